This design comes from an exercise in tuning for small area on the open sky130 flow, not from production work.
RTL that was checked went through simulation tests only; none was proved equivalent to the original.
The runs stand in the order in which they began. Some may have run side by side, so a run need not build on the results above it, and the first need not be the original design.
Not every run is shown, and edits may drop behaviour that the tests do not exercise.
Function not checked in run 2: the RTL went through the layout flow alone.
The clock cells of runs 25 to 28 come from the design's own scripts or RTL, not from TritonCTS.
No driver is modelled on the clock port, so clock power and skew are understated where the tree is cut down; a real chip needs a root buffer or a tree.

### flow/config.mk
export PLATFORM = sky130hd
export DESIGN_NAME = DUT
export DESIGN_NICKNAME = DUT
export VERILOG_FILES = /design/flow/design.v
export SDC_FILE = /design/flow/constraint.sdc
export NUM_CORES = 4
export LEC_CHECK = 0
export CAP_MARGIN = 20
export CORE_MARGIN = 2
export CORE_UTILIZATION = 40
export SLEW_MARGIN = 20
### flow/constraint.sdc
create_clock -name core_clock -period 5.0 [get_ports {CLK}]
set_input_delay 1.0000 -clock core_clock [delete_from_list [all_inputs] [get_ports {CLK}]]
set_output_delay 1.0000 -clock core_clock [all_outputs]
set_load 0.01 [all_outputs]
### flow/design.v
`timescale 1ns / 1ps
module ControlUnit(CLK, RST, START,
	IN_PRICE_CH, IN_MONEY, IN_PRICE_ADMIN, IN_PRICE_ADMIN_END, IN_MONEY_ENTER,
	KIND, NUM_ZERO, GE_PRICE, GE1000, GE500, GE100, GE50,
	OUT);
input CLK, RST, START;
input IN_PRICE_CH;
input [0:1] IN_MONEY;
input IN_PRICE_ADMIN, IN_PRICE_ADMIN_END, IN_MONEY_ENTER;
input KIND, NUM_ZERO, GE_PRICE, GE1000, GE500, GE100, GE50;
output [0:22] OUT;
localparam [4:0]
	IDLE              = 5'b00000,
	START_STATE       = 5'b00001,
	PRICE_ADMIN       = 5'b00010,
	MONEY_INPUT       = 5'b00011,
	PRICE_DOWN_JUICE0 = 5'b00100,
	PRICE_UP_JUICE0   = 5'b00101,
	PRICE_DOWN_JUICE1 = 5'b00110,
	PRICE_UP_JUICE1   = 5'b00111,
	MONEY_50UP        = 5'b01000,
	MONEY_100UP       = 5'b01001,
	MONEY_500UP       = 5'b01010,
	MONEY_1000UP      = 5'b01011,
	MONEY_RETURN_1000 = 5'b01100,
	MONEY_RETURN_500  = 5'b01101,
	MONEY_RETURN_100  = 5'b01110,
	MONEY_RETURN_50   = 5'b01111,
	MONEY_JUDGE       = 5'b10000,
	JUICE0_OUT_READY  = 5'b10001,
	JUICE0_OUT_SUC    = 5'b10010,
	JUICE1_OUT_READY  = 5'b10101,
	JUICE1_OUT_SUC    = 5'b10110,
	MONEY_RETURN      = 5'b11000,
	END_STATE         = 5'b11001;
reg [4:0] state, next_state;
always @* begin
	case(state)
		IDLE:					next_state = START ? START_STATE : IDLE;
		START_STATE:		next_state = IN_PRICE_ADMIN ? PRICE_ADMIN : MONEY_INPUT;
		PRICE_ADMIN:		next_state = {3'b001, KIND, IN_PRICE_CH};
		PRICE_DOWN_JUICE0,
		PRICE_UP_JUICE0,
		PRICE_DOWN_JUICE1,
		PRICE_UP_JUICE1:	next_state = IN_PRICE_ADMIN_END ? START_STATE : PRICE_ADMIN;
		MONEY_INPUT:		next_state = IN_MONEY_ENTER ? MONEY_JUDGE : {3'b010, IN_MONEY};
		MONEY_50UP,
		MONEY_100UP,
		MONEY_500UP,
		MONEY_1000UP:		next_state = MONEY_INPUT;
		MONEY_JUDGE:		next_state = (NUM_ZERO | ~GE_PRICE) ? MONEY_RETURN :
									(KIND ? JUICE1_OUT_READY : JUICE0_OUT_READY);
		JUICE0_OUT_READY:	next_state = JUICE0_OUT_SUC;
		JUICE1_OUT_READY:	next_state = JUICE1_OUT_SUC;
		JUICE0_OUT_SUC,
		JUICE1_OUT_SUC:	next_state = MONEY_JUDGE;
		MONEY_RETURN:		next_state = GE1000 ? MONEY_RETURN_1000 :
									GE500 ? MONEY_RETURN_500 :
									GE100 ? MONEY_RETURN_100 :
									GE50 ? MONEY_RETURN_50 : END_STATE;
		MONEY_RETURN_1000,
		MONEY_RETURN_500,
		MONEY_RETURN_100,
		MONEY_RETURN_50:	next_state = MONEY_RETURN;
		default:				next_state = IDLE;
	endcase
end
always @(posedge CLK) begin
	if(RST)	state <= IDLE;
	else		state <= next_state;
end
assign OUT[0]  = state == IDLE;
assign OUT[1]  = state == START_STATE;
assign OUT[2]  = state == PRICE_ADMIN;
assign OUT[3]  = state == PRICE_DOWN_JUICE0;
assign OUT[4]  = state == PRICE_UP_JUICE0;
assign OUT[5]  = state == PRICE_DOWN_JUICE1;
assign OUT[6]  = state == PRICE_UP_JUICE1;
assign OUT[7]  = state == MONEY_INPUT;
assign OUT[8]  = state == MONEY_50UP;
assign OUT[9]  = state == MONEY_100UP;
assign OUT[10] = state == MONEY_500UP;
assign OUT[11] = state == MONEY_1000UP;
assign OUT[12] = state == MONEY_JUDGE;
assign OUT[13] = state == JUICE0_OUT_READY;
assign OUT[14] = state == JUICE0_OUT_SUC;
assign OUT[15] = state == JUICE1_OUT_READY;
assign OUT[16] = state == JUICE1_OUT_SUC;
assign OUT[17] = state == MONEY_RETURN;
assign OUT[18] = state == MONEY_RETURN_1000;
assign OUT[19] = state == MONEY_RETURN_500;
assign OUT[20] = state == MONEY_RETURN_100;
assign OUT[21] = state == MONEY_RETURN_50;
assign OUT[22] = state == END_STATE;
endmodule
`timescale 1ns / 1ps
module MONEY_REG(CLK, RST, S, Q0, Q1, KIND, M, SUM, GE_PRICE, GE1000, GE500, GE100, GE50);
input CLK, RST;
input [0:22] S;
input [13:0] Q0, Q1;
input KIND;
output reg [14:0] M;
output [14:0] SUM;
output GE_PRICE, GE1000, GE500, GE100, GE50;
wire price_op = S[3] | S[4] | S[5] | S[6];
wire sel1 = S[5] | S[6] | (KIND & ~(S[3] | S[4]));
wire [13:0] qs = sel1 ? Q1 : Q0;
wire [14:0] a = price_op ? {qs, 1'b0} : M;
reg [14:0] b;
reg cin;
always @* begin
	b = 15'd0;
	cin = 1'b0;
	if(S[11])					b = 15'd500;
	else if(S[10])				b = 15'd250;
	else if(S[9] | S[4] | S[6])	b = 15'd50;
	else if(S[8])				b = 15'd25;
	else if(S[18])				b = 15'h7e0c;	 
	else if(S[19])				b = 15'h7f06;	 
	else if(S[20] | S[3] | S[5])	b = 15'h7fce;	 
	else if(S[21])				b = 15'h7fe7;	 
	else begin
		b = ~{qs, 1'b0};			 
		cin = 1'b1;
	end
end
wire [15:0] c;
assign c[0] = cin;
genvar i;
generate for(i = 0; i < 15; i = i + 1) begin : rca
	assign SUM[i] = a[i] ^ b[i] ^ c[i];
	assign c[i+1] = (a[i] & b[i]) | (c[i] & (a[i] ^ b[i]));
end endgenerate
assign GE_PRICE = c[15];	 
wire upd = S[8] | S[9] | S[10] | S[11] | S[18] | S[19] | S[20] | S[21] | S[14] | S[16];
always @(posedge CLK) begin
	if(RST | S[1])	M <= 15'd0;
	else if(upd)	M <= SUM;
end
assign GE1000 = (|M[14:9]) | (M[8] & M[7] & M[6] & M[5] & M[4] & (M[3] | M[2]));
assign GE500  = (|M[14:8]) | (M[7] & M[6] & M[5] & M[4] & M[3] & (M[2] | M[1]));
assign GE100  = (|M[14:6]) | (M[5] & M[4] & (M[3] | M[2] | M[1]));
assign GE50   = (|M[14:5]) | (M[4] & M[3] & (M[2] | M[1] | M[0]));
endmodule
`timescale 1ns / 1ps
module PRICE_REG(CLK, LOAD, SAVE, IN, Q);
input CLK;
input LOAD, SAVE;
input [13:0] IN;
output reg [13:0] Q;
always @(posedge CLK) begin
	if(LOAD)			Q <= 14'd50;
	else if(SAVE)	Q <= IN;
end
endmodule
`timescale 1ns / 1ps
module JUICE_NUM_REG(CLK, IN, SAVE, DEC, RST, OUT
    );
input CLK;
input [0:2] IN;
input SAVE, DEC, RST;
output reg [0:2] OUT;
always @(posedge CLK) begin
	if(RST) 			OUT <= 0;
	else if(SAVE)	OUT <= IN;
	else if(DEC)	OUT <= OUT - 1;
end
endmodule
`timescale 1ns / 1ps
module JUICE_KIND_REG(CLK, IN, SAVE, RST, OUT
    );
input CLK, IN, SAVE, RST;
output reg OUT;
always @(posedge CLK) begin
	if(RST) OUT <= 0;
	else if(SAVE) OUT <= IN;
end
endmodule
`timescale 1ns / 1ps
module DUT( RST,
				START,
				CLK,
				IN_MONEY,
				IN_PRICE_CH,
				IN_KIND,
				IN_NUM,
				IN_PRICE_ADMIN,
				IN_PRICE_ADMIN_END,
				IN_MONEY_ENTER,
				OUT_MONEY,
				OUT_JUICE0_MADE,
				OUT_JUICE1_MADE,
				END,
				OUT_1000WON,
				OUT_500WON,
				OUT_100WON,
				OUT_50WON,
				OUT_JUICE0_PRICE,
				OUT_JUICE1_PRICE,
				OUT_CU_SIGNAL
    );
input RST, START, CLK;
input [0:1] IN_MONEY;
input IN_PRICE_CH, IN_KIND;
input [0:2] IN_NUM;
input IN_PRICE_ADMIN, IN_PRICE_ADMIN_END, IN_MONEY_ENTER;
output [0:15] OUT_MONEY;
output OUT_JUICE0_MADE, OUT_JUICE1_MADE, END;
output OUT_1000WON, OUT_500WON, OUT_100WON, OUT_50WON;
output [0:15] OUT_JUICE0_PRICE;
output [0:15] OUT_JUICE1_PRICE;
output [0:22] OUT_CU_SIGNAL;
wire [14:0] m, sum;
wire [13:0] q0, q1;
wire [2:0] num;
wire kind;
wire [0:22] s;
wire ge_price, ge1000, ge500, ge100, ge50;
ControlUnit CU(.CLK(CLK), .RST(RST), .START(START),
	.IN_PRICE_CH(IN_PRICE_CH), .IN_MONEY(IN_MONEY), .IN_PRICE_ADMIN(IN_PRICE_ADMIN),
	.IN_PRICE_ADMIN_END(IN_PRICE_ADMIN_END), .IN_MONEY_ENTER(IN_MONEY_ENTER),
	.KIND(kind), .NUM_ZERO(num == 3'd0), .GE_PRICE(ge_price),
	.GE1000(ge1000), .GE500(ge500), .GE100(ge100), .GE50(ge50),
	.OUT(s));
MONEY_REG money(.CLK(CLK), .RST(RST), .S(s), .Q0(q0), .Q1(q1), .KIND(kind),
	.M(m), .SUM(sum), .GE_PRICE(ge_price), .GE1000(ge1000), .GE500(ge500), .GE100(ge100), .GE50(ge50));
PRICE_REG price0(.CLK(CLK), .LOAD(RST | s[0]), .SAVE(s[3] | s[4]), .IN(sum[14:1]), .Q(q0));
PRICE_REG price1(.CLK(CLK), .LOAD(RST | s[0]), .SAVE(s[5] | s[6]), .IN(sum[14:1]), .Q(q1));
JUICE_NUM_REG juice_num(.CLK(CLK), .IN(IN_NUM), .SAVE(s[7]), .DEC(s[14] | s[16]),
	.RST(RST | s[1]), .OUT(num));
JUICE_KIND_REG juice_kind(.CLK(CLK), .IN(IN_KIND), .SAVE(s[7] | s[2]), .RST(RST | s[1]),
	.OUT(kind));
assign OUT_CU_SIGNAL = s;
assign OUT_MONEY = {m, 1'b0};
assign OUT_JUICE0_PRICE = {q0, 2'b00};
assign OUT_JUICE1_PRICE = {q1, 2'b00};
assign OUT_JUICE0_MADE = s[14];
assign OUT_JUICE1_MADE = s[16];
assign END = s[0];
assign OUT_1000WON = s[18];
assign OUT_500WON = s[19];
assign OUT_100WON = s[20];
assign OUT_50WON = s[21];
endmodule
### flow/run.sh
#!/bin/bash
# synth_recipe.tcl (not shown) runs the flow's synth.tcl, then flattens the netlist and writes it again
# the make line also repeats each setting of config.mk as NAME=value (left out here)
make -C /OpenROAD-flow-scripts/flow DESIGN_CONFIG=/design/flow/config.mk WORK_HOME=/design/flow/orfs CLKGATE_MAP_FILE= SYNTH_SCRIPT=/design/flow/synth_recipe.tcl finish
==> impl_metrics.csv, run 1 <==
group,metric,value,unit
worst_setup_path,reg2reg_depth,27,
synthesis,synthArstFlopShare,0,%
global_routing,grt-ovfl-total,0,
timing,fin_crit,6.56,ns
floorplan,initial_core_util,40.8,%
synthesis,synthAdderAreaFrac,9.29,%
final_layout,multi_input_area,2300,um2
global_routing,grt_pass1_wl,19600,um
timing,hold_viol,0,
cts,cts_made_buffers,5,
timing,period_share,131,%
floorplan,die_h,97.6,um
worst_setup_path,path_max_fanout,4,
detailed_routing,drc,0,
synthesis,yosys_most_used_dff,"dfxtp_1",
synthesis,synth_seq_cells,52,
final_layout,layout_commonest_cell,"clkdlybuf4s50_1",
timing,worst_slew_pin_slew,0.969,ns
outcome,status,"finished with violations",
timing,finalSetupTns,-14.81,ns
worst_setup_path,critPathLaunch,"CU.state[3]",
synthesis,netlist_area,3500,um2
synthesis,ys_seq_area_share,29.7,%
detailed_routing,num_vias,3685,
worst_setup_path,cp-end-kind,"flip-flop",
final_layout,antenna_cells,0,
floorplan,die_area,9520,um2
hold_path,hold_end,"price1.Q[8]",
detailed_routing,viasPerCell,5.49,
timing,setup_ws,-1.56,ns
cts,cts_max_level,2,
outcome,so_faults,"negative setup slack",
synthesis,syn_avg_cell_area,7.73,um2
placement,io_buffers,85,
placement,place_ws,-1.58,ns
hold_path,whs_path_depth,2,
synthesis,synth_compound_area_share,19.5,%
worst_setup_path,reg2reg_from,"CU.state[3]",
final_layout,syn_to_final_growth,40.2,%
hold_path,min_from,"price1.Q[8]",
synthesis,yosysWarningCount,5,
timing,rsz0062_at_grt,"true",
job,maxCapViolations,0,
placement,dp_hpwl,9100,um
cts,cts.path.max_buffers,2,
timing,finalSetupViolations,15,
synthesis,synth_edf_count,0,
placement,place_area,4720,um2
floorplan,io_pins,91,
floorplan,die_w,97.6,um
placement,dp_cells,661,
global_routing,grt_use_total,25.6,%
cts,cts_tree,"done",
timing,max_freq,152,MHz
detailed_routing,drtPass1Iterations,5,
final_layout,fillCellCount,814,
final_layout,drive_above_1_share,22.2,%
synthesis,synth_xor_area_share,0,%
timing,worst_clock_skew,0.0156,ns
detailed_routing,ant_nets,0,
worst_setup_path,r2r-end,"CU.state[3]",
worst_setup_path,worstPathRequired,5.25,ns
synthesis,synth-simple-area-share,23.5,%
floorplan,rows,34,
global_routing,grt_pass1_vias,3669,
final_layout,final_cells,671,
placement,place_congestion,0.954,
final_layout,final_cell_mix,"85 x clkdlybuf4s50_1, 84 x nand2_1, 55 x buf_4",
synthesis,synth_cell_types,58,
hold_path,hp-class,"reg -> reg",
cts,cts_sinks,52,
synthesis,synth_top_family_by_area,"simple AND/OR/NAND/NOR gates",
timing,slew_violations,0,
timing,slew_headroom,35.2,%
detailed_routing,routedWlPerCell,18.1,um
synthesis,muxShareOfSynthArea,9.29,%
cts,clk_latency,0.32,ns
detailed_routing,drt-total-wl,12100,um
final_layout,fin_area,4910,um2
worst_setup_path,startpoint_type,"flip-flop",
cts,ctsRootBufferMaster,"clkbuf_8",
floorplan,core,8590,um2
final_layout,nets,592,
worst_setup_path,critPathArrivalTime,6.81,ns
global_routing,grt_antenna_before_repair,0,
worst_setup_path,path_class,"reg -> reg",
final_layout,seq_area,1040,um2
cts,cts_hold_buf,0,
worst_setup_path,ff2ff_setup_slack,-1.56,ns
detailed_routing,drtIter0Drc,166,
synthesis,synth_cells,453,
cts,clkTransAtPathRegs,0.10,ns
global_routing,grt_max_degree,23,
synth_stat cells, drive strengths merged, types with 4 or more instances:
cell type	count	area share (%)
mux2	12	3.9
a221oi	4	1.0
nand2b	6	1.1
mux2i	19	5.4
fa	15	8.6
nand2	87	9.3
a211oi	10	2.1
a21oi	50	7.5
dfxtp	52	30
o21ai	20	3.0
nor2	50	5.4
inv	14	1.5
or2	4	0.71
nand3	9	1.3
nor2b	5	0.89
buf	29	5.3
clkbuf	16	1.7
through the flow:
step           util, %  hold slack (ns)
3_5_place_dp      54.9            0.480
5_1_grt           57.1            0.525
2_1_floorplan        -            0.471
4_1_cts           56.2            0.496
3_3_place_gp      54.9            0.477
6_report          57.1            0.496
what timing repair did:
item                                    CTS  global route
pin swaps                                 0             6
endpoints found under the setup margin   18            20
buffers inserted                          1             2
resized for setup                         4            23
how the worst max path moves through the flow:
stage | to | slack [ns] | depth (start not counted)
2_1_floorplan | CU.state[0] | -1.52 | 27
3_3_place_gp | CU.state[0] | -1.49 | 25
3_5_place_dp | CU.state[0] | -1.58 | 25
4_1_cts | CU.state[0] | -1.53 | 28
5_1_grt | CU.state[3] | -1.74 | 28
6_report | CU.state[3] | -1.56 | 27
critical path, stage by stage (launching register included):
cell and delay (ns):
dfxtp_1 0.32, or3b_4 0.43, and2_4 0.18, fa_2 0.38, fa_2 0.35, fa_2 0.35
fa_2 0.34, inv_2 0.07, fa_2 0.18, inv_2 0.04, fa_2 0.33, fa_2 0.34
inv_2 0.06, fa_2 0.19, fa_2 0.19, inv_2 0.04, fa_2 0.34, fa_2 0.36
fa_2 0.35, fa_2 0.36, fa_2 0.35, fa_2 0.37, nand2b_4 0.09, buf_4 0.11
buf_6 0.08, buf_6 0.08, a21oi_2 0.04, a31oi_1 0.18
registers in the layout, indices dropped and copies added, names as in the netlist:
register,flops
CU.state,5
juice_kind.OUT,1
juice_num.OUT,3
money.M,15
price0.Q,14
price1.Q,14
cell type report:
cell class              instances  share of cell area, %
flip-flops and latches         52                   21.2
clock buffers                   6                   1.48
well taps                     108                   2.75
inverters                      14                   1.07
clock inverters                 2                  0.280
multi-input cells             346                   46.8
repair buffers                143                   26.4
per-layer routing:
layer / wire, um / part of all wire (%) / vias up / GRT usage (%)
li1: - / - / 1755 / -
met1: 5640 / 46 / 1771 / 36.6
met2: 5640 / 46 / 143 / 41.5
met3: 637 / 5.3 / 16 / 2.95
met4: 219 / 1.8 / 0 / 6.20
met5: 0 / 0 / - / 0
kinds of logic (layout without fill, tap and decap cells):
kind of cell / after synthesis / in the layout
buf+inv: 59 / 165
simple gates: 184 / 184
mux: 31 / 31
other cells: 1 / 5
fa+ha+maj: 17 / 17
flops: 52 / 52
compound gates: 109 / 109
Power of run 1 is not shown: the default activity estimate is doubtful for this run.
==> run 2: changes to the inputs <==
--- a/flow/design.v
+++ b/flow/design.v
@@ -105,7 +105,7 @@
 wire price_op = S[3] | S[4] | S[5] | S[6];
 wire sel1 = S[5] | S[6] | (KIND & ~(S[3] | S[4]));
 wire [13:0] qs = sel1 ? Q1 : Q0;
-wire [14:0] a = price_op ? {qs, 1'b0} : M;
+wire [14:0] a = M | ({15{price_op}} & {qs, 1'b0});
 reg [14:0] b;
 reg cin;
 always @* begin
==> flow/flow/run.sh (new file) <==
#!/bin/bash
# Layout flow: the standard layout (standard.sh), with
#  - full/half adders left to abc as plain gates (no fa/ha cells), so the
#    carry chain meets the clock period;
#  - the input and output ports buffered with the platform's smallest buffer.
# Each tool's full output goes to ORFS's own per-step logs under orfs/logs;
# make's output goes to make.log here.
set -euo pipefail
export BUFFER_PORTS_ARGS="-buffer_cell sky130_fd_sc_hd__buf_1"
bash standard.sh ADDER_MAP_FILE= finish > make.log 2>&1
==> flow/standard.sh (new file) <==
#!/bin/bash
# synth_recipe.tcl (not shown) runs the flow's synth.tcl, then flattens the netlist and writes it again
# the make line also repeats each setting of config.mk as NAME=value (left out here)
make -C /OpenROAD-flow-scripts/flow DESIGN_CONFIG=/design/flow/config.mk WORK_HOME=/design/flow/orfs CLKGATE_MAP_FILE= SYNTH_SCRIPT=/design/flow/synth_recipe.tcl "${@:-finish}"
--- a/flow/config.mk
+++ b/flow/config.mk
@@ -5,6 +5,7 @@
 export SDC_FILE = /design/flow/constraint.sdc
 export NUM_CORES = 4
 export LEC_CHECK = 0
+export ABC_AREA = 1
 export CAP_MARGIN = 20
 export CORE_MARGIN = 2
 export CORE_UTILIZATION = 40
removed: flow/run.sh
==> run 2 against run 1 <==
  * Now clean on timing, DRC and antenna
  * Routed wire length is 14% lower
  * Global-route usage is 4.4 points lower
  * Non-clock buffer count is 57 lower
  * Area after synthesis is 3.7% higher
  * Largest cell class unchanged
  * Fmax is 61% higher
  * Synthesized cell count is 29% higher
  * Core utilization is 11 points lower
  * Setup slack better by 2.5 ns
  * Clock skew is 0.010 ns lower
  * Register-to-register slack better by 2.5 ns
==> impl_metrics.csv, run 2 <==
group,metric,value,unit
synthesis,yosysWarningCount,5,
worst_setup_path,slowest_stage,"dfxtp_1",
final_layout,syn_to_final_growth,11.5,%
job,maxCapViolations,0,
cts,cts_hold_buf,0,
final_layout,regMostFlops,"money.M",
final_layout,multi_input_area,2000,um2
synthesis,synth_cells,585,
worst_setup_path,cp_common_cell,"nand2_2",
floorplan,die_w,99.3,um
detailed_routing,drtPass1Iterations,5,
detailed_routing,routedWlPerCell,13.7,um
cts,cts_made_buffers,5,
global_routing,grt_pass1_vias,3499,
global_routing,use_met2,36.9,%
timing,slew_headroom,34.9,%
timing,finalSetupTns,0,ns
detailed_routing,drt-total-wl,10500,um
global_routing,grt_use_total,21.3,%
worst_setup_path,slowest_delay,0.45,ns
detailed_routing,drc,0,
synthesis,yosysMostFrequentCell,"inv_1",
final_layout,fillCellCount,947,
floorplan,rows,34,
floorplan,die_area,9860,um2
cts,cts.path.max_buffers,2,
synthesis,synth_edf_count,0,
hold_path,hp-class,"reg -> reg",
timing,hold_viol,0,
global_routing,grt_antenna_before_repair,0,
synthesis,synth_area_leader_cell,"dfxtp_1",
synthesis,synthArstFlopShare,0,%
worst_setup_path,cp_top_family,"simple AND/OR/NAND/NOR gates",
cts,ctsRootBufferMaster,"clkbuf_8",
worst_setup_path,path_class,"reg -> reg",
global_routing,grt.busiest_layer,"met2",
synthesis,synth.area.top_cells,"dfxtp_1 29%, inv_1 12%, nand2_1 11%, nor2_1 6.3%, o21ai_0 5.4%",
global_routing,grt_max_degree,28,
synthesis,ys_seq_area_share,28.7,%
cts,cts_sinks,52,
synthesis,yosys_most_used_dff,"dfxtp_1",
synthesis,netlist_area,3630,um2
detailed_routing,drtIter0Drc,236,
final_layout,drive_above_1_share,9.30,%
timing,worst_clock_skew,0.00543,ns
floorplan,io_pins,91,
detailed_routing,ant_nets,0,
floorplan,core,8760,um2
timing,worst_slew_pin_slew,0.973,ns
global_routing,met3_usage,3.65,%
worst_setup_path,worst-path-buf-inv,3,
global_routing,grt-ovfl-total,0,
cts,post_cts_resized,0,
final_layout,nets,668,
timing,rsz0062_at_grt,"false",
synthesis,ys_top_cells_by_count,"112 x inv_1, 110 x nand2_1, 61 x nor2_1",
final_layout,layout_commonest_cell,"inv_1",
placement,io_buffers,85,
timing,period_share,81.5,%
synthesis,synth_cell_types,36,
cts,cts_max_level,2,
placement,place_ws,0.924,ns
timing,max_freq,246,MHz
synthesis,synth_seq_cells,52,
timing,slew_violations,0,
cts,cts_tree,"done",
global_routing,grt_pass1_wl,16800,um
worst_setup_path,path_max_fanout,27,
synthesis,netlist.area_leader.share,28.7,%
worst_setup_path,cp-end-kind,"flip-flop",
cts,clkTransAtPathRegs,0.10,ns
cts,clk_latency,0.30,ns
global_routing,use_met1,27.7,%
worst_setup_path,startpoint_type,"flip-flop",
floorplan,initial_core_util,41.4,%
final_layout,antenna_cells,0,
outcome,status,"complete, no violations",
final_layout,seq_area,1040,um2
worst_setup_path,worstPathRequired,5.25,ns
synthesis,syn_avg_cell_area,6.21,um2
detailed_routing,viasPerCell,4.97,
timing,finalSetupViolations,0,
placement,dp_hpwl,8270,um
final_layout,reg_top3,"money.M: 15 flops, price0.Q: 14 flops, price1.Q: 14 flops",
floorplan,die_h,99.3,um
timing,setup_ws,0.927,ns
final_layout,largest_reg_flops,15,
placement,place_congestion,0.942,
worst_setup_path,critPathArrivalTime,4.33,ns
final_layout,final_util,46.2,%
timing,fin_crit,4.07,ns
detailed_routing,num_vias,3794,
final_layout,final_cell_mix,"112 x inv_1, 110 x nand2_1, 85 x buf_1",
cts,post_cts_buffers,0,
run 2: changes by cell type in the layout (fill, tap and decap cells not counted), moves of 16 or more:
| cell | before | now |
|---|---|---|
| buf_4 | 55 | 1 |
| inv_1 | 10 | 112 |
| mux2i_1 | 19 | 0 |
| o211ai_1 | 0 | 18 |
| buf_1 | 0 | 85 |
| clkdlybuf4s50_1 | 85 | 0 |
| nand2_1 | 84 | 110 |
| nand2_2 | 3 | 29 |
| nand3_1 | 9 | 25 |
| o21ai_0 | 16 | 39 |
run 2: final cells by class:
type                       count  area share (%)
multi-input combinational    390            49.4
timing repair buffer          86            8.07
tap                          108            3.34
inverter                     120            11.1
sequential                    52            25.7
clock inverter                 1           0.185
clock buffer                   7            2.13
run 2: through the flow:
step / hold WS [ns] / cells / area, um2
global placement: 0.484 / 756 / 3960
global route: 0.539 / 764 / 4050
finish: 0.498 / 764 / 4050
CTS: 0.501 / 764 / 4050
detailed placement: 0.485 / 756 / 3960
floorplan: 0.464 / 589 / 3650
run 2: path summary, 6_finish.rpt:
kind | from | endpoint | slack, ns | cells after the start
setup / recovery | CU.state[2] | price1.Q[13] | 0.93 | 37
hold / removal | juice_num.OUT[0] | juice_num.OUT[0] | 0.50 | 2
setup reg to reg | CU.state[2] | price1.Q[13] | 0.93 | 37
hold reg to reg | juice_num.OUT[0] | juice_num.OUT[0] | 0.50 | 2
run 2: cell families (layout without fill, tap and decap cells):
group,Yosys count,count (layout),synth area share [%]
other,1,5,0.103
and+or+nand+nor,252,252,31.1
DFF,52,52,28.7
AOI/OAI and AO/OA,107,107,17.2
xor gates and xnor gates,26,26,6.27
buffers and inverters,147,214,16.6
run 2: routing by layer:
layer	vias up	wire length [um]
met3	10	598
met5	-	0
li1	1944	-
met4	0	112
met1	1730	4710
met2	110	5030
run 2: tightest hold or removal path: cells and delay by family, from the launching register on:
kind / cells / cell delay, ns
compound gates: 1 / 0.06
flops: 1 / 0.32
simple gates: 1 / 0.07
Power of run 2 is not shown: the default activity estimate is doubtful for this run.
==> run 3: changes to the inputs <==
==> flow/design.v (replaced) <==
`timescale 1ns / 1ps
module ControlUnit(CLK, RST, START,
	IN_PRICE_CH, IN_MONEY, IN_PRICE_ADMIN, IN_PRICE_ADMIN_END, IN_MONEY_ENTER,
	KIND, NUM_ZERO, GE_PRICE, GE1000, GE500, GE100, GE50,
	OUT, COIN, SUB, IDX, PRICE, PSEL, UP, SUC);
input CLK, RST, START;
input IN_PRICE_CH;
input [0:1] IN_MONEY;
input IN_PRICE_ADMIN, IN_PRICE_ADMIN_END, IN_MONEY_ENTER;
input KIND, NUM_ZERO, GE_PRICE, GE1000, GE500, GE100, GE50;
output [0:22] OUT;
output COIN, SUB, PRICE, PSEL, UP, SUC;
output [1:0] IDX;
reg [4:0] st;
wire [1:0] ix = st[1:0];
wire g0 = ~st[4] & ~st[3] & ~st[2];
wire gx = ~st[4] & ~st[3] & st[2];
wire gc = ~st[4] & st[3] & ~st[2];
wire gr = ~st[4] & st[3] & st[2];
wire gj = st[4] & ~st[3];
wire gp = st[4] & st[3];
wire s_idle   = g0 & (ix == 2'd0);
wire s_start  = g0 & (ix == 2'd1);
wire s_admin  = g0 & (ix == 2'd2);
wire s_input  = g0 & (ix == 2'd3);
wire s_judge  = gx & ~ix[1] & ~ix[0];
wire s_return = gx & ix[0];
wire s_end    = gx & ix[1];
wire ok = ~NUM_ZERO & GE_PRICE;
reg [4:0] nx;
always @* begin
	nx[4] = s_admin | (s_judge & ok) | (gj & ~ix[0]);
	nx[3] = s_admin | (s_input & ~IN_MONEY_ENTER) | (s_return & GE50);
	nx[2] = (s_input & IN_MONEY_ENTER) | (s_judge & ~ok) | (gj & ix[0]) | s_return | gr;
	nx[1] = s_start | (s_admin & KIND) | (gp & ~IN_PRICE_ADMIN_END) |
		(s_input & ~IN_MONEY_ENTER & IN_MONEY[0]) | gc | (s_judge & ok & KIND) |
		(gj & ~ix[0] & ix[1]) | (s_return & (GE500 | ~GE50));
	nx[0] = (s_idle & START) | (s_start & ~IN_PRICE_ADMIN) | (s_admin & IN_PRICE_CH) |
		(gp & IN_PRICE_ADMIN_END) | (s_input & ~IN_MONEY_ENTER & IN_MONEY[1]) | gc |
		(s_judge & ~ok) | (gj & ~ix[0]) | (s_return & (GE1000 | (GE100 & ~GE500))) | gr;
end
always @(posedge CLK) begin
	if(RST)	st <= 5'd0;
	else		st <= nx;
end
assign OUT[0]  = s_idle;
assign OUT[1]  = s_start;
assign OUT[2]  = s_admin;
assign OUT[3]  = gp & (ix == 2'd0);
assign OUT[4]  = gp & (ix == 2'd1);
assign OUT[5]  = gp & (ix == 2'd2);
assign OUT[6]  = gp & (ix == 2'd3);
assign OUT[7]  = s_input;
assign OUT[8]  = gc & (ix == 2'd0);
assign OUT[9]  = gc & (ix == 2'd1);
assign OUT[10] = gc & (ix == 2'd2);
assign OUT[11] = gc & (ix == 2'd3);
assign OUT[12] = s_judge;
assign OUT[13] = gj & (ix == 2'd0);
assign OUT[14] = gj & (ix == 2'd1);
assign OUT[15] = gj & (ix == 2'd2);
assign OUT[16] = gj & (ix == 2'd3);
assign OUT[17] = s_return;
assign OUT[18] = gr & (ix == 2'd3);
assign OUT[19] = gr & (ix == 2'd2);
assign OUT[20] = gr & (ix == 2'd1);
assign OUT[21] = gr & (ix == 2'd0);
assign OUT[22] = s_end;
assign COIN  = ~st[4] & st[3];
assign SUB   = st[2];
assign IDX   = ix;
assign PRICE = gp;
assign PSEL  = ix[1];
assign UP    = ix[0];
assign SUC   = gj & ix[0];
endmodule
`timescale 1ns / 1ps
module MONEY_REG(CLK, RST, CLR, COIN, SUB, IDX, PRICE, PSEL, UP, SUC,
	Q0, Q1, KIND, M, SUM, GE_PRICE, GE1000, GE500, GE100, GE50);
input CLK, RST, CLR;
input COIN, SUB, PRICE, PSEL, UP, SUC;
input [1:0] IDX;
input [13:0] Q0, Q1;
input KIND;
output reg [14:0] M;
output [14:0] SUM;
output GE_PRICE, GE1000, GE500, GE100, GE50;
wire sel1 = PRICE ? PSEL : KIND;
wire [13:0] qs = sel1 ? Q1 : Q0;
wire [1:0] ci = PRICE ? 2'd1 : IDX;
reg [14:0] csize;
always @* begin
	case(ci)
		2'd0:		csize = 15'd25;
		2'd1:		csize = 15'd50;
		2'd2:		csize = 15'd250;
		default:	csize = 15'd500;
	endcase
end
wire [14:0] a = M | ({15{PRICE}} & {qs, 1'b0});
wire use_c = COIN | PRICE;
wire neg = COIN ? SUB : (PRICE ? ~UP : 1'b1);
wire [14:0] b = (use_c ? csize : {qs, 1'b0}) ^ {15{neg}};
wire [15:0] c;
assign c[0] = neg;
genvar i;
generate for(i = 0; i < 15; i = i + 1) begin : rca
	assign SUM[i] = a[i] ^ b[i] ^ c[i];
	assign c[i+1] = (a[i] & b[i]) | (c[i] & (a[i] ^ b[i]));
end endgenerate
assign GE_PRICE = c[15];	 
always @(posedge CLK) begin
	if(RST | CLR)			M <= 15'd0;
	else if(COIN | SUC)	M <= SUM;
end
assign GE1000 = (|M[14:9]) | (M[8] & M[7] & M[6] & M[5] & M[4] & (M[3] | M[2]));
assign GE500  = (|M[14:8]) | (M[7] & M[6] & M[5] & M[4] & M[3] & (M[2] | M[1]));
assign GE100  = (|M[14:6]) | (M[5] & M[4] & (M[3] | M[2] | M[1]));
assign GE50   = (|M[14:5]) | (M[4] & M[3] & (M[2] | M[1] | M[0]));
endmodule
`timescale 1ns / 1ps
module PRICE_REG(CLK, LOAD, SAVE, IN, Q);
input CLK;
input LOAD, SAVE;
input [13:0] IN;
output reg [13:0] Q;
always @(posedge CLK) begin
	if(LOAD)			Q <= 14'd50;
	else if(SAVE)	Q <= IN;
end
endmodule
`timescale 1ns / 1ps
module JUICE_NUM_REG(CLK, IN, SAVE, DEC, RST, OUT
    );
input CLK;
input [0:2] IN;
input SAVE, DEC, RST;
output reg [0:2] OUT;
always @(posedge CLK) begin
	if(RST) 			OUT <= 0;
	else if(SAVE)	OUT <= IN;
	else if(DEC)	OUT <= OUT - 1;
end
endmodule
`timescale 1ns / 1ps
module JUICE_KIND_REG(CLK, IN, SAVE, RST, OUT
    );
input CLK, IN, SAVE, RST;
output reg OUT;
always @(posedge CLK) begin
	if(RST) OUT <= 0;
	else if(SAVE) OUT <= IN;
end
endmodule
`timescale 1ns / 1ps
module DUT( RST,
				START,
				CLK,
				IN_MONEY,
				IN_PRICE_CH,
				IN_KIND,
				IN_NUM,
				IN_PRICE_ADMIN,
				IN_PRICE_ADMIN_END,
				IN_MONEY_ENTER,
				OUT_MONEY,
				OUT_JUICE0_MADE,
				OUT_JUICE1_MADE,
				END,
				OUT_1000WON,
				OUT_500WON,
				OUT_100WON,
				OUT_50WON,
				OUT_JUICE0_PRICE,
				OUT_JUICE1_PRICE,
				OUT_CU_SIGNAL
    );
input RST, START, CLK;
input [0:1] IN_MONEY;
input IN_PRICE_CH, IN_KIND;
input [0:2] IN_NUM;
input IN_PRICE_ADMIN, IN_PRICE_ADMIN_END, IN_MONEY_ENTER;
output [0:15] OUT_MONEY;
output OUT_JUICE0_MADE, OUT_JUICE1_MADE, END;
output OUT_1000WON, OUT_500WON, OUT_100WON, OUT_50WON;
output [0:15] OUT_JUICE0_PRICE;
output [0:15] OUT_JUICE1_PRICE;
output [0:22] OUT_CU_SIGNAL;
wire [14:0] m, sum;
wire [13:0] q0, q1;
wire [2:0] num;
wire kind;
wire [0:22] s;
wire coin, sub, price, psel, up, suc;
wire [1:0] idx;
wire ge_price, ge1000, ge500, ge100, ge50;
ControlUnit CU(.CLK(CLK), .RST(RST), .START(START),
	.IN_PRICE_CH(IN_PRICE_CH), .IN_MONEY(IN_MONEY), .IN_PRICE_ADMIN(IN_PRICE_ADMIN),
	.IN_PRICE_ADMIN_END(IN_PRICE_ADMIN_END), .IN_MONEY_ENTER(IN_MONEY_ENTER),
	.KIND(kind), .NUM_ZERO(num == 3'd0), .GE_PRICE(ge_price),
	.GE1000(ge1000), .GE500(ge500), .GE100(ge100), .GE50(ge50),
	.OUT(s), .COIN(coin), .SUB(sub), .IDX(idx), .PRICE(price), .PSEL(psel), .UP(up),
	.SUC(suc));
MONEY_REG money(.CLK(CLK), .RST(RST), .CLR(s[1]), .COIN(coin), .SUB(sub), .IDX(idx),
	.PRICE(price), .PSEL(psel), .UP(up), .SUC(suc), .Q0(q0), .Q1(q1), .KIND(kind),
	.M(m), .SUM(sum), .GE_PRICE(ge_price),
	.GE1000(ge1000), .GE500(ge500), .GE100(ge100), .GE50(ge50));
PRICE_REG price0(.CLK(CLK), .LOAD(RST | s[0]), .SAVE(price & ~psel), .IN(sum[14:1]), .Q(q0));
PRICE_REG price1(.CLK(CLK), .LOAD(RST | s[0]), .SAVE(price & psel), .IN(sum[14:1]), .Q(q1));
JUICE_NUM_REG juice_num(.CLK(CLK), .IN(IN_NUM), .SAVE(s[7]), .DEC(suc),
	.RST(RST | s[1]), .OUT(num));
JUICE_KIND_REG juice_kind(.CLK(CLK), .IN(IN_KIND), .SAVE(s[2] | s[7]), .RST(RST | s[1]),
	.OUT(kind));
assign OUT_CU_SIGNAL = s;
assign OUT_MONEY = {m, 1'b0};
assign OUT_JUICE0_PRICE = {q0, 2'b00};
assign OUT_JUICE1_PRICE = {q1, 2'b00};
assign OUT_JUICE0_MADE = s[14];
assign OUT_JUICE1_MADE = s[16];
assign END = s[0];
assign OUT_1000WON = s[18];
assign OUT_500WON = s[19];
assign OUT_100WON = s[20];
assign OUT_50WON = s[21];
endmodule
==> run 3 against run 2 <==
  * Non-clock buffer count is 2 higher
  * Via count is 3.8% lower
  * Still clean
  * Cell count is 4.1% lower
  * Fmax is 6.5% lower
  * Critical path depth is 2 lower
==> impl_metrics.csv, run 3 <==
group,metric,value,unit
synthesis,ys_seq_area_share,29.2,%
hold_path,hp-class,"reg -> reg",
final_layout,largest_reg_flops,15,
timing,finalSetupViolations,0,
synthesis,yosys_most_used_dff,"dfxtp_1",
synthesis,synth_top_family_by_area,"simple AND/OR/NAND/NOR gates",
global_routing,grt_antenna_before_repair,0,
synthesis,synthAdderAreaFrac,0,%
final_layout,multi_input_area,1930,um2
timing,slew_violations,0,
final_layout,fillCellCount,962,
cts,ctsRootBufferMaster,"clkbuf_8",
timing,worst_clock_skew,0.00895,ns
worst_setup_path,worstPathRequired,5.27,ns
final_layout,seq_area,1040,um2
detailed_routing,routedWlPerCell,13.4,um
detailed_routing,num_vias,3649,
worst_setup_path,slowest_delay,0.82,ns
timing,slew_headroom,49.4,%
cts,cts_max_level,2,
worst_setup_path,cp-end-kind,"flip-flop",
global_routing,grt_use_total,20.4,%
worst_setup_path,cp_common_cell,"nand2_2",
cts,cts.path.max_buffers,2,
floorplan,die_h,98.3,um
synthesis,synth.area.top_cells,"dfxtp_1 29%, inv_1 10%, nand2_1 9.7%, o21ai_0 8.9%, nor2_1 6.5%",
final_layout,syn_to_final_growth,10.1,%
floorplan,io_pins,91,
synthesis,synthArstFlopShare,0,%
synthesis,syn_avg_cell_area,6.35,um2
cts,clkTransAtPathRegs,0.10,ns
final_layout,antenna_cells,0,
synthesis,ys_top_cells_by_count,"95 x inv_1, 92 x nand2_1, 63 x o21ai_0",
detailed_routing,drtIter0Drc,155,
cts,post_cts_buffers,0,
synthesis,synth_area_leader_cell,"dfxtp_1",
floorplan,die_area,9670,um2
worst_setup_path,slowest_stage,"dfxtp_1",
cts,cts_sinks,52,
job,maxCapViolations,0,
detailed_routing,ant_nets,0,
placement,place_congestion,0.907,
outcome,status,"complete, no violations",
synthesis,synth_seq_cells,52,
floorplan,die_w,98.3,um
synthesis,synth_cells,561,
global_routing,grt_pass1_wl,16200,um
detailed_routing,viasPerCell,4.98,
synthesis,synth-simple-area-share,26.0,%
global_routing,grt-ovfl-total,0,
final_layout,nets,637,
detailed_routing,drc,0,
detailed_routing,drt-total-wl,9790,um
synthesis,muxShareOfSynthArea,0.281,%
synthesis,synth_xor_area_share,6.61,%
synthesis,synth_edf_count,0,
final_layout,drive_above_1_share,8.48,%
worst_setup_path,startpoint_type,"flip-flop",
timing,rsz0062_at_grt,"false",
floorplan,initial_core_util,41.0,%
synthesis,synth_cell_types,40,
placement,io_buffers,85,
cts,clk_latency,0.32,ns
detailed_routing,drtPass1Iterations,6,
cts,cts_hold_buf,0,
timing,fin_hold_ws,0.516,ns
synthesis,yosysMostFrequentCell,"inv_1",
timing,period_share,87.1,%
worst_setup_path,critPathArrivalTime,4.63,ns
synthesis,netlist_area,3560,um2
synthesis,synth_compound_area_share,20.7,%
global_routing,grt_pass1_vias,3396,
final_layout,layout_commonest_cell,"inv_1",
synthesis,netlist.area_leader.share,29.2,%
floorplan,core,8680,um2
timing,finalSetupTns,0,ns
worst_setup_path,path_class,"reg -> reg",
synthesis,yosysWarningCount,5,
worst_setup_path,path_max_fanout,26,
final_layout,regMostFlops,"money.M",
floorplan,rows,34,
cts,cts_tree,"done",
final_layout,reg_top3,"money.M: 15 flops, price0.Q: 14 flops, price1.Q: 14 flops",
timing,worst_slew_pin_slew,0.757,ns
global_routing,grt_max_degree,30,
final_layout,final_cell_mix,"95 x inv_1, 92 x nand2_1, 85 x buf_1",
placement,dp_hpwl,7730,um
timing,max_freq,230,MHz
timing,fin_crit,4.36,ns
cts,cts_made_buffers,5,
cts,post_cts_resized,0,
timing,hold_viol,0,
==> run 3: changes by cell type after synthesis, sizes merged, moves of 3 or more <==
cell / change
nor3: -6
o21ai: +24
nand2: -22
nand3: -8
buf: +7
a21oi: +16
a2111oi: +3
o211ai: -14
nor2: -5
inv: -18
==> run 3: worst max-delay path: cells and delay by family (launching register included) <==
family	cells	cell delay (ns)
simple gates	29	2.60
flops	1	0.82
compound gates	3	0.40
xor+xnor	1	0.33
buf+inv	2	0.13
==> run 3: cell type report <==
class	count	area share, %
Clock inverter	3	0.575
Inverter	102	9.77
Multi-Input combinational cell	375	49.2
Sequential cell	52	26.6
Clock buffer	5	1.76
Timing Repair Buffer	88	8.72
Tap cell	108	3.45
==> run 3: cell families after synthesis <==
kind of cell | count (synthesis)
other | 1
buffers and inverters | 138
and+or+nand+nor | 208
xor gates and xnor gates | 26
muxes | 1
AOI/OAI and AO/OA | 135
DFF | 52
==> run 3: path summary, 6_finish.rpt <==
| kind | slack [ns] | cells after the start | to | start |
|---|---|---|---|---|
| setup / recovery | 0.64 | 35 | price1.Q[13] | CU.st[3] |
| hold / removal | 0.52 | 2 | juice_num.OUT[1] | juice_num.OUT[1] |
| setup reg to reg | 0.64 | 35 | price1.Q[13] | CU.st[3] |
| hold reg to reg | 0.52 | 2 | juice_num.OUT[1] | juice_num.OUT[1] |
==> run 3: through the flow <==
stage          instances  instance area (um2)  setup slack [ns]  utilization (%)
2_1_floorplan        565                 3570              1.95                -
3_3_place_gp         725                 3830             0.857             44.1
3_5_place_dp         725                 3830             0.689             44.1
4_1_cts              733                 3920             0.654             45.2
5_1_grt              733                 3920             0.137             45.2
6_report             733                 3920             0.643             45.2
==> run 3: layer usage <==
metal / track usage (%) / wire length [um] / part of all wire [%] / up-vias
li1: - / - / - / 1864
met1: 25.1 / 4130 / 42 / 1649
met2: 36.1 / 4900 / 50 / 122
met3: 4.29 / 599 / 6.1 / 14
met4: 5.58 / 170 / 1.7 / 0
met5: 0 / 0 / 0 / -
Power of run 3 is not shown: the default activity estimate is doubtful for this run.
==> run 4: changes to the inputs <==
==> flow/flow/run.sh (replaced) <==
#!/bin/bash
# Layout flow: the standard layout (standard.sh), with
#  - synthesis mapped by abc with an area-oriented script (flow/abc.script);
#    registers are made exactly as in the standard synthesis;
#  - full/half adders left to abc as plain gates (no fa/ha cells);
#  - the input and output ports buffered with the platform's smallest buffer.
# Each tool's full output goes to ORFS's own per-step logs under orfs/logs;
# make's output goes to make.log here.
set -euo pipefail
here=$(pwd)
export FLOW_ABC_SCRIPT="$here/flow/abc.script"
export BUFFER_PORTS_ARGS="-buffer_cell sky130_fd_sc_hd__buf_1"
bash standard.sh ADDER_MAP_FILE= SYNTH_SCRIPT="$here/flow/synth.tcl" finish > make.log 2>&1
==> flow/flow/abc.script (new file) <==
strash
dch
amap
topo
stime -c
buffer -c
upsize -c
dnsize -c
==> flow/flow/synth.tcl (new file) <==
# The standard flow's synthesis script (synth_recipe.tcl), with abc run on abc.script
# (area-oriented standard-cell mapping) in place of ORFS's own abc script.
proc synth {args} { yosys synth -nofsm -noshare {*}$args }
if {[llength [info commands abc]]} { rename abc __yosys_abc }
proc abc {args} {
  set i [lsearch -exact $args -script]
  if {$i >= 0} { lset args [expr {$i + 1}] $::env(FLOW_ABC_SCRIPT) }
  yosys abc {*}$args
}
source $::env(SCRIPTS_DIR)/synth.tcl
# left out here: clear keep_hierarchy, flatten, clean up, hide names made inside functions, write 1_2_yosys.v
==> run 4 against run 3 <==
  * Synthesized cell count shrank 28%
  * Clock-buffer cell count unchanged
  * Register-to-register slack worse by 0.21 ns
  * Cell count fell by 21%
  * Routed wire length shrank 0.76%
  * Area after synthesis is 12% lower
  * Clock skew down 0.0012 ns
  * Fmax fell by 4.6%
  * Setup slack got worse by 0.21 ns
  * Largest cell class unchanged
==> impl_metrics.csv, run 4 <==
group,metric,value,unit
final_layout,final_cell_mix,"85 x buf_1, 57 x nor2_1, 50 x dfxtp_1",
final_layout,final_cells,580,
outcome,status,"complete, no violations",
cts,cts_hold_buf,0,
detailed_routing,viasPerCell,5.67,
cts,ctsRootBufferMaster,"clkbuf_8",
detailed_routing,drt-total-wl,9720,um
global_routing,grt_pass1_vias,2904,
final_layout,antenna_cells,0,
job,maxCapViolations,0,
detailed_routing,drtPass1Iterations,5,
synthesis,syn_avg_cell_area,7.79,um2
detailed_routing,routedWlPerCell,16.8,um
detailed_routing,num_vias,3291,
final_layout,syn_to_final_growth,16.0,%
synthesis,yosysWarningCount,5,
final_layout,regMostFlops,"money.M",
worst_setup_path,cp_common_cell,"nand2_2",
synthesis,synth_area_leader_cell,"dfxtp_1",
timing,slew_headroom,36.9,%
synthesis,synth_cells,403,
final_layout,reg_top3,"money.M: 15 flops, price0.Q: 14 flops, price1.Q: 14 flops",
cts,cts_tree,"done",
timing,slew_violations,0,
timing,finalSetupViolations,0,
final_layout,layout_commonest_cell,"buf_1",
floorplan,initial_core_util,41.1,%
floorplan,die_h,92.6,um
worst_setup_path,path_max_fanout,20,
floorplan,rows,32,
placement,place_area,3460,um2
global_routing,grt_pass1_wl,15100,um
cts,cts.path.max_buffers,2,
timing,hold_viol,0,
worst_setup_path,reg2reg_from,"CU.st[3]",
final_layout,drive_above_1_share,20.7,%
worst_setup_path,worstPathRequired,5.20,ns
placement,io_buffers,85,
worst_setup_path,cp-end-kind,"flip-flop",
timing,worst_slew_pin_slew,0.943,ns
synthesis,yosys_most_used_dff,"dfxtp_1",
worst_setup_path,critPathLaunch,"CU.st[3]",
placement,place_congestion,0.926,
synthesis,ys_seq_area_share,33.2,%
hold_path,hp-class,"reg -> reg",
synthesis,synth.area.top_cells,"dfxtp_1 33%, o221a_2 12%, nor2_1 6.8%, o21a_1 5.0%, buf_4 4.5%",
cts,clkTransAtPathRegs,0.10,ns
final_layout,largest_reg_flops,15,
floorplan,io_pins,91,
placement,dp_hpwl,7270,um
worst_setup_path,critPathArrivalTime,4.77,ns
synthesis,synth_edf_count,0,
synthesis,netlist_area,3140,um2
cts,clk_latency,0.32,ns
timing,worst_clock_skew,0.00774,ns
worst_setup_path,slowest_delay,0.37,ns
synthesis,synth_cell_types,40,
detailed_routing,drc,0,
synthesis,synth_seq_cells,52,
global_routing,grt_max_degree,29,
timing,max_freq,219,MHz
cts,cts_sinks,52,
floorplan,die_area,8570,um2
global_routing,grt-ovfl-total,0,
synthesis,netlist.area_leader.share,33.2,%
placement,dp_cells,567,
global_routing,grt_use_total,22.2,%
detailed_routing,ant_nets,0,
cts,cts_max_level,2,
floorplan,core,7650,um2
detailed_routing,drtIter0Drc,247,
synthesis,synthArstFlopShare,0,%
synthesis,ys_top_cells_by_count,"57 x nor2_1, 52 x dfxtp_1, 34 x inv_1",
synthesis,yosysMostFrequentCell,"nor2_1",
final_layout,fin_area,3640,um2
timing,fin_crit,4.57,ns
cts,cts_made_buffers,5,
floorplan,die_w,92.6,um
worst_setup_path,slowest_stage,"dfxtp_2",
timing,period_share,91.4,%
worst_setup_path,path_class,"reg -> reg",
hold_path,min_from,"juice_num.OUT[1]",
worst_setup_path,startpoint_type,"flip-flop",
final_layout,nets,490,
global_routing,grt_antenna_before_repair,0,
## run 4: final timing paths
check	to	slack [ns]	cells past startpoint
worst max-delay path	CU.st[2]	0.43	44
worst min-delay path	juice_num.OUT[1]	0.51	2
worst max register to register	CU.st[2]	0.43	44
worst min register to register	juice_num.OUT[1]	0.51	2
## run 4: what timing repair did
item / 4_1_cts / 5_1_grt
buffers inserted: 0 / 5
resized for setup: 0 / 16
setup endpoints to repair: 0 / 7
## run 4: critical path, delay by kind of cell (launching register included)
kind,cells,cell delay (ns)
compound gates,11,1.33
buf+inv,4,0.37
flops,1,0.37
simple gates,29,2.41
## run 4: metal layers
| layer | global-route usage, % | routed length (um) | up-vias |
|---|---|---|---|
| li1 | - | - | 1592 |
| met1 | 34.4 | 4660 | 1543 |
| met2 | 31.4 | 4150 | 140 |
| met3 | 3.74 | 755 | 16 |
| met4 | 5.85 | 161 | 0 |
| met5 | 0 | 0 | - |
## run 4: layout make-up
| class | count | area (um2) |
|---|---|---|
| Fill cell | 781 | 4010 |
| Multi-Input combinational cell | 279 | 1770 |
| Sequential cell | 52 | 1040 |
| Timing Repair Buffer | 99 | 432 |
| Inverter | 40 | 170 |
| Tap cell | 102 | 128 |
| Clock buffer | 5 | 68.8 |
| Clock inverter | 3 | 27.5 |
## run 4: metrics by stage
stage	hold slack, ns	setup WS, ns	utilization (%)	TNS [ns]
finish	0.505	0.431	47.6	0
floorplan	0.455	0.922	-	0
detailed placement	0.492	0.280	45.2	0
CTS	0.510	0.258	46.5	0
global route	0.526	-0.0390	47.6	-0.0697
global placement	0.479	0.396	45.2	0
## run 4: cell families after synthesis
kind of cell	Yosys count	share of synthesized area, %
DFF	52	33.2
AOI/OAI and AO/OA	144	35.6
other	1	0.119
and+or+nand+nor	130	19.4
buffers and inverters	76	11.8
Power of run 4 is not shown: the default activity estimate is doubtful for this run.
==> run 5: changes to the inputs <==
==> flow/flow/abc.script (replaced) <==
strash
dch
amap
==> run 5 against run 4 <==
  * Still clean on timing, DRC and antenna
  * Setup slack better by 0.053 ns
  * Area after synthesis decreased by 6.7%
  * Clock-buffer cell count grew 2
  * Die area is 6.4% lower
  * Highest routed layer unchanged
==> impl_metrics.csv, run 5 <==
group,metric,value,unit
outcome,status,"complete, no violations",
final_layout,reg_top3,"money.M: 15 flops, price0.Q: 14 flops, price1.Q: 14 flops",
timing,slew_headroom,41.9,%
final_layout,drive_above_1_share,13.4,%
worst_setup_path,ff2ff_setup_slack,0.48,ns
detailed_routing,drtIter0Drc,258,
hold_path,hp-class,"reg -> reg",
synthesis,netlist.area_leader.share,35.5,%
timing,max_freq,221,MHz
global_routing,grt.busiest_layer,"met2",
global_routing,grt_max_degree,29,
synthesis,synth_seq_cells,52,
worst_setup_path,path_max_fanout,13,
global_routing,use_met1,32.2,%
final_layout,layout_commonest_cell,"buf_1",
worst_setup_path,startpoint_type,"flip-flop",
floorplan,core,7180,um2
global_routing,grt_pass1_vias,2965,
placement,io_buffers,85,
synthesis,yosysMostFrequentCell,"nor2_1",
global_routing,met3_usage,4.39,%
synthesis,ys_seq_area_share,35.5,%
final_layout,antenna_cells,0,
placement,dp_hpwl,7040,um
detailed_routing,drc,0,
synthesis,synth_edf_count,0,
timing,slew_violations,0,
floorplan,die_w,89.6,um
floorplan,io_pins,91,
worst_setup_path,cp-end-kind,"flip-flop",
detailed_routing,ant_nets,0,
timing,hold_viol,0,
worst_setup_path,worstPathRequired,5.23,ns
floorplan,rows,31,
synthesis,synth_cells,385,
timing,worst_clock_skew,0.0156,ns
synthesis,ys_top_cells_by_count,"59 x nor2_1, 53 x nand2_1, 52 x dfxtp_1",
timing,period_share,90.3,%
placement,place_congestion,0.947,
synthesis,syn_avg_cell_area,7.61,um2
global_routing,grt_use_total,24.3,%
cts,ctsRootBufferMaster,"clkbuf_8",
floorplan,die_h,89.6,um
timing,worst_slew_pin_slew,0.865,ns
final_layout,nets,505,
global_routing,use_met2,39.2,%
synthesis,synth.area.top_cells,"dfxtp_1 36%, o221a_1 13%, nor2_1 7.6%, nand2_1 6.8%, o21ai_0 5.8%",
detailed_routing,drt-total-wl,9920,um
worst_setup_path,path_class,"reg -> reg",
detailed_routing,drtPass1Iterations,6,
cts,cts.path.max_buffers,2,
worst_setup_path,cp_common_cell,"nand2_1",
cts,cts_tree,"done",
cts,cts_hold_buf,0,
detailed_routing,num_vias,3362,
cts,clkTransAtPathRegs,0.09,ns
cts,cts_sinks,52,
cts,cts_max_level,2,
synthesis,netlist_area,2930,um2
global_routing,grt-ovfl-total,0,
synthesis,synthArstFlopShare,0,%
worst_setup_path,slowest_stage,"dfxtp_4",
worst_setup_path,slowest_delay,0.39,ns
synthesis,yosysWarningCount,5,
synthesis,yosys_most_used_dff,"dfxtp_1",
final_layout,largest_reg_flops,15,
placement,dp_cells,571,
final_layout,final_cells,592,
final_layout,syn_to_final_growth,26.7,%
floorplan,die_area,8030,um2
timing,fin_crit,4.52,ns
job,maxCapViolations,0,
detailed_routing,routedWlPerCell,16.7,um
worst_setup_path,critPathArrivalTime,4.75,ns
synthesis,synth_area_leader_cell,"dfxtp_1",
cts,cts_made_buffers,5,
floorplan,initial_core_util,40.8,%
global_routing,grt_antenna_before_repair,0,
final_layout,final_cell_mix,"85 x buf_1, 57 x nor2_1, 50 x dfxtp_1",
cts,clk_latency,0.31,ns
detailed_routing,viasPerCell,5.68,
final_layout,regMostFlops,"money.M",
timing,finalSetupViolations,0,
synthesis,synth_cell_types,27,
global_routing,grt_pass1_wl,14800,um
[run 5: timing repair]
item / 4_1_cts / 5_1_grt
resized for setup: 1 / 30
endpoints found under the setup margin: 2 / 10
buffers inserted: 1 / 12
pin swaps: 1 / 16
[run 5: cell families (layout without fill, tap and decap cells)]
logic type / after synthesis / in the layout / share of synthesized area, %
other: 1 / 5 / 0.128
flip-flops: 52 / 52 / 35.5
buffers and inverters: 58 / 162 / 9.74
AO/OA/AOI/OAI: 144 / 144 / 36.8
AND/OR/NAND/NOR: 130 / 130 / 17.8
[run 5: final timing paths]
check,from,end,depth (start not counted)
worst max-delay path,CU.st[3],CU.st[1],45
worst max register to register,CU.st[3],CU.st[1],45
worst min-delay path,juice_kind.OUT,juice_kind.OUT,2
worst min register to register,juice_kind.OUT,juice_kind.OUT,2
[run 5: layout make-up]
type	instances	area, um2
Fill cell	729	3460
Multi-Input combinational cell	279	1710
Timing Repair Buffer	114	537
Clock inverter	1	8.76
Tap cell	99	124
Clock buffer	7	108
Inverter	40	175
Sequential cell	52	1050
[run 5: through the flow]
stage	cell area (um2)	hold slack [ns]	setup WS (ns)	util (%)	setup TNS, ns
after floorplan	3000	0.453	0.00795	-	0
after global placement	3420	0.482	0.161	47.7	0
after detailed placement	3420	0.495	0.0261	47.7	0
after CTS	3550	0.509	0.0203	49.5	0
after global routing	3710	0.533	-0.0589	51.7	-0.0589
final	3710	0.514	0.484	51.7	0
[run 5: critical path, delay by kind of cell, from the launching register on]
kind | cells | cell delay [ns]
compound gates | 10 | 0.99
simple gates | 31 | 2.74
buf+inv | 4 | 0.31
flops | 1 | 0.39
[run 5: routing by layer]
| metal | wire [um] | up-vias |
|---|---|---|
| met5 | 0 | - |
| met4 | 231 | 0 |
| met3 | 637 | 23 |
| met2 | 4620 | 139 |
| met1 | 4420 | 1576 |
| li1 | - | 1624 |
Power of run 5 is not shown: the default activity estimate is doubtful for this run.
==> run 6: changes to the inputs <==
==> flow/flow/abc.script (replaced) <==
strash
dch
amap
topo
stime -c
buffer -c
upsize -c
dnsize -c
--- a/flow/config.mk
+++ b/flow/config.mk
@@ -6,7 +6,7 @@
 export NUM_CORES = 4
 export LEC_CHECK = 0
 export ABC_AREA = 1
-export CAP_MARGIN = 20
+export CAP_MARGIN = 0
 export CORE_MARGIN = 2
-export CORE_UTILIZATION = 40
-export SLEW_MARGIN = 20
+export CORE_UTILIZATION = 60
+export SLEW_MARGIN = 0
==> run 6 against run 5 <==
  * Routed wire length decreased by 8.9%
  * Setup slack got worse by 0.12 ns
  * Register-to-register slack got worse by 0.12 ns
  * Global-route usage increased by 6.3 points
  * Core utilization increased by 19 points
  * Area after synthesis increased by 7.1%
  * Fmax decreased by 2.5%
  * Clock skew decreased by 0.0065 ns
  * Via count decreased by 1.7%
  * Flip-flop and latch count unchanged
==> impl_metrics.csv, run 6 <==
group,metric,value,unit
outcome,status,"complete, no violations",
global_routing,grt-ovfl-total,0,
final_layout,reg_top3,"money.M: 15 flops, price0.Q: 14 flops, price1.Q: 14 flops",
timing,period_share,92.6,%
placement,place_area,3420,um2
detailed_routing,num_vias,3305,
placement,dp_hpwl,6910,um
synthesis,netlist_area,3140,um2
placement,place_congestion,0.893,
cts,cts.path.max_buffers,2,
worst_setup_path,cp_common_cell,"nand2_2",
synthesis,synth_area_leader_cell,"dfxtp_1",
final_layout,nets,488,
worst_setup_path,path_class,"reg -> reg",
synthesis,synth_seq_cells,52,
synthesis,synth.area.top_cells,"dfxtp_1 33%, o221a_2 12%, nor2_1 6.8%, o21a_1 5.0%, buf_4 4.5%",
global_routing,grt_antenna_before_repair,0,
timing,worst_slew_pin_slew,0.784,ns
synthesis,netlist.area_leader.share,33.2,%
global_routing,grt_max_degree,29,
cts,cts_sinks,52,
hold_path,hold_end,"juice_num.OUT[1]",
worst_setup_path,worst-path-buf-inv,5,
detailed_routing,routedWlPerCell,16.5,um
timing,hold_viol,0,
worst_setup_path,worstPathRequired,5.20,ns
final_layout,layout_commonest_cell,"buf_1",
timing,slew_violations,0,
worst_setup_path,slowest_stage,"dfxtp_2",
synthesis,synth_cell_types,40,
worst_setup_path,path_max_fanout,20,
global_routing,grt_pass1_vias,2936,
hold_path,min_from,"juice_num.OUT[1]",
synthesis,yosysMostFrequentCell,"nor2_1",
final_layout,final_cell_mix,"85 x buf_1, 57 x nor2_1, 50 x dfxtp_1",
synthesis,synthArstFlopShare,0,%
floorplan,io_pins,91,
worst_setup_path,reg2reg_from,"CU.st[3]",
cts,clkTransAtPathRegs,0.10,ns
timing,setup_ws,0.369,ns
worst_setup_path,slowest_delay,0.35,ns
floorplan,rows,26,
cts,clk_latency,0.32,ns
synthesis,ys_top_cells_by_count,"57 x nor2_1, 52 x dfxtp_1, 34 x inv_1",
final_layout,fin_area,3570,um2
final_layout,regMostFlops,"money.M",
timing,slew_headroom,47.5,%
floorplan,die_h,76.3,um
worst_setup_path,startpoint_type,"flip-flop",
final_layout,largest_reg_flops,15,
cts,cts_hold_buf,0,
timing,finalSetupTns,0,ns
worst_setup_path,reg2reg_depth,41,
floorplan,die_w,76.3,um
worst_setup_path,cp_top_family,"simple AND/OR/NAND/NOR gates",
detailed_routing,drc,0,
worst_setup_path,cp-end-kind,"flip-flop",
hold_path,hp-class,"reg -> reg",
cts,cts_made_buffers,5,
worst_setup_path,ff2ff_setup_slack,0.37,ns
worst_setup_path,critPathArrivalTime,4.83,ns
detailed_routing,ant_nets,0,
synthesis,synth_edf_count,0,
floorplan,core,5070,um2
synthesis,ys_seq_area_share,33.2,%
final_layout,syn_to_final_growth,13.8,%
placement,io_buffers,85,
timing,fin_crit,4.63,ns
timing,worst_clock_skew,0.00906,ns
final_layout,drive_above_1_share,19.5,%
synthesis,synth_cells,403,
synthesis,yosysWarningCount,5,
final_layout,antenna_cells,0,
timing,max_freq,216,MHz
cts,cts_max_level,2,
timing,finalSetupViolations,0,
timing,rsz0062_at_grt,"false",
detailed_routing,viasPerCell,6.05,
job,maxCapViolations,0,
detailed_routing,drtPass1Iterations,7,
detailed_routing,drt-total-wl,9030,um
synthesis,syn_avg_cell_area,7.79,um2
worst_setup_path,r2r-end,"CU.st[2]",
synthesis,yosys_most_used_dff,"dfxtp_1",
floorplan,die_area,5830,um2
global_routing,grt_use_total,30.6,%
placement,place_ws,0.243,ns
cts,ctsRootBufferMaster,"clkbuf_8",
global_routing,grt_pass1_wl,14500,um
floorplan,initial_core_util,61.9,%
cts,cts_tree,"done",
hold_path,whs_path_depth,2,
detailed_routing,drtIter0Drc,269,
[run 6: cell count changes after synthesis, sizes merged]
cell and delta:
buf +2, clkinv -40, clkbuf +16, inv +40
[run 6: how the worst max path moves through the flow]
stage                     startpoint       end  slack (ns)  depth (start not counted)
final                       CU.st[3]  CU.st[2]        0.37                         41
after global routing        CU.st[3]  CU.st[2]       0.006                         44
after CTS                   CU.st[4]  CU.st[2]        0.22                         42
after detailed placement    CU.st[4]  CU.st[2]        0.24                         42
after global placement      CU.st[4]  CU.st[2]        0.40                         42
after floorplan             CU.st[3]  CU.st[2]        0.92                         45
[run 6: what timing repair did]
action	in CTS	in global routing
setup endpoints to repair	0	4
setup buffers	0	3
gates resized for setup	0	6
[run 6: logic make-up after synthesis]
group	count (synthesis)	synth area share, %
AOI/OAI and AO/OA	144	35.6
and+or+nand+nor	130	19.4
buffers and inverters	76	11.8
DFF	52	33.2
other	1	0.119
[run 6: final cells by class]
type / count / area (um2)
multi-input cells: 279 / 1750
repair buffers: 97 / 409
fillers: 454 / 1500
clock inverters: 3 / 46.3
clock buffers: 5 / 68.8
well taps: 70 / 87.6
inverters: 40 / 168
flip-flops and latches: 52 / 1040
[run 6: worst reg2reg max path: cells and delay by family, from the launching register on]
kind | cells | cell delay (ns)
DFF | 1 | 0.35
buffers and inverters | 5 | 0.69
and+or+nand+nor | 25 | 2.03
AOI/OAI and AO/OA | 11 | 1.44
[run 6: routing by layer]
| layer | vias up | wire [um] | track usage (%) |
|---|---|---|---|
| li1 | 1579 | - | - |
| met1 | 1547 | 4120 | 46.2 |
| met2 | 168 | 3900 | 45.5 |
| met3 | 11 | 923 | 5.33 |
| met4 | 0 | 85 | 6.36 |
| met5 | - | 0 | 0 |
[run 6: stage by stage]
step,hold slack [ns],cells,util [%]
after floorplan,0.455,407,-
after global placement,0.476,535,67.4
after detailed placement,0.482,535,67.4
after CTS,0.499,543,69.6
after global routing,0.547,546,70.4
final,0.497,546,70.4
Power of run 6 is not shown: the default activity estimate is doubtful for this run.
==> run 7: changes to the inputs <==
==> flow/flow/abc.script (replaced) <==
strash
dc2
dch
amap
topo
stime -c
buffer -c
upsize -c
dnsize -c
==> run 7 against run 6 <==
  * Cell count increased by 9.3%
  * Via count rose by 6.0%
  * Flip-flop and latch count did not move
  * Non-clock buffer count down 3
  * Critical path depth grew 2
  * Final area decreased by 1.2%
  * Global-route usage increased by 1.7 points
  * Register-to-register slack better by 0.02 ns
  * Setup slack better by 0.019 ns
  * Clock-buffer cell count increased by 1
==> impl_metrics.csv, run 7 <==
group,metric,value,unit
cts,clkTransAtPathRegs,0.10,ns
timing,slew_violations,0,
worst_setup_path,path_class,"reg -> reg",
placement,place_congestion,1.04,
synthesis,yosysWarningCount,5,
job,maxCapViolations,0,
final_layout,antenna_cells,0,
final_layout,layout_commonest_cell,"nor2_1",
worst_setup_path,critPathArrivalTime,4.85,ns
global_routing,grt_antenna_before_repair,0,
synthesis,synth_top_family_by_area,"simple AND/OR/NAND/NOR gates",
final_layout,largest_reg_flops,15,
final_layout,final_util,69.6,%
floorplan,die_w,76.1,um
floorplan,die_area,5790,um2
final_layout,drive_above_1_share,10.6,%
cts,clk_latency,0.31,ns
detailed_routing,drt-total-wl,9530,um
synthesis,syn_avg_cell_area,6.84,um2
timing,max_freq,217,MHz
timing,slew_headroom,42.7,%
global_routing,grt_pass1_vias,3032,
floorplan,rows,26,
timing,rsz0062_at_grt,"false",
worst_setup_path,ff2ff_setup_slack,0.39,ns
cts,cts_sinks,52,
synthesis,synth_cells,456,
worst_setup_path,slowest_stage,"dfxtp_2",
detailed_routing,ant_nets,0,
global_routing,grt_max_degree,29,
final_layout,final_cell_mix,"99 x nor2_1, 85 x buf_1, 50 x dfxtp_1",
final_layout,reg_top3,"money.M: 15 flops, price0.Q: 14 flops, price1.Q: 14 flops",
outcome,status,"complete, no violations",
cts,cts_made_buffers,5,
synthesis,netlist.area_leader.share,33.4,%
timing,fin_crit,4.61,ns
global_routing,grt-ovfl-total,0,
synthesis,synth_area_leader_cell,"dfxtp_1",
synthesis,synth-simple-area-share,28.0,%
timing,worst_slew_pin_slew,0.857,ns
cts,ctsRootBufferMaster,"clkbuf_8",
synthesis,netlist_area,3120,um2
placement,dp_cells,587,
synthesis,muxShareOfSynthArea,0,%
worst_setup_path,slowest_delay,0.37,ns
worst_setup_path,cp-end-kind,"flip-flop",
timing,period_share,92.2,%
floorplan,core,5070,um2
detailed_routing,num_vias,3502,
worst_setup_path,startpoint_type,"flip-flop",
final_layout,nets,539,
synthesis,yosysMostFrequentCell,"nor2_1",
final_layout,syn_to_final_growth,13.2,%
synthesis,synthAdderAreaFrac,0,%
worst_setup_path,reg2reg_depth,43,
synthesis,ys_top_cells_by_count,"99 x nor2_1, 52 x dfxtp_1, 48 x nand2_1",
worst_setup_path,cp_common_cell,"nand2_2",
placement,dp_hpwl,7250,um
floorplan,die_h,76.1,um
detailed_routing,routedWlPerCell,16.0,um
hold_path,hp-class,"reg -> reg",
detailed_routing,viasPerCell,5.87,
floorplan,io_pins,91,
global_routing,grt_use_total,32.2,%
synthesis,synthArstFlopShare,0,%
synthesis,synth_xor_area_share,0,%
worst_setup_path,critPathLaunch,"CU.st[4]",
synthesis,synth_cell_types,41,
worst_setup_path,path_max_fanout,20,
cts,cts_hold_buf,0,
timing,finalSetupViolations,0,
synthesis,yosys_most_used_dff,"dfxtp_1",
timing,finalSetupTns,0,ns
timing,hold_viol,0,
worst_setup_path,r2r-end,"CU.st[0]",
synthesis,synth_seq_cells,52,
worst_setup_path,reg2reg_from,"CU.st[4]",
global_routing,grt_pass1_wl,15200,um
worst_setup_path,worstPathRequired,5.24,ns
detailed_routing,drtPass1Iterations,6,
synthesis,ys_seq_area_share,33.4,%
cts,cts_max_level,2,
worst_setup_path,setup.worst_path.end,"CU.st[0]",
placement,io_buffers,85,
synthesis,synth_edf_count,0,
synthesis,synth.area.top_cells,"dfxtp_1 33%, nor2_1 12%, nand2_1 5.8%, o21a_1 5.5%, o21ai_0 5.5%",
final_layout,regMostFlops,"money.M",
floorplan,initial_core_util,61.5,%
synthesis,synth_compound_area_share,28.0,%
cts,cts_tree,"done",
detailed_routing,drtIter0Drc,281,
cts,cts.path.max_buffers,2,
final_layout,final_cells,597,
timing,worst_clock_skew,0.00498,ns
detailed_routing,drc,0,
-- run 7: cell types whose count changed after synthesis, sizes merged, moves of 9 or more --
| cell | previous run | this run |
|---|---|---|
| nor3 | 5 | 29 |
| inv | 40 | 30 |
| a21oi | 15 | 24 |
| o21ai | 34 | 44 |
| nand2 | 53 | 62 |
| nor2 | 59 | 101 |
| o221a | 33 | 5 |
-- run 7: worst max-delay path, delay by kind of cell, from the launching register on --
family / cells / cell delay, ns
AO/OA/AOI/OAI: 11 / 1.13
AND/OR/NAND/NOR: 28 / 2.51
buffers and inverters: 4 / 0.50
flip-flops: 1 / 0.37
-- run 7: timing repair --
item                                    4_1_cts  5_1_grt
buffers inserted                              0        2
endpoints found under the setup margin        0       13
gates resized for setup                       0        7
-- run 7: worst min path at each step --
stage / start / endpoint / slack [ns] / cells after the start
after floorplan: juice_num.OUT[0] / juice_num.OUT[0] / 0.46 / 2
after global placement: juice_num.OUT[0] / juice_num.OUT[0] / 0.48 / 2
after detailed placement: price0.Q[8] / price0.Q[8] / 0.50 / 2
after CTS: money.M[12] / money.M[12] / 0.52 / 2
after global routing: price0.Q[11] / price0.Q[11] / 0.54 / 2
final: money.M[12] / money.M[12] / 0.52 / 2
-- run 7: area by class of cell --
type	instances	area [um2]
Fill cell	467	1540
Sequential cell	52	1040
Timing Repair Buffer	94	390
Multi-Input combinational cell	341	1770
Clock buffer	6	72.6
Inverter	32	130
Tap cell	70	87.6
Clock inverter	2	35.0
-- run 7: cells by family after synthesis --
group           count (synthesis)
compound gates                134
buf+inv                        67
flops                          52
other cells                     1
simple gates                  202
-- run 7: per-stage QoR --
step	hold slack (ns)	setup WS (ns)	area, um2
detailed placement	0.504	0.0799	3390
finish	0.519	0.388	3530
global route	0.535	0.000228	3530
global placement	0.483	0.263	3390
floorplan	0.465	1.08	3140
CTS	0.519	0.0211	3500
-- run 7: layer usage --
metal / track usage [%] / routed length (um) / vias up
met4: 11.8 / 291 / 0
met1: 42.3 / 4010 / 1578
met3: 4.74 / 889 / 28
met5: 0 / 0 / -
li1: - / - / 1682
met2: 54.1 / 4340 / 214
Power of run 7 is not shown: the default activity estimate is doubtful for this run.
==> run 8: changes to the inputs <==
==> flow/flow/abc.script (replaced) <==
strash
dch
amap
topo
stime -c
upsize -c
dnsize -c
==> run 8 against run 7 <==
  * Final area rose by 2.8%
  * Flip-flop and latch count did not move
  * Setup slack got worse by 0.0088 ns
  * Clock-buffer cell count did not move
  * Via count fell by 1.8%
  * Area after synthesis fell by 1.2%
  * First-iteration DRC count fell by 24%
==> impl_metrics.csv, run 8 <==
group,metric,value,unit
worst_setup_path,cp_common_cell,"nand2_2",
synthesis,yosysWarningCount,5,
worst_setup_path,ff2ff_setup_slack,0.38,ns
cts,ctsRootBufferMaster,"clkbuf_8",
worst_setup_path,slowest_delay,0.36,ns
final_layout,antenna_cells,0,
synthesis,ys_seq_area_share,33.8,%
final_layout,layout_commonest_cell,"buf_1",
job,maxCapViolations,0,
final_layout,syn_to_final_growth,17.7,%
timing,max_freq,216,MHz
worst_setup_path,path_max_fanout,17,
timing,worst_clock_skew,0.00843,ns
synthesis,syn_avg_cell_area,8.01,um2
detailed_routing,ant_nets,0,
worst_setup_path,setup.worst_path.end,"CU.st[1]",
synthesis,synthAdderAreaFrac,0,%
worst_setup_path,path_depth,45,
detailed_routing,drtIter0Drc,214,
final_layout,final_cells,551,
synthesis,synth_edf_count,0,
floorplan,die_w,75.7,um
timing,slew_headroom,35.5,%
cts,cts.path.max_buffers,2,
synthesis,muxShareOfSynthArea,0,%
worst_setup_path,startpoint_type,"flip-flop",
detailed_routing,routedWlPerCell,17.3,um
detailed_routing,viasPerCell,6.24,
timing,period_share,92.4,%
final_layout,reg_top3,"money.M: 15 flops, price0.Q: 14 flops, price1.Q: 14 flops",
global_routing,grt_pass1_wl,14200,um
global_routing,grt_pass1_vias,2905,
detailed_routing,drc,0,
final_layout,regMostFlops,"money.M",
worst_setup_path,path_class,"reg -> reg",
final_layout,drive_above_1_share,14.1,%
placement,place_congestion,0.972,
placement,io_buffers,85,
global_routing,grt_max_degree,29,
placement,dp_cells,533,
timing,finalSetupViolations,0,
timing,slew_violations,0,
floorplan,die_area,5730,um2
synthesis,synth_cell_types,41,
synthesis,netlist.area_leader.share,33.8,%
timing,worst_slew_pin_slew,0.960,ns
timing,fin_hold_ws,0.496,ns
worst_setup_path,r2r-end,"CU.st[1]",
global_routing,grt-ovfl-total,0,
cts,clkTransAtPathRegs,0.10,ns
synthesis,synth_cells,385,
placement,dp_hpwl,6540,um
floorplan,rows,26,
worst_setup_path,critPathArrivalTime,4.85,ns
cts,cts_tree,"done",
final_layout,largest_reg_flops,15,
floorplan,core,5040,um2
cts,cts_sinks,52,
outcome,status,"complete, no violations",
cts,cts_hold_buf,0,
detailed_routing,num_vias,3440,
synthesis,synth.area.top_cells,"dfxtp_1 34%, o221a_1 12%, nor2_1 6.9%, o21a_1 5.1%, nand2_2 4.5%",
final_layout,final_cell_mix,"85 x buf_1, 57 x nor2_1, 49 x dfxtp_1",
hold_path,hp-class,"reg -> reg",
cts,cts_made_buffers,5,
floorplan,die_h,75.7,um
worst_setup_path,reg2reg_depth,45,
synthesis,synth-simple-area-share,19.6,%
worst_setup_path,cp_top_family,"simple AND/OR/NAND/NOR gates",
global_routing,grt_antenna_before_repair,0,
cts,cts_max_level,2,
synthesis,synth_xor_area_share,0,%
final_layout,final_util,72.0,%
synthesis,synth_seq_cells,52,
detailed_routing,drtPass1Iterations,5,
cts,clk_latency,0.31,ns
synthesis,yosys_most_used_dff,"dfxtp_1",
timing,fin_crit,4.62,ns
timing,setup_ws,0.379,ns
synthesis,synth_compound_area_share,36.8,%
global_routing,grt_use_total,32.9,%
worst_setup_path,critPathLaunch,"CU.st[3]",
worst_setup_path,worst-path-buf-inv,4,
worst_setup_path,reg2reg_from,"CU.st[3]",
synthesis,netlist_area,3080,um2
timing,hold_viol,0,
floorplan,io_pins,91,
synthesis,synthArstFlopShare,0,%
final_layout,nets,493,
placement,place_ws,0.116,ns
floorplan,initial_core_util,61.2,%
detailed_routing,drt-total-wl,9560,um
synthesis,yosysMostFrequentCell,"nor2_1",
worst_setup_path,worstPathRequired,5.23,ns
worst_setup_path,slowest_stage,"dfxtp_2",
synthesis,synth_top_family_by_area,"compound AO/OA/AOI/OAI gates",
synthesis,synth_area_leader_cell,"dfxtp_1",
synthesis,ys_top_cells_by_count,"57 x nor2_1, 52 x dfxtp_1, 35 x clkinv_1",
worst_setup_path,cp-end-kind,"flip-flop",
[run 8: cell types whose count changed after synthesis, moves of 17 or more]
cell	before	now
nor2_1	99	57
inv_1	24	0
nand2_1	48	31
nor3_1	29	5
clkinv_1	2	35
o221a_1	0	33
[run 8: cell type report]
| cell class | count | area (um2) |
|---|---|---|
| clock buffer | 6 | 72.6 |
| clock inverter | 2 | 35.0 |
| fill | 419 | 1410 |
| inverter | 40 | 171 |
| multi-input combinational | 279 | 1770 |
| sequential | 52 | 1050 |
| tap | 70 | 87.6 |
| timing repair buffer | 102 | 450 |
[run 8: per-stage QoR]
step           area (um2)   TNS, ns
2_1_floorplan        3100         0
6_report             3630         0
5_1_grt              3630  -0.00561
3_3_place_gp         3420         0
3_5_place_dp         3420         0
4_1_cts              3530         0
[run 8: worst min-delay path by stage]
stage | from | endpoint | slack (ns) | cells after the start
floorplan | juice_num.OUT[1] | juice_num.OUT[1] | 0.45 | 2
finish | juice_num.OUT[1] | juice_num.OUT[1] | 0.50 | 2
global route | juice_num.OUT[1] | juice_num.OUT[1] | 0.54 | 2
global placement | juice_num.OUT[1] | juice_num.OUT[1] | 0.47 | 2
detailed placement | juice_num.OUT[1] | juice_num.OUT[1] | 0.48 | 2
CTS | juice_num.OUT[1] | juice_num.OUT[1] | 0.50 | 2
[run 8: worst reg2reg max path, delay by kind of cell, from the launching register on]
kind	cells	cell delay [ns]
buf+inv	4	0.38
compound gates	10	1.06
flops	1	0.36
simple gates	31	2.76
[run 8: per-layer routing]
layer	wire [um]	GRT usage [%]	vias to the layer above
li1	-	-	1598
met1	4120	44.0	1616
met2	4360	50.3	188
met3	747	7.28	38
met4	332	15.6	0
met5	0	0	-
[run 8: logic make-up after synthesis]
logic type / after synthesis
AOI/OAI and AO/OA: 144
other: 1
buffers and inverters: 58
and+or+nand+nor: 130
DFF: 52
[run 8: what timing repair did]
action	in CTS	in global routing
setup buffers	0	10
endpoints found under the setup margin	0	7
gates resized for setup	0	9
Power of run 8 is not shown: the default activity estimate is doubtful for this run.
==> run 9: changes to the inputs <==
==> flow/flow/run.sh (replaced) <==
#!/bin/bash
# Layout flow: the standard layout (standard.sh), with
#  - synthesis mapped by abc with an area-oriented script (flow/abc.script);
#    registers are made exactly as in the standard synthesis;
#  - full/half adders left to abc as plain gates (no fa/ha cells);
#  - the input and output ports buffered with the platform's smallest buffer;
#  - clock tree synthesis without dummy loads.
# Each tool's full output goes to ORFS's own per-step logs under orfs/logs;
# make's output goes to make.log here.
set -euo pipefail
here=$(pwd)
export FLOW_ABC_SCRIPT="$here/flow/abc.script"
export BUFFER_PORTS_ARGS="-buffer_cell sky130_fd_sc_hd__buf_1"
export CTS_ARGS="-sink_clustering_enable -repair_clock_nets -dont_use_dummy_load -buf_list {sky130_fd_sc_hd__clkbuf_4 sky130_fd_sc_hd__clkbuf_8}"
bash standard.sh ADDER_MAP_FILE= SYNTH_SCRIPT="$here/flow/synth.tcl" finish > make.log 2>&1
==> flow/flow/abc.script (replaced) <==
strash
dc2
dch
amap
topo
stime -c
buffer -c
upsize -c
dnsize -c
==> run 9 against run 8 <==
  * Cell count increased by 8.0%
  * Critical path depth fell by 2
  * Fmax rose by 0.86%
  * Clock-buffer cell count decreased by 1
  * Non-clock buffer count decreased by 7
  * Sequential share of layout area increased by 0.95 points
  * Global-route usage decreased by 0.67 points
  * Synthesized cell count rose by 18%
==> impl_metrics.csv, run 9 <==
group,metric,value,unit
floorplan,die_area,5790,um2
final_layout,reg_top3,"money.M: 15 flops, price0.Q: 14 flops, price1.Q: 14 flops",
detailed_routing,viasPerCell,5.84,
worst_setup_path,startpoint_type,"flip-flop",
cts,clk_latency,0.30,ns
cts,cts_sinks,52,
final_layout,syn_to_final_growth,12.2,%
detailed_routing,drc,0,
worst_setup_path,path_class,"reg -> reg",
global_routing,grt_antenna_before_repair,0,
final_layout,multi_input_area,1770,um2
worst_setup_path,path_max_fanout,20,
cts,cts_max_level,2,
cts,clkTransAtPathRegs,0.09,ns
detailed_routing,num_vias,3473,
outcome,status,"complete, no violations",
synthesis,synth_cells,456,
worst_setup_path,slowest_stage,"dfxtp_2",
synthesis,yosysWarningCount,5,
detailed_routing,routedWlPerCell,16.0,um
detailed_routing,drtPass1Iterations,5,
timing,worst_slew_pin_slew,0.863,ns
final_layout,drive_above_1_share,10.5,%
timing,period_share,91.6,%
synthesis,synth_seq_cells,52,
job,maxCapViolations,0,
synthesis,synthAdderAreaFrac,0,%
cts,cts.path.max_buffers,2,
cts,ctsRootBufferMaster,"clkbuf_8",
placement,place_congestion,1.04,
floorplan,initial_core_util,61.5,%
worst_setup_path,worstPathRequired,5.23,ns
synthesis,netlist.area_leader.share,33.4,%
synthesis,ys_seq_area_share,33.4,%
global_routing,grt_pass1_vias,3028,
synthesis,synth_xor_area_share,0,%
worst_setup_path,critPathArrivalTime,4.81,ns
detailed_routing,drtIter0Drc,311,
detailed_routing,drt-total-wl,9520,um
timing,max_freq,218,MHz
synthesis,synth_cell_types,41,
synthesis,synthArstFlopShare,0,%
hold_path,hp-class,"reg -> reg",
synthesis,synth_top_family_by_area,"simple AND/OR/NAND/NOR gates",
final_layout,fillCellCount,474,
synthesis,synth_edf_count,0,
synthesis,yosysMostFrequentCell,"nor2_1",
worst_setup_path,cp_top_family,"simple AND/OR/NAND/NOR gates",
global_routing,grt_max_degree,29,
timing,rsz0062_at_grt,"false",
final_layout,final_cell_mix,"99 x nor2_1, 85 x buf_1, 50 x dfxtp_1",
floorplan,core,5070,um2
timing,slew_violations,0,
timing,finalSetupTns,0,ns
placement,dp_hpwl,7250,um
placement,io_buffers,85,
synthesis,synth-simple-area-share,28.0,%
synthesis,synth_compound_area_share,28.0,%
floorplan,die_w,76.1,um
worst_setup_path,slowest_delay,0.36,ns
final_layout,regMostFlops,"money.M",
detailed_routing,ant_nets,0,
synthesis,synth.area.top_cells,"dfxtp_1 33%, nor2_1 12%, nand2_1 5.8%, o21a_1 5.5%, o21ai_0 5.5%",
timing,fin_hold_ws,0.515,ns
timing,slew_headroom,42.2,%
final_layout,antenna_cells,0,
final_layout,seq_area,1040,um2
synthesis,ys_top_cells_by_count,"99 x nor2_1, 52 x dfxtp_1, 48 x nand2_1",
worst_setup_path,worst-path-buf-inv,4,
cts,cts_hold_buf,0,
synthesis,yosys_most_used_dff,"dfxtp_1",
worst_setup_path,cp_common_cell,"nand2_2",
timing,hold_viol,0,
timing,worst_clock_skew,0.0121,ns
synthesis,netlist_area,3120,um2
global_routing,grt-ovfl-total,0,
floorplan,rows,26,
synthesis,muxShareOfSynthArea,0,%
cts,cts_tree,"done",
timing,finalSetupViolations,0,
floorplan,io_pins,91,
worst_setup_path,cp-end-kind,"flip-flop",
global_routing,grt_pass1_wl,15100,um
synthesis,synth_area_leader_cell,"dfxtp_1",
floorplan,die_h,76.1,um
final_layout,largest_reg_flops,15,
timing,fin_crit,4.58,ns
final_layout,layout_commonest_cell,"nor2_1",
synthesis,syn_avg_cell_area,6.84,um2
cts,cts_made_buffers,5,
global_routing,grt_use_total,32.2,%
final_layout,nets,540,
## run 9: changes by cell type in the layout (fill, tap and decap cells not counted), moves of 17 or more
cell | previous run | this run
nor2_1 | 57 | 99
nor3_1 | 5 | 29
clkinv_1 | 34 | 2
inv_1 | 0 | 24
o221a_1 | 33 | 0
nand2_1 | 31 | 48
## run 9: final timing paths
check                   start           to  slack, ns  depth (start not counted)
hold / removal    money.M[12]  money.M[12]       0.51                          2
hold reg to reg   money.M[12]  money.M[12]       0.51                          2
setup reg to reg     CU.st[4]     CU.st[0]       0.42                         43
setup / recovery     CU.st[4]     CU.st[0]       0.42                         43
## run 9: cells by family (layout without fill, tap and decap cells)
logic type / Yosys count / count (layout)
flip-flops: 52 / 52
AND/OR/NAND/NOR: 202 / 202
AO/OA/AOI/OAI: 134 / 134
other: 1 / 5
buffers and inverters: 67 / 132
## run 9: stage by stage
step | setup slack (ns) | utilization (%) | instance area [um2] | instances
floorplan | 1.08 | - | 3140 | 460
global placement | 0.263 | 66.8 | 3390 | 587
detailed placement | 0.0799 | 66.8 | 3390 | 587
CTS | 0.0234 | 68.2 | 3460 | 592
global route | 0.0291 | 69.0 | 3500 | 595
finish | 0.419 | 69.0 | 3500 | 595
## run 9: what timing repair did
| item | CTS | global route |
|---|---|---|
| endpoints found under the setup margin | 0 | 13 |
| gates resized for setup | 0 | 7 |
| setup buffers | 0 | 3 |
## run 9: layout make-up
class | instances | area share, %
clock buffer | 5 | 1.97
multi-input combinational | 341 | 50.6
inverter | 32 | 3.72
timing repair buffer | 95 | 11.4
sequential | 52 | 29.8
tap | 70 | 2.50
## run 9: tightest hold or removal path: stages, from the launching register on
cell and delay, ns:
dfxtp_1 0.32, inv_1 0.08, a21oi_1 0.07
## run 9: routing by layer
metal / wire length [um] / GRT usage (%) / vias to the layer above
met1: 4050 / 42.6 / 1570
met4: 280 / 11.5 / 0
met3: 876 / 4.38 / 25
met5: 0 / 0 / -
met2: 4310 / 54.1 / 197
li1: - / - / 1681
Power of run 9 is not shown: the default activity estimate is doubtful for this run.
==> run 10: changes to the inputs <==
--- a/flow/flow/run.sh
+++ b/flow/flow/run.sh
@@ -11,5 +11,5 @@
 here=$(pwd)
 export FLOW_ABC_SCRIPT="$here/flow/abc.script"
 export BUFFER_PORTS_ARGS="-buffer_cell sky130_fd_sc_hd__buf_1"
-export CTS_ARGS="-sink_clustering_enable -repair_clock_nets -dont_use_dummy_load -buf_list {sky130_fd_sc_hd__clkbuf_4 sky130_fd_sc_hd__clkbuf_8}"
+export CTS_ARGS="-sink_clustering_enable -repair_clock_nets -dont_use_dummy_load"
 bash standard.sh ADDER_MAP_FILE= SYNTH_SCRIPT="$here/flow/synth.tcl" finish > make.log 2>&1
==> run 10 against run 9 <==
  * Cell count is the same
  * Critical path type unchanged
  * Critical endpoint unchanged
  * Die area unchanged
  * Non-clock buffer count unchanged
  * First-iteration DRC count unchanged
  * Sequential share of layout area stayed put
  * Synthesized cell count is the same
  * Clock-buffer cell count stayed put
==> impl_metrics.csv, run 10 <==
group,metric,value,unit
detailed_routing,routedWlPerCell,16.0,um
worst_setup_path,slowest_delay,0.36,ns
final_layout,largest_reg_flops,15,
global_routing,grt_pass1_vias,3028,
worst_setup_path,critPathLaunch,"CU.st[4]",
global_routing,grt_antenna_before_repair,0,
cts,ctsRootBufferMaster,"clkbuf_8",
synthesis,synth_edf_count,0,
synthesis,yosys_most_used_dff,"dfxtp_1",
final_layout,multi_input_area,1770,um2
synthesis,netlist.area_leader.share,33.4,%
placement,dp_hpwl,7250,um
final_layout,reg_top3,"money.M: 15 flops, price0.Q: 14 flops, price1.Q: 14 flops",
synthesis,yosysWarningCount,5,
timing,period_share,91.6,%
worst_setup_path,path_max_fanout,20,
cts,cts_tree,"done",
final_layout,regMostFlops,"money.M",
cts,clk_latency,0.30,ns
placement,io_buffers,85,
detailed_routing,ant_nets,0,
synthesis,synth_seq_cells,52,
timing,worst_slew_pin_slew,0.863,ns
floorplan,io_pins,91,
worst_setup_path,reg2reg_depth,43,
timing,rsz0062_at_grt,"false",
job,maxCapViolations,0,
timing,hold_viol,0,
worst_setup_path,reg2reg_from,"CU.st[4]",
synthesis,ys_seq_area_share,33.4,%
synthesis,synth.area.top_cells,"dfxtp_1 33%, nor2_1 12%, nand2_1 5.8%, o21a_1 5.5%, o21ai_0 5.5%",
worst_setup_path,ff2ff_setup_slack,0.42,ns
detailed_routing,viasPerCell,5.84,
worst_setup_path,setup.worst_path.end,"CU.st[0]",
global_routing,grt_max_degree,29,
final_layout,final_cell_mix,"99 x nor2_1, 85 x buf_1, 50 x dfxtp_1",
floorplan,core,5070,um2
worst_setup_path,critPathArrivalTime,4.81,ns
final_layout,drive_above_1_share,10.5,%
detailed_routing,num_vias,3473,
timing,slew_headroom,42.2,%
floorplan,die_h,76.1,um
final_layout,nets,540,
worst_setup_path,startpoint_type,"flip-flop",
synthesis,netlist_area,3120,um2
global_routing,grt-ovfl-total,0,
cts,cts.path.max_buffers,2,
detailed_routing,drtPass1Iterations,5,
timing,finalSetupTns,0,ns
synthesis,synth_area_leader_cell,"dfxtp_1",
global_routing,grt_pass1_wl,15100,um
final_layout,syn_to_final_growth,12.2,%
worst_setup_path,cp_common_cell,"nand2_2",
synthesis,syn_avg_cell_area,6.84,um2
synthesis,ys_top_cells_by_count,"99 x nor2_1, 52 x dfxtp_1, 48 x nand2_1",
worst_setup_path,worstPathRequired,5.23,ns
synthesis,synth_cells,456,
cts,clkTransAtPathRegs,0.09,ns
floorplan,die_w,76.1,um
hold_path,hp-class,"reg -> reg",
global_routing,grt_use_total,32.2,%
cts,cts_max_level,2,
worst_setup_path,r2r-end,"CU.st[0]",
synthesis,synthArstFlopShare,0,%
timing,finalSetupViolations,0,
final_layout,layout_commonest_cell,"nor2_1",
final_layout,fillCellCount,474,
timing,worst_clock_skew,0.0121,ns
placement,place_congestion,1.04,
detailed_routing,drc,0,
timing,fin_crit,4.58,ns
floorplan,die_area,5790,um2
synthesis,synth_cell_types,41,
worst_setup_path,slowest_stage,"dfxtp_2",
worst_setup_path,cp-end-kind,"flip-flop",
timing,max_freq,218,MHz
final_layout,seq_area,1040,um2
timing,slew_violations,0,
cts,cts_sinks,52,
synthesis,yosysMostFrequentCell,"nor2_1",
final_layout,antenna_cells,0,
detailed_routing,drt-total-wl,9520,um
cts,cts_made_buffers,5,
detailed_routing,drtIter0Drc,311,
floorplan,initial_core_util,61.5,%
floorplan,rows,26,
worst_setup_path,path_class,"reg -> reg",
outcome,status,"complete, no violations",
==> run 10: cell counts in the layout (fill, tap and decap cells not counted) <==
Identical to the previous run, type by type.
==> run 10: cell type report <==
cell class              instances  share of cell area (%)
repair buffers                 95                    11.4
well taps                      70                    2.50
flip-flops and latches         52                    29.8
clock buffers                   5                    1.97
inverters                      32                    3.72
multi-input cells             341                    50.6
==> run 10: cells by family after synthesis <==
logic type | after synthesis | synth area share, %
AND/OR/NAND/NOR | 202 | 28.0
AO/OA/AOI/OAI | 134 | 28.0
buffers and inverters | 67 | 10.5
flip-flops | 52 | 33.4
other | 1 | 0.120
==> run 10: worst min-delay path by stage <==
stage	from	endpoint	slack, ns	depth (start not counted)
final	money.M[12]	money.M[12]	0.51	2
after floorplan	juice_num.OUT[0]	juice_num.OUT[0]	0.46	2
after global routing	price0.Q[11]	price0.Q[11]	0.54	2
after detailed placement	price0.Q[8]	price0.Q[8]	0.50	2
after global placement	juice_num.OUT[0]	juice_num.OUT[0]	0.48	2
after CTS	money.M[12]	money.M[12]	0.52	2
==> run 10: what timing repair did <==
action	4_1_cts	5_1_grt
buffers inserted	0	3
resized for setup	0	7
setup endpoints to repair	0	13
hold buffers	0	0
==> run 10: metrics by stage <==
step / utilization (%) / setup WS [ns] / hold WS (ns) / area [um2] / std cells
after global placement: 66.8 / 0.263 / 0.483 / 3390 / 587
after detailed placement: 66.8 / 0.0799 / 0.504 / 3390 / 587
after floorplan: - / 1.08 / 0.465 / 3140 / 460
final: 69.0 / 0.419 / 0.515 / 3500 / 595
after global routing: 69.0 / 0.0291 / 0.535 / 3500 / 595
after CTS: 68.2 / 0.0234 / 0.517 / 3460 / 592
==> run 10: critical path: cells and delay by family, from the launching register on <==
kind / cells / cell delay, ns
buffers and inverters: 4 / 0.49
AND/OR/NAND/NOR: 28 / 2.49
flip-flops: 1 / 0.36
AO/OA/AOI/OAI: 11 / 1.13
==> run 10: metal layers <==
layer | global-route usage [%] | vias up | share of wire (%)
met4 | 11.5 | 0 | 2.9
met3 | 4.38 | 25 | 9.2
met1 | 42.6 | 1570 | 43
met2 | 54.1 | 197 | 45
li1 | - | 1681 | -
met5 | 0 | - | 0
Power of run 10 is not shown: the default activity estimate is doubtful for this run.
==> run 11: changes to the inputs <==
--- a/flow/design.v
+++ b/flow/design.v
@@ -1,15 +1,16 @@
 `timescale 1ns / 1ps
 module ControlUnit(CLK, RST, START,
-	IN_PRICE_CH, IN_MONEY, IN_PRICE_ADMIN, IN_PRICE_ADMIN_END, IN_MONEY_ENTER,
+	IN_KIND, IN_PRICE_CH, IN_MONEY, IN_PRICE_ADMIN, IN_PRICE_ADMIN_END, IN_MONEY_ENTER,
 	KIND, NUM_ZERO, GE_PRICE, GE1000, GE500, GE100, GE50,
-	OUT, COIN, SUB, IDX, PRICE, PSEL, UP, SUC);
+	OUT, COIN, SUB, IDX, PRICE, UP, SUC, KSAVE, KIN);
 input CLK, RST, START;
 input IN_PRICE_CH;
 input [0:1] IN_MONEY;
 input IN_PRICE_ADMIN, IN_PRICE_ADMIN_END, IN_MONEY_ENTER;
+input IN_KIND;
 input KIND, NUM_ZERO, GE_PRICE, GE1000, GE500, GE100, GE50;
 output [0:22] OUT;
-output COIN, SUB, PRICE, PSEL, UP, SUC;
+output COIN, SUB, PRICE, UP, SUC, KSAVE, KIN;
 output [1:0] IDX;
 reg [4:0] st;
 wire [1:0] ix = st[1:0];
@@ -32,7 +33,7 @@
 	nx[4] = s_admin | (s_judge & ok) | (gj & ~ix[0]);
 	nx[3] = s_admin | (s_input & ~IN_MONEY_ENTER) | (s_return & GE50);
 	nx[2] = (s_input & IN_MONEY_ENTER) | (s_judge & ~ok) | (gj & ix[0]) | s_return | gr;
-	nx[1] = s_start | (s_admin & KIND) | (gp & ~IN_PRICE_ADMIN_END) |
+	nx[1] = s_start | (s_admin & IN_KIND) | (gp & ~IN_PRICE_ADMIN_END) |
 		(s_input & ~IN_MONEY_ENTER & IN_MONEY[0]) | gc | (s_judge & ok & KIND) |
 		(gj & ~ix[0] & ix[1]) | (s_return & (GE500 | ~GE50));
 	nx[0] = (s_idle & START) | (s_start & ~IN_PRICE_ADMIN) | (s_admin & IN_PRICE_CH) |
@@ -46,10 +47,10 @@
 assign OUT[0]  = s_idle;
 assign OUT[1]  = s_start;
 assign OUT[2]  = s_admin;
-assign OUT[3]  = gp & (ix == 2'd0);
-assign OUT[4]  = gp & (ix == 2'd1);
-assign OUT[5]  = gp & (ix == 2'd2);
-assign OUT[6]  = gp & (ix == 2'd3);
+assign OUT[3]  = gp & ~KIND & ~ix[0];
+assign OUT[4]  = gp & ~KIND & ix[0];
+assign OUT[5]  = gp & KIND & ~ix[0];
+assign OUT[6]  = gp & KIND & ix[0];
 assign OUT[7]  = s_input;
 assign OUT[8]  = gc & (ix == 2'd0);
 assign OUT[9]  = gc & (ix == 2'd1);
@@ -70,23 +71,23 @@
 assign SUB   = st[2];
 assign IDX   = ix;
 assign PRICE = gp;
-assign PSEL  = ix[1];
 assign UP    = ix[0];
 assign SUC   = gj & ix[0];
-endmodule
-`timescale 1ns / 1ps
-module MONEY_REG(CLK, RST, CLR, COIN, SUB, IDX, PRICE, PSEL, UP, SUC,
+assign KSAVE = gp;
+assign KIN   = ix[1];
+endmodule
+`timescale 1ns / 1ps
+module MONEY_REG(CLK, RST, CLR, COIN, SUB, IDX, PRICE, UP, SUC,
 	Q0, Q1, KIND, M, SUM, GE_PRICE, GE1000, GE500, GE100, GE50);
 input CLK, RST, CLR;
-input COIN, SUB, PRICE, PSEL, UP, SUC;
+input COIN, SUB, PRICE, UP, SUC;
 input [1:0] IDX;
 input [13:0] Q0, Q1;
 input KIND;
 output reg [14:0] M;
 output [14:0] SUM;
 output GE_PRICE, GE1000, GE500, GE100, GE50;
-wire sel1 = PRICE ? PSEL : KIND;
-wire [13:0] qs = sel1 ? Q1 : Q0;
+wire [13:0] qs = KIND ? Q1 : Q0;
 wire [1:0] ci = PRICE ? 2'd1 : IDX;
 reg [14:0] csize;
 always @* begin
@@ -191,26 +192,26 @@
 wire [2:0] num;
 wire kind;
 wire [0:22] s;
-wire coin, sub, price, psel, up, suc;
+wire coin, sub, price, up, suc, ksave, kin;
 wire [1:0] idx;
 wire ge_price, ge1000, ge500, ge100, ge50;
 ControlUnit CU(.CLK(CLK), .RST(RST), .START(START),
-	.IN_PRICE_CH(IN_PRICE_CH), .IN_MONEY(IN_MONEY), .IN_PRICE_ADMIN(IN_PRICE_ADMIN),
+	.IN_KIND(IN_KIND), .IN_PRICE_CH(IN_PRICE_CH), .IN_MONEY(IN_MONEY), .IN_PRICE_ADMIN(IN_PRICE_ADMIN),
 	.IN_PRICE_ADMIN_END(IN_PRICE_ADMIN_END), .IN_MONEY_ENTER(IN_MONEY_ENTER),
 	.KIND(kind), .NUM_ZERO(num == 3'd0), .GE_PRICE(ge_price),
 	.GE1000(ge1000), .GE500(ge500), .GE100(ge100), .GE50(ge50),
-	.OUT(s), .COIN(coin), .SUB(sub), .IDX(idx), .PRICE(price), .PSEL(psel), .UP(up),
-	.SUC(suc));
+	.OUT(s), .COIN(coin), .SUB(sub), .IDX(idx), .PRICE(price), .UP(up),
+	.SUC(suc), .KSAVE(ksave), .KIN(kin));
 MONEY_REG money(.CLK(CLK), .RST(RST), .CLR(s[1]), .COIN(coin), .SUB(sub), .IDX(idx),
-	.PRICE(price), .PSEL(psel), .UP(up), .SUC(suc), .Q0(q0), .Q1(q1), .KIND(kind),
+	.PRICE(price), .UP(up), .SUC(suc), .Q0(q0), .Q1(q1), .KIND(kind),
 	.M(m), .SUM(sum), .GE_PRICE(ge_price),
 	.GE1000(ge1000), .GE500(ge500), .GE100(ge100), .GE50(ge50));
-PRICE_REG price0(.CLK(CLK), .LOAD(RST | s[0]), .SAVE(price & ~psel), .IN(sum[14:1]), .Q(q0));
-PRICE_REG price1(.CLK(CLK), .LOAD(RST | s[0]), .SAVE(price & psel), .IN(sum[14:1]), .Q(q1));
+PRICE_REG price0(.CLK(CLK), .LOAD(RST | s[0]), .SAVE(price & ~kind), .IN(sum[14:1]), .Q(q0));
+PRICE_REG price1(.CLK(CLK), .LOAD(RST | s[0]), .SAVE(price & kind), .IN(sum[14:1]), .Q(q1));
 JUICE_NUM_REG juice_num(.CLK(CLK), .IN(IN_NUM), .SAVE(s[7]), .DEC(suc),
 	.RST(RST | s[1]), .OUT(num));
-JUICE_KIND_REG juice_kind(.CLK(CLK), .IN(IN_KIND), .SAVE(s[2] | s[7]), .RST(RST | s[1]),
-	.OUT(kind));
+JUICE_KIND_REG juice_kind(.CLK(CLK), .IN(ksave ? kin : IN_KIND), .SAVE(s[7] | ksave),
+	.RST(RST | s[1]), .OUT(kind));
 assign OUT_CU_SIGNAL = s;
 assign OUT_MONEY = {m, 1'b0};
 assign OUT_JUICE0_PRICE = {q0, 2'b00};
==> run 11 against run 10 <==
  * Setup slack improved by 0.015 ns
  * Flip-flop and latch count did not move
  * Register-to-register slack barely moved
  * Clock skew rose by 0.012 ns
  * Routed wire length fell by 6.4%
==> impl_metrics.csv, run 11 <==
group,metric,value,unit
cts,cts_made_buffers,5,
cts,cts.path.max_buffers,2,
synthesis,synth_edf_count,0,
hold_path,whs_path_depth,2,
synthesis,synth.area.top_cells,"dfxtp_1 33%, nor2_1 12%, o21ai_0 6.1%, o21a_1 5.1%, nand2_2 4.8%",
timing,worst_clock_skew,0.0242,ns
synthesis,ys_seq_area_share,33.5,%
timing,hold_viol,0,
final_layout,antenna_cells,0,
detailed_routing,drtPass1Iterations,5,
cts,cts_max_level,2,
floorplan,die_h,76.0,um
final_layout,nets,527,
global_routing,grt_pass1_vias,3031,
job,maxCapViolations,0,
synthesis,synth_cell_types,43,
placement,io_buffers,85,
final_layout,fillCellCount,476,
synthesis,synth_seq_cells,52,
floorplan,die_area,5770,um2
timing,slew_headroom,64.0,%
floorplan,core,5040,um2
timing,rsz0062_at_grt,"false",
cts,cts_tree,"done",
worst_setup_path,cp-end-kind,"flip-flop",
synthesis,synthArstFlopShare,0,%
timing,finalSetupTns,0,ns
hold_path,hp-class,"reg -> reg",
global_routing,grt.busiest_layer,"met2",
detailed_routing,routedWlPerCell,15.3,um
worst_setup_path,reg2reg_depth,38,
global_routing,grt_antenna_before_repair,0,
timing,worst_slew_pin_slew,0.541,ns
floorplan,rows,26,
final_layout,multi_input_area,1760,um2
placement,place_congestion,1.03,
synthesis,yosysWarningCount,5,
worst_setup_path,startpoint_type,"flip-flop",
synthesis,netlist.area_leader.share,33.5,%
detailed_routing,drtIter0Drc,283,
worst_setup_path,path_max_fanout,16,
synthesis,synth_cells,446,
timing,max_freq,219,MHz
worst_setup_path,worstPathRequired,5.21,ns
timing,finalSetupViolations,0,
global_routing,use_met1,41.5,%
detailed_routing,drc,0,
synthesis,synth_area_leader_cell,"dfxtp_1",
final_layout,reg_top3,"money.M: 15 flops, price0.Q: 14 flops, price1.Q: 14 flops",
global_routing,grt-ovfl-total,0,
final_layout,syn_to_final_growth,11.1,%
worst_setup_path,slowest_stage,"dfxtp_1",
timing,slew_violations,0,
cts,clkTransAtPathRegs,0.10,ns
global_routing,met3_usage,5.81,%
worst_setup_path,cp_common_cell,"nand2_2",
timing,fin_crit,4.57,ns
floorplan,initial_core_util,61.7,%
synthesis,yosys_most_used_dff,"dfxtp_1",
final_layout,drive_above_1_share,12.7,%
cts,cts_sinks,52,
timing,period_share,91.3,%
placement,dp_hpwl,6820,um
synthesis,syn_avg_cell_area,6.97,um2
worst_setup_path,slowest_delay,0.60,ns
detailed_routing,viasPerCell,5.81,
final_layout,largest_reg_flops,15,
final_layout,layout_commonest_cell,"nor2_1",
floorplan,io_pins,91,
floorplan,die_w,76.0,um
worst_setup_path,path_class,"reg -> reg",
cts,cts_hold_buf,0,
synthesis,netlist_area,3110,um2
cts,clk_latency,0.31,ns
outcome,status,"complete, no violations",
detailed_routing,drt-total-wl,8910,um
cts,post_cts_buffers,0,
worst_setup_path,critPathArrivalTime,4.78,ns
global_routing,grt_use_total,30.9,%
final_layout,final_cell_mix,"97 x nor2_1, 85 x buf_1, 51 x dfxtp_1",
cts,ctsRootBufferMaster,"clkbuf_8",
global_routing,grt_max_degree,29,
final_layout,seq_area,1040,um2
global_routing,grt_pass1_wl,14500,um
global_routing,use_met2,49.6,%
detailed_routing,num_vias,3384,
synthesis,ys_top_cells_by_count,"97 x nor2_1, 52 x dfxtp_1, 38 x o21ai_0",
timing,fin_hold_ws,0.500,ns
final_layout,regMostFlops,"money.M",
detailed_routing,ant_nets,0,
synthesis,yosysMostFrequentCell,"nor2_1",
## run 11: timing repair
action / in CTS / in global routing
endpoints found under the setup margin: 0 / 4
hold endpoints to repair: 0 / 0
gates resized for setup: 0 / 2
## run 11: cells by family (layout without fill, tap and decap cells)
logic type / after synthesis / count (layout) / share of synthesized area, %
DFF: 52 / 52 / 33.5
AOI/OAI and AO/OA: 134 / 134 / 28.0
and+or+nand+nor: 192 / 192 / 27.6
other: 1 / 5 / 0.121
buffers and inverters: 67 / 129 / 10.8
## run 11: worst max-delay path: cells and delay by family, from the launching register on
kind / cells / cell delay [ns]
compound gates: 8 / 1.14
buf+inv: 1 / 0.26
flops: 1 / 0.60
simple gates: 29 / 2.47
## run 11: final cells by class
cell class                 instances  share of cell area, %
clock buffer                       5                   1.99
inverter                          32                   3.70
multi-input combinational        331                   50.8
sequential                        52                   30.2
tap                               70                   2.54
timing repair buffer              92                   10.8
## run 11: final timing paths
check                           slack (ns)      startpoint     endpoint
worst max-delay path                  0.43  juice_kind.OUT     CU.st[1]
worst max register to register        0.43  juice_kind.OUT     CU.st[1]
worst min-delay path                  0.50     price0.Q[5]  price0.Q[5]
worst min register to register        0.50     price0.Q[5]  price0.Q[5]
## run 11: metal layers
layer | vias to the layer above | wire length, um
li1 | 1646 | -
met1 | 1551 | 3910
met2 | 165 | 3970
met3 | 22 | 805
met4 | 0 | 227
met5 | - | 0
## run 11: per-stage QoR
stage | setup slack (ns) | instances | instance area (um2) | util (%)
final | 0.433 | 582 | 3450 | 68.5
after global routing | 0.0134 | 582 | 3450 | 68.5
after CTS | 0.234 | 582 | 3440 | 68.3
after detailed placement | 0.288 | 577 | 3380 | 66.9
after global placement | 0.452 | 577 | 3380 | 66.9
after floorplan | 1.06 | 450 | 3120 | -
Power of run 11 is not shown: the default activity estimate is doubtful for this run.
==> run 12: changes to the inputs <==
==> flow/flow/abc.script (replaced) <==
strash
dc2
dch
amap
topo
stime -c
upsize -c
dnsize -c
==> run 12 against run 11 <==
  * Synthesized cell count fell by 3.8%
  * Setup slack improved by 0.031 ns
  * Clock-buffer cell count unchanged
  * Routed wire length grew 3.5%
  * Via count up 1.9%
  * Die area down 1.6%
  * Core utilization grew 3.5 points
  * Final area is 0.47% higher
  * Area after synthesis fell by 1.7%
  * Flip-flop and latch count unchanged
  * Non-clock buffer count grew 1
  * Cell count shrank 0.34%
  * Critical endpoint unchanged
==> impl_metrics.csv, run 12 <==
group,metric,value,unit
hold_path,whs_path_depth,2,
outcome,status,"complete, no violations",
timing,slew_violations,0,
final_layout,multi_input_area,1770,um2
worst_setup_path,path_max_fanout,19,
hold_path,hp-class,"reg -> reg",
synthesis,netlist_area,3060,um2
synthesis,ys_seq_area_share,34.1,%
worst_setup_path,reg2reg_depth,42,
worst_setup_path,cp_top_family,"simple AND/OR/NAND/NOR gates",
detailed_routing,ant_nets,0,
cts,cts_sinks,52,
worst_setup_path,path_class,"reg -> reg",
final_layout,drive_above_1_share,10.9,%
floorplan,die_w,75.4,um
cts,clkTransAtPathRegs,0.09,ns
synthesis,synth_cell_types,43,
synthesis,ys_top_cells_by_count,"95 x nor2_1, 52 x dfxtp_1, 37 x o21ai_0",
placement,dp_hpwl,6950,um
floorplan,die_h,75.4,um
timing,fin_hold_ws,0.489,ns
worst_setup_path,cp-end-kind,"flip-flop",
detailed_routing,viasPerCell,5.95,
timing,period_share,90.7,%
global_routing,grt-ovfl-total,0,
final_layout,syn_to_final_growth,13.5,%
floorplan,die_area,5680,um2
timing,worst_clock_skew,0.0327,ns
timing,finalSetupViolations,0,
worst_setup_path,critPathArrivalTime,4.75,ns
timing,max_freq,220,MHz
worst_setup_path,ff2ff_setup_slack,0.46,ns
cts,cts_made_buffers,5,
final_layout,final_cells,580,
timing,slew_headroom,65.0,%
floorplan,initial_core_util,63.5,%
synthesis,yosys_most_used_dff,"dfxtp_1",
cts,cts_max_level,2,
placement,place_congestion,1.01,
timing,worst_slew_pin_slew,0.525,ns
worst_setup_path,slowest_stage,"dfxtp_2",
worst_setup_path,critPathLaunch,"CU.st[3]",
global_routing,grt_pass1_wl,14300,um
worst_setup_path,worst-path-buf-inv,2,
worst_setup_path,r2r-end,"CU.st[1]",
detailed_routing,drt-total-wl,9220,um
synthesis,synth_area_leader_cell,"dfxtp_1",
synthesis,yosysWarningCount,5,
final_layout,fin_area,3470,um2
synthesis,netlist.area_leader.share,34.1,%
worst_setup_path,setup.worst_path.end,"CU.st[1]",
timing,finalSetupTns,0,ns
synthesis,syn_avg_cell_area,7.13,um2
worst_setup_path,startpoint_type,"flip-flop",
placement,dp_cells,575,
final_layout,layout_commonest_cell,"nor2_1",
detailed_routing,drtIter0Drc,260,
detailed_routing,drtPass1Iterations,6,
placement,io_buffers,85,
worst_setup_path,path_depth,42,
job,maxCapViolations,0,
detailed_routing,num_vias,3449,
cts,cts_tree,"done",
detailed_routing,routedWlPerCell,15.9,um
synthesis,yosysMostFrequentCell,"nor2_1",
final_layout,seq_area,1040,um2
timing,hold_viol,0,
placement,place_area,3400,um2
worst_setup_path,cp_common_cell,"nand2_2",
synthesis,synth_cells,429,
detailed_routing,drc,0,
cts,ctsRootBufferMaster,"clkbuf_8",
final_layout,reg_top3,"money.M: 15 flops, price0.Q: 14 flops, price1.Q: 14 flops",
global_routing,grt_use_total,33.1,%
final_layout,antenna_cells,0,
final_layout,fillCellCount,435,
final_layout,final_cell_mix,"95 x nor2_1, 85 x buf_1, 51 x dfxtp_1",
final_layout,nets,528,
timing,rsz0062_at_grt,"false",
final_layout,largest_reg_flops,15,
floorplan,io_pins,91,
synthesis,synthArstFlopShare,0,%
synthesis,synth_seq_cells,52,
worst_setup_path,reg2reg_from,"CU.st[3]",
floorplan,rows,25,
floorplan,core,4820,um2
cts,clk_latency,0.31,ns
synthesis,synth_edf_count,0,
global_routing,grt_antenna_before_repair,0,
synthesis,synth.area.top_cells,"dfxtp_1 34%, nor2_1 12%, o21ai_0 6.1%, o21a_1 5.2%, nand2_2 4.7%",
cts,cts.path.max_buffers,2,
worst_setup_path,worstPathRequired,5.21,ns
worst_setup_path,slowest_delay,0.39,ns
global_routing,grt_pass1_vias,3012,
global_routing,grt_max_degree,23,
timing,fin_crit,4.54,ns
final_layout,regMostFlops,"money.M",
## run 12: changes by cell type in the layout (fill, tap and decap cells not counted), sizes merged
| cell | delta |
|---|---|
| clkinv | +22 |
| buf | +1 |
| inv | -22 |
## run 12: worst min-delay path by stage
stage | slack, ns | to | from
2_1_floorplan | 0.46 | juice_num.OUT[2] | juice_num.OUT[2]
3_3_place_gp | 0.47 | money.M[12] | money.M[12]
3_5_place_dp | 0.47 | money.M[10] | money.M[10]
4_1_cts | 0.49 | money.M[10] | money.M[10]
5_1_grt | 0.52 | money.M[12] | money.M[12]
6_report | 0.49 | money.M[10] | money.M[10]
## run 12: cells by family (layout without fill, tap and decap cells)
family,count (synthesis),in the layout,share of synthesized area [%]
other,1,5,0.123
DFF,52,52,34.1
buffers and inverters,50,130,8.64
AOI/OAI and AO/OA,134,134,28.4
and+or+nand+nor,192,192,28.7
## run 12: stage by stage
stage / utilization [%] / setup slack (ns)
2_1_floorplan: - / 0.933
3_3_place_gp: 70.6 / 0.665
3_5_place_dp: 70.6 / 0.485
4_1_cts: 72.0 / 0.434
5_1_grt: 72.0 / 0.0323
6_report: 72.0 / 0.464
## run 12: per-layer routing
| layer | GRT usage (%) | up-vias | wire [um] |
|---|---|---|---|
| met3 | 6.08 | 33 | 832 |
| met2 | 55.4 | 184 | 4280 |
| met4 | 10.9 | 0 | 251 |
| met5 | 0 | - | 0 |
| li1 | - | 1655 | - |
| met1 | 43.3 | 1577 | 3860 |
## run 12: cell type report
type | count | share of cell area (%)
Timing Repair Buffer | 93 | 10.9
Sequential cell | 52 | 30.0
Multi-Input combinational cell | 331 | 50.9
Tap cell | 67 | 2.42
Clock buffer | 5 | 1.98
Inverter | 32 | 3.71
## run 12: tightest hold or removal path, delay by kind of cell, from the launching register on
family / cells / cell delay, ns
AO/OA/AOI/OAI: 1 / 0.06
flip-flops: 1 / 0.32
buffers and inverters: 1 / 0.07
## run 12: repair_timing
action / 4_1_cts / 5_1_grt
buffers inserted: 0 / 0
gates resized for setup: 0 / 1
hold buffers: 0 / 0
endpoints found under the hold margin: 0 / 0
endpoints found under the setup margin: 0 / 3
Power of run 12 is not shown: the default activity estimate is doubtful for this run.
==> run 13: changes to the inputs <==
==> flow/flow/abc.script (replaced) <==
strash
dc2
dch
amap -A 8 -F 2
topo
stime -c
buffer -c
upsize -c
dnsize -c
==> run 13 against run 12 <==
  * Setup slack worse by 0.33 ns
  * Clock-buffer cell count unchanged
  * Synthesized cell count down 5.4%
  * Largest cell class unchanged
  * Flip-flop and latch count unchanged
  * Critical path type unchanged
==> impl_metrics.csv, run 13 <==
group,metric,value,unit
synthesis,syn_avg_cell_area,7.41,um2
worst_setup_path,path_class,"reg -> reg",
global_routing,grt-ovfl-total,0,
placement,place_congestion,1.04,
outcome,status,"complete, no violations",
detailed_routing,drt-total-wl,9370,um
cts,cts.path.max_buffers,2,
detailed_routing,drtPass1Iterations,5,
global_routing,grt_pass1_wl,13800,um
cts,cts_made_buffers,5,
detailed_routing,num_vias,3435,
global_routing,grt_use_total,32.4,%
detailed_routing,drc,0,
synthesis,yosysMostFrequentCell,"nor2_1",
final_layout,largest_reg_flops,15,
synthesis,synth_xor_area_share,0.291,%
worst_setup_path,startpoint_type,"flip-flop",
synthesis,synth_cell_types,41,
worst_setup_path,critPathArrivalTime,5.11,ns
timing,finalSetupViolations,0,
final_layout,drive_above_1_share,21.1,%
synthesis,synth-simple-area-share,18.2,%
synthesis,netlist_area,3010,um2
cts,cts_sinks,52,
final_layout,reg_top3,"money.M: 15 flops, price0.Q: 14 flops, price1.Q: 14 flops",
global_routing,grt_pass1_vias,2744,
timing,slew_headroom,20.3,%
synthesis,yosys_most_used_dff,"dfxtp_1",
worst_setup_path,cp_common_cell,"nor2_2",
detailed_routing,drtIter0Drc,289,
synthesis,netlist.area_leader.share,34.6,%
cts,ctsRootBufferMaster,"clkbuf_8",
timing,setup_ws,0.130,ns
final_layout,fillCellCount,401,
final_layout,antenna_cells,0,
cts,cts_max_level,2,
final_layout,final_cell_mix,"85 x buf_1, 74 x nor2_1, 50 x dfxtp_1",
job,maxCapViolations,0,
hold_path,hp-class,"reg -> reg",
global_routing,grt_antenna_before_repair,0,
placement,dp_hpwl,6770,um
worst_setup_path,cp-end-kind,"flip-flop",
synthesis,synth.area.top_cells,"dfxtp_1 35%, nor2_1 10%, o221a_2 10%, o21ai_0 6.0%, a21oi_1 5.8%",
cts,cts_tree,"done",
synthesis,yosysWarningCount,5,
synthesis,ys_top_cells_by_count,"84 x nor2_1, 52 x dfxtp_1, 36 x o21ai_0",
floorplan,core,4790,um2
timing,period_share,97.4,%
floorplan,die_h,74.8,um
worst_setup_path,worstPathRequired,5.24,ns
final_layout,syn_to_final_growth,20.8,%
cts,clkTransAtPathRegs,0.09,ns
final_layout,nets,512,
floorplan,die_area,5600,um2
detailed_routing,routedWlPerCell,16.6,um
placement,place_ws,-0.113,ns
floorplan,io_pins,91,
detailed_routing,ant_nets,0,
worst_setup_path,worst-path-buf-inv,2,
timing,rsz0062_at_grt,"true",
worst_setup_path,slowest_stage,"dfxtp_2",
worst_setup_path,path_max_fanout,6,
synthesis,synthAdderAreaFrac,0,%
final_layout,fin_area,3640,um2
final_layout,regMostFlops,"money.M",
floorplan,die_w,74.8,um
synthesis,muxShareOfSynthArea,0,%
floorplan,initial_core_util,62.9,%
detailed_routing,viasPerCell,6.09,
synthesis,synth_edf_count,0,
timing,fin_hold_ws,0.519,ns
synthesis,synthArstFlopShare,0,%
global_routing,grt_max_degree,29,
timing,max_freq,205,MHz
timing,worst_slew_pin_slew,1.19,ns
cts,clk_latency,0.31,ns
placement,io_buffers,85,
synthesis,ys_seq_area_share,34.6,%
timing,hold_viol,0,
worst_setup_path,cp_top_family,"simple AND/OR/NAND/NOR gates",
timing,worst_clock_skew,0.00916,ns
timing,fin_crit,4.87,ns
synthesis,synth_cells,406,
synthesis,synth_seq_cells,52,
synthesis,synth_compound_area_share,35.8,%
synthesis,synth_area_leader_cell,"dfxtp_1",
floorplan,rows,25,
timing,slew_violations,0,
cts,cts_hold_buf,0,
placement,place_area,3400,um2
final_layout,final_util,76.0,%
synthesis,synth_top_family_by_area,"compound AO/OA/AOI/OAI gates",
worst_setup_path,slowest_delay,0.36,ns
final_layout,layout_commonest_cell,"buf_1",
[run 13: cell types whose count changed after synthesis, sizes merged, moves of 12 or more]
cell / delta
o21a: -21
o221a: +23
inv: +28
clkbuf: +14
nor3: -23
a21oi: +12
nand2: -30
clkinv: -24
[run 13: kinds of logic (layout without fill, tap and decap cells)]
| group | after synthesis | after routing |
|---|---|---|
| AO/OA/AOI/OAI | 153 | 153 |
| XOR/XNOR | 1 | 1 |
| buffers and inverters | 69 | 156 |
| flip-flops | 52 | 52 |
| other | 1 | 5 |
| AND/OR/NAND/NOR | 130 | 130 |
[run 13: timing repair]
action / CTS / global route
resized for setup: 5 / 22
endpoints found under the setup margin: 2 / 10
buffers inserted: 1 / 9
pin swaps: 6 / 25
[run 13: path summary, 6_finish.rpt]
check	start	endpoint	slack, ns	cells after the start
worst max-delay path	CU.st[3]	CU.st[1]	0.13	39
worst min register to register	money.M[14]	money.M[14]	0.52	2
worst min-delay path	money.M[14]	money.M[14]	0.52	2
worst max register to register	CU.st[3]	CU.st[1]	0.13	39
[run 13: per-stage QoR]
stage | TNS [ns] | instances
2_1_floorplan | 0 | 410
3_3_place_gp | 0 | 549
3_5_place_dp | -0.151 | 549
4_1_cts | 0 | 555
5_1_grt | -0.788 | 564
6_report | 0 | 564
[run 13: metal layers]
| layer | routed length, um | part of all wire [%] | GRT usage, % | vias up |
|---|---|---|---|---|
| met2 | 4290 | 46 | 48.3 | 243 |
| met4 | 172 | 1.8 | 11.3 | 0 |
| li1 | - | - | - | 1619 |
| met1 | 4010 | 43 | 48.2 | 1550 |
| met5 | 0 | 0 | 0 | - |
| met3 | 894 | 9.5 | 4.02 | 23 |
[run 13: final cells by class]
| type | instances | area [um2] | area share (%) |
|---|---|---|---|
| repair buffers | 115 | 561 | 15.4 |
| clock buffers | 5 | 68.8 | 1.89 |
| well taps | 67 | 83.8 | 2.30 |
| multi-input cells | 289 | 1740 | 47.7 |
| flip-flops and latches | 52 | 1050 | 28.8 |
| inverters | 36 | 143 | 3.92 |
[run 13: worst reg2reg max path, delay by kind of cell (launching register included)]
family                 cells  cell delay (ns)
AOI/OAI and AO/OA         14             1.64
buffers and inverters      2             0.19
DFF                        1             0.36
and+or+nand+nor           23             2.64
Power of run 13 is not shown: the default activity estimate is doubtful for this run.
==> run 14: changes to the inputs <==
==> flow/flow/abc.script (replaced) <==
strash
dc2
dch
amap
topo
stime -c
buffer -c
upsize -c -D 3500
dnsize -c -D 3500
==> run 14 against run 13 <==
  * Cell count increased by 3.2%
  * Area after synthesis up 3.3%
  * Final area is 5.1% lower
  * Largest cell class unchanged
  * Non-clock buffer count down 23
  * Synthesized cell count rose by 9.9%
  * Worst hold slack worse by 0.019 ns
  * Clock-buffer cell count did not move
  * Sequential share of layout area grew 1.4 points
  * Highest routed layer unchanged
==> impl_metrics.csv, run 14 <==
group,metric,value,unit
timing,worst_slew_pin_slew,0.541,ns
final_layout,antenna_cells,0,
synthesis,synth_cells,446,
synthesis,yosysWarningCount,5,
synthesis,ys_top_cells_by_count,"97 x nor2_1, 52 x dfxtp_1, 38 x o21ai_0",
floorplan,die_h,76.0,um
timing,period_share,91.3,%
cts,cts_sinks,52,
worst_setup_path,reg2reg_from,"juice_kind.OUT",
cts,clkTransAtPathRegs,0.10,ns
synthesis,yosysMostFrequentCell,"nor2_1",
worst_setup_path,r2r-end,"CU.st[1]",
timing,fin_hold_ws,0.500,ns
timing,finalSetupViolations,0,
detailed_routing,drtPass1Iterations,5,
final_layout,nets,527,
detailed_routing,viasPerCell,5.81,
floorplan,core,5040,um2
cts,post_cts_resized,0,
floorplan,io_pins,91,
hold_path,hold_end,"price0.Q[5]",
global_routing,grt_pass1_wl,14500,um
global_routing,grt_max_degree,29,
floorplan,die_area,5770,um2
synthesis,synthArstFlopShare,0,%
timing,finalSetupTns,0,ns
detailed_routing,routedWlPerCell,15.3,um
hold_path,hp-class,"reg -> reg",
floorplan,initial_core_util,61.7,%
detailed_routing,drt-total-wl,8910,um
cts,clk_latency,0.31,ns
worst_setup_path,slowest_delay,0.60,ns
placement,place_area,3380,um2
cts,cts_made_buffers,5,
detailed_routing,num_vias,3384,
detailed_routing,drtIter0Drc,283,
global_routing,grt-ovfl-total,0,
synthesis,netlist_area,3110,um2
final_layout,regMostFlops,"money.M",
cts,cts.path.max_buffers,2,
timing,fin_crit,4.57,ns
synthesis,netlist.area_leader.share,33.5,%
final_layout,layout_commonest_cell,"nor2_1",
cts,cts_max_level,2,
global_routing,grt_use_total,30.9,%
placement,place_congestion,1.03,
worst_setup_path,ff2ff_setup_slack,0.43,ns
synthesis,ys_seq_area_share,33.5,%
synthesis,synth_edf_count,0,
synthesis,synth_seq_cells,52,
outcome,status,"complete, no violations",
worst_setup_path,cp-end-kind,"flip-flop",
cts,post_cts_buffers,0,
cts,ctsRootBufferMaster,"clkbuf_8",
job,maxCapViolations,0,
worst_setup_path,startpoint_type,"flip-flop",
final_layout,drive_above_1_share,12.7,%
worst_setup_path,path_class,"reg -> reg",
worst_setup_path,worstPathRequired,5.21,ns
final_layout,syn_to_final_growth,11.1,%
placement,dp_hpwl,6820,um
synthesis,synth_cell_types,43,
worst_setup_path,reg2reg_depth,38,
timing,worst_clock_skew,0.0242,ns
worst_setup_path,path_max_fanout,16,
hold_path,whs_path_depth,2,
timing,rsz0062_at_grt,"false",
floorplan,rows,26,
worst_setup_path,critPathArrivalTime,4.78,ns
final_layout,final_cell_mix,"97 x nor2_1, 85 x buf_1, 51 x dfxtp_1",
cts,cts_tree,"done",
floorplan,die_w,76.0,um
synthesis,synth_area_leader_cell,"dfxtp_1",
worst_setup_path,slowest_stage,"dfxtp_1",
final_layout,fin_area,3450,um2
timing,slew_headroom,64.0,%
global_routing,grt_antenna_before_repair,0,
detailed_routing,ant_nets,0,
detailed_routing,drc,0,
synthesis,yosys_most_used_dff,"dfxtp_1",
synthesis,synth.area.top_cells,"dfxtp_1 33%, nor2_1 12%, o21ai_0 6.1%, o21a_1 5.1%, nand2_2 4.8%",
final_layout,reg_top3,"money.M: 15 flops, price0.Q: 14 flops, price1.Q: 14 flops",
hold_path,min_from,"price0.Q[5]",
timing,max_freq,219,MHz
timing,slew_violations,0,
global_routing,grt_pass1_vias,3031,
cts,cts_hold_buf,0,
timing,hold_viol,0,
final_layout,largest_reg_flops,15,
synthesis,syn_avg_cell_area,6.97,um2
placement,io_buffers,85,
worst_setup_path,cp_common_cell,"nand2_2",
==> run 14: layout make-up <==
class / count / area [um2]
clock buffer: 5 / 68.8
fill: 476 / 1590
inverter: 32 / 128
multi-input combinational: 331 / 1760
sequential: 52 / 1040
tap: 70 / 87.6
timing repair buffer: 92 / 372
==> run 14: worst max-delay path by stage <==
stage               endpoint  cells after the start            from  slack [ns]
global placement    CU.st[1]                     38        CU.st[3]        0.45
floorplan           CU.st[1]                     43        CU.st[3]        1.06
CTS                 CU.st[1]                     38        CU.st[3]        0.23
finish              CU.st[1]                     38  juice_kind.OUT        0.43
detailed placement  CU.st[1]                     38        CU.st[3]        0.29
global route        CU.st[1]                     38  juice_kind.OUT        0.01
==> run 14: worst max-delay path: cells and delay by family (launching register included) <==
family | cells | cell delay (ns)
buffers and inverters | 1 | 0.26
flip-flops | 1 | 0.60
AND/OR/NAND/NOR | 29 | 2.47
AO/OA/AOI/OAI | 8 | 1.14
==> run 14: kinds of logic (layout without fill, tap and decap cells) <==
group                  after synthesis  count (layout)  share of synthesized area, %
and+or+nand+nor                    192             192                          27.6
buffers and inverters               67             129                          10.8
AOI/OAI and AO/OA                  134             134                          28.0
DFF                                 52              52                          33.5
other                                1               5                         0.121
==> run 14: per-layer routing <==
layer	vias up	part of all wire, %	track usage [%]
met5	-	0	0
met4	0	2.5	12.2
met3	22	9.0	5.81
met2	165	45	49.6
met1	1551	44	41.5
li1	1646	-	-
==> run 14: stage by stage <==
step | instances | util [%] | worst slack (ns)
after floorplan | 450 | - | 1.06
after global placement | 577 | 66.9 | 0.452
after detailed placement | 577 | 66.9 | 0.288
after CTS | 582 | 68.3 | 0.234
after global routing | 582 | 68.5 | 0.0134
final | 582 | 68.5 | 0.433
Power of run 14 is not shown: the default activity estimate is doubtful for this run.
==> run 15: changes to the inputs <==
==> flow/flow/abc.script (replaced) <==
strash
dc2
dch
amap
topo
stime -c
buffer -c
upsize -c -D 4500
dnsize -c -D 4500
==> run 15 against run 14 <==
  * Fmax up 1.6%
  * Global-route usage increased by 1.7 points
  * Register-to-register slack gained 0.07 ns
  * Final area stayed put
==> impl_metrics.csv, run 15 <==
group,metric,value,unit
global_routing,grt_max_degree,29,
final_layout,layout_commonest_cell,"nor2_1",
floorplan,core,4750,um2
detailed_routing,routedWlPerCell,15.7,um
synthesis,netlist.area_leader.share,34.8,%
cts,cts_made_buffers,5,
worst_setup_path,cp-end-kind,"flip-flop",
worst_setup_path,critPathArrivalTime,4.71,ns
timing,max_freq,222,MHz
timing,fin_crit,4.50,ns
final_layout,antenna_cells,0,
detailed_routing,drc,0,
detailed_routing,ant_nets,0,
final_layout,reg_top3,"money.M: 15 flops, price0.Q: 14 flops, price1.Q: 14 flops",
cts,clk_latency,0.31,ns
detailed_routing,num_vias,3475,
detailed_routing,drtPass1Iterations,6,
synthesis,synth.area.top_cells,"dfxtp_1 35%, nor2_1 12%, o21ai_0 7.2%, nand2_1 6.4%, o21a_1 5.5%",
timing,finalSetupViolations,0,
timing,worst_clock_skew,0.0208,ns
synthesis,synth_cells,446,
synthesis,yosys_most_used_dff,"dfxtp_1",
cts,cts_tree,"done",
synthesis,synth_seq_cells,52,
timing,slew_violations,0,
placement,io_buffers,85,
synthesis,ys_seq_area_share,34.8,%
detailed_routing,drt-total-wl,9210,um
worst_setup_path,cp_common_cell,"nand2_1",
floorplan,rows,25,
timing,hold_viol,0,
final_layout,fin_area,3450,um2
final_layout,drive_above_1_share,9.60,%
cts,ctsRootBufferMaster,"clkbuf_8",
synthesis,synth_area_leader_cell,"dfxtp_1",
global_routing,grt_pass1_wl,13800,um
cts,clkTransAtPathRegs,0.08,ns
floorplan,die_area,5560,um2
synthesis,synth_edf_count,0,
worst_setup_path,slowest_stage,"dfxtp_1",
floorplan,die_w,74.6,um
worst_setup_path,slowest_delay,0.32,ns
synthesis,synthArstFlopShare,0,%
job,maxCapViolations,0,
worst_setup_path,worstPathRequired,5.22,ns
worst_setup_path,startpoint_type,"flip-flop",
detailed_routing,viasPerCell,5.91,
placement,dp_hpwl,6860,um
cts,cts.path.max_buffers,2,
cts,cts_max_level,2,
placement,place_area,3280,um2
floorplan,io_pins,91,
cts,cts_sinks,52,
timing,slew_headroom,45.2,%
synthesis,syn_avg_cell_area,6.70,um2
worst_setup_path,path_max_fanout,6,
timing,period_share,89.9,%
final_layout,largest_reg_flops,15,
floorplan,die_h,74.6,um
synthesis,ys_top_cells_by_count,"99 x nor2_1, 52 x dfxtp_1, 51 x nand2_1",
synthesis,synth_cell_types,33,
synthesis,netlist_area,2990,um2
global_routing,grt_antenna_before_repair,0,
final_layout,fillCellCount,418,
final_layout,syn_to_final_growth,15.5,%
final_layout,regMostFlops,"money.M",
floorplan,initial_core_util,62.9,%
timing,worst_slew_pin_slew,0.818,ns
final_layout,final_cell_mix,"96 x nor2_1, 85 x buf_1, 50 x dfxtp_1",
worst_setup_path,path_class,"reg -> reg",
final_layout,nets,536,
global_routing,grt-ovfl-total,0,
hold_path,hp-class,"reg -> reg",
placement,place_congestion,1.04,
global_routing,grt_pass1_vias,2742,
detailed_routing,drtIter0Drc,347,
global_routing,grt_use_total,32.6,%
outcome,status,"complete, no violations",
synthesis,yosysMostFrequentCell,"nor2_1",
synthesis,yosysWarningCount,5,
run 15: worst paths after layout:
path                                  start  cells past startpoint          end  slack, ns
worst max register to register     CU.st[3]                     41     CU.st[1]       0.50
worst min-delay path            price0.Q[1]                      2  price0.Q[1]       0.51
worst min register to register  price0.Q[1]                      2  price0.Q[1]       0.51
worst max-delay path               CU.st[3]                     41     CU.st[1]       0.50
run 15: layer usage:
| layer | share of wire (%) | vias to the layer above | wire [um] | global-route usage [%] |
|---|---|---|---|---|
| met5 | 0 | - | 0 | 0 |
| met4 | 2.4 | 0 | 218 | 10.7 |
| met3 | 9.5 | 30 | 872 | 5.01 |
| met2 | 45 | 220 | 4150 | 50.4 |
| met1 | 43 | 1567 | 3970 | 46.5 |
| li1 | - | 1658 | - | - |
run 15: layout make-up:
cell class                      instances  area, um2  area share, %
Timing Repair Buffer                  101        447           12.9
Multi-Input combinational cell        331       1690           48.9
Clock buffer                            5       68.8           1.99
Tap cell                               67       83.8           2.43
Sequential cell                        52       1040           30.2
Inverter                               32        120           3.48
run 15: cell families (layout without fill, tap and decap cells):
logic type / after synthesis / count (layout) / share of synthesized area, %
AOI/OAI and AO/OA: 134 / 134 / 28.0
buffers and inverters: 67 / 138 / 10.7
DFF: 52 / 52 / 34.8
other: 1 / 5 / 0.125
and+or+nand+nor: 192 / 192 / 26.3
run 15: through the flow:
| stage | utilization, % | instances | setup TNS [ns] | hold WS (ns) | worst slack, ns |
|---|---|---|---|---|---|
| 2_1_floorplan | - | 450 | 0 | 0.455 | 0.573 |
| 3_3_place_gp | 68.9 | 576 | 0 | 0.477 | 0.427 |
| 3_5_place_dp | 68.9 | 576 | 0 | 0.488 | 0.185 |
| 4_1_cts | 70.3 | 581 | 0 | 0.508 | 0.145 |
| 5_1_grt | 72.6 | 588 | -0.0140 | 0.531 | -0.0140 |
| 6_report | 72.6 | 588 | 0 | 0.507 | 0.505 |
run 15: repair_timing:
action | CTS | global route
endpoints found under the setup margin | 0 | 7
gates resized for setup | 0 | 26
setup buffers | 0 | 7
hold buffers | 0 | 0
run 15: worst max-delay path, delay by kind of cell (launching register included):
| family | cells | cell delay (ns) |
|---|---|---|
| AO/OA/AOI/OAI | 9 | 0.91 |
| buffers and inverters | 2 | 0.29 |
| flip-flops | 1 | 0.32 |
| AND/OR/NAND/NOR | 30 | 2.93 |
Power of run 15 is not shown: the default activity estimate is doubtful for this run.
==> run 16: changes to the inputs <==
==> flow/flow/abc.script (replaced) <==
strash
dc2
dch
amap
topo
stime -c
upsize -c -D 4500
dnsize -c -D 4500
--- a/flow/config.mk
+++ b/flow/config.mk
@@ -9,4 +9,5 @@
 export CAP_MARGIN = 0
 export CORE_MARGIN = 2
 export CORE_UTILIZATION = 60
+export GPL_TIMING_DRIVEN = 0
 export SLEW_MARGIN = 0
==> run 16 against run 15 <==
  * Largest cell class unchanged
  * Worst hold slack got worse by 0.021 ns
  * Core utilization up 5.6 points
  * Final area is 7.0% higher
  * Global-route usage rose by 2.1 points
  * Critical path type unchanged
  * Sequential share of layout area fell by 1.7 points
  * Critical path depth did not move
  * Flip-flop and latch count unchanged
  * Cell count increased by 3.9%
==> impl_metrics.csv, run 16 <==
group,metric,value,unit
outcome,status,"complete, no violations",
final_layout,antenna_cells,0,
detailed_routing,routedWlPerCell,15.7,um
detailed_routing,ant_nets,0,
synthesis,synth_seq_cells,52,
global_routing,grt_max_degree,20,
global_routing,grt-ovfl-total,0,
worst_setup_path,critPathArrivalTime,4.92,ns
detailed_routing,drt-total-wl,9590,um
cts,clkTransAtPathRegs,0.10,ns
worst_setup_path,cp-end-kind,"flip-flop",
cts,clk_latency,0.31,ns
synthesis,yosysWarningCount,5,
detailed_routing,drc,0,
final_layout,largest_reg_flops,15,
timing,period_share,93.7,%
synthesis,netlist.area_leader.share,35.5,%
final_layout,multi_input_area,1720,um2
final_layout,final_cell_mix,"96 x nor2_1, 85 x buf_1, 47 x dfxtp_1",
detailed_routing,num_vias,3602,
worst_setup_path,r2r-end,"CU.st[1]",
detailed_routing,drtIter0Drc,336,
timing,worst_slew_pin_slew,1.16,ns
final_layout,regMostFlops,"money.M",
final_layout,nets,559,
synthesis,synth_cell_types,32,
timing,max_freq,213,MHz
worst_setup_path,path_class,"reg -> reg",
worst_setup_path,slowest_stage,"dfxtp_4",
cts,ctsRootBufferMaster,"clkbuf_8",
synthesis,yosysMostFrequentCell,"nor2_1",
synthesis,synth.area.top_cells,"dfxtp_1 36%, nor2_1 13%, o21ai_0 7.2%, nand2_1 6.5%, o21a_1 5.6%",
final_layout,seq_area,1050,um2
timing,setup_ws,0.314,ns
synthesis,synth_cells,429,
synthesis,synthArstFlopShare,0,%
global_routing,grt_antenna_before_repair,0,
timing,slew_headroom,22.3,%
synthesis,syn_avg_cell_area,6.83,um2
global_routing,grt_use_total,34.7,%
placement,io_buffers,85,
worst_setup_path,reg2reg_depth,41,
floorplan,initial_core_util,62.0,%
cts,cts_tree,"done",
detailed_routing,viasPerCell,5.90,
final_layout,syn_to_final_growth,26.1,%
timing,finalSetupViolations,0,
placement,place_ws,-0.643,ns
cts,cts.path.max_buffers,2,
placement,dp_hpwl,6390,um
final_layout,drive_above_1_share,14.2,%
synthesis,synth_area_leader_cell,"dfxtp_1",
hold_path,min_from,"money.M[10]",
timing,slew_violations,0,
hold_path,hp-class,"reg -> reg",
job,maxCapViolations,0,
floorplan,core,4720,um2
final_layout,layout_commonest_cell,"nor2_1",
detailed_routing,drtPass1Iterations,5,
global_routing,grt_pass1_wl,14600,um
worst_setup_path,cp_common_cell,"nand2_1",
cts,cts_made_buffers,5,
synthesis,netlist_area,2930,um2
final_layout,reg_top3,"money.M: 15 flops, price0.Q: 14 flops, price1.Q: 14 flops",
synthesis,synth_edf_count,0,
synthesis,yosys_most_used_dff,"dfxtp_1",
floorplan,rows,25,
placement,place_congestion,0.913,
floorplan,die_area,5460,um2
cts,cts_sinks,52,
worst_setup_path,slowest_delay,0.41,ns
synthesis,ys_top_cells_by_count,"99 x nor2_1, 52 x dfxtp_1, 51 x nand2_1",
floorplan,io_pins,91,
hold_path,hold_end,"money.M[10]",
floorplan,die_h,73.9,um
worst_setup_path,cp_top_family,"simple AND/OR/NAND/NOR gates",
worst_setup_path,worstPathRequired,5.23,ns
worst_setup_path,startpoint_type,"flip-flop",
hold_path,whs_path_depth,2,
worst_setup_path,path_max_fanout,7,
timing,hold_viol,0,
cts,cts_max_level,2,
synthesis,ys_seq_area_share,35.5,%
worst_setup_path,ff2ff_setup_slack,0.31,ns
timing,fin_crit,4.69,ns
floorplan,die_w,73.9,um
final_layout,fillCellCount,370,
worst_setup_path,worst-path-buf-inv,2,
worst_setup_path,reg2reg_from,"CU.st[3]",
global_routing,grt_pass1_vias,3110,
cts,cts_hold_buf,0,
timing,worst_clock_skew,0.0120,ns
## run 16: how the worst max path moves through the flow
stage	from	to	cells past startpoint
5_1_grt	CU.st[3]	CU.st[1]	41
2_1_floorplan	CU.st[3]	CU.st[1]	42
4_1_cts	CU.st[4]	CU.st[1]	41
3_5_place_dp	juice_kind.OUT	CU.st[1]	38
3_3_place_gp	juice_kind.OUT	CU.st[1]	38
6_report	CU.st[3]	CU.st[1]	41
## run 16: repair_timing
item | 4_1_cts | 5_1_grt
setup endpoints to repair | 8 | 7
setup buffers | 5 | 14
resized for setup | 10 | 35
pin swaps | 0 | 10
## run 16: layer usage
layer | track usage (%) | wire length, um | vias up
li1 | - | - | 1720
met1 | 43.4 | 3680 | 1631
met2 | 58.9 | 4690 | 227
met3 | 5.35 | 1020 | 24
met4 | 14.7 | 192 | 0
met5 | 0 | 0 | -
## run 16: logic make-up after synthesis
logic type,Yosys count,share of synthesized area (%)
buffers and inverters,50,8.71
AO/OA/AOI/OAI,134,28.7
other,1,0.128
flip-flops,52,35.5
AND/OR/NAND/NOR,192,26.9
## run 16: per-stage QoR
step | util [%] | hold slack (ns) | area [um2] | TNS (ns) | instances
after floorplan | - | 0.457 | 2940 | 0 | 433
after global placement | 70.9 | 0.462 | 3350 | -1.71 | 585
after detailed placement | 71.5 | 0.472 | 3380 | -2.56 | 587
after CTS | 74.3 | 0.487 | 3510 | 0 | 597
after global routing | 78.2 | 0.519 | 3690 | -0.0719 | 611
final | 78.2 | 0.486 | 3690 | 0 | 611
## run 16: area by class of cell
type	count	share of cell area [%]
clock buffer	5	1.86
timing repair buffer	106	13.3
inverter	32	3.83
multi-input combinational	331	46.6
sequential	52	28.5
buffer	18	3.66
tap	67	2.27
## run 16: worst reg2reg max path: cells and delay by family (launching register included)
family          cells  cell delay [ns]
simple gates       30             3.15
compound gates      9             0.89
flops               1             0.41
buf+inv             2             0.15
Power of run 16 is not shown: the default activity estimate is doubtful for this run.
==> run 17: changes to the inputs <==
==> flow/flow/abc.script (replaced) <==
strash
dc2
dch
amap
topo
stime -c
buffer -c
upsize -c
dnsize -c
--- a/flow/config.mk
+++ b/flow/config.mk
@@ -8,6 +8,5 @@
 export ABC_AREA = 1
 export CAP_MARGIN = 0
 export CORE_MARGIN = 2
-export CORE_UTILIZATION = 60
-export GPL_TIMING_DRIVEN = 0
+export CORE_UTILIZATION = 75
 export SLEW_MARGIN = 0
==> run 17 against run 16 <==
  * Fmax increased by 1.5%
  * Final area decreased by 7.4%
  * Global-route usage increased by 6.6 points
  * Clock skew increased by 0.0093 ns
  * Clock-buffer cell count unchanged
  * Register-to-register slack improved by 0.07 ns
  * Sequential share of layout area increased by 2.0 points
  * Non-clock buffer count decreased by 32
  * Flip-flop and latch count unchanged
  * Critical path depth unchanged
  * Die area decreased by 14%
  * Core utilization increased by 7.3 points
  * Critical path type unchanged
  * Largest cell class unchanged
==> impl_metrics.csv, run 17 <==
group,metric,value,unit
synthesis,synth_area_leader_cell,"dfxtp_1",
cts,ctsRootBufferMaster,"clkbuf_8",
hold_path,hp-class,"reg -> reg",
cts,post_cts_resized,0,
worst_setup_path,cp_top_family,"simple AND/OR/NAND/NOR gates",
synthesis,ys_seq_area_share,33.5,%
cts,cts_made_buffers,5,
synthesis,netlist_area,3110,um2
synthesis,synth_seq_cells,52,
global_routing,grt_pass1_wl,14200,um
cts,cts_sinks,52,
detailed_routing,drt-total-wl,9580,um
cts,clkTransAtPathRegs,0.09,ns
placement,dp_cells,557,
cts,cts_max_level,2,
timing,rsz0062_at_grt,"false",
timing,slew_violations,0,
global_routing,grt_antenna_before_repair,0,
floorplan,die_w,68.4,um
job,maxCapViolations,0,
cts,post_cts_buffers,0,
timing,finalSetupViolations,0,
final_layout,antenna_cells,0,
placement,io_buffers,85,
final_layout,regMostFlops,"money.M",
timing,period_share,92.3,%
worst_setup_path,cp_common_cell,"nand2_2",
cts,cts.path.max_buffers,2,
timing,slew_headroom,30.1,%
timing,hold_viol,0,
synthesis,muxShareOfSynthArea,0,%
global_routing,grt.busiest_layer,"met2",
synthesis,synth_cell_types,43,
floorplan,io_pins,91,
floorplan,initial_core_util,77.7,%
final_layout,fillCellCount,270,
worst_setup_path,critPathArrivalTime,4.86,ns
worst_setup_path,startpoint_type,"flip-flop",
floorplan,core,4000,um2
worst_setup_path,slowest_delay,0.46,ns
worst_setup_path,path_depth,41,
synthesis,netlist.area_leader.share,33.5,%
timing,max_freq,217,MHz
detailed_routing,drtPass1Iterations,8,
synthesis,yosysMostFrequentCell,"nor2_1",
worst_setup_path,reg2reg_depth,41,
cts,clk_latency,0.32,ns
final_layout,seq_area,1040,um2
final_layout,syn_to_final_growth,10.0,%
synthesis,synth_cells,446,
synthesis,synth_xor_area_share,0,%
floorplan,die_h,68.4,um
synthesis,synth_top_family_by_area,"compound AO/OA/AOI/OAI gates",
worst_setup_path,cp-end-kind,"flip-flop",
global_routing,grt_pass1_vias,3046,
detailed_routing,viasPerCell,6.53,
timing,fin_crit,4.61,ns
placement,place_congestion,1.01,
final_layout,layout_commonest_cell,"nor2_1",
final_layout,final_cell_mix,"97 x nor2_1, 85 x buf_1, 51 x dfxtp_1",
synthesis,synth.area.top_cells,"dfxtp_1 33%, nor2_1 12%, o21ai_0 6.1%, o21a_1 5.1%, nand2_2 4.8%",
worst_setup_path,path_class,"reg -> reg",
final_layout,nets,527,
synthesis,yosysWarningCount,5,
synthesis,ys_top_cells_by_count,"97 x nor2_1, 52 x dfxtp_1, 38 x o21ai_0",
synthesis,syn_avg_cell_area,6.97,um2
timing,worst_clock_skew,0.0213,ns
global_routing,use_met2,69.4,%
outcome,status,"complete, no violations",
cts,cts_hold_buf,0,
final_layout,multi_input_area,1750,um2
synthesis,yosys_most_used_dff,"dfxtp_1",
synthesis,synth-simple-area-share,27.6,%
global_routing,use_met1,49.9,%
synthesis,synth_edf_count,0,
detailed_routing,drtIter0Drc,336,
worst_setup_path,worstPathRequired,5.24,ns
global_routing,grt_max_degree,29,
timing,worst_slew_pin_slew,1.05,ns
hold_path,whs_path_depth,2,
final_layout,reg_top3,"money.M: 15 flops, price0.Q: 14 flops, price1.Q: 14 flops",
global_routing,grt-ovfl-total,0,
synthesis,synth_compound_area_share,28.0,%
worst_setup_path,path_max_fanout,19,
detailed_routing,num_vias,3672,
detailed_routing,drc,0,
final_layout,final_cells,562,
global_routing,grt_use_total,41.3,%
worst_setup_path,worst-path-buf-inv,2,
synthesis,synthArstFlopShare,0,%
worst_setup_path,slowest_stage,"dfxtp_2",
final_layout,largest_reg_flops,15,
cts,cts_tree,"done",
floorplan,die_area,4680,um2
timing,finalSetupTns,0,ns
synthesis,synthAdderAreaFrac,0,%
detailed_routing,ant_nets,0,
global_routing,met3_usage,8.72,%
floorplan,rows,23,
final_layout,drive_above_1_share,12.7,%
detailed_routing,routedWlPerCell,17.1,um
placement,dp_hpwl,7120,um
[run 17: path summary, 6_finish.rpt]
check	startpoint	to	slack [ns]
worst min register to register	price1.Q[1]	price1.Q[1]	0.51
worst max-delay path	CU.st[3]	CU.st[1]	0.39
worst min-delay path	price1.Q[1]	price1.Q[1]	0.51
worst max register to register	CU.st[3]	CU.st[1]	0.39
[run 17: cells by family (layout without fill, tap and decap cells)]
group | count (synthesis) | after routing
AOI/OAI and AO/OA | 134 | 134
buffers and inverters | 67 | 129
other | 1 | 5
and+or+nand+nor | 192 | 192
DFF | 52 | 52
[run 17: layout make-up]
class                   count  share of cell area (%)
flip-flops and latches     52                    30.5
well taps                  50                    1.83
multi-input cells         331                    51.1
clock buffers               5                    2.01
repair buffers             92                    10.9
inverters                  32                    3.73
[run 17: routing by layer]
metal	wire (um)	vias up
met3	1240	54
met2	4350	347
met5	0	-
met4	434	0
met1	3560	1623
li1	-	1648
[run 17: worst register-to-register path, delay by kind of cell (launching register included)]
| kind | cells | cell delay, ns |
|---|---|---|
| flip-flops | 1 | 0.46 |
| AO/OA/AOI/OAI | 9 | 0.96 |
| buffers and inverters | 2 | 0.29 |
| AND/OR/NAND/NOR | 30 | 2.84 |
[run 17: per-stage QoR]
| stage | util [%] | setup WS, ns | instance area [um2] | hold slack [ns] |
|---|---|---|---|---|
| floorplan | - | 1.06 | 3120 | 0.455 |
| global placement | 83.8 | 0.624 | 3350 | 0.472 |
| detailed placement | 83.8 | 0.379 | 3350 | 0.486 |
| CTS | 85.5 | 0.320 | 3420 | 0.506 |
| global route | 85.5 | 0.0103 | 3420 | 0.534 |
| finish | 85.5 | 0.385 | 3420 | 0.505 |
Power of run 17 is not shown: the default activity estimate is doubtful for this run.
==> run 18: changes to the inputs <==
--- a/flow/config.mk
+++ b/flow/config.mk
@@ -8,5 +8,5 @@
 export ABC_AREA = 1
 export CAP_MARGIN = 0
 export CORE_MARGIN = 2
-export CORE_UTILIZATION = 75
+export CORE_UTILIZATION = 45
 export SLEW_MARGIN = 0
==> run 18 against run 17 <==
  * Still clean
  * Via count fell by 8.9%
  * Sequential share of layout area fell by 0.29 points
  * Setup slack improved by 0.15 ns
  * Register-to-register slack improved by 0.15 ns
  * Flip-flop and latch count did not move
  * Synthesized cell count did not move
  * First-iteration DRC count fell by 57%
  * Clock skew fell by 0.0058 ns
==> impl_metrics.csv, run 18 <==
group,metric,value,unit
worst_setup_path,slowest_stage,"dfxtp_4",
global_routing,grt_use_total,25.8,%
cts,cts_max_level,2,
outcome,status,"complete, no violations",
placement,io_buffers,85,
final_layout,largest_reg_flops,15,
synthesis,yosysMostFrequentCell,"nor2_1",
placement,place_congestion,0.934,
global_routing,grt_antenna_before_repair,0,
synthesis,synth.area.top_cells,"dfxtp_1 33%, nor2_1 12%, o21ai_0 6.1%, o21a_1 5.1%, nand2_2 4.8%",
synthesis,netlist.area_leader.share,33.5,%
worst_setup_path,r2r-end,"CU.st[1]",
final_layout,antenna_cells,0,
timing,finalSetupTns,0,ns
hold_path,hp-class,"reg -> reg",
timing,max_freq,224,MHz
worst_setup_path,path_class,"reg -> reg",
synthesis,syn_avg_cell_area,6.97,um2
job,maxCapViolations,0,
cts,cts_made_buffers,5,
synthesis,synth_seq_cells,52,
floorplan,core,6760,um2
final_layout,final_util,51.2,%
timing,period_share,89.3,%
timing,hold_viol,0,
worst_setup_path,cp_common_cell,"nand2_2",
synthesis,netlist_area,3110,um2
synthesis,synth_area_leader_cell,"dfxtp_1",
worst_setup_path,path_max_fanout,19,
cts,cts.path.max_buffers,2,
detailed_routing,drt-total-wl,9470,um
detailed_routing,num_vias,3345,
cts,post_cts_buffers,0,
synthesis,ys_seq_area_share,33.5,%
cts,cts_hold_buf,0,
worst_setup_path,ff2ff_setup_slack,0.53,ns
final_layout,layout_commonest_cell,"nor2_1",
timing,rsz0062_at_grt,"false",
global_routing,grt_pass1_wl,15300,um
floorplan,rows,30,
final_layout,drive_above_1_share,12.7,%
synthesis,ys_top_cells_by_count,"97 x nor2_1, 52 x dfxtp_1, 38 x o21ai_0",
worst_setup_path,cp-end-kind,"flip-flop",
global_routing,grt-ovfl-total,0,
worst_setup_path,startpoint_type,"flip-flop",
synthesis,yosys_most_used_dff,"dfxtp_1",
synthesis,synth_cells,446,
cts,cts_tree,"done",
worst_setup_path,worstPathRequired,5.23,ns
worst_setup_path,critPathArrivalTime,4.70,ns
worst_setup_path,reg2reg_depth,42,
floorplan,initial_core_util,46.0,%
final_layout,regMostFlops,"money.M",
placement,dp_hpwl,7070,um
timing,slew_headroom,24.2,%
synthesis,synth_edf_count,0,
final_layout,reg_top3,"money.M: 15 flops, price0.Q: 14 flops, price1.Q: 14 flops",
synthesis,yosysWarningCount,5,
detailed_routing,routedWlPerCell,16.0,um
global_routing,grt_pass1_vias,3091,
hold_path,whs_path_depth,2,
floorplan,die_area,7590,um2
detailed_routing,drtPass1Iterations,5,
final_layout,final_cell_mix,"97 x nor2_1, 85 x buf_1, 51 x dfxtp_1",
cts,clkTransAtPathRegs,0.08,ns
floorplan,die_w,87.1,um
cts,cts_sinks,52,
detailed_routing,viasPerCell,5.65,
floorplan,io_pins,91,
final_layout,nets,527,
timing,worst_slew_pin_slew,1.13,ns
global_routing,grt_max_degree,29,
worst_setup_path,slowest_delay,0.39,ns
timing,worst_clock_skew,0.0156,ns
detailed_routing,drtIter0Drc,146,
floorplan,die_h,87.1,um
hold_path,hold_end,"juice_num.OUT[2]",
timing,finalSetupViolations,0,
timing,fin_crit,4.47,ns
final_layout,syn_to_final_growth,11.3,%
timing,slew_violations,0,
synthesis,synthArstFlopShare,0,%
synthesis,synth_cell_types,43,
cts,clk_latency,0.31,ns
hold_path,min_from,"juice_num.OUT[2]",
detailed_routing,ant_nets,0,
cts,ctsRootBufferMaster,"clkbuf_8",
worst_setup_path,reg2reg_from,"CU.st[3]",
timing,fin_hold_ws,0.490,ns
detailed_routing,drc,0,
[run 18: cell counts after synthesis]
No cell type changed its count.
[run 18: logic make-up after synthesis]
family | share of synthesized area [%]
other | 0.121
AND/OR/NAND/NOR | 27.6
flip-flops | 33.5
buffers and inverters | 10.8
AO/OA/AOI/OAI | 28.0
[run 18: per-stage QoR]
step	worst slack, ns	instances	cell area, um2
global placement	0.556	587	3390
finish	0.534	592	3460
floorplan	1.06	450	3120
detailed placement	0.382	587	3390
global route	0.0331	592	3460
CTS	0.338	592	3460
[run 18: metal layers]
layer | wire length [um] | GRT usage, % | share of wire (%) | vias up
met5 | 0 | 0 | 0 | -
met4 | 287 | 9.79 | 3.0 | 0
met3 | 683 | 4.08 | 7.2 | 23
met2 | 4050 | 40.0 | 43 | 156
met1 | 4450 | 36.2 | 47 | 1520
li1 | - | - | - | 1646
[run 18: repair_timing]
action                     CTS  global route
resized for setup            0             3
setup endpoints to repair    0             3
hold endpoints to repair     0             0
[run 18: final cells by class]
class,count,area (um2)
timing repair buffer,92,372
sequential,52,1040
tap,80,100
fill,706,3290
inverter,32,128
clock buffer,5,68.8
multi-input combinational,331,1750
[run 18: worst max-delay path by stage]
| stage | start | end | cells after the start |
|---|---|---|---|
| 2_1_floorplan | CU.st[3] | CU.st[1] | 43 |
| 3_3_place_gp | CU.st[3] | CU.st[1] | 38 |
| 3_5_place_dp | CU.st[3] | CU.st[1] | 38 |
| 4_1_cts | CU.st[3] | CU.st[1] | 38 |
| 5_1_grt | CU.st[3] | CU.st[1] | 42 |
| 6_report | CU.st[3] | CU.st[1] | 42 |
[run 18: critical path, delay by kind of cell, from the launching register on]
family,cells,cell delay (ns)
flops,1,0.39
simple gates,31,2.83
compound gates,9,0.91
buf+inv,2,0.28
Power of run 18 is not shown: the default activity estimate is doubtful for this run.
==> run 19: changes to the inputs <==
--- a/flow/design.v
+++ b/flow/design.v
@@ -32,7 +32,7 @@
 always @* begin
 	nx[4] = s_admin | (s_judge & ok) | (gj & ~ix[0]);
 	nx[3] = s_admin | (s_input & ~IN_MONEY_ENTER) | (s_return & GE50);
-	nx[2] = (s_input & IN_MONEY_ENTER) | (s_judge & ~ok) | (gj & ix[0]) | s_return | gr;
+	nx[2] = (s_input & IN_MONEY_ENTER) | s_judge | gj | s_return | gr;
 	nx[1] = s_start | (s_admin & IN_KIND) | (gp & ~IN_PRICE_ADMIN_END) |
 		(s_input & ~IN_MONEY_ENTER & IN_MONEY[0]) | gc | (s_judge & ok & KIND) |
 		(gj & ~ix[0] & ix[1]) | (s_return & (GE500 | ~GE50));
--- a/flow/config.mk
+++ b/flow/config.mk
@@ -8,5 +8,5 @@
 export ABC_AREA = 1
 export CAP_MARGIN = 0
 export CORE_MARGIN = 2
-export CORE_UTILIZATION = 45
+export CORE_UTILIZATION = 60
 export SLEW_MARGIN = 0
==> run 19 against run 18 <==
  * Area after synthesis decreased by 0.72%
  * Register-to-register slack improved by 0.17 ns
  * Clock skew decreased by 0.0035 ns
  * Die area shrank 24%
  * Global-route usage rose by 5.6 points
  * Non-clock buffer count decreased by 1
  * Critical endpoint is now money.M[14]
  * Largest cell class unchanged
  * Highest routed layer unchanged
==> impl_metrics.csv, run 19 <==
group,metric,value,unit
timing,rsz0062_at_grt,"false",
timing,period_share,85.8,%
hold_path,hold_end,"money.M[13]",
detailed_routing,routedWlPerCell,16.4,um
final_layout,final_cell_mix,"85 x buf_1, 53 x nor2_1, 52 x dfxtp_1",
worst_setup_path,path_max_fanout,20,
synthesis,synthArstFlopShare,0,%
floorplan,core,5040,um2
timing,worst_slew_pin_slew,1.08,ns
worst_setup_path,critPathArrivalTime,4.53,ns
final_layout,syn_to_final_growth,10.8,%
global_routing,grt_max_degree,29,
cts,post_cts_resized,0,
floorplan,rows,26,
floorplan,initial_core_util,61.2,%
global_routing,grt-ovfl-total,0,
timing,max_freq,233,MHz
floorplan,die_w,75.7,um
cts,cts_made_buffers,5,
global_routing,grt_antenna_before_repair,0,
timing,worst_clock_skew,0.0120,ns
detailed_routing,drtPass1Iterations,5,
outcome,status,"complete, no violations",
worst_setup_path,path_class,"reg -> reg",
detailed_routing,drtIter0Drc,269,
floorplan,die_h,75.7,um
cts,post_cts_buffers,0,
timing,finalSetupTns,0,ns
worst_setup_path,r2r-end,"money.M[14]",
worst_setup_path,ff2ff_setup_slack,0.71,ns
synthesis,synth_area_leader_cell,"dfxtp_1",
cts,clk_latency,0.30,ns
synthesis,yosysWarningCount,5,
final_layout,layout_commonest_cell,"buf_1",
cts,ctsRootBufferMaster,"clkbuf_8",
final_layout,largest_reg_flops,15,
global_routing,grt_pass1_vias,2637,
timing,finalSetupViolations,0,
worst_setup_path,worstPathRequired,5.24,ns
worst_setup_path,startpoint_type,"flip-flop",
cts,cts_hold_buf,0,
final_layout,final_util,67.8,%
worst_setup_path,reg2reg_depth,37,
synthesis,synth_edf_count,0,
final_layout,reg_top3,"money.M: 15 flops, price0.Q: 14 flops, price1.Q: 14 flops",
cts,cts.path.max_buffers,2,
synthesis,synth.area.top_cells,"dfxtp_1 34%, nor2_1 6.4%, o221a_2 6.2%, o21a_1 5.4%, o21ai_0 5.0%",
synthesis,synth_seq_cells,52,
timing,hold_viol,0,
final_layout,drive_above_1_share,15.5,%
synthesis,syn_avg_cell_area,7.58,um2
synthesis,synth_cell_types,37,
floorplan,io_pins,91,
hold_path,whs_path_depth,2,
cts,clkTransAtPathRegs,0.08,ns
worst_setup_path,reg2reg_from,"CU.st[3]",
floorplan,die_area,5730,um2
synthesis,yosysMostFrequentCell,"nor2_1",
job,maxCapViolations,0,
final_layout,antenna_cells,0,
synthesis,yosys_most_used_dff,"dfxtp_1",
synthesis,ys_seq_area_share,33.7,%
global_routing,grt_pass1_wl,13600,um
timing,slew_violations,0,
placement,dp_hpwl,6680,um
synthesis,ys_top_cells_by_count,"53 x nor2_1, 52 x dfxtp_1, 34 x nand2_1",
worst_setup_path,cp-end-kind,"flip-flop",
timing,fin_crit,4.29,ns
worst_setup_path,slowest_delay,0.47,ns
cts,cts_tree,"done",
worst_setup_path,cp_common_cell,"nand2_2",
cts,cts_sinks,52,
synthesis,netlist.area_leader.share,33.7,%
final_layout,nets,487,
synthesis,netlist_area,3090,um2
worst_setup_path,slowest_stage,"dfxtp_1",
detailed_routing,drt-total-wl,8880,um
synthesis,synth_cells,407,
final_layout,regMostFlops,"money.M",
detailed_routing,num_vias,3232,
detailed_routing,ant_nets,0,
placement,place_congestion,0.944,
hold_path,hp-class,"reg -> reg",
detailed_routing,viasPerCell,5.96,
cts,cts_max_level,2,
hold_path,min_from,"money.M[13]",
global_routing,grt_use_total,31.4,%
detailed_routing,drc,0,
placement,io_buffers,85,
timing,slew_headroom,28.0,%
## run 19: metrics by stage
stage	setup WS (ns)	hold WS, ns	area, um2	cells
2_1_floorplan	1.54	0.467	3100	411
3_3_place_gp	0.942	0.498	3350	537
3_5_place_dp	0.786	0.496	3350	537
4_1_cts	0.759	0.511	3420	542
5_1_grt	0.257	0.549	3420	542
6_report	0.708	0.513	3420	542
## run 19: critical path, delay by kind of cell (launching register included)
kind	cells	cell delay (ns)
buffers and inverters	2	0.44
and+or+nand+nor	28	2.41
DFF	1	0.47
AOI/OAI and AO/OA	7	0.93
## run 19: how the worst max path moves through the flow
stage,cells after the start,startpoint,endpoint,slack (ns)
floorplan,41,CU.st[3],CU.st[1],1.54
global placement,39,CU.st[3],CU.st[1],0.94
detailed placement,41,CU.st[3],CU.st[1],0.79
CTS,39,CU.st[3],CU.st[1],0.76
global route,42,CU.st[3],CU.st[1],0.26
finish,37,CU.st[3],money.M[14],0.71
## run 19: area by class of cell
cell class	count	area, um2
multi-input combinational	284	1710
fill	466	1620
sequential	52	1040
timing repair buffer	91	364
inverter	40	153
tap	70	87.6
clock buffer	5	68.8
## run 19: logic make-up after synthesis
kind of cell | count (synthesis) | share of synthesized area, %
flops | 52 | 33.7
other cells | 1 | 0.121
simple gates | 129 | 19.0
compound gates | 150 | 35.6
buf+inv | 75 | 11.5
## run 19: layer usage
metal | GRT usage [%] | share of wire [%] | up-vias
met5 | 0 | 0 | -
li1 | - | - | 1563
met1 | 45.9 | 45 | 1481
met3 | 4.50 | 8.0 | 15
met4 | 10.1 | 2.3 | 0
met2 | 47.7 | 44 | 173
Power of run 19 is not shown: the default activity estimate is doubtful for this run.
==> run 20: changes to the inputs <==
==> flow/flow/abc.script (replaced) <==
strash
dc2
dch
amap
topo
stime -c
buffer -c
upsize -c -D 4000
dnsize -c -D 4000
==> run 20 against run 19 <==
  * Core utilization rose by 3.0 points
  * Register-to-register slack lost 0.04 ns
  * Still clean
  * Synthesized cell count unchanged
  * Global-route usage increased by 0.37 points
  * Largest cell class unchanged
  * Critical endpoint is now CU.st[4]
  * Setup slack got worse by 0.042 ns
  * Clock-buffer cell count unchanged
  * Critical path depth is 5 higher
==> impl_metrics.csv, run 20 <==
group,metric,value,unit
outcome,status,"complete, no violations",
global_routing,grt_max_degree,29,
cts,ctsRootBufferMaster,"clkbuf_8",
hold_path,whs_path_depth,2,
worst_setup_path,worstPathRequired,5.22,ns
final_layout,final_cells,544,
detailed_routing,drtPass1Iterations,5,
synthesis,netlist.area_leader.share,34.9,%
synthesis,ys_top_cells_by_count,"58 x nand2_1, 54 x nor2_1, 52 x dfxtp_1",
floorplan,io_pins,91,
final_layout,antenna_cells,0,
timing,worst_slew_pin_slew,0.623,ns
detailed_routing,drtIter0Drc,212,
synthesis,synth.area.top_cells,"dfxtp_1 35%, o221a_2 10%, nand2_1 7.3%, o21ai_0 6.9%, nor2_1 6.8%",
detailed_routing,drc,0,
timing,slew_headroom,58.3,%
worst_setup_path,startpoint_type,"flip-flop",
timing,slew_violations,0,
detailed_routing,num_vias,3247,
synthesis,synth_seq_cells,52,
detailed_routing,ant_nets,0,
worst_setup_path,cp-end-kind,"flip-flop",
final_layout,largest_reg_flops,15,
detailed_routing,routedWlPerCell,16.0,um
cts,cts_tree,"done",
cts,cts.path.max_buffers,2,
timing,finalSetupViolations,0,
synthesis,yosysMostFrequentCell,"nand2_1",
synthesis,yosys_most_used_dff,"dfxtp_1",
floorplan,initial_core_util,62.7,%
floorplan,die_h,74.5,um
worst_setup_path,r2r-end,"CU.st[4]",
timing,hold_viol,0,
final_layout,regMostFlops,"money.M",
placement,place_congestion,1.03,
worst_setup_path,reg2reg_from,"CU.st[4]",
floorplan,die_w,74.5,um
cts,cts_max_level,2,
floorplan,die_area,5550,um2
synthesis,ys_seq_area_share,34.9,%
worst_setup_path,path_class,"reg -> reg",
global_routing,grt_pass1_vias,2724,
synthesis,synth_cells,407,
timing,fin_crit,4.33,ns
timing,max_freq,231,MHz
cts,post_cts_buffers,0,
floorplan,core,4750,um2
hold_path,hp-class,"reg -> reg",
global_routing,grt_antenna_before_repair,0,
synthesis,synth_edf_count,0,
synthesis,yosysWarningCount,5,
cts,cts_sinks,52,
global_routing,grt-ovfl-total,0,
final_layout,final_cell_mix,"85 x buf_1, 57 x nand2_1, 53 x nor2_1",
worst_setup_path,cp_common_cell,"nand2_1",
final_layout,reg_top3,"money.M: 15 flops, price0.Q: 14 flops, price1.Q: 14 flops",
worst_setup_path,ff2ff_setup_slack,0.67,ns
hold_path,min_from,"juice_num.OUT[2]",
placement,dp_hpwl,6580,um
timing,worst_clock_skew,0.0258,ns
worst_setup_path,path_max_fanout,5,
synthesis,syn_avg_cell_area,7.33,um2
final_layout,layout_commonest_cell,"buf_1",
cts,clk_latency,0.31,ns
final_layout,drive_above_1_share,11.1,%
placement,io_buffers,85,
synthesis,netlist_area,2980,um2
detailed_routing,viasPerCell,5.97,
worst_setup_path,reg2reg_depth,42,
timing,period_share,86.7,%
worst_setup_path,slowest_delay,0.32,ns
job,maxCapViolations,0,
cts,clkTransAtPathRegs,0.08,ns
placement,dp_cells,539,
detailed_routing,drt-total-wl,8690,um
cts,cts_hold_buf,0,
cts,cts_made_buffers,5,
worst_setup_path,critPathArrivalTime,4.55,ns
synthesis,synth_area_leader_cell,"dfxtp_1",
synthesis,synth_cell_types,31,
hold_path,hold_end,"juice_num.OUT[2]",
final_layout,syn_to_final_growth,13.0,%
floorplan,rows,25,
global_routing,grt_pass1_wl,13400,um
global_routing,grt_use_total,31.8,%
worst_setup_path,slowest_stage,"or2_2",
final_layout,nets,492,
synthesis,synthArstFlopShare,0,%
run 20: changes by cell type after synthesis, sizes merged:
cell / change
buf: -1
clkbuf: +1
clkinv: +1
inv: -1
run 20: what timing repair did:
action | in CTS | in global routing
gates resized for setup | 0 | 11
endpoints found under the setup margin | 0 | 9
hold endpoints to repair | 0 | 0
run 20: stage by stage:
stage	area [um2]	setup TNS [ns]	worst slack (ns)	hold slack (ns)	util [%]
after floorplan	3000	0	1.03	0.456	-
after global placement	3280	0	0.654	0.486	69.0
after detailed placement	3280	0	0.397	0.491	69.0
after CTS	3350	0	0.347	0.502	70.5
after global routing	3370	-0.0413	-0.0237	0.542	70.8
final	3370	0	0.667	0.498	70.8
run 20: cells by family (layout without fill, tap and decap cells):
| logic type | Yosys count | count (layout) | synth area share (%) |
|---|---|---|---|
| compound gates | 150 | 150 | 35.9 |
| simple gates | 129 | 129 | 17.3 |
| flops | 52 | 52 | 34.9 |
| buf+inv | 75 | 141 | 11.7 |
| other cells | 1 | 5 | 0.126 |
run 20: critical path: cells and delay by family, from the launching register on:
kind                   cells  cell delay, ns
AO/OA/AOI/OAI              9            1.02
buffers and inverters      3            0.27
flip-flops                 1            0.31
AND/OR/NAND/NOR           30            2.65
run 20: metal layers:
layer	wire [um]	global-route usage [%]	part of all wire, %	vias up
met5	0	0	0	-
met4	99	8.93	1.1	0
met3	743	4.07	8.5	11
met2	3860	50.0	44	192
met1	3990	45.9	46	1466
li1	-	-	-	1578
run 20: how the worst max path moves through the flow:
stage,startpoint,end,depth (start not counted)
final,CU.st[4],CU.st[4],42
after global routing,CU.st[3],CU.st[1],41
after CTS,CU.st[4],CU.st[4],39
after detailed placement,CU.st[3],CU.st[4],39
after global placement,CU.st[3],CU.st[4],38
after floorplan,CU.st[3],CU.st[1],39
run 20: final cells by class:
cell class / count / area, um2
Multi-Input combinational cell: 284 / 1620
Clock buffer: 5 / 68.8
Tap cell: 67 / 83.8
Sequential cell: 52 / 1040
Inverter: 40 / 150
Fill cell: 446 / 1390
Timing Repair Buffer: 96 / 402
Power of run 20 is not shown: the default activity estimate is doubtful for this run.
==> run 21: changes to the inputs <==
==> flow/flow/run.sh (replaced) <==
#!/bin/bash
# Layout flow: the standard layout (standard.sh), with
#  - synthesis mapped by abc with an area-oriented script (flow/abc.script);
#    registers are made exactly as in the standard synthesis;
#  - full/half adders left to abc as plain gates (no fa/ha cells);
#  - the input and output ports buffered with the platform's smallest buffer;
#  - clock tree synthesis without dummy loads;
#  - one tie cell for the constant outputs (no repair_tie_fanout).
# Each tool's full output goes to ORFS's own per-step logs under orfs/logs;
# make's output goes to make.log here.
set -euo pipefail
here=$(pwd)
export FLOW_ABC_SCRIPT="$here/flow/abc.script"
export BUFFER_PORTS_ARGS="-buffer_cell sky130_fd_sc_hd__buf_1"
export CTS_ARGS="-sink_clustering_enable -repair_clock_nets -dont_use_dummy_load"
bash standard.sh ADDER_MAP_FILE= SKIP_REPAIR_TIE_FANOUT=1 SYNTH_SCRIPT="$here/flow/synth.tcl" finish > make.log 2>&1
==> flow/flow/abc.script (replaced) <==
strash
dc2
dch
amap
topo
stime -c
buffer -c
upsize -c -D 4500
dnsize -c -D 4500
==> run 21 against run 20 <==
  * Via count grew 0.28%
  * Core utilization shrank 0.45 points
  * Sequential share of layout area grew 0.20 points
  * Critical endpoint is now CU.st[1]
  * Clock skew grew 0.0029 ns
  * Critical path depth grew 1
  * Largest cell class unchanged
  * Final area shrank 0.63%
  * Setup slack lost 0.12 ns
  * Worst hold slack gained 0.0079 ns
  * Synthesized cell count is the same
  * First-iteration DRC count grew 16%
==> impl_metrics.csv, run 21 <==
group,metric,value,unit
outcome,status,"complete, no violations",
global_routing,grt_pass1_wl,13700,um
floorplan,die_area,5550,um2
synthesis,synth_area_leader_cell,"dfxtp_1",
global_routing,grt_max_degree,29,
worst_setup_path,slowest_stage,"dfxtp_1",
timing,period_share,89.1,%
synthesis,yosysMostFrequentCell,"nand2_1",
detailed_routing,viasPerCell,6.04,
synthesis,synth_cells,407,
synthesis,netlist_area,2980,um2
cts,cts.path.max_buffers,2,
detailed_routing,drtPass1Iterations,5,
final_layout,syn_to_final_growth,12.3,%
synthesis,ys_seq_area_share,34.9,%
synthesis,synth.area.top_cells,"dfxtp_1 35%, o221a_2 10%, nand2_1 7.3%, o21ai_0 6.9%, nor2_1 6.8%",
cts,clk_latency,0.31,ns
floorplan,core,4750,um2
worst_setup_path,cp-end-kind,"flip-flop",
job,maxCapViolations,0,
global_routing,grt_use_total,32.1,%
timing,finalSetupTns,0,ns
floorplan,initial_core_util,62.7,%
global_routing,grt_pass1_vias,2775,
synthesis,netlist.area_leader.share,34.9,%
worst_setup_path,worstPathRequired,5.22,ns
final_layout,fillCellCount,458,
cts,cts_made_buffers,5,
final_layout,regMostFlops,"money.M",
worst_setup_path,path_max_fanout,19,
timing,worst_clock_skew,0.0287,ns
final_layout,antenna_cells,0,
synthesis,syn_avg_cell_area,7.32,um2
synthesis,yosysWarningCount,5,
cts,cts_max_level,2,
placement,dp_hpwl,6480,um
floorplan,rows,25,
final_layout,layout_commonest_cell,"buf_1",
cts,ctsRootBufferMaster,"clkbuf_8",
worst_setup_path,critPathArrivalTime,4.67,ns
worst_setup_path,startpoint_type,"flip-flop",
synthesis,ys_top_cells_by_count,"58 x nand2_1, 54 x nor2_1, 52 x dfxtp_1",
global_routing,grt-ovfl-total,0,
hold_path,hp-class,"reg -> reg",
timing,max_freq,225,MHz
timing,slew_violations,0,
synthesis,synthArstFlopShare,0,%
timing,worst_slew_pin_slew,1.05,ns
detailed_routing,ant_nets,0,
placement,io_buffers,85,
cts,clkTransAtPathRegs,0.08,ns
floorplan,die_h,74.5,um
timing,hold_viol,0,
detailed_routing,routedWlPerCell,16.3,um
floorplan,io_pins,91,
final_layout,final_cell_mix,"85 x buf_1, 58 x nand2_1, 53 x nor2_1",
worst_setup_path,path_class,"reg -> reg",
synthesis,synth_edf_count,0,
floorplan,die_w,74.5,um
worst_setup_path,slowest_delay,0.32,ns
detailed_routing,drt-total-wl,8770,um
detailed_routing,drtIter0Drc,246,
final_layout,reg_top3,"money.M: 15 flops, price0.Q: 14 flops, price1.Q: 14 flops",
timing,slew_headroom,29.7,%
cts,cts_sinks,52,
final_layout,drive_above_1_share,10.8,%
timing,fin_crit,4.45,ns
detailed_routing,drc,0,
timing,rsz0062_at_grt,"false",
cts,cts_tree,"done",
placement,place_congestion,0.991,
synthesis,synth_cell_types,30,
synthesis,synth_seq_cells,52,
global_routing,grt_antenna_before_repair,0,
final_layout,largest_reg_flops,15,
synthesis,yosys_most_used_dff,"dfxtp_1",
timing,finalSetupViolations,0,
cts,cts_hold_buf,0,
worst_setup_path,cp_common_cell,"nand2_1",
final_layout,nets,487,
detailed_routing,num_vias,3256,
run 21: final timing paths:
check               from     endpoint  slack (ns)  cells past startpoint
max             CU.st[4]     CU.st[1]        0.55                     43
min          money.M[13]  money.M[13]        0.51                      2
max reg2reg     CU.st[4]     CU.st[1]        0.55                     43
min reg2reg  money.M[13]  money.M[13]        0.51                      2
run 21: cell families (layout without fill, tap and decap cells):
logic type | Yosys count | after routing | synth area share, %
AOI/OAI and AO/OA | 150 | 150 | 35.9
buffers and inverters | 75 | 140 | 11.7
DFF | 52 | 52 | 34.9
other | 1 | 1 | 0.126
and+or+nand+nor | 129 | 129 | 17.3
run 21: final cells by class:
| type | instances | area (um2) | area share [%] |
|---|---|---|---|
| Clock buffer | 5 | 68.8 | 2.06 |
| Timing Repair Buffer | 95 | 407 | 12.1 |
| Tap cell | 67 | 83.8 | 2.50 |
| Sequential cell | 52 | 1040 | 31.1 |
| Inverter | 40 | 150 | 4.49 |
| Multi-Input combinational cell | 280 | 1600 | 47.7 |
run 21: repair_timing:
item / 4_1_cts / 5_1_grt
endpoints found under the hold margin: 0 / 0
endpoints found under the setup margin: 0 / 12
buffers inserted: 0 / 1
gates resized for setup: 0 / 11
run 21: per-layer routing:
| layer | GRT usage, % | wire length (um) | up-vias | part of all wire [%] |
|---|---|---|---|---|
| met2 | 49.6 | 3990 | 156 | 46 |
| met4 | 9.72 | 148 | 0 | 1.7 |
| met1 | 46.1 | 3840 | 1509 | 44 |
| li1 | - | - | 1573 | - |
| met3 | 5.56 | 781 | 18 | 8.9 |
| met5 | 0 | 0 | - | 0 |
run 21: stage by stage:
| step | hold WS (ns) | utilization (%) | setup WS, ns | std cells | cell area [um2] |
|---|---|---|---|---|---|
| 4_1_cts | 0.507 | 69.8 | 0.229 | 538 | 3320 |
| 2_1_floorplan | 0.456 | - | 0.963 | 407 | 2980 |
| 5_1_grt | 0.542 | 70.4 | 0.0193 | 539 | 3350 |
| 6_report | 0.506 | 70.4 | 0.546 | 539 | 3350 |
| 3_3_place_gp | 0.492 | 68.4 | 0.494 | 533 | 3250 |
| 3_5_place_dp | 0.493 | 68.4 | 0.280 | 533 | 3250 |
run 21: worst max-delay path, delay by kind of cell, from the launching register on:
| family | cells | cell delay, ns |
|---|---|---|
| AND/OR/NAND/NOR | 30 | 2.68 |
| buffers and inverters | 4 | 0.40 |
| flip-flops | 1 | 0.32 |
| AO/OA/AOI/OAI | 9 | 0.99 |
Power of run 21 is not shown: the default activity estimate is doubtful for this run.
==> run 22: changes to the inputs <==
==> flow/flow/abc.script (replaced) <==
strash
dc2
dch
amap
topo
stime -c
buffer -c
upsize -c -D 4000
dnsize -c -D 4000
==> run 22 against run 21 <==
  * Register-to-register slack improved by 0.09 ns
  * Sequential share of layout area fell by 0.12 points
  * Critical endpoint is now money.M[14]
  * Core utilization rose by 0.26 points
  * Worst hold slack improved by 0.012 ns
==> impl_metrics.csv, run 22 <==
group,metric,value,unit
worst_setup_path,reg2reg_from,"CU.st[3]",
worst_setup_path,cp-end-kind,"flip-flop",
synthesis,synth_area_leader_cell,"dfxtp_1",
cts,clk_latency,0.31,ns
cts,clkTransAtPathRegs,0.08,ns
timing,worst_clock_skew,0.0147,ns
worst_setup_path,slowest_stage,"dfxtp_1",
synthesis,synthArstFlopShare,0,%
worst_setup_path,critPathArrivalTime,4.61,ns
hold_path,min_from,"money.M[13]",
timing,max_freq,229,MHz
floorplan,die_h,74.5,um
detailed_routing,drc,0,
synthesis,netlist.area_leader.share,34.9,%
worst_setup_path,slowest_delay,0.39,ns
floorplan,rows,25,
worst_setup_path,reg2reg_depth,37,
global_routing,grt_pass1_wl,13600,um
final_layout,final_cells,541,
final_layout,regMostFlops,"money.M",
timing,hold_viol,0,
final_layout,largest_reg_flops,15,
timing,period_share,87.2,%
global_routing,grt-ovfl-total,0,
synthesis,synth_cells,407,
hold_path,whs_path_depth,2,
worst_setup_path,cp_top_family,"simple AND/OR/NAND/NOR gates",
cts,cts_tree,"done",
worst_setup_path,ff2ff_setup_slack,0.64,ns
worst_setup_path,r2r-end,"money.M[14]",
synthesis,synth_cell_types,31,
timing,fin_crit,4.36,ns
detailed_routing,viasPerCell,6.13,
cts,cts_max_level,2,
placement,dp_hpwl,6510,um
final_layout,fin_area,3360,um2
final_layout,nets,489,
cts,cts.path.max_buffers,2,
worst_setup_path,critPathLaunch,"CU.st[3]",
synthesis,syn_avg_cell_area,7.33,um2
global_routing,grt_use_total,31.9,%
floorplan,core,4750,um2
timing,finalSetupViolations,0,
placement,place_area,3240,um2
synthesis,netlist_area,2980,um2
detailed_routing,drt-total-wl,8740,um
worst_setup_path,worstPathRequired,5.25,ns
floorplan,die_area,5550,um2
final_layout,antenna_cells,0,
timing,fin_hold_ws,0.517,ns
cts,ctsRootBufferMaster,"clkbuf_8",
final_layout,fillCellCount,443,
detailed_routing,drtPass1Iterations,5,
timing,slew_violations,0,
timing,slew_headroom,30.8,%
synthesis,yosysMostFrequentCell,"nand2_1",
synthesis,synth_seq_cells,52,
global_routing,grt_pass1_vias,2876,
cts,cts_hold_buf,0,
placement,io_buffers,85,
final_layout,drive_above_1_share,11.2,%
placement,dp_cells,531,
worst_setup_path,worst-path-buf-inv,4,
job,maxCapViolations,0,
final_layout,final_cell_mix,"85 x buf_1, 57 x nand2_1, 53 x nor2_1",
worst_setup_path,startpoint_type,"flip-flop",
floorplan,io_pins,91,
timing,finalSetupTns,0,ns
detailed_routing,drtIter0Drc,276,
synthesis,ys_seq_area_share,34.9,%
global_routing,grt_antenna_before_repair,0,
worst_setup_path,path_max_fanout,19,
detailed_routing,ant_nets,0,
synthesis,yosys_most_used_dff,"dfxtp_1",
detailed_routing,num_vias,3319,
worst_setup_path,cp_common_cell,"nand2_1",
floorplan,die_w,74.5,um
synthesis,ys_top_cells_by_count,"58 x nand2_1, 54 x nor2_1, 52 x dfxtp_1",
synthesis,synth.area.top_cells,"dfxtp_1 35%, o221a_2 10%, nand2_1 7.3%, o21ai_0 6.9%, nor2_1 6.8%",
outcome,status,"complete, no violations",
detailed_routing,routedWlPerCell,16.2,um
placement,place_congestion,0.949,
final_layout,syn_to_final_growth,12.7,%
hold_path,hp-class,"reg -> reg",
timing,worst_slew_pin_slew,1.03,ns
synthesis,synth_edf_count,0,
final_layout,reg_top3,"money.M: 15 flops, price0.Q: 14 flops, price1.Q: 14 flops",
cts,cts_sinks,52,
hold_path,hold_end,"money.M[13]",
worst_setup_path,path_class,"reg -> reg",
cts,cts_made_buffers,5,
floorplan,initial_core_util,62.7,%
global_routing,grt_max_degree,29,
synthesis,yosysWarningCount,5,
final_layout,layout_commonest_cell,"buf_1",
-- run 22: cell count changes in the layout (fill, tap and decap cells not counted), sizes merged --
cell	before	now
buf	95	97
clkinv	1	0
clkinvlp	0	1
-- run 22: worst register-to-register path: cells and delay by family (launching register included) --
family	cells	cell delay, ns
flip-flops	1	0.39
buffers and inverters	4	0.61
AND/OR/NAND/NOR	27	2.39
AO/OA/AOI/OAI	6	0.92
-- run 22: final cells by class --
class / count / area (um2) / area share (%)
well taps: 67 / 83.8 / 2.50
multi-input cells: 280 / 1600 / 47.7
inverters: 40 / 154 / 4.58
clock buffers: 5 / 68.8 / 2.05
repair buffers: 97 / 409 / 12.2
flip-flops and latches: 52 / 1040 / 31.0
-- run 22: kinds of logic (layout without fill, tap and decap cells) --
logic type / after synthesis / count (layout) / synth area share (%)
AO/OA/AOI/OAI: 150 / 150 / 35.9
buffers and inverters: 75 / 142 / 11.7
flip-flops: 52 / 52 / 34.9
other: 1 / 1 / 0.126
AND/OR/NAND/NOR: 129 / 129 / 17.3
-- run 22: layer usage --
| metal | share of wire (%) | vias up | track usage, % |
|---|---|---|---|
| met3 | 9.3 | 27 | 5.96 |
| met4 | 2.3 | 0 | 11.7 |
| li1 | - | 1577 | - |
| met2 | 45 | 187 | 50.9 |
| met5 | 0 | - | 0 |
| met1 | 44 | 1528 | 43.1 |
-- run 22: what timing repair did --
item                                    4_1_cts  5_1_grt
setup buffers                                 0        5
resized for setup                             0        6
endpoints found under the setup margin        0        6
-- run 22: worst max-delay path by stage --
stage	to	cells after the start
floorplan	CU.st[1]	39
global placement	CU.st[4]	40
detailed placement	CU.st[4]	40
CTS	CU.st[4]	40
global route	CU.st[1]	41
finish	money.M[14]	37
-- run 22: metrics by stage --
step           utilization [%]  setup WS [ns]
2_1_floorplan                -           1.03
3_3_place_gp              68.1          0.778
3_5_place_dp              68.1          0.570
4_1_cts                   69.5          0.539
5_1_grt                   70.7        -0.0578
6_report                  70.7          0.638
Power of run 22 is not shown: the default activity estimate is doubtful for this run.
==> run 23: changes to the inputs <==
--- a/flow/design.v
+++ b/flow/design.v
@@ -22,8 +22,8 @@
 wire gp = st[4] & st[3];
 wire s_idle   = g0 & (ix == 2'd0);
 wire s_start  = g0 & (ix == 2'd1);
-wire s_admin  = g0 & (ix == 2'd2);
-wire s_input  = g0 & (ix == 2'd3);
+wire s_input  = g0 & (ix == 2'd2);
+wire s_admin  = g0 & (ix == 2'd3);
 wire s_judge  = gx & ~ix[1] & ~ix[0];
 wire s_return = gx & ix[0];
 wire s_end    = gx & ix[1];
@@ -36,8 +36,8 @@
 	nx[1] = s_start | (s_admin & IN_KIND) | (gp & ~IN_PRICE_ADMIN_END) |
 		(s_input & ~IN_MONEY_ENTER & IN_MONEY[0]) | gc | (s_judge & ok & KIND) |
 		(gj & ~ix[0] & ix[1]) | (s_return & (GE500 | ~GE50));
-	nx[0] = (s_idle & START) | (s_start & ~IN_PRICE_ADMIN) | (s_admin & IN_PRICE_CH) |
-		(gp & IN_PRICE_ADMIN_END) | (s_input & ~IN_MONEY_ENTER & IN_MONEY[1]) | gc |
+	nx[0] = (s_idle & START) | (s_start & IN_PRICE_ADMIN) | (s_admin & IN_PRICE_CH) |
+		gp | (s_input & ~IN_MONEY_ENTER & IN_MONEY[1]) |
 		(s_judge & ~ok) | (gj & ~ix[0]) | (s_return & (GE1000 | (GE100 & ~GE500))) | gr;
 end
 always @(posedge CLK) begin
==> run 23 against run 22 <==
  * Still clean
  * First-iteration DRC count rose by 19%
  * Synthesized cell count rose by 1.2%
  * Cell count did not move
  * Sequential share of layout area rose by 0.20 points
  * Highest routed layer unchanged
==> impl_metrics.csv, run 23 <==
group,metric,value,unit
worst_setup_path,critPathArrivalTime,4.61,ns
placement,io_buffers,85,
floorplan,die_h,74.8,um
global_routing,grt_antenna_before_repair,0,
cts,cts_sinks,52,
placement,place_congestion,0.952,
synthesis,synth_cell_types,32,
final_layout,multi_input_area,1630,um2
cts,cts_tree,"done",
cts,cts_hold_buf,0,
timing,hold_viol,0,
final_layout,seq_area,1040,um2
worst_setup_path,cp_common_cell,"nand2_1",
floorplan,io_pins,91,
placement,dp_hpwl,6650,um
timing,rsz0062_at_grt,"false",
synthesis,yosysMostFrequentCell,"nand2_1",
floorplan,initial_core_util,62.8,%
timing,fin_hold_ws,0.513,ns
detailed_routing,drc,0,
cts,cts_made_buffers,5,
detailed_routing,num_vias,3283,
cts,clkTransAtPathRegs,0.08,ns
global_routing,grt_max_degree,29,
synthesis,ys_top_cells_by_count,"65 x nand2_1, 62 x nor2_1, 52 x dfxtp_1",
cts,post_cts_buffers,0,
timing,fin_crit,4.46,ns
worst_setup_path,path_max_fanout,13,
floorplan,rows,25,
final_layout,regMostFlops,"money.M",
placement,place_area,3270,um2
global_routing,grt_pass1_wl,13600,um
worst_setup_path,slowest_stage,"dfxtp_1",
final_layout,antenna_cells,0,
timing,finalSetupTns,0,ns
global_routing,grt-ovfl-total,0,
worst_setup_path,worstPathRequired,5.15,ns
synthesis,synth_cells,412,
synthesis,synth.area.top_cells,"dfxtp_1 35%, o221a_2 10%, nand2_1 8.1%, nor2_1 7.7%, o21a_1 5.5%",
worst_setup_path,startpoint_type,"flip-flop",
timing,period_share,89.1,%
detailed_routing,routedWlPerCell,16.5,um
timing,worst_clock_skew,0.0202,ns
cts,cts.path.max_buffers,2,
synthesis,yosys_most_used_dff,"dfxtp_1",
final_layout,reg_top3,"money.M: 15 flops, price0.Q: 14 flops, price1.Q: 14 flops",
final_layout,syn_to_final_growth,11.0,%
cts,ctsRootBufferMaster,"clkbuf_8",
worst_setup_path,path_class,"reg -> reg",
synthesis,synthArstFlopShare,0,%
hold_path,hp-class,"reg -> reg",
timing,max_freq,224,MHz
final_layout,fillCellCount,429,
timing,slew_violations,0,
synthesis,synth_area_leader_cell,"dfxtp_1",
detailed_routing,viasPerCell,6.07,
final_layout,layout_commonest_cell,"buf_1",
final_layout,fin_area,3340,um2
cts,cts_max_level,2,
global_routing,grt_use_total,31.9,%
synthesis,synth_edf_count,0,
detailed_routing,drtIter0Drc,328,
worst_setup_path,cp-end-kind,"flip-flop",
timing,worst_slew_pin_slew,0.986,ns
synthesis,synth_seq_cells,52,
final_layout,nets,489,
synthesis,netlist_area,3010,um2
final_layout,largest_reg_flops,15,
detailed_routing,drtPass1Iterations,5,
final_layout,drive_above_1_share,9.49,%
cts,post_cts_resized,0,
timing,finalSetupViolations,0,
floorplan,core,4790,um2
timing,slew_headroom,34.1,%
floorplan,die_w,74.8,um
worst_setup_path,slowest_delay,0.40,ns
job,maxCapViolations,0,
synthesis,syn_avg_cell_area,7.30,um2
cts,clk_latency,0.31,ns
final_layout,final_cell_mix,"85 x buf_1, 65 x nand2_1, 61 x nor2_1",
global_routing,grt_pass1_vias,2737,
outcome,status,"complete, no violations",
detailed_routing,drt-total-wl,8930,um
floorplan,die_area,5600,um2
synthesis,ys_seq_area_share,34.6,%
detailed_routing,ant_nets,0,
synthesis,yosysWarningCount,5,
synthesis,netlist.area_leader.share,34.6,%
## run 23: per-layer routing
layer  GRT usage, %  wire [um]  share of wire (%)
met3           3.35        780                8.7
met5              0          0                  0
met4           6.94         82               0.92
met2           50.4       4060                 45
met1           47.2       4000                 45
## run 23: path summary, 6_finish.rpt
kind	startpoint	to	slack (ns)	cells past startpoint
worst max-delay path	CU.st[4]	CU.st[1]	0.54	40
worst min-delay path	juice_num.OUT[0]	juice_num.OUT[0]	0.51	2
worst max register to register	CU.st[4]	CU.st[1]	0.54	40
worst min register to register	juice_num.OUT[0]	juice_num.OUT[0]	0.51	2
## run 23: final cells by class
class                      instances  share of cell area, %
inverter                          37                   4.16
clock buffer                       5                   2.06
sequential                        52                   31.2
tap                               67                   2.51
timing repair buffer              93                   11.4
multi-input combinational        287                   48.7
## run 23: cell families (layout without fill, tap and decap cells)
logic type	after synthesis	after routing	share of synthesized area (%)
AOI/OAI and AO/OA	140	140	34.5
buffers and inverters	73	135	11.4
DFF	52	52	34.6
other	1	1	0.125
and+or+nand+nor	146	146	19.4
## run 23: worst max-delay path: cells and delay by family, from the launching register on
kind / cells / cell delay (ns)
simple gates: 29 / 2.56
compound gates: 7 / 0.88
flops: 1 / 0.40
buf+inv: 4 / 0.48
## run 23: metrics by stage
stage / worst slack (ns) / std cells / util [%]
after floorplan: 1.09 / 412 / -
after global placement: 0.771 / 536 / 68.3
after detailed placement: 0.593 / 536 / 68.3
after global routing: 0.0603 / 541 / 69.8
final: 0.544 / 541 / 69.8
after CTS: 0.545 / 541 / 69.7
Power of run 23 is not shown: the default activity estimate is doubtful for this run.
==> run 24: changes to the inputs <==
==> flow/flow/abc.script (replaced) <==
strash
dc2
dch
amap
topo
stime -c
buffer -c
upsize -c -D 4500
dnsize -c -D 4500
==> run 24 against run 23 <==
  * Final area grew 1.2%
  * Clock skew shrank 0.0014 ns
  * Critical endpoint unchanged
  * Critical path depth grew 1
  * Cell count grew 0.74%
  * First-iteration DRC count shrank 10%
  * Routed wire length grew 1.8%
  * Non-clock buffer count grew 4
  * Die area is essentially flat
  * Register-to-register slack gained 0.02 ns
==> impl_metrics.csv, run 24 <==
group,metric,value,unit
outcome,status,"complete, no violations",
timing,worst_clock_skew,0.0189,ns
detailed_routing,drt-total-wl,9080,um
floorplan,die_area,5590,um2
worst_setup_path,cp-end-kind,"flip-flop",
detailed_routing,routedWlPerCell,16.7,um
final_layout,seq_area,1040,um2
synthesis,synth_cells,412,
final_layout,reg_top3,"money.M: 15 flops, price0.Q: 14 flops, price1.Q: 14 flops",
detailed_routing,viasPerCell,6.17,
synthesis,synthArstFlopShare,0,%
worst_setup_path,path_class,"reg -> reg",
synthesis,yosys_most_used_dff,"dfxtp_1",
final_layout,antenna_cells,0,
placement,dp_cells,536,
timing,max_freq,226,MHz
floorplan,initial_core_util,62.8,%
synthesis,synth_area_leader_cell,"dfxtp_1",
global_routing,grt_antenna_before_repair,0,
hold_path,min_from,"juice_num.OUT[0]",
cts,cts.path.max_buffers,2,
detailed_routing,drtIter0Drc,294,
cts,cts_hold_buf,0,
final_layout,fillCellCount,442,
final_layout,final_cell_mix,"85 x buf_1, 65 x nand2_1, 60 x nor2_1",
timing,hold_viol,0,
timing,worst_slew_pin_slew,0.981,ns
final_layout,nets,493,
global_routing,grt_max_degree,29,
timing,finalSetupViolations,0,
final_layout,drive_above_1_share,10.7,%
worst_setup_path,cp_common_cell,"nand2_1",
final_layout,layout_commonest_cell,"buf_1",
synthesis,yosysMostFrequentCell,"nand2_1",
global_routing,grt_pass1_vias,2855,
worst_setup_path,worstPathRequired,5.15,ns
timing,slew_headroom,34.4,%
detailed_routing,ant_nets,0,
floorplan,die_w,74.8,um
final_layout,largest_reg_flops,15,
floorplan,io_pins,91,
cts,cts_tree,"done",
worst_setup_path,slowest_stage,"dfxtp_1",
final_layout,fin_area,3380,um2
synthesis,netlist.area_leader.share,34.6,%
global_routing,grt_use_total,32.5,%
synthesis,synth_seq_cells,52,
synthesis,yosysWarningCount,5,
placement,dp_hpwl,6780,um
final_layout,regMostFlops,"money.M",
placement,place_area,3270,um2
placement,io_buffers,85,
final_layout,multi_input_area,1630,um2
synthesis,synth_cell_types,31,
detailed_routing,num_vias,3365,
synthesis,ys_top_cells_by_count,"65 x nand2_1, 62 x nor2_1, 52 x dfxtp_1",
hold_path,hold_end,"juice_num.OUT[0]",
detailed_routing,drc,0,
synthesis,synth.area.top_cells,"dfxtp_1 35%, o221a_2 10%, nand2_1 8.1%, nor2_1 7.7%, o21a_1 5.5%",
cts,clk_latency,0.30,ns
worst_setup_path,reg2reg_from,"CU.st[3]",
final_layout,final_cells,545,
hold_path,hp-class,"reg -> reg",
cts,ctsRootBufferMaster,"clkbuf_8",
synthesis,synth_edf_count,0,
cts,clkTransAtPathRegs,0.07,ns
timing,fin_crit,4.43,ns
global_routing,grt_pass1_wl,13900,um
worst_setup_path,critPathArrivalTime,4.59,ns
timing,period_share,88.7,%
placement,place_congestion,0.922,
job,maxCapViolations,0,
floorplan,die_h,74.8,um
final_layout,syn_to_final_growth,12.4,%
global_routing,grt-ovfl-total,0,
cts,cts_max_level,2,
worst_setup_path,slowest_delay,0.38,ns
synthesis,syn_avg_cell_area,7.30,um2
cts,cts_sinks,52,
timing,slew_violations,0,
worst_setup_path,reg2reg_depth,41,
floorplan,core,4790,um2
floorplan,rows,25,
worst_setup_path,path_max_fanout,9,
hold_path,whs_path_depth,2,
synthesis,netlist_area,3010,um2
worst_setup_path,r2r-end,"CU.st[1]",
synthesis,ys_seq_area_share,34.6,%
worst_setup_path,startpoint_type,"flip-flop",
cts,cts_made_buffers,5,
detailed_routing,drtPass1Iterations,5,
worst_setup_path,ff2ff_setup_slack,0.57,ns
[run 24: cell types whose count changed after synthesis]
cell	previous run	this run
buf_2	1	0
clkbuf_1	17	18
[run 24: worst max-delay path by stage]
stage | slack (ns) | depth (start not counted) | startpoint | endpoint
detailed placement | 0.53 | 42 | CU.st[3] | CU.st[1]
finish | 0.57 | 41 | CU.st[3] | CU.st[1]
global route | -0.002 | 41 | CU.st[3] | CU.st[4]
CTS | 0.51 | 42 | CU.st[3] | CU.st[1]
floorplan | 0.99 | 36 | CU.st[4] | CU.st[1]
global placement | 0.75 | 42 | CU.st[3] | CU.st[1]
[run 24: routing by layer]
layer  up-vias  global-route usage (%)  share of wire [%]
met5         -                       0                  0
met1      1571                    45.5                 43
met3        18                    6.02                9.1
li1       1593                       -                  -
met4         0                    9.72                1.8
met2       183                    51.2                 46
[run 24: kinds of logic (layout without fill, tap and decap cells)]
group | after synthesis | count (layout) | share of synthesized area, %
AND/OR/NAND/NOR | 146 | 146 | 19.4
AO/OA/AOI/OAI | 140 | 140 | 34.5
buffers and inverters | 73 | 139 | 11.4
flip-flops | 52 | 52 | 34.6
other | 1 | 1 | 0.125
[run 24: what timing repair did]
action / in CTS / in global routing
setup endpoints to repair: 0 / 3
gates resized for setup: 0 / 5
setup buffers: 0 / 4
[run 24: final cells by class]
type	count	share of cell area [%]
clock buffer	5	2.04
inverter	37	4.33
multi-input combinational	287	48.2
sequential	52	30.8
tap	67	2.48
timing repair buffer	97	12.1
[run 24: stage by stage]
stage	TNS [ns]	util [%]	setup WS, ns	hold slack, ns
2_1_floorplan	0	-	0.990	0.459
3_3_place_gp	0	68.3	0.749	0.476
3_5_place_dp	0	68.3	0.535	0.494
4_1_cts	0	69.7	0.513	0.508
5_1_grt	-0.00161	70.6	-0.00161	0.547
6_report	0	70.6	0.566	0.503
[run 24: critical path: cells and delay by family, from the launching register on]
| kind | cells | cell delay [ns] |
|---|---|---|
| buffers and inverters | 6 | 0.74 |
| AO/OA/AOI/OAI | 7 | 0.80 |
| AND/OR/NAND/NOR | 28 | 2.41 |
| flip-flops | 1 | 0.38 |
Power of run 24 is not shown: the default activity estimate is doubtful for this run.
==> run 25: changes to the inputs <==
--- a/flow/flow/run.sh
+++ b/flow/flow/run.sh
@@ -4,7 +4,8 @@
 #    registers are made exactly as in the standard synthesis;
 #  - full/half adders left to abc as plain gates (no fa/ha cells);
 #  - the input and output ports buffered with the platform's smallest buffer;
-#  - clock tree synthesis without dummy loads;
+#  - a one-level clock tree: four clkbuf_8 driven by the clock port, each
+#    driving a cluster of registers (flow/clock_tree.tcl, after CTS);
 #  - one tie cell for the constant outputs (no repair_tie_fanout).
 # Each tool's full output goes to ORFS's own per-step logs under orfs/logs;
 # make's output goes to make.log here.
@@ -13,4 +14,7 @@
 export FLOW_ABC_SCRIPT="$here/flow/abc.script"
 export BUFFER_PORTS_ARGS="-buffer_cell sky130_fd_sc_hd__buf_1"
 export CTS_ARGS="-sink_clustering_enable -repair_clock_nets -dont_use_dummy_load"
+export POST_CTS_TCL="$here/flow/clock_tree.tcl"
+export ONEBUF_CELL=sky130_fd_sc_hd__clkbuf_8
+export ONEBUF_N=4
 bash standard.sh ADDER_MAP_FILE= SKIP_REPAIR_TIE_FANOUT=1 SYNTH_SCRIPT="$here/flow/synth.tcl" finish > make.log 2>&1
==> flow/flow/abc.script (replaced) <==
strash
dc2
dch
amap
topo
stime -c
buffer -c
upsize -c -D 4000
dnsize -c -D 4000
==> flow/flow/clock_tree.tcl (new file) <==
# POST_CTS hook: replace the clock tree that clock_tree_synthesis built with
# a flatter one: ONEBUF_N clock buffers (ONEBUF_CELL) driven by the clock
# port, each driving the register clock pins of one cluster of registers
# (k-means on their locations). Every register's clock goes through exactly
# one buffer.
set block [ord::get_db_block]
set db [ord::get_db]
set clk_bterm [$block findBTerm CLK]
set port_net [$clk_bterm getNet]
set sinks {}
set old_insts {}
set old_nets {}
set todo [list $port_net]
while {[llength $todo]} {
  set net [lindex $todo 0]
  set todo [lrange $todo 1 end]
  foreach it [$net getITerms] {
    set inst [$it getInst]
    set m [$inst getMaster]
    if {[$it isInputSignal] || [$it getSigType] == "CLOCK" || [[$it getMTerm] getName] == "CLK" || [[$it getMTerm] getName] == "A"} {
      if {[string match "sky130_fd_sc_hd__clkbuf_*" [$m getName]] || [string match "sky130_fd_sc_hd__clkinv*" [$m getName]]} {
        if {[[$it getMTerm] getName] == "A"} {
          lappend old_insts $inst
          set outnet [[$inst findITerm X] getNet]
          if {$outnet != "NULL"} { lappend old_nets $outnet; lappend todo $outnet }
        }
      } elseif {[[$it getMTerm] getName] == "CLK"} {
        lappend sinks $it
      }
    }
  }
}
puts "onebuf: [llength $sinks] sinks, removing [llength $old_insts] clock buffers"
set pts {}
foreach it $sinks {
  set b [[$it getInst] getBBox]
  lappend pts [list [expr {([$b xMin] + [$b xMax]) / 2}] [expr {([$b yMin] + [$b yMax]) / 2}]]
  $it disconnect
}
foreach inst $old_insts { odb::dbInst_destroy $inst }
foreach net $old_nets { odb::dbNet_destroy $net }
# k-means of the sink locations, one buffer per cluster
set k $::env(ONEBUF_N)
set n [llength $sinks]
set cents {}
set sorted [lsort -integer -index 0 $pts]
for {set c 0} {$c < $k} {incr c} { lappend cents [lindex $sorted [expr {int(($c + 0.5) * $n / $k)}]] }
for {set iter 0} {$iter < 20} {incr iter} {
  set asg {}
  foreach p $pts {
    set best 0; set bd 1e18
    for {set c 0} {$c < $k} {incr c} {
      set d [expr {pow([lindex $p 0] - [lindex $cents $c 0], 2) + pow([lindex $p 1] - [lindex $cents $c 1], 2)}]
      if {$d < $bd} { set bd $d; set best $c }
    }
    lappend asg $best
  }
  set new {}
  for {set c 0} {$c < $k} {incr c} {
    set sx 0; set sy 0; set cnt 0
    foreach p $pts a $asg { if {$a == $c} { set sx [expr {$sx + [lindex $p 0]}]; set sy [expr {$sy + [lindex $p 1]}]; incr cnt } }
    if {$cnt} { lappend new [list [expr {$sx / $cnt}] [expr {$sy / $cnt}]] } else { lappend new [lindex $cents $c] }
  }
  set cents $new
}
set master [$db findMaster $::env(ONEBUF_CELL)]
for {set c 0} {$c < $k} {incr c} {
  set buf [odb::dbInst_create $block $master clkbuf_${c}_CLK]
  $buf setLocation [expr {int([lindex $cents $c 0])}] [expr {int([lindex $cents $c 1])}]
  $buf setPlacementStatus PLACED
  [$buf findITerm A] connect $port_net
  set net [odb::dbNet_create $block clknet_${c}_CLK]
  $net setSigType CLOCK
  [$buf findITerm X] connect $net
  foreach it $sinks a $asg { if {$a == $c} { $it connect $net } }
}
detailed_placement
estimate_parasitics -placement
report_clock_skew
==> run 25 against run 24 <==
  * Worst hold slack improved by 0.0071 ns
  * Still clean
  * Highest routed layer unchanged
  * Register-to-register slack got worse by 0.05 ns
  * Flip-flop and latch count unchanged
  * Via count about the same
  * First-iteration DRC count increased by 8.5%
  * Critical endpoint unchanged
  * Critical path depth decreased by 1
  * Routed wire length decreased by 0.76%
  * Final area decreased by 1.6%
  * Die area about the same
==> impl_metrics.csv, run 25 <==
group,metric,value,unit
final_layout,reg_top3,"money.M: 15 flops, price0.Q: 14 flops, price1.Q: 14 flops",
worst_setup_path,startpoint_type,"flip-flop",
worst_setup_path,critPathArrivalTime,4.48,ns
worst_setup_path,ff2ff_setup_slack,0.52,ns
worst_setup_path,r2r-end,"CU.st[1]",
floorplan,die_w,74.8,um
final_layout,seq_area,1040,um2
global_routing,grt_pass1_vias,2715,
detailed_routing,drtPass1Iterations,5,
synthesis,yosysWarningCount,5,
worst_setup_path,worstPathRequired,5.00,ns
timing,fin_hold_ws,0.510,ns
detailed_routing,num_vias,3367,
timing,setup_ws,0.520,ns
timing,fin_crit,4.48,ns
worst_setup_path,path_class,"reg -> reg",
worst_setup_path,reg2reg_from,"CU.st[4]",
synthesis,synth_cell_types,32,
synthesis,synth_seq_cells,52,
floorplan,initial_core_util,62.8,%
timing,worst_slew_pin_slew,1.01,ns
global_routing,grt-ovfl-total,0,
detailed_routing,drc,0,
placement,io_buffers,85,
timing,finalSetupViolations,0,
placement,place_congestion,0.952,
synthesis,synth_cells,412,
hold_path,hp-class,"reg -> reg",
floorplan,rows,25,
placement,place_ws,0.593,ns
synthesis,synth_edf_count,0,
timing,slew_violations,0,
final_layout,nets,488,
hold_path,min_from,"juice_num.OUT[0]",
final_layout,fillCellCount,423,
synthesis,synth_area_leader_cell,"dfxtp_1",
synthesis,netlist_area,3010,um2
final_layout,layout_commonest_cell,"buf_1",
detailed_routing,routedWlPerCell,16.7,um
global_routing,grt_max_degree,29,
synthesis,netlist.area_leader.share,34.6,%
worst_setup_path,cp_top_family,"simple AND/OR/NAND/NOR gates",
outcome,status,"complete, no violations",
timing,worst_clock_skew,0.0335,ns
hold_path,whs_path_depth,2,
global_routing,grt_use_total,32.2,%
worst_setup_path,worst-path-buf-inv,4,
final_layout,fin_area,3320,um2
cts,clk_latency,0.16,ns
detailed_routing,drtIter0Drc,319,
floorplan,die_h,74.8,um
worst_setup_path,cp-end-kind,"flip-flop",
timing,period_share,89.6,%
cts,clkTransAtPathRegs,0.08,ns
detailed_routing,ant_nets,0,
final_layout,drive_above_1_share,9.30,%
floorplan,io_pins,91,
worst_setup_path,cp_common_cell,"nand2_1",
placement,dp_hpwl,6650,um
synthesis,yosys_most_used_dff,"dfxtp_1",
worst_setup_path,slowest_delay,0.40,ns
final_layout,syn_to_final_growth,10.5,%
job,maxCapViolations,0,
synthesis,syn_avg_cell_area,7.30,um2
placement,place_area,3270,um2
detailed_routing,drt-total-wl,9010,um
hold_path,hold_end,"juice_num.OUT[0]",
worst_setup_path,path_max_fanout,13,
detailed_routing,viasPerCell,6.24,
timing,finalSetupTns,0,ns
floorplan,core,4790,um2
global_routing,grt_pass1_wl,13600,um
worst_setup_path,slowest_stage,"dfxtp_1",
synthesis,ys_seq_area_share,34.6,%
final_layout,final_cell_mix,"85 x buf_1, 65 x nand2_1, 61 x nor2_1",
timing,max_freq,223,MHz
synthesis,ys_top_cells_by_count,"65 x nand2_1, 62 x nor2_1, 52 x dfxtp_1",
cts,cts_sinks,52,
floorplan,die_area,5600,um2
timing,hold_viol,0,
worst_setup_path,reg2reg_depth,40,
synthesis,yosysMostFrequentCell,"nand2_1",
timing,rsz0062_at_grt,"false",
final_layout,antenna_cells,0,
final_layout,multi_input_area,1630,um2
synthesis,synth.area.top_cells,"dfxtp_1 35%, o221a_2 10%, nand2_1 8.1%, nor2_1 7.7%, o21a_1 5.5%",
final_layout,largest_reg_flops,15,
synthesis,synthArstFlopShare,0,%
global_routing,grt_antenna_before_repair,0,
final_layout,regMostFlops,"money.M",
timing,slew_headroom,32.6,%
run 25: cell count changes after synthesis:
cell and change:
clkbuf_1 -1, buf_2 +1
run 25: cell families (layout without fill, tap and decap cells):
group / after synthesis / after routing / share of synthesized area, %
AND/OR/NAND/NOR: 146 / 146 / 19.4
buffers and inverters: 73 / 134 / 11.4
flip-flops: 52 / 52 / 34.6
other: 1 / 1 / 0.125
AO/OA/AOI/OAI: 140 / 140 / 34.5
run 25: per-layer routing:
layer / wire, um / part of all wire [%] / global-route usage (%) / vias to the layer above
met5: 0 / 0 / 0 / -
met4: 157 / 1.7 / 8.73 / 0
met3: 796 / 8.8 / 3.21 / 18
li1: - / - / - / 1577
met2: 4090 / 45 / 51.8 / 196
met1: 3970 / 44 / 46.4 / 1576
run 25: per-stage QoR:
step,std cells,util [%]
detailed placement,536,68.3
finish,540,69.5
floorplan,412,-
global route,540,69.5
global placement,536,68.3
run 25: worst max path at each step:
| stage | from | endpoint | depth (start not counted) |
|---|---|---|---|
| 2_1_floorplan | CU.st[4] | CU.st[1] | 36 |
| 3_3_place_gp | CU.st[3] | CU.st[1] | 42 |
| 3_5_place_dp | CU.st[3] | CU.st[1] | 42 |
| 5_1_grt | CU.st[4] | CU.st[1] | 40 |
| 6_report | CU.st[4] | CU.st[1] | 40 |
run 25: cell type report:
class | count | share of cell area (%)
inverter | 37 | 4.18
buffer | 4 | 1.66
multi-input combinational | 287 | 48.9
tap | 67 | 2.52
sequential | 52 | 31.3
timing repair buffer | 93 | 11.4
run 25: worst reg2reg max path: cells and delay by family (launching register included):
kind	cells	cell delay [ns]
buf+inv	4	0.48
simple gates	29	2.60
compound gates	7	0.87
flops	1	0.40
Power of run 25 is not shown: the default activity estimate is doubtful for this run.
==> run 26: changes to the inputs <==
--- a/flow/config.mk
+++ b/flow/config.mk
@@ -9,4 +9,5 @@
 export CAP_MARGIN = 0
 export CORE_MARGIN = 2
 export CORE_UTILIZATION = 60
+export SETUP_SLACK_MARGIN = -0.3
 export SLEW_MARGIN = 0
==> run 26 against run 25 <==
  * Sequential share of layout area barely moved
  * Fmax is 2.3% lower
  * Die area unchanged
==> impl_metrics.csv, run 26 <==
group,metric,value,unit
outcome,status,"complete, no violations",
detailed_routing,drtPass1Iterations,5,
final_layout,layout_commonest_cell,"buf_1",
synthesis,synth.area.top_cells,"dfxtp_1 35%, o221a_2 10%, nand2_1 8.1%, nor2_1 7.7%, o21a_1 5.5%",
global_routing,grt_pass1_vias,2715,
worst_setup_path,reg2reg_depth,42,
final_layout,syn_to_final_growth,10.4,%
detailed_routing,viasPerCell,6.17,
timing,fin_crit,4.59,ns
timing,period_share,91.7,%
detailed_routing,ant_nets,0,
final_layout,final_cell_mix,"85 x buf_1, 65 x nand2_1, 62 x nor2_1",
final_layout,nets,488,
timing,finalSetupTns,0,ns
synthesis,syn_avg_cell_area,7.30,um2
synthesis,synth_seq_cells,52,
hold_path,whs_path_depth,2,
global_routing,grt.busiest_layer,"met2",
synthesis,synth_cells,412,
worst_setup_path,slowest_delay,0.33,ns
timing,worst_slew_pin_slew,0.989,ns
worst_setup_path,path_class,"reg -> reg",
floorplan,die_h,74.8,um
final_layout,drive_above_1_share,8.88,%
synthesis,synth_cell_types,32,
timing,fin_hold_ws,0.512,ns
synthesis,yosysWarningCount,5,
final_layout,regMostFlops,"money.M",
final_layout,reg_top3,"money.M: 15 flops, price0.Q: 14 flops, price1.Q: 14 flops",
floorplan,io_pins,91,
worst_setup_path,worstPathRequired,5.00,ns
synthesis,yosys_most_used_dff,"dfxtp_1",
worst_setup_path,slowest_stage,"dfxtp_1",
placement,io_buffers,85,
floorplan,die_area,5600,um2
cts,cts_sinks,52,
global_routing,grt-ovfl-total,0,
global_routing,grt_pass1_wl,13600,um
synthesis,synth_area_leader_cell,"dfxtp_1",
floorplan,die_w,74.8,um
placement,dp_hpwl,6650,um
final_layout,antenna_cells,0,
synthesis,synthArstFlopShare,0,%
floorplan,rows,25,
timing,worst_clock_skew,0.0306,ns
timing,finalSetupViolations,0,
placement,place_congestion,0.952,
worst_setup_path,critPathArrivalTime,4.59,ns
detailed_routing,routedWlPerCell,16.6,um
detailed_routing,num_vias,3334,
synthesis,synth_edf_count,0,
job,maxCapViolations,0,
timing,slew_headroom,33.8,%
synthesis,netlist.area_leader.share,34.6,%
detailed_routing,drtIter0Drc,317,
timing,slew_violations,0,
global_routing,met3_usage,3.21,%
floorplan,core,4790,um2
global_routing,grt_max_degree,29,
hold_path,hp-class,"reg -> reg",
global_routing,use_met2,51.8,%
synthesis,yosysMostFrequentCell,"nand2_1",
placement,place_area,3270,um2
timing,hold_viol,0,
worst_setup_path,startpoint_type,"flip-flop",
worst_setup_path,cp-end-kind,"flip-flop",
cts,clkTransAtPathRegs,0.08,ns
final_layout,largest_reg_flops,15,
final_layout,fin_area,3320,um2
cts,clk_latency,0.16,ns
detailed_routing,drc,0,
floorplan,initial_core_util,62.8,%
worst_setup_path,path_max_fanout,13,
synthesis,ys_top_cells_by_count,"65 x nand2_1, 62 x nor2_1, 52 x dfxtp_1",
global_routing,use_met1,46.4,%
global_routing,grt_antenna_before_repair,0,
timing,max_freq,218,MHz
global_routing,grt_use_total,32.2,%
worst_setup_path,cp_common_cell,"nand2_1",
synthesis,netlist_area,3010,um2
synthesis,ys_seq_area_share,34.6,%
detailed_routing,drt-total-wl,8960,um
==> run 26: path summary, 6_finish.rpt <==
path,startpoint,slack [ns],endpoint
setup / recovery,CU.st[3],0.41,CU.st[1]
hold / removal,juice_num.OUT[0],0.51,juice_num.OUT[0]
setup reg to reg,CU.st[3],0.41,CU.st[1]
hold reg to reg,juice_num.OUT[0],0.51,juice_num.OUT[0]
==> run 26: logic make-up (layout without fill, tap and decap cells) <==
family                 Yosys count  count (layout)  share of synthesized area (%)
AO/OA/AOI/OAI                  140             140                           34.5
buffers and inverters           73             134                           11.4
flip-flops                      52              52                           34.6
other                            1               1                          0.125
AND/OR/NAND/NOR                146             146                           19.4
==> run 26: final cells by class <==
type,instances,area (um2)
Inverter,37,139
Buffer,4,55.1
Tap cell,67,83.8
Timing Repair Buffer,93,379
Sequential cell,52,1040
Multi-Input combinational cell,287,1620
Fill cell,424,1460
==> run 26: per-stage QoR <==
| stage | util (%) | setup WS [ns] | cells |
|---|---|---|---|
| 6_report | 69.4 | 0.414 | 540 |
| 3_3_place_gp | 68.3 | 0.771 | 536 |
| 2_1_floorplan | - | 1.09 | 412 |
| 3_5_place_dp | 68.3 | 0.593 | 536 |
| 5_1_grt | 69.4 | -0.101 | 540 |
==> run 26: critical path, delay by kind of cell (launching register included) <==
family,cells,cell delay (ns)
and+or+nand+nor,30,2.66
AOI/OAI and AO/OA,7,0.81
buffers and inverters,5,0.65
DFF,1,0.33
==> run 26: metal layers <==
layer | share of wire (%) | up-vias
met5 | 0 | -
met4 | 1.5 | 0
met3 | 9.0 | 15
met2 | 45 | 203
met1 | 44 | 1536
li1 | - | 1580
Power of run 26 is not shown: the default activity estimate is doubtful for this run.
==> run 27: changes to the inputs <==
--- a/flow/config.mk
+++ b/flow/config.mk
@@ -8,6 +8,5 @@
 export ABC_AREA = 1
 export CAP_MARGIN = 0
 export CORE_MARGIN = 2
-export CORE_UTILIZATION = 60
-export SETUP_SLACK_MARGIN = -0.3
+export CORE_UTILIZATION = 50
 export SLEW_MARGIN = 0
==> run 27 against run 26 <==
  * Still clean
  * Routed wire length up 2.6%
  * Flip-flop and latch count is the same
  * Via count is 3.8% lower
  * Global-route usage fell by 4.3 points
  * Area after synthesis unchanged
  * Setup slack improved by 0.33 ns
  * Worst hold slack worse by 0.012 ns
  * Core utilization shrank 12 points
  * Final area rose by 1.3%
  * Register-to-register slack improved by 0.33 ns
  * Critical path depth fell by 4
  * Highest routed layer unchanged
==> impl_metrics.csv, run 27 <==
group,metric,value,unit
worst_setup_path,path_max_fanout,12,
timing,fin_hold_ws,0.499,ns
detailed_routing,wl_met2,3950,um
placement,io_buffers,85,
synthesis,synth_edf_count,0,
synthesis,synth_area_leader_cell,"dfxtp_1",
global_routing,grt-ovfl-total,0,
detailed_routing,drtIter0Drc,237,
synthesis,synth.area.top_cells,"dfxtp_1 35%, o221a_2 10%, nand2_1 8.1%, nor2_1 7.7%, o21a_1 5.5%",
floorplan,die_w,81.6,um
detailed_routing,met3RoutedLength,839,um
synthesis,netlist_area,3010,um2
synthesis,synth_seq_cells,52,
floorplan,die_area,6650,um2
synthesis,yosysMostFrequentCell,"nand2_1",
floorplan,initial_core_util,51.4,%
worst_setup_path,ff2ff_setup_slack,0.74,ns
timing,fin_crit,4.26,ns
synthesis,ys_top_cells_by_count,"65 x nand2_1, 62 x nor2_1, 52 x dfxtp_1",
final_layout,syn_to_final_growth,11.9,%
final_layout,layout_commonest_cell,"buf_1",
cts,clk_latency,0.15,ns
detailed_routing,drc,0,
final_layout,largest_reg_flops,15,
timing,worst_clock_skew,0.0201,ns
floorplan,io_pins,91,
global_routing,grt_pass1_vias,2658,
worst_setup_path,critPathArrivalTime,4.27,ns
cts,clkTransAtPathRegs,0.09,ns
floorplan,die_h,81.6,um
timing,finalSetupViolations,0,
timing,rsz0062_at_grt,"false",
timing,slew_headroom,31.2,%
detailed_routing,wl_met1,4220,um
synthesis,yosysWarningCount,5,
synthesis,synth_cells,412,
cts,cts_sinks,52,
global_routing,grt_max_degree,29,
synthesis,ys_seq_area_share,34.6,%
final_layout,final_cell_mix,"85 x buf_1, 65 x nand2_1, 62 x nor2_1",
hold_path,min_from,"juice_num.OUT[0]",
detailed_routing,routedWlPerCell,16.6,um
timing,period_share,85.1,%
detailed_routing,drt-total-wl,9190,um
global_routing,grt_pass1_wl,14100,um
global_routing,grt_antenna_before_repair,0,
detailed_routing,drtPass1Iterations,5,
synthesis,synthArstFlopShare,0,%
worst_setup_path,reg2reg_from,"CU.st[3]",
detailed_routing,num_vias,3207,
worst_setup_path,slowest_delay,0.33,ns
final_layout,regMostFlops,"money.M",
detailed_routing,top_layer,"met4",
synthesis,netlist.area_leader.share,34.6,%
placement,place_congestion,0.916,
final_layout,antenna_cells,0,
worst_setup_path,worstPathRequired,5.02,ns
hold_path,hp-class,"reg -> reg",
worst_setup_path,r2r-end,"CU.st[1]",
final_layout,drive_above_1_share,10.1,%
timing,finalSetupTns,0,ns
timing,max_freq,235,MHz
global_routing,grt_use_total,27.9,%
worst_setup_path,startpoint_type,"flip-flop",
detailed_routing,viasPerCell,5.81,
worst_setup_path,cp_common_cell,"nand2_1",
timing,hold_viol,0,
timing,worst_slew_pin_slew,1.03,ns
placement,dp_hpwl,6690,um
job,maxCapViolations,0,
floorplan,rows,28,
worst_setup_path,path_class,"reg -> reg",
floorplan,core,5850,um2
final_layout,nets,492,
synthesis,synth_cell_types,32,
synthesis,yosys_most_used_dff,"dfxtp_1",
hold_path,hold_end,"juice_num.OUT[0]",
final_layout,reg_top3,"money.M: 15 flops, price0.Q: 14 flops, price1.Q: 14 flops",
worst_setup_path,reg2reg_depth,38,
worst_setup_path,slowest_stage,"dfxtp_1",
timing,slew_violations,0,
detailed_routing,ant_nets,0,
synthesis,syn_avg_cell_area,7.30,um2
outcome,status,"complete, no violations",
worst_setup_path,cp-end-kind,"flip-flop",
hold_path,whs_path_depth,2,
-- run 27: cell counts after synthesis --
No cell type changed its count.
-- run 27: worst max path at each step --
| stage | from | endpoint | slack, ns |
|---|---|---|---|
| 2_1_floorplan | CU.st[4] | CU.st[1] | 1.09 |
| 6_report | CU.st[3] | CU.st[1] | 0.74 |
| 3_3_place_gp | CU.st[3] | CU.st[1] | 0.85 |
| 3_5_place_dp | CU.st[3] | CU.st[1] | 0.69 |
| 5_1_grt | CU.st[3] | CU.st[1] | 0.11 |
-- run 27: final cells by class --
cell class | instances | area, um2
timing repair buffer | 97 | 409
fill | 590 | 2480
multi-input combinational | 287 | 1630
tap | 75 | 93.8
sequential | 52 | 1040
inverter | 37 | 139
buffer | 4 | 55.1
-- run 27: metal layers --
metal	vias up	track usage [%]
li1	1590	-
met1	1454	40.7
met2	151	40.6
met3	12	5.82
met4	0	9.83
met5	-	0
-- run 27: critical path: cells and delay by family (launching register included) --
family | cells | cell delay [ns]
flops | 1 | 0.33
buf+inv | 3 | 0.39
compound gates | 8 | 1.22
simple gates | 27 | 2.18
-- run 27: cell families after synthesis --
group / share of synthesized area, %
other cells: 0.125
simple gates: 19.4
flops: 34.6
compound gates: 34.5
buf+inv: 11.4
-- run 27: stage by stage --
step | cell area, um2 | std cells | setup WS [ns] | utilization (%)
after global routing | 3370 | 552 | 0.105 | 57.5
after global placement | 3310 | 548 | 0.850 | 56.5
after detailed placement | 3310 | 548 | 0.687 | 56.5
final | 3370 | 552 | 0.743 | 57.5
after floorplan | 3010 | 412 | 1.09 | -
Power of run 27 is not shown: the default activity estimate is doubtful for this run.
==> run 28: changes to the inputs <==
==> flow/flow/abc.script (replaced) <==
strash
dc2
balance
dc2
dch
amap
topo
stime -c
buffer -c
upsize -c -D 4000
dnsize -c -D 4000
--- a/flow/config.mk
+++ b/flow/config.mk
@@ -8,5 +8,5 @@
 export ABC_AREA = 1
 export CAP_MARGIN = 0
 export CORE_MARGIN = 2
-export CORE_UTILIZATION = 50
+export CORE_UTILIZATION = 60
 export SLEW_MARGIN = 0
==> run 28 against run 27 <==
  * Cell count fell by 2.5%
  * Fmax up 0.33%
  * Critical path type unchanged
  * Die area down 16%
  * Sequential share of layout area grew 0.29 points
  * Critical path depth unchanged
  * Routed wire length down 0.65%
==> impl_metrics.csv, run 28 <==
group,metric,value,unit
final_layout,final_cell_mix,"85 x buf_1, 61 x nor2_1, 60 x nand2_1",
floorplan,initial_core_util,62.8,%
detailed_routing,routedWlPerCell,17.0,um
placement,dp_hpwl,6640,um
timing,rsz0062_at_grt,"false",
synthesis,synth_cell_types,38,
detailed_routing,drt-total-wl,9130,um
job,maxCapViolations,0,
global_routing,grt_use_total,34.0,%
worst_setup_path,reg2reg_depth,38,
worst_setup_path,ff2ff_setup_slack,0.76,ns
worst_setup_path,cp-end-kind,"flip-flop",
global_routing,grt_antenna_before_repair,0,
detailed_routing,drtPass1Iterations,5,
synthesis,synth.area.top_cells,"dfxtp_1 35%, o221a_2 11%, nor2_1 7.8%, nand2_1 7.5%, o21a_1 5.3%",
worst_setup_path,cp_common_cell,"nand2_1",
worst_setup_path,slowest_stage,"dfxtp_1",
floorplan,die_area,5560,um2
hold_path,whs_path_depth,2,
synthesis,ys_seq_area_share,34.8,%
global_routing,grt_max_degree,20,
detailed_routing,num_vias,3345,
global_routing,grt-ovfl-total,0,
floorplan,die_h,74.6,um
synthesis,yosys_most_used_dff,"dfxtp_1",
timing,slew_violations,0,
cts,clk_latency,0.16,ns
final_layout,antenna_cells,0,
final_layout,reg_top3,"money.M: 15 flops, price0.Q: 14 flops, price1.Q: 14 flops",
final_layout,drive_above_1_share,10.4,%
outcome,status,"complete, no violations",
final_layout,nets,486,
placement,dp_cells,534,
timing,finalSetupTns,0,ns
worst_setup_path,path_class,"reg -> reg",
worst_setup_path,r2r-end,"CU.st[1]",
synthesis,netlist.area_leader.share,34.8,%
worst_setup_path,critPathArrivalTime,4.32,ns
floorplan,io_pins,91,
worst_setup_path,path_max_fanout,9,
final_layout,final_cells,538,
final_layout,largest_reg_flops,15,
timing,max_freq,236,MHz
hold_path,hold_end,"price1.Q[1]",
floorplan,core,4750,um2
floorplan,die_w,74.6,um
global_routing,grt_pass1_wl,14400,um
placement,io_buffers,85,
final_layout,layout_commonest_cell,"buf_1",
synthesis,synth_edf_count,0,
worst_setup_path,worstPathRequired,5.08,ns
detailed_routing,viasPerCell,6.22,
timing,finalSetupViolations,0,
final_layout,regMostFlops,"money.M",
detailed_routing,drtIter0Drc,405,
worst_setup_path,reg2reg_from,"CU.st[0]",
synthesis,synth_cells,406,
timing,period_share,84.9,%
timing,worst_clock_skew,0.0371,ns
worst_setup_path,startpoint_type,"flip-flop",
detailed_routing,drc,0,
synthesis,ys_top_cells_by_count,"62 x nor2_1, 60 x nand2_1, 52 x dfxtp_1",
detailed_routing,ant_nets,0,
final_layout,syn_to_final_growth,11.6,%
synthesis,yosysMostFrequentCell,"nor2_1",
global_routing,grt_pass1_vias,2940,
placement,place_congestion,0.984,
cts,cts_sinks,52,
synthesis,netlist_area,2990,um2
timing,fin_crit,4.24,ns
hold_path,min_from,"price1.Q[1]",
synthesis,synth_area_leader_cell,"dfxtp_1",
floorplan,rows,25,
synthesis,yosysWarningCount,5,
synthesis,syn_avg_cell_area,7.36,um2
timing,worst_slew_pin_slew,1.07,ns
worst_setup_path,slowest_delay,0.43,ns
timing,slew_headroom,28.6,%
cts,clkTransAtPathRegs,0.09,ns
timing,hold_viol,0,
synthesis,synthArstFlopShare,0,%
hold_path,hp-class,"reg -> reg",
synthesis,synth_seq_cells,52,
run 28: changes by cell type after synthesis, moves of 3 or more:
cell	before	now
nand2_1	65	60
a21oi_1	13	16
o21ai_1	0	3
a31oi_1	8	5
inv_1	35	30
run 28: metrics by stage:
stage	util (%)	area, um2	hold WS (ns)	worst slack (ns)
floorplan	-	2990	0.465	1.10
global placement	68.8	3270	0.477	0.834
detailed placement	68.8	3270	0.499	0.597
global route	70.1	3330	0.551	0.0112
finish	70.1	3330	0.508	0.757
run 28: per-layer routing:
layer	global-route usage [%]	wire length, um	vias to the layer above
li1	-	-	1577
met1	45.4	3790	1543
met2	54.2	4150	214
met3	8.81	1060	11
met4	10.7	120	0
met5	0	0	-
run 28: layout make-up:
type	count	area, um2
inverters	34	128
plain buffers	4	55.1
well taps	67	83.8
repair buffers	95	394
multi-input cells	286	1630
fillers	427	1420
flip-flops and latches	52	1040
run 28: cell families after synthesis:
family	synth area share, %
AND/OR/NAND/NOR	18.7
other	0.126
buffers and inverters	10.8
flip-flops	34.8
AO/OA/AOI/OAI	35.5
run 28: how the worst max path moves through the flow:
stage / from / endpoint / slack, ns / cells past startpoint
2_1_floorplan: CU.st[3] / CU.st[1] / 1.10 / 41
3_3_place_gp: CU.st[3] / CU.st[1] / 0.83 / 40
3_5_place_dp: CU.st[3] / CU.st[1] / 0.60 / 40
5_1_grt: CU.st[0] / CU.st[1] / 0.01 / 38
6_report: CU.st[0] / CU.st[1] / 0.76 / 38
run 28: worst max-delay path, delay by kind of cell, from the launching register on:
family	cells	cell delay [ns]
and+or+nand+nor	30	2.60
AOI/OAI and AO/OA	7	0.89
DFF	1	0.43
buffers and inverters	1	0.27
Power of run 28 is not shown: the default activity estimate is doubtful for this run.

[static timing again, ports no longer ideal]
The flow's constraints put no driver on any port. The routed layouts listed below were extracted and timed again, unchanged, in two steps. Step 1 sets driving cells, clkbuf_16 on the clock port and buf_2 on the other inputs (assumed; they add their load-dependent delay and slew). Step 2, shift: input delay + t, output delay - t, t = (earliest + latest rising clock arrival at the registers) / 2. This alone moves slack from input paths to output paths. Three values: no drivers, after step 1, after step 2; two values: the first two.
run | shift t [ns] | setup WS [ns] | worst setup path at the end | slew at the worst register clock pin (ns)
run 1 | 0.347 | -1.558 / -1.558 / -1.558 | register to register | 0.11 / 0.11
run 2 | 0.327 | 0.927 / 0.927 / 0.927 | register to register | 0.10 / 0.10
run 3 | 0.348 | 0.643 / 0.643 / 0.643 | register to register | 0.10 / 0.10
run 4 | 0.343 | 0.431 / 0.431 / 0.431 | register to register | 0.11 / 0.11
run 5 | 0.338 | 0.484 / 0.484 / 0.484 | register to register | 0.10 / 0.10
run 6 | 0.342 | 0.369 / 0.369 / 0.369 | register to register | 0.10 / 0.10
run 7 | 0.333 | 0.388 / 0.388 / 0.388 | register to register | 0.10 / 0.10
run 8 | 0.340 | 0.379 / 0.379 / 0.379 | register to register | 0.10 / 0.10
run 9 | 0.327 | 0.419 / 0.419 / 0.419 | register to register | 0.09 / 0.09
run 10 | 0.327 | 0.419 / 0.419 / 0.419 | register to register | 0.09 / 0.09
run 11 | 0.328 | 0.433 / 0.433 / 0.433 | register to register | 0.10 / 0.10
run 12 | 0.327 | 0.464 / 0.464 / 0.464 | register to register | 0.11 / 0.11
run 13 | 0.333 | 0.130 / 0.130 / 0.130 | register to register | 0.09 / 0.09
run 14 | 0.328 | 0.433 / 0.433 / 0.433 | register to register | 0.10 / 0.10
run 15 | 0.329 | 0.505 / 0.505 / 0.505 | register to register | 0.10 / 0.10
run 16 | 0.332 | 0.314 / 0.314 / 0.314 | register to register | 0.10 / 0.10
run 17 | 0.337 | 0.385 / 0.385 / 0.385 | register to register | 0.10 / 0.10
run 18 | 0.334 | 0.534 / 0.534 / 0.534 | register to register | 0.10 / 0.10
run 19 | 0.326 | 0.708 / 0.708 / 0.708 | register to register | 0.09 / 0.09
run 20 | 0.326 | 0.667 / 0.667 / 0.667 | register to register | 0.10 / 0.10
run 21 | 0.330 | 0.546 / 0.546 / 0.546 | register to register | 0.11 / 0.11
run 22 | 0.329 | 0.638 / 0.638 / 0.638 | register to register | 0.09 / 0.09
run 23 | 0.326 | 0.544 / 0.544 / 0.544 | register to register | 0.10 / 0.10
run 24 | 0.319 | 0.566 / 0.566 / 0.566 | register to register | 0.10 / 0.10
run 25 | 0.204 | 0.520 / 0.520 / 0.520 | register to register | 0.11 / 0.11
run 26 | 0.206 | 0.414 / 0.414 / 0.414 | register to register | 0.10 / 0.10
run 27 | 0.206 | 0.743 / 0.743 / 0.743 | register to register | 0.09 / 0.09
run 28 | 0.203 | 0.757 / 0.757 / 0.757 | register to register | 0.11 / 0.11
